Source: an optimization exercise on an open RTL-to-GDS flow (aim: small area). Production flows keep margins and buffers that such runs may drop.
Where RTL was checked, it was by simulation tests only, not by an equivalence proof against the original.
Runs are listed by start time; runs that overlapped did not see each other's results, and the first one shown may already differ from the original design.
Some runs may be left out. An edit can pass the tests and still lose a function that they never use.
For runs 1 to 5, 10, 17, 18 and 24, only the layout was checked, not whether the RTL still works.
Power figures rest on the tool's default switching activity, not on a simulated workload. No driver is modelled on the clock port, so clocking that relies on it looks cheaper here than on a real chip.

--- design/flow/run.sh ---
#!/bin/bash
# synth_recipe.tcl (not shown) runs the flow's synth.tcl, then flattens the netlist and writes it again
# the make line also repeats each setting of config.mk as NAME=value (left out here)
make -C /OpenROAD-flow-scripts/flow DESIGN_CONFIG=/design/flow/config.mk WORK_HOME=/design/flow/orfs CLKGATE_MAP_FILE= SYNTH_SCRIPT=/design/flow/synth_recipe.tcl finish
--- design/flow/config.mk ---
export PLATFORM = sky130hd
export DESIGN_NAME = sv_remapper_12k_top
export DESIGN_NICKNAME = sv_remapper_12k_top
export VERILOG_FILES = /design/flow/design.v
export SDC_FILE = /design/flow/constraint.sdc
export NUM_CORES = 4
export LEC_CHECK = 0
export CAP_MARGIN = 20
export CORE_MARGIN = 2
export CORE_UTILIZATION = 40
export SLEW_MARGIN = 20
--- design/flow/constraint.sdc ---
create_clock -name core_clock -period 4.0 [get_ports {i_clk}]
set_input_delay 0.8000 -clock core_clock [delete_from_list [all_inputs] [get_ports {i_clk}]]
set_output_delay 0.8000 -clock core_clock [all_outputs]
set_load 0.01 [all_outputs]
--- design/flow/design.v ---
`timescale 1ns / 1ps
module s_axis_remapper #(
  parameter DATA_WIDTH       = 8,
  parameter IMAGE_KERNEL_12K = 64
)(
  input  logic                                         i_clk,
  input  logic                                         i_aresetn,
  input  logic [DATA_WIDTH-1:0]                        i_axis_tdata,
  input  logic                                         i_axis_tvalid,
  output logic [0:IMAGE_KERNEL_12K-1] [DATA_WIDTH-1:0] o_image_kernel,
  output logic                                         o_kernel_is_ready,
  output logic                                         o_kernel_is_odd
);
always_ff @( posedge i_clk, negedge i_aresetn )
  begin
    if ( ~i_aresetn ) begin 
      o_image_kernel <= '0;
    end else begin
      if ( i_axis_tvalid ) begin
        o_image_kernel <= {o_image_kernel[1:IMAGE_KERNEL_12K-1], i_axis_tdata};
      end	
    end	
  end
logic [5:0] pixels_in_kernel;
always_ff @( posedge i_clk, negedge i_aresetn )
  begin
    if ( ~i_aresetn ) begin
      pixels_in_kernel  <= 0;
      o_kernel_is_ready <= 1'b0;
    end else begin
      o_kernel_is_ready <= 1'b0;	
      if ( i_axis_tvalid ) begin
        pixels_in_kernel <= pixels_in_kernel + 1;
        if ( pixels_in_kernel == (IMAGE_KERNEL_12K-1) ) begin
          pixels_in_kernel  <= 0;
          o_kernel_is_ready <= 1'b1;
        end 
      end	
    end	
  end 
always_ff @( posedge i_clk, negedge i_aresetn ) 
  begin
    if ( ~i_aresetn ) begin
      o_kernel_is_odd <= 1'b0;
    end else begin
      if ( o_kernel_is_ready ) begin
        o_kernel_is_odd <= ~o_kernel_is_odd;  
      end
    end	
  end 	
endmodule
`timescale 1ns / 1ps
module remapper_module #(
  parameter DATA_WIDTH       = 8,
  parameter IMAGE_KERNEL_12K = 64
)(
  input  logic                                         i_clk,
  input  logic                                         i_aresetn,
  input  logic [0:IMAGE_KERNEL_12K-1] [DATA_WIDTH-1:0] i_image_kernel,
  input  logic                                         i_kernel_is_ready,
  input  logic                                         i_kernel_is_odd,
  output logic [0:IMAGE_KERNEL_12K-1] [DATA_WIDTH-1:0] o_image_kernel_remapped,
  output logic                                         o_kernel_is_remapped	
);
logic [0:IMAGE_KERNEL_12K-1] [DATA_WIDTH-1:0]  image_kernel_remapped;
always_ff @( posedge i_clk, negedge i_aresetn )
  begin
    if ( ~i_aresetn ) begin
      o_image_kernel_remapped <= '0;
      o_kernel_is_remapped    <= 1'b0;
    end else begin
      o_image_kernel_remapped <= image_kernel_remapped;
      o_kernel_is_remapped    <= i_kernel_is_ready; 	
    end	
  end
always_comb
  begin
    image_kernel_remapped = o_image_kernel_remapped;
    if ( i_kernel_is_ready ) begin
      for ( int i = 0; i <= 3; i++ ) begin
        for ( int j = 0; j <= 7; j++ ) begin
          for ( int k = 0; k <= 1; k++ ) begin
          	if ( i_kernel_is_odd ) begin
              image_kernel_remapped[(3-i)*16 + (7-j)*2 + (1-k)] = i_image_kernel[k*32 + j*4 + i*1];
            end else begin
              image_kernel_remapped[i*16 + j*2 + k] = i_image_kernel[k*32 + j*4 + i*1];
            end  
          end	
        end	
      end
    end	
  end 
endmodule
`timescale 1ns / 1ps
module m_axis_remapper #(
  parameter DATA_WIDTH       = 8,
  parameter IMAGE_KERNEL_12K = 64,
  parameter IMG_WIDTH        = 4096,
  parameter IMG_HEIGHT       = 3072
)(
  input  logic                                         i_clk,
  input  logic                                         i_aresetn,
  input  logic [0:IMAGE_KERNEL_12K-1] [DATA_WIDTH-1:0] i_image_kernel_remapped,
  input  logic                                         i_kernel_is_remapped,
  output logic [DATA_WIDTH-1:0]                        m_axis_tdata,
  output logic                                         m_axis_tvalid,
  output logic                                         m_axis_tuser,
  output logic                                         m_axis_tlast
);
typedef enum logic [2:0] {IDLE, TUSER, KERNEL_TRANSMITTING, WAIT_FOR_NEW_KERNEL, TLAST} statetype;
statetype state, nextstate;
logic [DATA_WIDTH-1:0] axis_tdata;
logic                  axis_tvalid;
logic                  axis_tuser;
logic                  axis_tlast;
logic                  en_counter, en_counter_reg;
logic [5:0]            kernel_addr_next_to_rd;
logic [11:0]           img_pixel_counter;
logic [11:0]           img_line_counter;
logic                  end_of_frame;
logic                  next_is_tlast;
always_ff @( posedge i_clk, negedge i_aresetn )
  begin
    if   ( ~i_aresetn ) state <= IDLE;
    else                state <= nextstate;	
  end
always_ff @( posedge i_clk, negedge i_aresetn )
  begin
    if ( ~i_aresetn ) begin
      m_axis_tdata   <= '0;
      m_axis_tvalid  <= 1'b0;
      m_axis_tuser   <= 1'b0;
      m_axis_tlast   <= 1'b0;
      en_counter_reg <= 1'b0;
    end else begin
      m_axis_tdata   <= axis_tdata;
      m_axis_tvalid  <= axis_tvalid;	
      m_axis_tuser   <= axis_tuser;
      m_axis_tlast   <= axis_tlast;
      en_counter_reg <= en_counter;
    end   
  end
always_comb
  begin
    nextstate   = state;
    axis_tdata  = m_axis_tdata;
    axis_tvalid = 1'b0;
    axis_tuser  = 1'b0;
    axis_tlast  = 1'b0;
    en_counter  = en_counter_reg;
    case ( state )
      IDLE : begin
        en_counter = 1'b0;
        if ( i_kernel_is_remapped ) begin
          axis_tdata  = i_image_kernel_remapped [kernel_addr_next_to_rd];
          axis_tvalid = 1'b1;
          axis_tuser  = 1'b1;
          en_counter  = 1'b1;
          nextstate   = TUSER;
        end	
      end  
      TUSER : begin
      	axis_tdata  = i_image_kernel_remapped [kernel_addr_next_to_rd];
        axis_tvalid = 1'b1;
        nextstate   = KERNEL_TRANSMITTING;
      end  
      KERNEL_TRANSMITTING : begin
      	if ( ( ~i_kernel_is_remapped ) && ( kernel_addr_next_to_rd == 0 ) ) begin
          axis_tdata = 0;
          axis_tvalid = 1'b0;
          en_counter = 1'b0;	
          nextstate = WAIT_FOR_NEW_KERNEL;
        end	else begin
          axis_tdata  = i_image_kernel_remapped [kernel_addr_next_to_rd];
          axis_tvalid = 1'b1;
          nextstate = KERNEL_TRANSMITTING;
          if ( img_pixel_counter == (IMG_WIDTH-2) ) begin	
            axis_tlast = 1'b1;
            nextstate  = TLAST;
          end 
        end	
      end  
      WAIT_FOR_NEW_KERNEL : begin
        if ( i_kernel_is_remapped ) begin
          axis_tdata  = i_image_kernel_remapped [kernel_addr_next_to_rd];
          axis_tvalid = 1'b1;
          en_counter  = 1'b1;
          nextstate   = KERNEL_TRANSMITTING;
        end 
      end  
      TLAST : begin
        if ( i_kernel_is_remapped ) begin
          axis_tdata  = i_image_kernel_remapped [kernel_addr_next_to_rd];
          axis_tvalid = 1'b1;
          en_counter  = 1'b1;
          nextstate   = KERNEL_TRANSMITTING;
        end else begin
      	  en_counter = 1'b0;
          nextstate  = WAIT_FOR_NEW_KERNEL;
        end  
        if ( ( img_line_counter == (IMG_HEIGHT-1) ) && ( img_pixel_counter == (IMG_WIDTH-1) ) ) begin
          nextstate = IDLE;
          if ( i_kernel_is_remapped ) begin
            axis_tuser = 1'b1;
            nextstate  = TUSER;
          end
        end	
      end  
      default : nextstate = IDLE;	
    endcase	
  end	
always @( posedge i_clk, negedge i_aresetn )
  begin
    if ( ~i_aresetn ) begin
      img_pixel_counter <= 0;
      img_line_counter  <= 0;
    end else begin
      if ( en_counter_reg ) begin
        img_pixel_counter <= img_pixel_counter + 1;
      end
      if ( img_pixel_counter == IMG_WIDTH - 1 ) begin
      	img_pixel_counter  <= 0;
        img_line_counter   <= img_line_counter + 1;
        if ( img_line_counter == IMG_HEIGHT - 1 ) begin
          img_line_counter <= 0;	
        end 	
      end    
    end
  end 
always @( posedge i_clk, negedge i_aresetn )
  begin
    if ( ~i_aresetn ) begin
      kernel_addr_next_to_rd <= 0;
    end else begin
      if ( en_counter ) begin
        kernel_addr_next_to_rd <= kernel_addr_next_to_rd + 1;
      end
      if ( kernel_addr_next_to_rd == IMAGE_KERNEL_12K - 1 ) begin
      	kernel_addr_next_to_rd  <= 0;
      end    
    end
  end 
endmodule
`timescale 1ns / 1ps
module sv_remapper_12k_top #(
  parameter DATA_WIDTH       = 8,
  parameter IMAGE_KERNEL_12K = 64,
  parameter IMG_WIDTH        = 256,
  parameter IMG_HEIGHT       = 128	
)(
  input  logic                  i_clk,
  input  logic                  i_aresetn,
  input  logic [DATA_WIDTH-1:0] s_axis_tdata,
  input  logic                  s_axis_tvalid,
  input  logic                  s_axis_tuser,
  input  logic                  s_axis_tlast,
  output logic                  s_axis_tready,
  output logic [DATA_WIDTH-1:0] m_axis_tdata,
  output logic                  m_axis_tvalid,
  output logic                  m_axis_tuser,
  output logic                  m_axis_tlast	
);
always_ff @( posedge i_clk, negedge i_aresetn )
  begin 
    if ( ~i_aresetn ) begin
      s_axis_tready <= 1'b0;
    end else begin
      s_axis_tready <= 1'b1;
    end
end
logic [0:IMAGE_KERNEL_12K-1] [DATA_WIDTH-1:0] image_kernel_from_rec;
logic                                         kernel_is_ready_from_rec;
logic                                         kernel_is_odd_from_rec;
s_axis_remapper #(
  .DATA_WIDTH       ( DATA_WIDTH       ),
  .IMAGE_KERNEL_12K ( IMAGE_KERNEL_12K )
) remapper_receiver (
  .i_clk             ( i_clk                    ),
  .i_aresetn         ( i_aresetn                ),
  .i_axis_tdata      ( s_axis_tdata             ),
  .i_axis_tvalid     ( s_axis_tvalid            ),
  .o_image_kernel    ( image_kernel_from_rec    ),
  .o_kernel_is_ready ( kernel_is_ready_from_rec ),
  .o_kernel_is_odd   ( kernel_is_odd_from_rec   )
);
logic [0:IMAGE_KERNEL_12K-1] [DATA_WIDTH-1:0] image_kernel_remapped_from_rem;
logic                                         kernel_is_remapped_from_rem;
remapper_module #(
  .DATA_WIDTH       ( DATA_WIDTH       ),
  .IMAGE_KERNEL_12K ( IMAGE_KERNEL_12K )
) remapper_proc (
  .i_clk                   ( i_clk                          ),
  .i_aresetn               ( i_aresetn                      ),
  .i_image_kernel          ( image_kernel_from_rec          ),
  .i_kernel_is_ready       ( kernel_is_ready_from_rec       ),
  .i_kernel_is_odd         ( kernel_is_odd_from_rec         ),
  .o_image_kernel_remapped ( image_kernel_remapped_from_rem ),
  .o_kernel_is_remapped    ( kernel_is_remapped_from_rem    )	
);
m_axis_remapper #(
  .DATA_WIDTH       ( DATA_WIDTH       ),
  .IMAGE_KERNEL_12K ( IMAGE_KERNEL_12K ),
  .IMG_WIDTH        ( IMG_WIDTH        ),
  .IMG_HEIGHT       ( IMG_HEIGHT       )
) remapper_transmitter (
  .i_clk                   ( i_clk ),
  .i_aresetn               ( i_aresetn ),
  .i_image_kernel_remapped ( image_kernel_remapped_from_rem ),
  .i_kernel_is_remapped    ( kernel_is_remapped_from_rem ),
  .m_axis_tdata            ( m_axis_tdata ),
  .m_axis_tvalid           ( m_axis_tvalid ),
  .m_axis_tuser            ( m_axis_tuser ),
  .m_axis_tlast            ( m_axis_tlast )
);
endmodule
==> flow_summary.json, run 1 <==
{
  "root_buffer": "clkbuf_16",
  "p_int_mw": 21.3,
  "setup.worst_path.class": "reg -> reg",
  "critical-path-top-delay-family": "compound AO/OA/AOI/OAI gates",
  "cellLeakagePower_nw": 23.3,
  "skew_ns": 0.0311,
  "crit_chain": "clkinv_1 -> ha_1 -> or4b_4 -> o21ai_1 -> a211o_2 -> a2bb2oi_1 -> o211ai_1",
  "antenna_cells": 0,
  "worstPathRequired_ns": 4.56,
  "fill_cells": 10900,
  "syn-instance-count": 3866,
  "yosysWarnings": 4,
  "fin_util": 0.453,
  "worst_path_largest_cell_delay_ns": 0.61,
  "clock_sinks": 1079,
  "route.detailed.drc": 0,
  "die_height_um": 352,
  "crit_arrival_ns": 3.24,
  "cts_max_level": 3,
  "synth-seq-cells": 1079,
  "routedWlPerCell_um": 19.3,
  "pwr-share-clk": 0.360,
  "hold_path.class": "reg -> reg",
  "pin_count": 25,
  "antenna_found_initial": 4,
  "yosys-top-cells-area": "dfrtp_1, mux2_2, mux2i_1",
  "grt_usage": 0.171,
  "port_buffers": 22,
  "cts_tree": "yes",
  "via_per_inst": 5.30,
  "setup.worst_path.end_class": "flop",
  "crit_buf_inv": 1,
  "ir_drop_mv": 0.372,
  "first_global_vias": 28800,
  "die_area_sq_um": 124000,
  "hpwl_mm": 66.3,
  "num-nets-final": 3828,
  "firstDrtPassIters": 5,
  "comb_power_share": 0.157,
  "netSwitchingPower_mw": 8.14,
  "fin_crit_sh": 0.671,
  "ys_seq_area_frac": 0.556,
  "status": "complete, no violations",
  "min_period_ns": 2.68,
  "grt-ovfl-total": 0,
  "max_freq_mhz": 373,
  "start_util": 0.404,
  "ff_latch_area_sq_um": 27000,
  "postCtsSetupBuffers": 0,
  "fin_tns_setup_ns": 0,
  "worst_skew_pair.late_latency_ns": 0.71,
  "cts_made_buffers": 116,
  "start_kind": "flop",
  "fp.dieW_um": 352,
  "gp_congestion": 0.769,
  "power_frac_seq": 0.484,
  "cts.clk_slew.worst_paths_ns": 0.06,
  "synth_area_sq_um": 48600,
  "cts_max_path_buffers": 3,
  "grt_setup_unrepaired": "false",
  "rows": 127,
  "synth_largest_area_cell": "dfrtp_1",
  "hold_viol": 0,
  "area_growth_pct": 12.2,
  "synth-main-ff-cell": "dfrtp_1",
  "wirelength_mm": 106,
  "power_density_nw_per_um2": 540,
  "synth_top_area_frac": 0.556,
  "grt_start_max_net_pins": 185,
  "syn_area_per_cell_sq_um": 12.6,
  "finalSetupViolations": 0,
  "worst_slew_margin_rel": 0.297,
  "worst-slew-pin-transition_ns": 1.05,
  "cp_max_fo": 17,
  "multi_input_area_sq_um": 20400,
  "final_max_slew_viol_count": 0,
  "drtAntennaViolNets": 0,
  "reg.largest.list": "remapper_proc.o_image_kernel_remapped (512), remapper_receiver.o_image_kernel (512)",
  "first_iter_violations": 2200,
  "synth_edf_count": 0,
  "grt_pass1_wl_mm": 170,
  "num_vias": 29200,
  "final_layout_size_suffix_gt1_frac": 0.235,
  "power.share.switching": 0.277,
  "cp_slowest_cell": "dfrtp_4",
  "async_flop_share": 1.00,
  "coreArea_sq_um": 120000,
  "synth_cell_types": 60,
  "maxCapViolCount": 0
}
## Yosys cell counts (all sizes together), types with 2 or more instances
| master | number |
|---|---|
| dfrtp | 1079 |
| nor2 | 549 |
| mux2i | 537 |
| a21oi | 520 |
| mux2 | 517 |
| clkbuf | 177 |
| mux4 | 123 |
| buf | 102 |
| nand2 | 41 |
| a22oi | 20 |
| nor2b | 18 |
| o21ai | 17 |
| xor2 | 16 |
| a211oi | 15 |
| nand3 | 14 |
| nand4 | 13 |
| inv | 10 |
| o22ai | 10 |
| xnor2 | 10 |
| a2bb2oi | 9 |
| a21o | 7 |
| ha | 7 |
| nor4 | 7 |
| nand2b | 5 |
| nor3 | 5 |
| a22o | 3 |
| or3 | 3 |
| a211o | 2 |
| and2 | 2 |
| nor3b | 2 |
| nor4b | 2 |
| o211ai | 2 |
| o21bai | 2 |
| o31ai | 2 |
| or2 | 2 |
## per-stage QoR
stage	area, sq um	power [mW]	instances	worst slack, ns	hold WS (ns)
3_5_place_dp	50600	19.1	5300	1.32	0.459
6_report	54500	29.4	5509	1.32	0.469
4_1_cts	54400	29.8	5508	1.25	0.470
3_3_place_gp	50600	19.0	5300	1.29	0.461
5_1_grt	54500	31.0	5509	1.16	0.478
2_1_floorplan	48600	17.5	3866	1.56	0.352
## power by group through the flow
stage / Combinational (mW) / Sequential [mW] / Clock, mW
floorplan: 3.74 / 13.8 / 0
finish: 4.61 / 14.2 / 10.6
global placement: 4.60 / 14.4 / 0
global route: 5.15 / 14.5 / 11.3
CTS: 4.70 / 14.2 / 10.9
detailed placement: 4.67 / 14.4 / 0
## cell type report
class / count / area share
Timing Repair Buffer: 103 / 0.0229
Multi-Input combinational cell: 2497 / 0.374
Tap cell: 1612 / 0.0370
Clock inverter: 28 / 0.00519
Sequential cell: 1079 / 0.496
Inverter: 11 / 0.000758
Clock buffer: 179 / 0.0643
## per-layer routing
metal	up-vias	track usage	part of all wire
li1	13700	-	-
met1	14900	0.256	0.49
met2	420	0.259	0.45
met3	131	0.0249	0.038
met4	0	0.0456	0.020
met5	-	0	0
## logic make-up after synthesis
| kind of cell | Yosys count | share of synthesized area |
|---|---|---|
| multiplexers | 1177 | 0.288 |
| flip-flops | 1079 | 0.556 |
| AND/OR/NAND/NOR | 668 | 0.0561 |
| AO/OA/AOI/OAI | 618 | 0.0686 |
| buffers and inverters | 290 | 0.0251 |
| XOR/XNOR | 26 | 0.00469 |
| adder cells (fa/ha/maj) | 7 | 0.00180 |
| other | 1 | 0.0000772 |
## placed cells by master, fill, tap and decap left out, types with 15 or more instances in the layout
cell,n
a21oi_1,519
mux2i_1,537
buf_12,31
clkbuf_8,32
clkdlybuf4s50_1,20
nand2_1,41
nor2_1,548
nor2b_1,16
a22oi_1,20
mux2_2,517
clkbuf_16,118
xor2_1,16
a211oi_1,15
clkbuf_1,29
buf_4,48
clkinv_2,15
dfrtp_1,1074
mux4_2,123
## timing repair
action / 4_1_cts / 5_1_grt
resized for setup: 0 / 0
hold endpoints to repair: 18 / 0
hold buffers: 1 / 0
## final timing paths
path / end / slack, ns / cells after the start / startpoint
max: remapper_transmitter.m_axis_tdata[7] / 1.32 / 7 / remapper_transmitter.kernel_addr_next_to_rd[1]
min: remapper_transmitter.img_pixel_counter[11] / 0.47 / 1 / remapper_transmitter.img_pixel_counter[11]
max reg2reg: remapper_transmitter.m_axis_tdata[7] / 1.32 / 7 / remapper_transmitter.kernel_addr_next_to_rd[1]
min reg2reg: remapper_transmitter.img_pixel_counter[11] / 0.47 / 1 / remapper_transmitter.img_pixel_counter[11]
max in group asynchronous: remapper_receiver.o_image_kernel[315] / 2.06 / 3 / i_aresetn
min in group asynchronous: remapper_receiver.o_image_kernel[287] / 0.65 / 2 / i_aresetn
==> run 2: changes to the inputs <==
==> design/flow/design.v (replaced) <==
`timescale 1ns / 1ps
module s_axis_remapper #(
  parameter DATA_WIDTH       = 8,
  parameter IMAGE_KERNEL_12K = 64
)(
  input  logic                  i_clk,
  input  logic                  i_aresetn,
  input  logic [DATA_WIDTH-1:0] i_axis_tdata,
  input  logic                  i_axis_tvalid,
  output logic [DATA_WIDTH-1:0] o_wr_data,      
  output logic                  o_wr_en,        
  output logic [5:0]            o_wr_idx,       
  output logic                  o_kernel_done   
);
always_ff @( posedge i_clk )
  o_wr_data <= i_axis_tdata;
always_ff @( posedge i_clk, negedge i_aresetn )
  begin
    if ( ~i_aresetn ) begin
      o_wr_en  <= 1'b0;
      o_wr_idx <= '0;
    end else begin
      o_wr_en <= i_axis_tvalid;
      if ( o_wr_en ) o_wr_idx <= o_wr_idx + 1'b1;
    end
  end
assign o_kernel_done = o_wr_en & ( &o_wr_idx );
endmodule
`timescale 1ns / 1ps
module remapper_module #(
  parameter DATA_WIDTH       = 8,
  parameter IMAGE_KERNEL_12K = 64
)(
  input  logic                  i_clk,
  input  logic                  i_aresetn,
  input  logic [DATA_WIDTH-1:0] i_wr_data,
  input  logic                  i_wr_en,
  input  logic [5:0]            i_wr_idx,
  input  logic                  i_kernel_done,
  input  logic [5:0]            i_rd_idx,
  output logic [DATA_WIDTH-1:0] o_rd_data,
  output logic                  o_rd_frame_start,  
  output logic                  o_rd_line_end      
);
logic [8:0] kernel_cnt;
logic [1:0] kernel_mod3;
always_ff @( posedge i_clk, negedge i_aresetn )
  begin
    if ( ~i_aresetn ) begin
      kernel_cnt  <= '0;
      kernel_mod3 <= '0;
    end else if ( i_kernel_done ) begin
      kernel_cnt  <= kernel_cnt + 1'b1;
      kernel_mod3 <= ( kernel_mod3 == 2'd2 ) ? 2'd0 : kernel_mod3 + 1'b1;
    end
  end
assign o_rd_frame_start = ( kernel_cnt == 9'd1 );
assign o_rd_line_end    = ( kernel_cnt[1:0] == 2'd0 );
function automatic logic [5:0] slot_of ( input logic [5:0] x, input logic [1:0] m3,
                                         input logic m0, input logic m1 );
  logic [5:0] y;
  case ( { m3, m0 } )
    3'b000 : y = x;                                            
    3'b011 : y = { x[0], x[3], x[2], x[1], x[5], x[4] };       
    3'b100 : y = { x[4], x[2], x[1], x[5], x[0], x[3] };       
    3'b001 : y = { x[3], x[1], x[5], x[0], x[4], x[2] };       
    3'b010 : y = { x[2], x[5], x[0], x[4], x[3], x[1] };       
    default: y = { x[1], x[0], x[4], x[3], x[2], x[5] };       
  endcase
  slot_of = y ^ { 6 { m1 } };
endfunction
logic [5:0] wr_slot, rd_slot;
assign wr_slot = slot_of( i_wr_idx, kernel_mod3, kernel_cnt[0], kernel_cnt[1] );
assign rd_slot = slot_of( i_rd_idx, kernel_mod3, kernel_cnt[0], kernel_cnt[1] );
logic [DATA_WIDTH-1:0] mem [0:IMAGE_KERNEL_12K-1];
always_ff @( posedge i_clk )
  if ( i_wr_en ) mem[wr_slot] <= i_wr_data;
assign o_rd_data = mem[rd_slot];
endmodule
`timescale 1ns / 1ps
module m_axis_remapper #(
  parameter DATA_WIDTH       = 8,
  parameter IMAGE_KERNEL_12K = 64
)(
  input  logic                  i_clk,
  input  logic                  i_aresetn,
  input  logic                  i_kernel_done,
  output logic [5:0]            o_rd_idx,
  input  logic [DATA_WIDTH-1:0] i_rd_data,
  input  logic                  i_rd_frame_start,
  input  logic                  i_rd_line_end,
  output logic [DATA_WIDTH-1:0] m_axis_tdata,
  output logic                  m_axis_tvalid,
  output logic                  m_axis_tuser,
  output logic                  m_axis_tlast
);
logic rd_active;
always_ff @( posedge i_clk, negedge i_aresetn )
  begin
    if ( ~i_aresetn ) begin
      rd_active     <= 1'b0;
      o_rd_idx      <= '0;
      m_axis_tvalid <= 1'b0;
      m_axis_tuser  <= 1'b0;
      m_axis_tlast  <= 1'b0;
    end else begin
      rd_active     <= i_kernel_done | ( rd_active & ~( &o_rd_idx ) );
      if ( rd_active ) o_rd_idx <= o_rd_idx + 1'b1;
      m_axis_tvalid <= rd_active;
      m_axis_tuser  <= ( o_rd_idx == 6'd0 ) & i_rd_frame_start;
      m_axis_tlast  <= ( &o_rd_idx ) & i_rd_line_end;
    end
  end
always_ff @( posedge i_clk )
  m_axis_tdata <= i_rd_data;
endmodule
`timescale 1ns / 1ps
module sv_remapper_12k_top #(
  parameter DATA_WIDTH       = 8,
  parameter IMAGE_KERNEL_12K = 64,
  parameter IMG_WIDTH        = 256,
  parameter IMG_HEIGHT       = 128
)(
  input  logic                  i_clk,
  input  logic                  i_aresetn,
  input  logic [DATA_WIDTH-1:0] s_axis_tdata,
  input  logic                  s_axis_tvalid,
  input  logic                  s_axis_tuser,
  input  logic                  s_axis_tlast,
  output logic                  s_axis_tready,
  output logic [DATA_WIDTH-1:0] m_axis_tdata,
  output logic                  m_axis_tvalid,
  output logic                  m_axis_tuser,
  output logic                  m_axis_tlast
);
always_ff @( posedge i_clk, negedge i_aresetn )
  begin
    if ( ~i_aresetn ) s_axis_tready <= 1'b0;
    else              s_axis_tready <= 1'b1;
  end
logic [DATA_WIDTH-1:0] wr_data;
logic                  wr_en;
logic [5:0]            wr_idx;
logic                  kernel_done;
logic [5:0]            rd_idx;
logic [DATA_WIDTH-1:0] rd_data;
logic                  rd_frame_start;
logic                  rd_line_end;
s_axis_remapper #(
  .DATA_WIDTH       ( DATA_WIDTH       ),
  .IMAGE_KERNEL_12K ( IMAGE_KERNEL_12K )
) remapper_receiver (
  .i_clk         ( i_clk         ),
  .i_aresetn     ( i_aresetn     ),
  .i_axis_tdata  ( s_axis_tdata  ),
  .i_axis_tvalid ( s_axis_tvalid ),
  .o_wr_data     ( wr_data       ),
  .o_wr_en       ( wr_en         ),
  .o_wr_idx      ( wr_idx        ),
  .o_kernel_done ( kernel_done   )
);
remapper_module #(
  .DATA_WIDTH       ( DATA_WIDTH       ),
  .IMAGE_KERNEL_12K ( IMAGE_KERNEL_12K )
) remapper_proc (
  .i_clk            ( i_clk          ),
  .i_aresetn        ( i_aresetn      ),
  .i_wr_data        ( wr_data        ),
  .i_wr_en          ( wr_en          ),
  .i_wr_idx         ( wr_idx         ),
  .i_kernel_done    ( kernel_done    ),
  .i_rd_idx         ( rd_idx         ),
  .o_rd_data        ( rd_data        ),
  .o_rd_frame_start ( rd_frame_start ),
  .o_rd_line_end    ( rd_line_end    )
);
m_axis_remapper #(
  .DATA_WIDTH       ( DATA_WIDTH       ),
  .IMAGE_KERNEL_12K ( IMAGE_KERNEL_12K )
) remapper_transmitter (
  .i_clk            ( i_clk          ),
  .i_aresetn        ( i_aresetn      ),
  .i_kernel_done    ( kernel_done    ),
  .o_rd_idx         ( rd_idx         ),
  .i_rd_data        ( rd_data        ),
  .i_rd_frame_start ( rd_frame_start ),
  .i_rd_line_end    ( rd_line_end    ),
  .m_axis_tdata     ( m_axis_tdata   ),
  .m_axis_tvalid    ( m_axis_tvalid  ),
  .m_axis_tuser     ( m_axis_tuser   ),
  .m_axis_tlast     ( m_axis_tlast   )
);
endmodule
==> run 2 against run 1 <==
  * Flip-flop and latch count is 522 lower
  * Clock skew is 0.022 ns higher
  * Combinational power is 34% lower
  * Wire length is 31% lower
  * Sequential power is 52% lower
  * Total power is 49% lower
  * Core utilization is 1.6 points higher
  * Setup slack worse by 1.1 ns
  * Critical endpoint is now remapper_proc.mem[11][7]
  * Largest cell class unchanged
  * Highest routed layer is now met5
==> flow_summary.json, run 2 <==
{
  "status": "complete, no violations",
  "first_global_vias": 16600,
  "synth_cell_types": 84,
  "finalSetupViolations": 0,
  "final_common_cell": "edfxtp_1",
  "yosys.cell_count.top_type": "edfxtp_1",
  "crit_arrival_ns": 4.12,
  "coreArea_sq_um": 61500,
  "rows": 91,
  "cellLeakagePower_nw": 9.86,
  "worst_slew_margin_rel": 0.316,
  "mostFrequentLayoutCells": "edfxtp_1, nand2_1, buf_4",
  "cts_made_buffers": 57,
  "ir_drop_mv": 0.441,
  "synth_area_sq_um": 24800,
  "whs_path_depth": 0,
  "setup.worst_path.end_class": "flop",
  "first_iter_violations": 2001,
  "firstDrtPassIters": 5,
  "hold-path-endpoint": "remapper_proc.mem[59][5]",
  "regMostFlops": "remapper_proc.mem",
  "min_period_ns": 3.79,
  "yosys-top-cells-area": "edfxtp_1, nand2_1, mux2i_1",
  "fin_util": 0.469,
  "synth_top_area_frac": 0.621,
  "grt_setup_unrepaired": "false",
  "final_layout_size_suffix_gt1_frac": 0.174,
  "synth_edf_count": 512,
  "area_growth_pct": 16.6,
  "gp_congestion": 0.921,
  "cts_max_level": 2,
  "start_util": 0.403,
  "grt-ovfl-total": 0,
  "muxShareOfSynthArea": 0.0656,
  "worstPathRequired_ns": 4.33,
  "hpwl_mm": 48.0,
  "hp-start": "remapper_receiver.o_wr_data[5]",
  "syn_area_per_cell_sq_um": 13.3,
  "root_buffer": "clkbuf_16",
  "async_flop_share": 0.0521,
  "setup_slack_ns": 0.213,
  "r2r-end": "remapper_proc.mem[11][7]",
  "cp_max_fo": 10,
  "fp.dieW_um": 253,
  "hold_path.class": "reg -> reg",
  "rr_worst_depth": 10,
  "largest_register_ffs": 512,
  "routedWlPerCell_um": 25.6,
  "synth-xor-area-share": 0.0106,
  "synth-adder-area-share": 0.00303,
  "drtAntennaViolNets": 0,
  "antenna_found_initial": 1,
  "maxCapViolCount": 0,
  "fin_crit_sh": 0.947,
  "wirelength_mm": 72.8,
  "cts_max_path_buffers": 3,
  "via_per_inst": 6.11,
  "syn-instance-count": 1868,
  "setup.worst_path.class": "reg -> reg",
  "dp_worst_setup_slack_ns": 0.0783,
  "r2r_start": "remapper_proc.kernel_cnt[0]",
  "start_kind": "flop",
  "hold_viol": 0,
  "clock_sinks": 557,
  "fin_total_pwr_mw": 15.1,
  "num-nets-final": 2024,
  "cts_hold_buf": 0,
  "synth_top_family_by_area": "compound AO/OA/AOI/OAI gates",
  "skew_ns": 0.0528,
  "antenna_cells": 0,
  "synth-main-ff-cell": "edfxtp_1",
  "cts_tree": "yes",
  "synth_largest_area_cell": "edfxtp_1",
  "final_max_slew_viol_count": 0,
  "die_height_um": 253,
  "route.detailed.drc": 0,
  "grt_pass1_wl_mm": 107,
  "cts.clk_slew.worst_paths_ns": 0.06,
  "num_vias": 17400,
  "power_density_nw_per_um2": 523,
  "port_buffers": 22,
  "ys_seq_area_frac": 0.663,
  "worst_skew_pair.late_latency_ns": 0.65,
  "yosys.area_share.simple": 0.103,
  "rrSetupSlack_ns": 0.21,
  "fin_tns_setup_ns": 0,
  "grt_start_max_net_pins": 66,
  "reg.largest.list": "remapper_proc.mem (512), remapper_proc.kernel_cnt (9)",
  "synth_common_cells": "edfxtp_1, nand2_1, nor2_1, mux2i_1, clkbuf_1",
  "synth_compound_area_frac": 0.128,
  "synth-seq-cells": 557,
  "die_area_sq_um": 63900,
  "worst-slew-pin-transition_ns": 1.02,
  "yosysWarnings": 4,
  "grt_usage": 0.226,
  "pin_count": 25,
  "max_freq_mhz": 264
}
run 2: changes by cell type after synthesis, sizes merged, moves of 99 or more:
| cell | delta |
|---|---|
| dfrtp | -1050 |
| mux2 | -500 |
| mux2i | -448 |
| nor2 | -436 |
| clkbuf | -99 |
| edfxtp | +512 |
| nand2 | +223 |
| mux4 | -99 |
| a21oi | -478 |
run 2: cell families after synthesis:
group | count (synthesis)
simple gates | 566
flops | 557
compound gates | 428
buf+inv | 150
mux | 130
xor+xnor | 30
fa+ha+maj | 6
other cells | 1
run 2: power breakdown:
group	switching [mW]	internal (mW)	leakage (nW)
Sequential	0.194	6.64	5.13
Combinational	1.92	1.12	3.84
Clock	2.27	2.95	0.893
Total	4.38	10.7	9.86
run 2: metal layers:
metal  routed length [um]  share of wire  vias to the layer above  GRT usage
met5                   11        0.00015                        -          0
met1                29500           0.40                     8746      0.305
li1                     -              -                     7640          -
met3                 6390          0.088                      135     0.0388
met2                34300           0.47                      855      0.367
met4                 2620          0.036                        2     0.0854
run 2: final cells by class:
class,count,area (sq um)
fill,5382,32600
sequential,557,16400
inverter,10,37.5
tap,790,988
clock inverter,27,255
timing repair buffer,218,1800
clock buffer,80,1580
multi-input combinational,1161,7760
run 2: worst max-delay path by stage:
stage                     slack, ns  cells past startpoint                                    to                    startpoint
after floorplan                0.77                     13              remapper_proc.mem[56][0]  remapper_proc.kernel_mod3[0]
after global placement         0.07                     12  remapper_transmitter.m_axis_tdata[4]   remapper_proc.kernel_cnt[0]
after detailed placement       0.08                     12  remapper_transmitter.m_axis_tdata[4]   remapper_proc.kernel_cnt[0]
after CTS                      0.03                     12  remapper_transmitter.m_axis_tdata[4]   remapper_proc.kernel_cnt[0]
after global routing           0.06                     13  remapper_transmitter.m_axis_tdata[7]  remapper_proc.kernel_mod3[1]
final                          0.21                     10              remapper_proc.mem[11][7]   remapper_proc.kernel_cnt[0]
run 2: metrics by stage:
| stage | std cells | area (sq um) | hold slack, ns |
|---|---|---|---|
| final | 2843 | 28900 | 0.448 |
| after detailed placement | 2736 | 27000 | 0.443 |
| after global routing | 2843 | 28900 | 0.458 |
| after global placement | 2736 | 27000 | 0.446 |
| after CTS | 2843 | 28800 | 0.454 |
| after floorplan | 1868 | 24800 | 0.352 |
run 2: what timing repair did:
| action | 4_1_cts | 5_1_grt |
|---|---|---|
| setup endpoints to repair | 0 | 82 |
| resized for setup | 0 | 2 |
| buffers inserted | 0 | 0 |
run 2: critical path, stage by stage, from the launching register on:
cell      delay [ns]
dfrtp_1         0.46
buf_4           0.21
nor2b_1         0.23
buf_4           0.16
a32oi_1         0.09
o211ai_1        0.12
o21ai_0         0.38
xnor2_1         0.73
nand3_1         0.51
nor2_1          0.38
buf_4           0.23
==> run 3: changes to the inputs <==
--- a/design/flow/design.v
+++ b/design/flow/design.v
@@ -73,8 +73,26 @@
 assign wr_slot = slot_of( i_wr_idx, kernel_mod3, kernel_cnt[0], kernel_cnt[1] );
 assign rd_slot = slot_of( i_rd_idx, kernel_mod3, kernel_cnt[0], kernel_cnt[1] );
+logic [7:0] wr_hi, wr_lo, rd_hi, rd_lo;
+always_comb
+  begin
+    for ( int i = 0; i < 8; i++ ) begin
+      wr_hi[i] = i_wr_en & ( wr_slot[5:3] == i );
+      wr_lo[i] = ( wr_slot[2:0] == i );
+      rd_hi[i] = ( rd_slot[5:3] == i );
+      rd_lo[i] = ( rd_slot[2:0] == i );
+    end
+  end
 logic [DATA_WIDTH-1:0] mem [0:IMAGE_KERNEL_12K-1];
+logic [DATA_WIDTH-1:0] rd_or;
 always_ff @( posedge i_clk )
-  if ( i_wr_en ) mem[wr_slot] <= i_wr_data;
-assign o_rd_data = mem[rd_slot];
+  for ( int s = 0; s < IMAGE_KERNEL_12K; s++ )
+    if ( wr_hi[s/8] & wr_lo[s%8] ) mem[s] <= i_wr_data;
+always_comb
+  begin
+    rd_or = '0;
+    for ( int s = 0; s < IMAGE_KERNEL_12K; s++ )
+      rd_or = rd_or | ( mem[s] & { DATA_WIDTH { rd_hi[s/8] & rd_lo[s%8] } } );
+  end
+assign o_rd_data = rd_or;
 endmodule
 `timescale 1ns / 1ps
==> run 3 against run 2 <==
  * Fmax fell by 3.1%
  * Combinational power is 41% higher
  * Setup slack got worse by 0.12 ns
  * Clock-buffer cell count decreased by 16
  * Register-to-register slack lost 0.12 ns
  * Design area shrank 3.3%
  * Via count down 7.1%
  * Still clean on timing, DRC and antenna
  * First-iteration DRC count up 24%
  * Global-route usage increased by 3.7 points
  * Largest power group unchanged
  * Sequential power grew 2%
  * Total power increased by 12%
  * Synthesized area is 8.4% lower
==> flow_summary.json, run 3 <==
{
  "firstDrtPassIters": 6,
  "rrSetupSlack_ns": 0.09,
  "cp_max_fo": 25,
  "fill_cells": 4897,
  "setup.worst_path.end_class": "flop",
  "ys_seq_area_frac": 0.725,
  "status": "complete, no violations",
  "synth_edf_count": 512,
  "antenna_cells": 0,
  "use_met2": 0.393,
  "start_util": 0.403,
  "grt_setup_unrepaired": "false",
  "cts_hold_buf": 0,
  "min_period_ns": 3.91,
  "synth_cell_types": 83,
  "final_common_cell": "edfxtp_1",
  "fin_hold_ws_ns": 0.464,
  "maxCapViolCount": 0,
  "area_growth_pct": 23.1,
  "yosysWarnings": 5,
  "hpwl_mm": 55.0,
  "first_global_vias": 15500,
  "wirelength_mm": 77.8,
  "drtAntennaViolNets": 0,
  "final_max_slew_viol_count": 0,
  "yosys.cell_count.top_type": "edfxtp_1",
  "cellLeakagePower_nw": 9.53,
  "skew_ns": 0.0299,
  "setup.worst_path.class": "reg -> reg",
  "use_met3": 0.0606,
  "yosys-top-cells-area": "edfxtp_1, a22oi_1, dfrtp_1",
  "fp.dieW_um": 242,
  "crit_arrival_ns": 4.43,
  "synth_top_area_frac": 0.678,
  "route.detailed.drc": 0,
  "grt_busiest_layer": "met2",
  "gp_congestion": 0.995,
  "async_flop_share": 0.0521,
  "num-nets-final": 1859,
  "syn_area_per_cell_sq_um": 14.7,
  "grt-ovfl-total": 0,
  "multi_input_area_sq_um": 5930,
  "hold_viol": 0,
  "cts_made_buffers": 57,
  "reg.largest.list": "remapper_proc.mem (512), remapper_proc.kernel_cnt (9)",
  "ff_latch_area_sq_um": 16400,
  "use_met1": 0.368,
  "pin_count": 25,
  "synth_largest_area_cell": "edfxtp_1",
  "worst-slew-pin-transition_ns": 1.07,
  "clock_sinks": 557,
  "final_layout_size_suffix_gt1_frac": 0.231,
  "die_area_sq_um": 58600,
  "synth-main-ff-cell": "edfxtp_1",
  "grt_usage": 0.263,
  "cts.clk_slew.worst_paths_ns": 0.06,
  "largest_register_ffs": 512,
  "finalSetupViolations": 0,
  "hold_path.class": "reg -> reg",
  "power_density_nw_per_um2": 606,
  "root_buffer": "clkbuf_16",
  "worst_skew_pair.late_latency_ns": 0.64,
  "grt_start_max_net_pins": 65,
  "worstPathRequired_ns": 4.52,
  "coreArea_sq_um": 56200,
  "synth_common_cells": "edfxtp_1, nand2_1, nor2_1, a22oi_1, nor3_1",
  "fin_crit_sh": 0.977,
  "grt_pass1_wl_mm": 111,
  "fin_tns_setup_ns": 0,
  "ir_drop_mv": 0.395,
  "first_iter_violations": 2485,
  "regMostFlops": "remapper_proc.mem",
  "synth-seq-cells": 557,
  "mostFrequentLayoutCells": "edfxtp_1, buf_4, nand2_1",
  "max_freq_mhz": 256,
  "routedWlPerCell_um": 29.4,
  "num_vias": 16100,
  "cts_tree": "yes",
  "fin_util": 0.497,
  "synth_area_sq_um": 22700,
  "via_per_inst": 6.10,
  "rows": 87,
  "die_height_um": 242,
  "worst_slew_margin_rel": 0.286,
  "antenna_found_initial": 0,
  "syn-instance-count": 1538,
  "cts_max_path_buffers": 3,
  "port_buffers": 22,
  "cts_max_level": 2,
  "start_kind": "flop"
}
## run 3: cell types whose count changed after synthesis, sizes merged, moves of 26 or more
cell,before,now
a22oi,12,111
nand2,264,122
buf,62,29
clkbuf,78,40
mux2i,89,31
a211oi,38,12
## run 3: path summary, 6_finish.rpt
path	start	to	cells after the start
min reg2reg	remapper_proc.kernel_cnt[8]	remapper_proc.kernel_cnt[8]	1
max in group asynchronous	i_aresetn	remapper_proc.kernel_mod3[1]	2
min in group asynchronous	i_aresetn	s_axis_tready	1
max	remapper_proc.kernel_cnt[0]	remapper_transmitter.m_axis_tdata[3]	15
max reg2reg	remapper_proc.kernel_cnt[0]	remapper_transmitter.m_axis_tdata[3]	15
min	remapper_proc.kernel_cnt[8]	remapper_proc.kernel_cnt[8]	1
## run 3: metal layers
layer	routed length (um)	share of wire
met5	0	0
met2	34200	0.44
met3	8420	0.11
met4	3800	0.049
met1	31400	0.40
## run 3: power breakdown
| part | switching [mW] | internal (mW) |
|---|---|---|
| Clock | 2.30 | 3.33 |
| Combinational | 2.72 | 1.57 |
| Sequential | 0.242 | 6.77 |
## run 3: timing repair
| action | in CTS | in global routing |
|---|---|---|
| resized for setup | 0 | 18 |
| endpoints found under the setup margin | 0 | 7 |
| buffers inserted | 0 | 4 |
## run 3: critical path: stages, from the launching register on
cell      delay, ns
dfrtp_1        0.38
buf_12         0.18
buf_4          0.20
inv_2          0.10
and4_1         0.21
o32a_4         0.37
xnor2_4        0.17
buf_12         0.21
nor2_1         0.13
a32oi_1        0.42
buf_4          0.19
o211ai_1       0.09
nor4_1         0.30
buf_4          0.18
nand4_1        0.10
or4_1          0.54
## run 3: stage by stage
step / setup WS (ns) / area (sq um) / std cells / power [mW]
finish: 0.0909 / 27900 / 2645 / 16.9
global route: 0.00371 / 27900 / 2645 / 17.4
detailed placement: 0.0709 / 25800 / 2533 / 11.2
CTS: 0.0640 / 27800 / 2641 / 16.8
global placement: 0.0162 / 25800 / 2533 / 11.1
floorplan: 0.762 / 22700 / 1538 / 8.97
## run 3: cell type report
class                   instances  area share
flip-flops and latches        557       0.589
multi-input cells             895       0.213
repair buffers                312      0.0913
clock buffers                  64      0.0521
well taps                     756      0.0339
clock inverters                44      0.0189
inverters                      17     0.00233
## run 3: logic make-up (layout without fill, tap and decap cells)
| kind of cell | count (synthesis) | in the layout | synth area share |
|---|---|---|---|
| AND/OR/NAND/NOR | 437 | 437 | 0.0935 |
| XOR/XNOR | 31 | 31 | 0.0148 |
| buffers and inverters | 86 | 437 | 0.0178 |
| multiplexers | 42 | 42 | 0.0202 |
| flip-flops | 557 | 557 | 0.725 |
| adder cells (fa/ha/maj) | 6 | 6 | 0.00331 |
| AO/OA/AOI/OAI | 378 | 378 | 0.126 |
| other | 1 | 1 | 0.000165 |
==> run 4: changes to the inputs <==
--- a/design/flow/config.mk
+++ b/design/flow/config.mk
@@ -9,3 +9,4 @@
 export CORE_MARGIN = 2
 export CORE_UTILIZATION = 40
+export GPL_TIMING_DRIVEN = 0
 export SLEW_MARGIN = 20
==> run 4 against run 3 <==
  * The layout now fails its checks (negative setup slack)
  * Flip-flop and latch count is the same
  * Clock-buffer cell count grew 1
  * Final cell count shrank 7.0%
  * Total power shrank 1.3%
  * Setup slack lost 0.21 ns
  * Non-clock buffer count shrank 179
  * Critical path type unchanged
  * Critical endpoint is now remapper_transmitter.m_axis_tdata[6]
  * Largest power group unchanged
==> flow_summary.json, run 4 <==
{
  "regMostFlops": "remapper_proc.mem",
  "yosysWarnings": 5,
  "setup.worst_path.class": "reg -> reg",
  "grt_pass1_wl_mm": 111,
  "fin_total_pwr_mw": 16.7,
  "grt-ovfl-total": 0,
  "syn_area_per_cell_sq_um": 14.7,
  "drtAntennaViolNets": 0,
  "dp_worst_setup_slack_ns": -1.30,
  "root_buffer": "clkbuf_16",
  "num_vias": 15600,
  "status": "complete, but fails checks",
  "yosys-top-cells-area": "edfxtp_1, a22oi_1, dfrtp_1",
  "worstPathRequired_ns": 4.44,
  "cellLeakagePower_nw": 8.64,
  "power.share.switching": 0.337,
  "ff_latch_area_sq_um": 16500,
  "final_common_cell": "edfxtp_1",
  "antenna_found_initial": 1,
  "first_iter_violations": 2221,
  "synth_top_area_frac": 0.678,
  "synth_common_cells": "edfxtp_1, nand2_1, nor2_1, a22oi_1, nor3_1",
  "hpwl_mm": 54.5,
  "grt_start_max_net_pins": 65,
  "via_per_inst": 6.34,
  "grt_usage": 0.266,
  "synth_largest_area_cell": "edfxtp_1",
  "cts_max_path_buffers": 3,
  "synth-seq-cells": 557,
  "finalSetupViolations": 2,
  "fin_crit_sh": 1.03,
  "synth-main-ff-cell": "edfxtp_1",
  "wl_met2_mm": 34.9,
  "fp.dieW_um": 242,
  "pwr-share-clk": 0.319,
  "die_height_um": 242,
  "largest_register_ffs": 512,
  "violations": "negative setup slack",
  "finalNonFillerCells": 2460,
  "mostFrequentLayoutCells": "edfxtp_1, a22oi_1, nand2_1",
  "synth_edf_count": 512,
  "reg.largest.list": "remapper_proc.mem (512), remapper_proc.kernel_cnt (9)",
  "worst-slew-pin-transition_ns": 1.26,
  "worst_skew_pair.late_latency_ns": 0.63,
  "power_frac_seq": 0.416,
  "cp_max_fo": 10,
  "cts.clk_slew.worst_paths_ns": 0.06,
  "ys_seq_area_frac": 0.725,
  "netSwitchingPower_mw": 5.63,
  "die_area_sq_um": 58600,
  "place_inst": 2334,
  "crit_arrival_ns": 4.56,
  "port_buffers": 22,
  "final_max_slew_viol_count": 0,
  "final_layout_size_suffix_gt1_frac": 0.229,
  "m1WireLength_mm": 31.4,
  "hold_viol": 0,
  "power_density_nw_per_um2": 611,
  "start_util": 0.403,
  "rows": 87,
  "fill_cells": 4861,
  "async_flop_share": 0.0521,
  "fin_area_sq_um": 27300,
  "grt_setup_unrepaired": "true",
  "placed_area_sq_um": 24200,
  "top_layer": "met4",
  "route.detailed.drc": 0,
  "num-nets-final": 1679,
  "max_freq_mhz": 243,
  "min_period_ns": 4.12,
  "pin_count": 25,
  "met3_length_mm": 8.58,
  "maxCapViolCount": 0,
  "syn-instance-count": 1538,
  "hold_path.class": "in -> async",
  "skew_ns": 0.0295,
  "ir_drop_mv": 0.403,
  "comb_power_share": 0.265,
  "firstDrtPassIters": 5,
  "multi_input_area_sq_um": 6880,
  "coreArea_sq_um": 56200,
  "setup.worst_path.end_class": "flop",
  "synth_cell_types": 83,
  "cts_tree": "yes",
  "setup_slack_ns": -0.118,
  "start_kind": "flop",
  "wirelength_mm": 78.9,
  "first_global_vias": 14800,
  "cts_max_level": 2,
  "area_growth_pct": 20.6,
  "worst_slew_margin_rel": 0.150,
  "yosys.cell_count.top_type": "edfxtp_1",
  "gp_congestion": 1.02,
  "cts_made_buffers": 56,
  "cts_hold_buf": 0,
  "p_int_mw": 11.1,
  "synth_area_sq_um": 22700,
  "clock_sinks": 557,
  "routedWlPerCell_um": 32.1
}
==> run 4: cell counts after synthesis <==
Identical to the previous run, type by type.
==> run 4: critical path: stages (launching register included) <==
cell       delay, ns
dfrtp_1         0.39
buf_6           0.16
buf_8           0.14
mux2i_2         0.25
nand2_2         0.17
and3_1          0.23
buf_4           0.17
xnor2_2         0.40
clkbuf_8        0.33
mux2i_2         0.41
a2bb2oi_1       0.32
nand4_1         0.25
nor4_4          0.47
nand4_1         0.23
==> run 4: worst paths after layout <==
| check | startpoint | end | slack, ns | depth (start not counted) |
|---|---|---|---|---|
| setup / recovery | remapper_proc.kernel_cnt[0] | remapper_transmitter.m_axis_tdata[6] | -0.12 | 13 |
| hold / removal | i_aresetn | remapper_receiver.o_wr_idx[4] | 0.20 | 1 |
| setup reg to reg | remapper_proc.kernel_cnt[0] | remapper_transmitter.m_axis_tdata[6] | -0.12 | 13 |
| hold reg to reg | remapper_transmitter.rd_active | remapper_transmitter.m_axis_tvalid | 0.37 | 0 |
| max in group asynchronous | i_aresetn | remapper_transmitter.o_rd_idx[1] | 3.34 | 1 |
| min in group core_clock | remapper_transmitter.rd_active | remapper_transmitter.m_axis_tvalid | 0.37 | 0 |
==> run 4: what timing repair did <==
item,CTS,global route
resized for setup,166,126
hold endpoints to repair,0,0
pin swaps,12,16
buffers inserted,22,7
setup endpoints to repair,520,520
==> run 4: metrics by stage <==
step / TNS [ns] / util / hold WS [ns]
after CTS: -42.23 / 0.477 / 0.210
after detailed placement: -217.66 / 0.430 / 0.358
final: -0.122 / 0.486 / 0.196
after global placement: -205.80 / 0.424 / 0.360
after global routing: -0.254 / 0.486 / 0.249
after floorplan: 0 / - / 0.352
==> run 4: metal layers <==
metal | GRT usage | vias to the layer above
met5 | 0 | -
met4 | 0.120 | 0
met3 | 0.0576 | 195
met2 | 0.401 | 1013
met1 | 0.372 | 7914
li1 | - | 6463
==> run 4: power groups by stage <==
stage          registers, mW  clock network [mW]  logic (mW)
6_report                6.94                5.32        4.43
5_1_grt                 6.98                5.57        4.55
4_1_cts                 6.94                5.35        4.06
3_5_place_dp            7.06                   0        3.60
3_3_place_gp            7.11                   0        3.48
2_1_floorplan           7.04                   0        1.93
==> run 4: cells by family after synthesis <==
| family | after synthesis | synth area share |
|---|---|---|
| compound gates | 378 | 0.126 |
| xor+xnor | 31 | 0.0148 |
| fa+ha+maj | 6 | 0.00331 |
| buf+inv | 86 | 0.0178 |
| flops | 557 | 0.725 |
| mux | 42 | 0.0202 |
| other cells | 1 | 0.000165 |
| simple gates | 437 | 0.0935 |
==> run 4: layout make-up <==
cell class / count / area share
sequential: 557 / 0.602
clock buffer: 65 / 0.0533
multi-input combinational: 895 / 0.252
inverter: 17 / 0.00243
antenna: 1 / 0.0000916
timing repair buffer: 69 / 0.0266
clock inverter: 36 / 0.0136
tap: 756 / 0.0346
buffer: 64 / 0.0152
==> run 5: changes to the inputs <==
--- a/design/flow/config.mk
+++ b/design/flow/config.mk
@@ -8,5 +8,6 @@
 export CAP_MARGIN = 20
 export CORE_MARGIN = 2
-export CORE_UTILIZATION = 40
+export CORE_UTILIZATION = 55
+export CTS_BUF_LIST = sky130_fd_sc_hd__clkbuf_4 sky130_fd_sc_hd__clkbuf_8
 export GPL_TIMING_DRIVEN = 0
 export SLEW_MARGIN = 20
==> run 5 against run 4 <==
  * Still fails the layout checks on negative setup slack
  * Register-to-register slack improved by 0.05 ns
  * First-iteration DRC count increased by 6.2%
  * Critical path type unchanged
  * Total power decreased by 2.3%
  * Global-route usage increased by 10 points
  * Synthesized cell count unchanged
  * Clock skew increased by 0.012 ns
  * Critical endpoint is now remapper_transmitter.m_axis_tdata[3]
  * Largest power group unchanged
  * Largest cell class unchanged
  * Flip-flop and latch count unchanged
  * Die area decreased by 27%
  * Combinational power increased by 0.9%
==> flow_summary.json, run 5 <==
{
  "firstDrtPassIters": 5,
  "reg.largest.list": "remapper_proc.mem (512), remapper_proc.kernel_cnt (9)",
  "grt_pass1_wl_mm": 108,
  "finalNonFillerCells": 2307,
  "worst-slew-pin-transition_ns": 1.06,
  "hold_path.class": "in -> async",
  "syn-instance-count": 1538,
  "pin_count": 25,
  "max_freq_mhz": 246,
  "ys_seq_area_frac": 0.725,
  "worst_slew_margin_rel": 0.290,
  "hpwl_mm": 51.9,
  "final_max_slew_viol_count": 0,
  "grt-ovfl-total": 0,
  "die_area_sq_um": 42800,
  "first_global_vias": 14700,
  "m1WireLength_mm": 30.4,
  "start_kind": "flop",
  "largest_register_ffs": 512,
  "status": "complete, but fails checks",
  "synth_cell_types": 83,
  "mostFrequentLayoutCells": "edfxtp_1, a22oi_1, nand2_1, clkbuf_8, nor2_4",
  "async_flop_share": 0.0521,
  "skew_ns": 0.0410,
  "yosysWarnings": 5,
  "top_layer": "met5",
  "route.detailed.drc": 0,
  "cts_max_path_buffers": 3,
  "routedWlPerCell_um": 33.5,
  "cts_made_buffers": 88,
  "violations": "negative setup slack",
  "first_iter_violations": 2359,
  "power_density_nw_per_um2": 601,
  "min_period_ns": 4.07,
  "port_buffers": 22,
  "worstPathRequired_ns": 4.54,
  "grt_setup_unrepaired": "true",
  "antenna_found_initial": 2,
  "setup.worst_path.end_class": "flop",
  "final_layout_size_suffix_gt1_frac": 0.266,
  "hold_viol": 0,
  "worst_skew_pair.late_latency_ns": 0.69,
  "num-nets-final": 1720,
  "synth_top_area_frac": 0.678,
  "synth_area_sq_um": 22700,
  "die_height_um": 207,
  "num_vias": 15900,
  "fin_hold_ws_ns": 0.147,
  "root_buffer": "clkbuf_8",
  "cts_max_level": 3,
  "met3_length_mm": 9.90,
  "yosys-top-cells-area": "edfxtp_1, a22oi_1, dfrtp_1",
  "syn_area_per_cell_sq_um": 14.7,
  "gp_congestion": 1.01,
  "wl_met2_mm": 33.3,
  "yosys.cell_count.top_type": "edfxtp_1",
  "via_per_inst": 6.91,
  "place_inst": 2109,
  "wirelength_mm": 77.4,
  "finalSetupViolations": 4,
  "synth_largest_area_cell": "edfxtp_1",
  "clock_sinks": 557,
  "cp_max_fo": 10,
  "crit_arrival_ns": 4.61,
  "maxCapViolCount": 0,
  "rows": 74,
  "grt_start_max_net_pins": 65,
  "cellLeakagePower_nw": 8.76,
  "drtAntennaViolNets": 0,
  "cts_tree": "yes",
  "start_util": 0.556,
  "regMostFlops": "remapper_proc.mem",
  "final_common_cell": "edfxtp_1",
  "ir_drop_mv": 0.400,
  "setup_slack_ns": -0.0665,
  "synth_common_cells": "edfxtp_1, nand2_1, nor2_1, a22oi_1, nor3_1",
  "fp.dieW_um": 207,
  "synth-seq-cells": 557,
  "synth-main-ff-cell": "edfxtp_1",
  "area_growth_pct": 19.7,
  "synth_edf_count": 512,
  "setup.worst_path.class": "reg -> reg",
  "grt_usage": 0.366,
  "fin_crit_sh": 1.02,
  "coreArea_sq_um": 40700,
  "cts.clk_slew.worst_paths_ns": 0.06
}
run 5: changes by cell type in the layout (fill, tap and decap cells not counted), sizes merged:
cell    previous run  this run
clkbuf           102       169
buf               75        89
bufinv             7         1
clkinv            26        23
inv               19        18
run 5: final timing paths:
check | from | endpoint | slack (ns) | depth (start not counted)
max | remapper_proc.kernel_cnt[0] | remapper_transmitter.m_axis_tdata[3] | -0.07 | 14
min | i_aresetn | remapper_receiver.o_wr_idx[0] | 0.15 | 1
max reg2reg | remapper_proc.kernel_cnt[0] | remapper_transmitter.m_axis_tdata[3] | -0.07 | 14
min reg2reg | remapper_transmitter.rd_active | remapper_transmitter.m_axis_tvalid | 0.38 | 0
max in group asynchronous | i_aresetn | remapper_transmitter.o_rd_idx[1] | 3.40 | 1
min in group core_clock | remapper_transmitter.rd_active | remapper_transmitter.m_axis_tvalid | 0.38 | 0
run 5: cell type report:
class	instances	area (sq um)
timing repair buffer	78	758
multi-input combinational	895	6990
fill	2887	13600
tap	532	666
antenna	1	2.50
clock inverter	26	144
sequential	557	16500
buffer	64	418
clock buffer	137	1640
inverter	17	66.3
run 5: stage by stage:
step | setup TNS (ns) | instance area (sq um) | setup WS (ns) | power (mW) | util
floorplan | 0 | 22700 | 0.762 | 8.97 | -
global placement | -180.32 | 23500 | -1.26 | 10.5 | 0.578
detailed placement | -171.04 | 23900 | -1.33 | 10.6 | 0.587
CTS | -16.65 | 26500 | -0.232 | 15.8 | 0.649
global route | -0.180 | 27100 | -0.0601 | 16.7 | 0.666
finish | -0.116 | 27100 | -0.0665 | 16.3 | 0.666
run 5: repair_timing:
item,CTS,global route
hold buffers,0,0
cloned,0,1
pin swaps,10,28
resized for setup,173,141
setup endpoints to repair,520,499
buffers inserted,13,24
run 5: cells by family (layout without fill, tap and decap cells):
family / after synthesis / count (layout) / synth area share
adder cells (fa/ha/maj): 6 / 6 / 0.00331
flip-flops: 557 / 557 / 0.725
AO/OA/AOI/OAI: 378 / 378 / 0.126
AND/OR/NAND/NOR: 437 / 437 / 0.0935
buffers and inverters: 86 / 322 / 0.0178
multiplexers: 42 / 42 / 0.0202
XOR/XNOR: 31 / 31 / 0.0148
other: 1 / 2 / 0.000165
run 5: power by group:
group	switching (mW)	internal [mW]	leakage (nW)	total [mW]
clock	2.22	2.67	0.957	4.89
sequential	0.178	6.77	5.13	6.95
combinational	3.18	1.29	2.68	4.47
total	5.58	10.7	8.76	16.3
run 5: critical path: stages (launching register included):
cell	delay, ns
dfrtp_1	0.40
buf_6	0.15
buf_8	0.14
o22a_1	0.19
nor2_1	0.18
or3_1	0.24
and3_1	0.21
buf_6	0.15
nor2_1	0.12
buf_6	0.17
a22oi_2	0.38
o22ai_2	0.18
a211oi_4	0.40
nand4_1	0.38
or4_4	0.62
run 5: layer usage:
layer,vias to the layer above,GRT usage
li1,6570,-
met1,8010,0.508
met2,1155,0.524
met3,200,0.128
met4,2,0.162
met5,-,0
==> run 6: changes to the inputs <==
--- a/design/flow/design.v
+++ b/design/flow/design.v
@@ -10,20 +10,22 @@
   output logic [DATA_WIDTH-1:0] o_wr_data,      
   output logic                  o_wr_en,        
-  output logic [5:0]            o_wr_idx,       
+  output logic [5:0]            o_wr_idx_nx,    
   output logic                  o_kernel_done   
 );
 always_ff @( posedge i_clk )
   o_wr_data <= i_axis_tdata;
+logic [5:0] wr_idx;
+assign o_wr_idx_nx = wr_idx + o_wr_en;
 always_ff @( posedge i_clk, negedge i_aresetn )
   begin
     if ( ~i_aresetn ) begin
-      o_wr_en  <= 1'b0;
-      o_wr_idx <= '0;
+      o_wr_en <= 1'b0;
+      wr_idx  <= '0;
     end else begin
       o_wr_en <= i_axis_tvalid;
-      if ( o_wr_en ) o_wr_idx <= o_wr_idx + 1'b1;
-    end
-  end
-assign o_kernel_done = o_wr_en & ( &o_wr_idx );
+      wr_idx  <= o_wr_idx_nx;
+    end
+  end
+assign o_kernel_done = o_wr_en & ( &wr_idx );
 endmodule
 `timescale 1ns / 1ps
@@ -36,13 +38,22 @@
   input  logic [DATA_WIDTH-1:0] i_wr_data,
   input  logic                  i_wr_en,
-  input  logic [5:0]            i_wr_idx,
+  input  logic [5:0]            i_wr_idx_nx,    
   input  logic                  i_kernel_done,
-  input  logic [5:0]            i_rd_idx,
+  input  logic [5:0]            i_rd_idx_nx,    
   output logic [DATA_WIDTH-1:0] o_rd_data,
   output logic                  o_rd_frame_start,  
   output logic                  o_rd_line_end      
 );
-logic [8:0] kernel_cnt;
-logic [1:0] kernel_mod3;
+logic [8:0] kernel_cnt, kernel_cnt_nx;
+logic [1:0] kernel_mod3, kernel_mod3_nx;
+always_comb
+  begin
+    kernel_cnt_nx  = kernel_cnt;
+    kernel_mod3_nx = kernel_mod3;
+    if ( i_kernel_done ) begin
+      kernel_cnt_nx  = kernel_cnt + 1'b1;
+      kernel_mod3_nx = ( kernel_mod3 == 2'd2 ) ? 2'd0 : kernel_mod3 + 1'b1;
+    end
+  end
 always_ff @( posedge i_clk, negedge i_aresetn )
   begin
@@ -50,7 +61,7 @@
       kernel_cnt  <= '0;
       kernel_mod3 <= '0;
-    end else if ( i_kernel_done ) begin
-      kernel_cnt  <= kernel_cnt + 1'b1;
-      kernel_mod3 <= ( kernel_mod3 == 2'd2 ) ? 2'd0 : kernel_mod3 + 1'b1;
+    end else begin
+      kernel_cnt  <= kernel_cnt_nx;
+      kernel_mod3 <= kernel_mod3_nx;
     end
   end
@@ -71,6 +82,9 @@
 endfunction
 logic [5:0] wr_slot, rd_slot;
-assign wr_slot = slot_of( i_wr_idx, kernel_mod3, kernel_cnt[0], kernel_cnt[1] );
-assign rd_slot = slot_of( i_rd_idx, kernel_mod3, kernel_cnt[0], kernel_cnt[1] );
+always_ff @( posedge i_clk )
+  begin
+    wr_slot <= slot_of( i_wr_idx_nx, kernel_mod3_nx, kernel_cnt_nx[0], kernel_cnt_nx[1] );
+    rd_slot <= slot_of( i_rd_idx_nx, kernel_mod3_nx, kernel_cnt_nx[0], kernel_cnt_nx[1] );
+  end
 logic [7:0] wr_hi, wr_lo, rd_hi, rd_lo;
 always_comb
@@ -104,5 +118,5 @@
   input  logic                  i_aresetn,
   input  logic                  i_kernel_done,
-  output logic [5:0]            o_rd_idx,
+  output logic [5:0]            o_rd_idx_nx,    
   input  logic [DATA_WIDTH-1:0] i_rd_data,
   input  logic                  i_rd_frame_start,
@@ -113,19 +127,21 @@
   output logic                  m_axis_tlast
 );
-logic rd_active;
+logic       rd_active;
+logic [5:0] rd_idx;
+assign o_rd_idx_nx = rd_idx + rd_active;
 always_ff @( posedge i_clk, negedge i_aresetn )
   begin
     if ( ~i_aresetn ) begin
       rd_active     <= 1'b0;
-      o_rd_idx      <= '0;
+      rd_idx        <= '0;
       m_axis_tvalid <= 1'b0;
       m_axis_tuser  <= 1'b0;
       m_axis_tlast  <= 1'b0;
     end else begin
-      rd_active     <= i_kernel_done | ( rd_active & ~( &o_rd_idx ) );
-      if ( rd_active ) o_rd_idx <= o_rd_idx + 1'b1;
+      rd_active     <= i_kernel_done | ( rd_active & ~( &rd_idx ) );
+      rd_idx        <= o_rd_idx_nx;
       m_axis_tvalid <= rd_active;
-      m_axis_tuser  <= ( o_rd_idx == 6'd0 ) & i_rd_frame_start;
-      m_axis_tlast  <= ( &o_rd_idx ) & i_rd_line_end;
+      m_axis_tuser  <= ( rd_idx == 6'd0 ) & i_rd_frame_start;
+      m_axis_tlast  <= ( &rd_idx ) & i_rd_line_end;
     end
   end
@@ -159,7 +175,7 @@
 logic [DATA_WIDTH-1:0] wr_data;
 logic                  wr_en;
-logic [5:0]            wr_idx;
+logic [5:0]            wr_idx_nx;
 logic                  kernel_done;
-logic [5:0]            rd_idx;
+logic [5:0]            rd_idx_nx;
 logic [DATA_WIDTH-1:0] rd_data;
 logic                  rd_frame_start;
@@ -175,5 +191,5 @@
   .o_wr_data     ( wr_data       ),
   .o_wr_en       ( wr_en         ),
-  .o_wr_idx      ( wr_idx        ),
+  .o_wr_idx_nx   ( wr_idx_nx     ),
   .o_kernel_done ( kernel_done   )
 );
@@ -186,7 +202,7 @@
   .i_wr_data        ( wr_data        ),
   .i_wr_en          ( wr_en          ),
-  .i_wr_idx         ( wr_idx         ),
+  .i_wr_idx_nx      ( wr_idx_nx      ),
   .i_kernel_done    ( kernel_done    ),
-  .i_rd_idx         ( rd_idx         ),
+  .i_rd_idx_nx      ( rd_idx_nx      ),
   .o_rd_data        ( rd_data        ),
   .o_rd_frame_start ( rd_frame_start ),
@@ -200,5 +216,5 @@
   .i_aresetn        ( i_aresetn      ),
   .i_kernel_done    ( kernel_done    ),
-  .o_rd_idx         ( rd_idx         ),
+  .o_rd_idx_nx      ( rd_idx_nx      ),
   .i_rd_data        ( rd_data        ),
   .i_rd_frame_start ( rd_frame_start ),
--- a/design/flow/config.mk
+++ b/design/flow/config.mk
@@ -9,5 +9,5 @@
 export CORE_MARGIN = 2
 export CORE_UTILIZATION = 55
-export CTS_BUF_LIST = sky130_fd_sc_hd__clkbuf_4 sky130_fd_sc_hd__clkbuf_8
+export CTS_BUF_LIST = sky130_fd_sc_hd__clkbuf_8
 export GPL_TIMING_DRIVEN = 0
 export SLEW_MARGIN = 20
==> run 6 against run 5 <==
  * The layout still fails its checks (negative setup slack)
  * Fmax decreased by 1.8%
  * Setup slack got worse by 0.074 ns
  * Wire length down 0.33%
  * Register-to-register slack got worse by 0.07 ns
  * Final cell count fell by 8.1%
  * Global-route usage is 1.5 points higher
  * First-iteration DRC count increased by 5.1%
  * Sequential power grew 1%
  * Clock skew fell by 0.013 ns
  * Clock power fell by 9.0%
  * Synthesized area fell by 3.9%
  * Total power is 19% lower
  * Highest routed layer is now met4
==> flow_summary.json, run 6 <==
{
  "num-nets-final": 1550,
  "port_buffers": 22,
  "cts_made_buffers": 87,
  "power_density_nw_per_um2": 539,
  "grt-ovfl-total": 0,
  "fin_crit_sh": 1.04,
  "cts.clk_slew.worst_paths_ns": 0.06,
  "synth-seq-cells": 569,
  "worstPathRequired_ns": 4.50,
  "grt_usage": 0.381,
  "fin_total_pwr_mw": 13.3,
  "routedWlPerCell_um": 36.4,
  "mostFrequentLayoutCells": "edfxtp_1, a22oi_1, nand2_1",
  "setup.worst_path.class": "reg -> reg",
  "drtAntennaViolNets": 0,
  "synth_area_sq_um": 21800,
  "gp_congestion": 1.02,
  "max_freq_mhz": 242,
  "start_util": 0.561,
  "reg.largest.list": "remapper_proc.mem (512), remapper_proc.kernel_cnt (9)",
  "power_frac_seq": 0.530,
  "pwr-share-clk": 0.335,
  "cellLeakagePower_nw": 8.21,
  "critical-path-top-delay-family": "simple AND/OR/NAND/NOR gates",
  "cts_max_path_buffers": 3,
  "grt_pass1_wl_mm": 106,
  "root_buffer": "clkbuf_8",
  "fp.dieW_um": 203,
  "first_iter_violations": 2479,
  "postCtsSetupBuffers": 0,
  "dp_worst_setup_slack_ns": 0.125,
  "grt_setup_unrepaired": "false",
  "synth_top_area_frac": 0.706,
  "clock_sinks": 569,
  "synth_common_cells": "edfxtp_1, a22oi_1, nor2_1, nand2_1, nand4_1",
  "die_area_sq_um": 41200,
  "status": "complete, but fails checks",
  "pin_count": 25,
  "final_common_cell": "edfxtp_1",
  "violations": "negative setup slack",
  "synth_edf_count": 512,
  "power.share.switching": 0.281,
  "grt_start_max_net_pins": 65,
  "setup_slack_ns": -0.140,
  "cts_max_level": 3,
  "regMostFlops": "remapper_proc.mem",
  "fin_hold_ws_ns": 0.171,
  "syn-instance-count": 1401,
  "worst_skew_pair.late_latency_ns": 0.67,
  "cts_tree": "yes",
  "largest_register_ffs": 512,
  "final_max_slew_viol_count": 0,
  "cts_hold_buf": 0,
  "setup.worst_path.end_class": "flop",
  "synth_largest_area_cell": "edfxtp_1",
  "wirelength_mm": 77.1,
  "via_per_inst": 6.89,
  "worst_path_largest_cell_delay_ns": 1.03,
  "yosysWarnings": 5,
  "skew_ns": 0.0281,
  "coreArea_sq_um": 38800,
  "fin_util": 0.635,
  "ys_seq_area_frac": 0.765,
  "cpMostUsedCell": "nand3_1",
  "route.detailed.drc": 0,
  "cp_slowest_cell": "nor4_1",
  "cp_max_fo": 8,
  "yosys.cell_count.top_type": "edfxtp_1",
  "final_layout_size_suffix_gt1_frac": 0.153,
  "syn_area_per_cell_sq_um": 15.5,
  "worst_slew_margin_rel": 0.109,
  "min_period_ns": 4.14,
  "comb_power_share": 0.135,
  "p_int_mw": 9.55,
  "num_vias": 14600,
  "worst-slew-pin-transition_ns": 1.33,
  "yosys-top-cells-area": "edfxtp_1, a22oi_1, dfrtp_1",
  "die_height_um": 203,
  "maxCapViolCount": 0,
  "antenna_found_initial": 0,
  "rows": 72,
  "cts_resized": 0,
  "hpwl_mm": 51.4,
  "crit_buf_inv": 1,
  "hold_path.class": "in -> async",
  "fill_cells": 2891,
  "firstDrtPassIters": 7,
  "async_flop_share": 0.0510,
  "antenna_cells": 0,
  "crit_chain": "or3b_1 -> clkbuf_1 -> nor2_1 -> a2111oi_1 -> nand3_1 -> nor4_1 -> nand3_1",
  "crit_arrival_ns": 4.64,
  "hold_viol": 0,
  "synth_cell_types": 67,
  "synth-main-ff-cell": "edfxtp_1",
  "first_global_vias": 13700,
  "ir_drop_mv": 0.347,
  "start_kind": "flop",
  "area_growth_pct": 13.1,
  "finalSetupViolations": 1,
  "netSwitchingPower_mw": 3.73
}
==> run 6: changes by cell type in the layout (fill, tap and decap cells not counted), sizes merged, moves of 27 or more <==
cell / delta
a22oi: +136
nand2: -27
a21oi: -31
mux2i: -29
a221oi: -30
buf: -48
o22ai: -29
clkbuf: -62
nor2: +33
==> run 6: power by group through the flow <==
| stage | combinational [mW] | sequential (mW) | clock, mW |
|---|---|---|---|
| finish | 1.80 | 7.04 | 4.45 |
| CTS | 1.74 | 7.03 | 4.43 |
| global route | 1.87 | 7.07 | 4.71 |
| detailed placement | 1.73 | 7.15 | 0 |
| floorplan | 0.943 | 7.11 | 0 |
| global placement | 1.63 | 7.16 | 0 |
==> run 6: layout make-up <==
cell class	instances	area, sq um	share of cell area
multi-input combinational	783	5030	0.204
inverter	12	45.0	0.00183
timing repair buffer	40	447	0.0181
clock buffer	92	1270	0.0514
tap	518	648	0.0263
sequential	569	16700	0.677
clock inverter	69	312	0.0126
buffer	37	205	0.00833
==> run 6: per-layer routing <==
metal | track usage | vias to the layer above | part of all wire
met2 | 0.548 | 1172 | 0.43
met1 | 0.528 | 7287 | 0.37
li1 | - | 5907 | -
met5 | 0 | - | 0
met3 | 0.117 | 233 | 0.14
met4 | 0.197 | 0 | 0.059
==> run 6: stage by stage <==
| step | instances | TNS, ns | instance area, sq um |
|---|---|---|---|
| floorplan | 1401 | 0 | 21800 |
| global route | 2120 | 0 | 24600 |
| finish | 2120 | -0.140 | 24600 |
| detailed placement | 1957 | 0 | 23000 |
| CTS | 2118 | 0 | 24600 |
| global placement | 1941 | 0 | 22600 |
==> run 6: worst paths after layout <==
check | start | end | slack (ns) | depth (start not counted)
worst max-delay path | remapper_proc.rd_slot[2] | remapper_transmitter.m_axis_tdata[6] | -0.14 | 7
worst min-delay path | i_aresetn | remapper_receiver.o_wr_en | 0.17 | 1
worst max register to register | remapper_proc.rd_slot[2] | remapper_transmitter.m_axis_tdata[6] | -0.14 | 7
worst min register to register | remapper_transmitter.rd_active | remapper_transmitter.m_axis_tvalid | 0.41 | 0
max in group asynchronous | i_aresetn | remapper_proc.kernel_cnt[2] | 3.38 | 1
min in group core_clock | remapper_transmitter.rd_active | remapper_transmitter.m_axis_tvalid | 0.41 | 0
==> run 6: cell families (layout without fill, tap and decap cells) <==
| family | count (synthesis) | count (layout) | share of synthesized area |
|---|---|---|---|
| buffers and inverters | 49 | 250 | 0.0115 |
| multiplexers | 2 | 2 | 0.000919 |
| flip-flops | 569 | 569 | 0.765 |
| AO/OA/AOI/OAI | 321 | 321 | 0.113 |
| XOR/XNOR | 28 | 28 | 0.0113 |
| AND/OR/NAND/NOR | 424 | 424 | 0.0941 |
| adder cells (fa/ha/maj) | 7 | 7 | 0.00402 |
| other | 1 | 1 | 0.000172 |
==> run 7: changes to the inputs <==
--- a/design/flow/config.mk
+++ b/design/flow/config.mk
@@ -8,6 +8,5 @@
 export CAP_MARGIN = 20
 export CORE_MARGIN = 2
-export CORE_UTILIZATION = 55
-export CTS_BUF_LIST = sky130_fd_sc_hd__clkbuf_8
+export CORE_UTILIZATION = 40
 export GPL_TIMING_DRIVEN = 0
 export SLEW_MARGIN = 20
==> run 7 against run 6 <==
  * Synthesized cell count unchanged
  * Global-route usage decreased by 11 points
  * Core utilization decreased by 17 points
  * Combinational power about the same
  * Non-clock buffer count decreased by 4
  * The run now finishes clean
  * Register-to-register slack improved by 0.35 ns
  * Flip-flop and latch count unchanged
  * Worst hold slack improved by 0.034 ns
  * Setup slack better by 0.35 ns
  * Die area rose by 37%
  * Total power is 8.1% higher
==> flow_summary.json, run 7 <==
{
  "synth_top_area_frac": 0.706,
  "synth-seq-cells": 569,
  "cts_made_buffers": 56,
  "first_global_vias": 13600,
  "setup.worst_path.end_class": "flop",
  "maxCapViolCount": 0,
  "die_area_sq_um": 56300,
  "mostFrequentLayoutCells": "edfxtp_1, a22oi_1, nand2_1",
  "synth_cell_types": 67,
  "port_buffers": 22,
  "hold_path.class": "in -> async",
  "regMostFlops": "remapper_proc.mem",
  "synth-main-ff-cell": "edfxtp_1",
  "yosysWarnings": 5,
  "die_height_um": 237,
  "skew_ns": 0.0478,
  "ys_seq_area_frac": 0.765,
  "first_iter_violations": 2993,
  "synth_common_cells": "edfxtp_1, a22oi_1, nor2_1, nand2_1, nand4_1",
  "worst_skew_pair.late_latency_ns": 0.66,
  "largest_register_ffs": 512,
  "use_met3": 0.0836,
  "synth_area_sq_um": 21800,
  "antenna_found_initial": 1,
  "fin_crit_sh": 0.947,
  "grt_usage": 0.272,
  "syn_area_per_cell_sq_um": 15.5,
  "place_inst": 2133,
  "final_max_slew_viol_count": 0,
  "pin_count": 25,
  "firstDrtPassIters": 6,
  "root_buffer": "clkbuf_16",
  "num-nets-final": 1515,
  "drtAntennaViolNets": 0,
  "fp.dieW_um": 237,
  "final_layout_size_suffix_gt1_frac": 0.143,
  "grt_busiest_layer": "met2",
  "grt-ovfl-total": 0,
  "cts_max_path_buffers": 3,
  "cts_resized": 0,
  "synth_edf_count": 512,
  "coreArea_sq_um": 53800,
  "power_density_nw_per_um2": 570,
  "routedWlPerCell_um": 34.4,
  "status": "complete, no violations",
  "area_growth_pct": 15.6,
  "setup.worst_path.class": "reg -> reg",
  "hold_viol": 0,
  "cts_max_level": 2,
  "hpwl_mm": 50.5,
  "use_met1": 0.364,
  "use_met2": 0.407,
  "num_vias": 14500,
  "finalSetupViolations": 0,
  "grt_setup_unrepaired": "false",
  "reg.largest.list": "remapper_proc.mem (512), remapper_proc.kernel_cnt (9)",
  "gp_congestion": 1.00,
  "cts_hold_buf": 0,
  "start_util": 0.405,
  "final_common_cell": "edfxtp_1",
  "min_period_ns": 3.79,
  "fill_cells": 4638,
  "grt_start_max_net_pins": 65,
  "async_flop_share": 0.0510,
  "start_kind": "flop",
  "grt_pass1_wl_mm": 105,
  "cts_tree": "yes",
  "worst_slew_margin_rel": 0.172,
  "yosys.cell_count.top_type": "edfxtp_1",
  "cellLeakagePower_nw": 8.19,
  "cts.clk_slew.worst_paths_ns": 0.07,
  "max_freq_mhz": 264,
  "finalNonFillerCells": 2235,
  "clock_sinks": 569,
  "ir_drop_mv": 0.319,
  "crit_arrival_ns": 4.25,
  "antenna_cells": 0,
  "yosys-top-cells-area": "edfxtp_1, a22oi_1, dfrtp_1",
  "postCtsSetupBuffers": 0,
  "synth_largest_area_cell": "edfxtp_1",
  "route.detailed.drc": 0,
  "rows": 85,
  "syn-instance-count": 1401,
  "worst-slew-pin-transition_ns": 1.24,
  "wirelength_mm": 76.9,
  "cp_max_fo": 10,
  "via_per_inst": 6.48,
  "worstPathRequired_ns": 4.46,
  "fin_tns_setup_ns": 0
}
==> run 7: final timing paths <==
| kind | from | to | slack [ns] | cells after the start |
|---|---|---|---|---|
| worst min-delay path | i_aresetn | remapper_transmitter.m_axis_tuser | 0.21 | 1 |
| worst min register to register | remapper_transmitter.rd_active | remapper_transmitter.m_axis_tvalid | 0.41 | 0 |
| min in group core_clock | remapper_transmitter.rd_active | remapper_transmitter.m_axis_tvalid | 0.41 | 0 |
| worst max register to register | remapper_proc.rd_slot[4] | remapper_transmitter.m_axis_tdata[6] | 0.21 | 7 |
| max in group asynchronous | i_aresetn | remapper_proc.kernel_cnt[1] | 3.36 | 1 |
| worst max-delay path | remapper_proc.rd_slot[4] | remapper_transmitter.m_axis_tdata[6] | 0.21 | 7 |
==> run 7: metrics by stage <==
| stage | worst slack [ns] | hold WS [ns] | util | power, mW | area [sq um] |
|---|---|---|---|---|---|
| 2_1_floorplan | 1.98 | 0.377 | - | 8.05 | 21800 |
| 3_3_place_gp | 0.518 | 0.402 | 0.425 | 8.79 | 22900 |
| 3_5_place_dp | 0.554 | 0.404 | 0.432 | 8.89 | 23200 |
| 4_1_cts | 0.562 | 0.213 | 0.468 | 14.3 | 25200 |
| 5_1_grt | 0.376 | 0.254 | 0.468 | 14.7 | 25200 |
| 6_report | 0.212 | 0.205 | 0.468 | 14.4 | 25200 |
==> run 7: logic make-up after synthesis <==
| family | after synthesis | share of synthesized area |
|---|---|---|
| fa+ha+maj | 7 | 0.00402 |
| flops | 569 | 0.765 |
| other cells | 1 | 0.000172 |
| mux | 2 | 0.000919 |
| simple gates | 424 | 0.0941 |
| buf+inv | 49 | 0.0115 |
| xor+xnor | 28 | 0.0113 |
| compound gates | 321 | 0.113 |
==> run 7: layer usage <==
metal / vias up / part of all wire
met5: - / 0.00010
met1: 7278 / 0.38
met2: 1152 / 0.44
li1: 5832 / -
met4: 2 / 0.053
met3: 229 / 0.13
==> run 7: power breakdown <==
group          switching, mW  internal, mW  total (mW)
sequential             0.232          6.81        7.04
clock                   2.33          3.19        5.53
combinational           1.26         0.526        1.78
total                   3.82          10.5        14.4
==> run 7: worst max-delay path, cell delays in order, from the launching register on <==
cell and delay (ns):
dfxtp_1 0.35, buf_2 0.23, nand3b_2 0.30, nor2_1 0.33
a2111oi_0 0.92, nand3_1 0.23, nor4_1 0.97, nand3_1 0.28
==> run 7: cell type report <==
class | count | area [sq um] | share of cell area
Clock buffer | 70 | 1500 | 0.0597
Clock inverter | 32 | 422 | 0.0167
Timing Repair Buffer | 36 | 413 | 0.0164
Tap cell | 696 | 871 | 0.0346
Buffer | 37 | 205 | 0.00815
Sequential cell | 569 | 16700 | 0.663
Multi-Input combinational cell | 783 | 5040 | 0.200
Inverter | 12 | 45.0 | 0.00179
==> run 8: changes to the inputs <==
--- a/design/flow/config.mk
+++ b/design/flow/config.mk
@@ -8,5 +8,7 @@
 export CAP_MARGIN = 20
 export CORE_MARGIN = 2
-export CORE_UTILIZATION = 40
+export CORE_UTILIZATION = 55
+export CTS_BUF_LIST = sky130_fd_sc_hd__clkbuf_8
 export GPL_TIMING_DRIVEN = 0
+export SETUP_SLACK_MARGIN = 0.3
 export SLEW_MARGIN = 20
==> run 8 against run 7 <==
  * Combinational power barely moved
  * Register-to-register slack improved by 0.11 ns
  * Clock power fell by about 20%
  * Total power is 7.5% lower
==> flow_summary.json, run 8 <==
{
  "largest_register_ffs": 512,
  "synth_largest_area_cell": "edfxtp_1",
  "grt_start_max_net_pins": 65,
  "startpoint": "remapper_proc.rd_slot[2]",
  "syn-instance-count": 1401,
  "cts_tree": "yes",
  "area_growth_pct": 13.2,
  "firstDrtPassIters": 6,
  "fp.dieW_um": 203,
  "antenna_cells": 0,
  "power_density_nw_per_um2": 539,
  "setup.worst_path.class": "reg -> reg",
  "reg.largest.list": "remapper_proc.mem (512), remapper_proc.kernel_cnt (9)",
  "final_max_slew_viol_count": 0,
  "clock_sinks": 569,
  "routedWlPerCell_um": 36.4,
  "port_buffers": 22,
  "ys_seq_area_frac": 0.765,
  "min_period_ns": 3.68,
  "synth-adder-area-share": 0.00402,
  "fin_util": 0.635,
  "synth-main-ff-cell": "edfxtp_1",
  "fin_crit_sh": 0.920,
  "via_per_inst": 6.92,
  "hold_path.class": "in -> async",
  "fin_tns_setup_ns": 0,
  "grt_pass1_wl_mm": 106,
  "async_flop_share": 0.0510,
  "grt_setup_unrepaired": "false",
  "synth_top_family_by_area": "compound AO/OA/AOI/OAI gates",
  "rows": 72,
  "fin_hold_ws_ns": 0.176,
  "hpwl_mm": 51.4,
  "finalSetupViolations": 0,
  "num-nets-final": 1550,
  "crit_chain": "or3b_1 -> clkbuf_1 -> nor2_1 -> a2111oi_1 -> nand3_1 -> nor4_2 -> nand3_1",
  "synth_edf_count": 512,
  "gp_congestion": 1.02,
  "final_common_cell": "edfxtp_1",
  "root_buffer": "clkbuf_8",
  "regMostFlops": "remapper_proc.mem",
  "first_global_vias": 13700,
  "wirelength_mm": 77.2,
  "first_iter_violations": 2408,
  "worst-slew-pin-transition_ns": 1.34,
  "hold_viol": 0,
  "r2r_start": "remapper_proc.rd_slot[2]",
  "muxShareOfSynthArea": 0.000919,
  "cts.clk_slew.worst_paths_ns": 0.06,
  "worst_path_largest_cell_delay_ns": 0.88,
  "max_freq_mhz": 272,
  "worstPathRequired_ns": 4.51,
  "cp_max_fo": 8,
  "yosys.cell_count.top_type": "edfxtp_1",
  "worst_slew_margin_rel": 0.106,
  "cpMostUsedCell": "nand3_1",
  "final_layout_size_suffix_gt1_frac": 0.154,
  "mostFrequentLayoutCells": "edfxtp_1, a22oi_1, nand2_1",
  "cellLeakagePower_nw": 8.22,
  "maxCapViolCount": 0,
  "coreArea_sq_um": 38800,
  "yosys.area_share.simple": 0.0941,
  "route.detailed.drc": 0,
  "ir_drop_mv": 0.347,
  "worst_skew_pair.late_latency_ns": 0.67,
  "cts_made_buffers": 87,
  "yosysWarnings": 5,
  "antenna_found_initial": 0,
  "die_height_um": 203,
  "rr_worst_depth": 7,
  "synth-seq-cells": 569,
  "die_area_sq_um": 41200,
  "synth-xor-area-share": 0.0113,
  "cts_max_path_buffers": 3,
  "yosys-top-cells-area": "edfxtp_1, a22oi_1, dfrtp_1",
  "synth_area_sq_um": 21800,
  "postCtsSetupBuffers": 0,
  "synth_top_area_frac": 0.706,
  "synth_compound_area_frac": 0.113,
  "start_util": 0.561,
  "setup.worst_path.end_class": "flop",
  "skew_ns": 0.0279,
  "start_kind": "flop",
  "crit_arrival_ns": 4.19,
  "pin_count": 25,
  "cp_slowest_cell": "a2111oi_1",
  "num_vias": 14700,
  "synth_cell_types": 67,
  "status": "complete, no violations",
  "grt_usage": 0.381,
  "cts_hold_buf": 0,
  "fill_cells": 2890,
  "synth_common_cells": "edfxtp_1, a22oi_1, nor2_1, nand2_1, nand4_1",
  "cts_max_level": 3,
  "grt-ovfl-total": 0,
  "syn_area_per_cell_sq_um": 15.5,
  "drtAntennaViolNets": 0
}
-- run 8: layout make-up --
class	count	area [sq um]	area share
inverter	12	45.0	0.00183
clock buffer	92	1270	0.0514
clock inverter	69	312	0.0126
buffer	37	205	0.00832
multi-input combinational	783	5040	0.204
tap	518	648	0.0263
sequential	569	16700	0.677
timing repair buffer	40	447	0.0181
-- run 8: per-stage QoR --
| step | std cells | worst slack, ns | area [sq um] | power [mW] |
|---|---|---|---|---|
| 2_1_floorplan | 1401 | 1.98 | 21800 | 8.05 |
| 3_3_place_gp | 1941 | 0.136 | 22600 | 8.79 |
| 3_5_place_dp | 1957 | 0.125 | 23000 | 8.88 |
| 4_1_cts | 2118 | 0.302 | 24600 | 13.2 |
| 5_1_grt | 2120 | 0.384 | 24700 | 13.6 |
| 6_report | 2120 | 0.321 | 24700 | 13.3 |
-- run 8: routing by layer --
layer  global-route usage  vias up  share of wire
met5                    0        -              0
met4                0.197        0          0.059
met3                0.117      245           0.14
met2                0.548     1181           0.43
met1                0.528     7334           0.37
li1                     -     5915              -
-- run 8: timing repair --
item	CTS	global route
endpoints found under the setup margin	1	2
resized for setup	1	2
cloned	0	0
-- run 8: logic make-up after synthesis --
group | after synthesis
AOI/OAI and AO/OA | 321
muxes | 2
xor gates and xnor gates | 28
and+or+nand+nor | 424
buffers and inverters | 49
other | 1
adders and majority gates | 7
DFF | 569
-- run 8: path summary, 6_finish.rpt --
check	end	slack (ns)
max reg2reg	remapper_transmitter.m_axis_tdata[6]	0.32
min	remapper_receiver.o_wr_en	0.18
max	remapper_transmitter.m_axis_tdata[6]	0.32
min in group core_clock	remapper_transmitter.m_axis_tvalid	0.41
max in group asynchronous	remapper_proc.kernel_cnt[2]	3.36
min reg2reg	remapper_transmitter.m_axis_tvalid	0.41
-- run 8: where the power goes --
part	switching (mW)	leakage (nW)	total [mW]	internal (mW)
clock	2.25	0.934	4.45	2.19
combinational	1.26	2.05	1.80	0.539
sequential	0.221	5.23	7.04	6.81
-- run 8: worst max-delay path, delay by kind of cell, from the launching register on --
kind,cells,cell delay (ns)
compound gates,1,0.88
buf+inv,1,0.48
flops,1,0.32
simple gates,5,1.86
==> run 9: changes to the inputs <==
--- a/design/flow/config.mk
+++ b/design/flow/config.mk
@@ -9,5 +9,7 @@
 export CORE_MARGIN = 2
 export CORE_UTILIZATION = 55
-export CTS_BUF_LIST = sky130_fd_sc_hd__clkbuf_8
+export CTS_BUF_LIST = sky130_fd_sc_hd__clkbuf_16
+export CTS_CLUSTER_DIAMETER = 80
+export CTS_CLUSTER_SIZE = 30
 export GPL_TIMING_DRIVEN = 0
 export SETUP_SLACK_MARGIN = 0.3
==> run 9 against run 8 <==
  * Sequential power hardly changed
  * Sequential share of layout area increased by 1.9 points
  * Core utilization fell by 1.7 points
  * Design area shrank 2.7%
  * Worst hold slack better by 0.060 ns
  * Wire length fell by 1.4%
  * Synthesized area did not move
  * Highest routed layer is now met5
  * Clock power shrank 26%
  * Critical path depth stayed put
  * Non-clock buffer count fell by 1
  * Via count shrank 2.5%
  * Still clean on timing, DRC and antenna
  * Final cell count is 5.3% lower
==> flow_summary.json, run 9 <==
{
  "status": "complete, no violations",
  "worst-slew-pin-transition_ns": 1.33,
  "start_kind": "flop",
  "die_area_sq_um": 41200,
  "power_density_nw_per_um2": 506,
  "ff_latch_area_sq_um": 16700,
  "cts_made_buffers": 27,
  "pin_count": 25,
  "final_layout_size_suffix_gt1_frac": 0.121,
  "routedWlPerCell_um": 37.9,
  "syn_area_per_cell_sq_um": 15.5,
  "maxCapViolCount": 0,
  "grt_usage": 0.374,
  "regMostFlops": "remapper_proc.mem",
  "synth-seq-cells": 569,
  "finalSetupViolations": 0,
  "syn-instance-count": 1401,
  "route.detailed.drc": 0,
  "final_max_slew_viol_count": 0,
  "synth_edf_count": 512,
  "start_util": 0.561,
  "crit_buf_inv": 1,
  "yosys-top-cells-area": "edfxtp_1, a22oi_1, dfrtp_1",
  "num_vias": 14300,
  "largest_register_ffs": 512,
  "placed_area_sq_um": 23000,
  "grt-ovfl-total": 0,
  "cp_max_fo": 8,
  "yosysWarnings": 5,
  "hold_viol": 0,
  "min_period_ns": 3.64,
  "synth_cell_types": 67,
  "antenna_found_initial": 2,
  "power.share.switching": 0.285,
  "cts_max_level": 1,
  "drtAntennaViolNets": 0,
  "comb_power_share": 0.148,
  "mostFrequentLayoutCells": "edfxtp_1, a22oi_1, nand2_1",
  "ys_seq_area_frac": 0.765,
  "setup.worst_path.end_class": "flop",
  "fin_crit_sh": 0.911,
  "hold_path.class": "in -> async",
  "worst_skew_pair.late_latency_ns": 0.61,
  "power_frac_seq": 0.579,
  "grt_start_max_net_pins": 65,
  "pwr-share-clk": 0.273,
  "dp_worst_setup_slack_ns": 0.125,
  "firstDrtPassIters": 7,
  "cpMostUsedCell": "nand3_1",
  "fin_area_sq_um": 24000,
  "antenna_cells": 0,
  "p_int_mw": 8.67,
  "cp_slowest_cell": "a2111oi_1",
  "max_freq_mhz": 274,
  "synth_area_sq_um": 21800,
  "netSwitchingPower_mw": 3.45,
  "multi_input_area_sq_um": 5050,
  "cts_tree": "yes",
  "hpwl_mm": 51.4,
  "synth-main-ff-cell": "edfxtp_1",
  "grt_pass1_wl_mm": 104,
  "critical-path-top-delay-family": "simple AND/OR/NAND/NOR gates",
  "synth_largest_area_cell": "edfxtp_1",
  "worstPathRequired_ns": 4.45,
  "ir_drop_mv": 0.390,
  "root_buffer": "clkbuf_16",
  "first_iter_violations": 2574,
  "fill_cells": 2915,
  "async_flop_share": 0.0510,
  "cts_max_path_buffers": 3,
  "setup.worst_path.class": "reg -> reg",
  "fp.dieW_um": 203,
  "first_global_vias": 13100,
  "final_common_cell": "edfxtp_1",
  "coreArea_sq_um": 38800,
  "place_inst": 1957,
  "area_growth_pct": 10.1,
  "cts.clk_slew.worst_paths_ns": 0.10,
  "fin_util": 0.618,
  "grt_setup_unrepaired": "false",
  "port_buffers": 22,
  "fin_tns_setup_ns": 0,
  "gp_congestion": 1.02,
  "worst_slew_margin_rel": 0.111,
  "crit_arrival_ns": 4.10,
  "synth_top_area_frac": 0.706,
  "die_height_um": 203,
  "worst_path_largest_cell_delay_ns": 0.83,
  "clock_sinks": 569,
  "setup_slack_ns": 0.356,
  "via_per_inst": 7.13,
  "rows": 72,
  "cellLeakagePower_nw": 7.73,
  "wirelength_mm": 76.1,
  "yosys.cell_count.top_type": "edfxtp_1",
  "crit_chain": "or3b_1 -> clkbuf_1 -> nor2_1 -> a2111oi_1 -> nand3_1 -> nor4_2 -> nand3_1",
  "num-nets-final": 1489,
  "synth_common_cells": "edfxtp_1, a22oi_1, nor2_1, nand2_1, nand4_1",
  "skew_ns": 0.0324,
  "finalNonFillerCells": 2007,
  "reg.largest.list": "remapper_proc.mem (512), remapper_proc.kernel_cnt (9)"
}
-- run 9: cell counts after synthesis --
Identical to the previous run, type by type.
-- run 9: timing repair --
action	4_1_cts	5_1_grt
endpoints found under the hold margin	0	0
resized for setup	2	1
endpoints found under the setup margin	1	1
hold buffers	0	0
buffers inserted	0	0
-- run 9: metrics by stage --
stage               hold WS (ns)  total power, mW
global placement           0.389             8.79
CTS                        0.247             12.1
floorplan                  0.377             8.05
global route               0.277             12.4
detailed placement         0.400             8.88
finish                     0.236             12.1
-- run 9: area by class of cell --
type,instances,area share
timing repair buffer,39,0.0183
buffer,37,0.00856
tap,518,0.0270
clock buffer,27,0.0282
multi-input combinational,783,0.210
clock inverter,22,0.00955
sequential,569,0.696
inverter,12,0.00188
-- run 9: logic make-up (layout without fill, tap and decap cells) --
family                     Yosys count  in the layout  synth area share
muxes                                2              2          0.000919
AOI/OAI and AO/OA                  321            321             0.113
xor gates and xnor gates            28             28            0.0113
DFF                                569            569             0.765
other                                1              1          0.000172
adders and majority gates            7              7           0.00402
buffers and inverters               49            137            0.0115
and+or+nand+nor                    424            424            0.0941
-- run 9: metal layers --
| metal | GRT usage | wire length, um | part of all wire | vias to the layer above |
|---|---|---|---|---|
| met5 | 0 | 31 | 0.00041 | - |
| met4 | 0.169 | 4430 | 0.058 | 4 |
| met3 | 0.0981 | 10300 | 0.13 | 211 |
| met2 | 0.555 | 33400 | 0.44 | 1109 |
| met1 | 0.523 | 28000 | 0.37 | 7240 |
| li1 | - | - | - | 5751 |
-- run 9: final timing paths --
path / startpoint / end / slack, ns / depth (start not counted)
max reg2reg: remapper_proc.rd_slot[2] / remapper_transmitter.m_axis_tdata[6] / 0.36 / 7
min in group core_clock: remapper_transmitter.rd_active / remapper_transmitter.m_axis_tvalid / 0.42 / 0
min: i_aresetn / remapper_proc.kernel_cnt[4] / 0.24 / 1
max: remapper_proc.rd_slot[2] / remapper_transmitter.m_axis_tdata[6] / 0.36 / 7
max in group asynchronous: i_aresetn / remapper_transmitter.m_axis_tvalid / 3.33 / 1
min reg2reg: remapper_transmitter.rd_active / remapper_transmitter.m_axis_tvalid / 0.42 / 0
-- run 9: power groups by stage --
stage	sequential [mW]	clock, mW	combinational, mW
after floorplan	7.11	0	0.943
after global placement	7.16	0	1.63
after global routing	7.06	3.52	1.87
after detailed placement	7.15	0	1.73
after CTS	7.02	3.31	1.74
final	7.02	3.31	1.80
==> run 10: changes to the inputs <==
--- a/design/flow/design.v
+++ b/design/flow/design.v
@@ -45,15 +45,6 @@
   output logic                  o_rd_line_end      
 );
-logic [8:0] kernel_cnt, kernel_cnt_nx;
-logic [1:0] kernel_mod3, kernel_mod3_nx;
-always_comb
-  begin
-    kernel_cnt_nx  = kernel_cnt;
-    kernel_mod3_nx = kernel_mod3;
-    if ( i_kernel_done ) begin
-      kernel_cnt_nx  = kernel_cnt + 1'b1;
-      kernel_mod3_nx = ( kernel_mod3 == 2'd2 ) ? 2'd0 : kernel_mod3 + 1'b1;
-    end
-  end
+logic [8:0] kernel_cnt;
+logic [1:0] kernel_mod3;
 always_ff @( posedge i_clk, negedge i_aresetn )
   begin
@@ -61,29 +52,30 @@
       kernel_cnt  <= '0;
       kernel_mod3 <= '0;
-    end else begin
-      kernel_cnt  <= kernel_cnt_nx;
-      kernel_mod3 <= kernel_mod3_nx;
+    end else if ( i_kernel_done ) begin
+      kernel_cnt  <= kernel_cnt + 1'b1;
+      kernel_mod3 <= ( kernel_mod3 == 2'd2 ) ? 2'd0 : kernel_mod3 + 1'b1;
     end
   end
 assign o_rd_frame_start = ( kernel_cnt == 9'd1 );
 assign o_rd_line_end    = ( kernel_cnt[1:0] == 2'd0 );
-function automatic logic [5:0] slot_of ( input logic [5:0] x, input logic [1:0] m3,
-                                         input logic m0, input logic m1 );
-  logic [5:0] y;
-  case ( { m3, m0 } )
-    3'b000 : y = x;                                            
-    3'b011 : y = { x[0], x[3], x[2], x[1], x[5], x[4] };       
-    3'b100 : y = { x[4], x[2], x[1], x[5], x[0], x[3] };       
-    3'b001 : y = { x[3], x[1], x[5], x[0], x[4], x[2] };       
-    3'b010 : y = { x[2], x[5], x[0], x[4], x[3], x[1] };       
-    default: y = { x[1], x[0], x[4], x[3], x[2], x[5] };       
-  endcase
-  slot_of = y ^ { 6 { m1 } };
-endfunction
-logic [5:0] wr_slot, rd_slot;
-always_ff @( posedge i_clk )
-  begin
-    wr_slot <= slot_of( i_wr_idx_nx, kernel_mod3_nx, kernel_cnt_nx[0], kernel_cnt_nx[1] );
-    rd_slot <= slot_of( i_rd_idx_nx, kernel_mod3_nx, kernel_cnt_nx[0], kernel_cnt_nx[1] );
+logic [5:0] wr_slot, rd_slot, wr_slot_nx, rd_slot_nx;
+remapper_slot wr_slot_map (
+  .i_idx_nx ( i_wr_idx_nx    ),
+  .i_m3     ( kernel_mod3    ),
+  .i_m      ( kernel_cnt[1:0] ),
+  .i_done   ( i_kernel_done  ),
+  .o_slot   ( wr_slot_nx     )
+);
+remapper_slot rd_slot_map (
+  .i_idx_nx ( i_rd_idx_nx    ),
+  .i_m3     ( kernel_mod3    ),
+  .i_m      ( kernel_cnt[1:0] ),
+  .i_done   ( i_kernel_done  ),
+  .o_slot   ( rd_slot_nx     )
+);
+always_ff @( posedge i_clk )
+  begin
+    wr_slot <= wr_slot_nx;
+    rd_slot <= rd_slot_nx;
   end
 logic [7:0] wr_hi, wr_lo, rd_hi, rd_lo;
@@ -98,15 +90,82 @@
   end
 logic [DATA_WIDTH-1:0] mem [0:IMAGE_KERNEL_12K-1];
-logic [DATA_WIDTH-1:0] rd_or;
 always_ff @( posedge i_clk )
   for ( int s = 0; s < IMAGE_KERNEL_12K; s++ )
     if ( wr_hi[s/8] & wr_lo[s%8] ) mem[s] <= i_wr_data;
+logic [IMAGE_KERNEL_12K-1:0] rd_sel;
 always_comb
-  begin
-    rd_or = '0;
-    for ( int s = 0; s < IMAGE_KERNEL_12K; s++ )
-      rd_or = rd_or | ( mem[s] & { DATA_WIDTH { rd_hi[s/8] & rd_lo[s%8] } } );
-  end
-assign o_rd_data = rd_or;
+  for ( int s = 0; s < IMAGE_KERNEL_12K; s++ )
+    rd_sel[s] = rd_hi[s/8] & rd_lo[s%8];
+for ( genvar b = 0; b < DATA_WIDTH; b++ ) begin : g_rd_bit
+  logic [IMAGE_KERNEL_12K-1:0] col;
+  for ( genvar s = 0; s < IMAGE_KERNEL_12K; s++ ) begin : g_col
+    assign col[s] = mem[s][b];
+  end
+  remapper_rd_bit rd_bit ( .i_data ( col ), .i_sel ( rd_sel ), .o_bit ( o_rd_data[b] ) );
+end
+endmodule
+module remapper_rd_bit (
+  input  logic [63:0] i_data,
+  input  logic [63:0] i_sel,
+  output logic        o_bit
+);
+logic [21:0] nterm;    
+for ( genvar t = 0; t < 21; t++ ) begin : g_aoi
+  remapper_aoi222 aoi (
+    .i_a ( i_data[3*t+2:3*t] ),
+    .i_b ( i_sel[3*t+2:3*t]  ),
+    .o_y ( nterm[t]          )
+  );
+end
+assign nterm[21] = ~( i_data[63] & i_sel[63] );
+assign o_bit = ~&nterm;
+endmodule
+module remapper_aoi222 (
+  input  logic [2:0] i_a,
+  input  logic [2:0] i_b,
+  output logic       o_y
+);
+assign o_y = ~|( i_a & i_b );
+endmodule
+module remapper_slot (
+  input  logic [5:0] i_idx_nx,
+  input  logic [1:0] i_m3,       
+  input  logic [1:0] i_m,        
+  input  logic       i_done,
+  output logic [5:0] o_slot
+);
+logic [5:0] b, t, u;
+logic       fill;
+assign b    = { i_idx_nx[4], i_idx_nx[3], i_idx_nx[2], i_idx_nx[1], i_idx_nx[5], i_idx_nx[0] };
+assign fill = i_m[1] ^ i_m[0];
+for ( genvar j = 0; j < 6; j++ ) begin : g_bit
+  remapper_mux4 rot_m3 (
+    .i_d ( { b[j], b[(j+4)%6], b[(j+2)%6], b[j] } ),
+    .i_s ( i_m3 ),
+    .o_y ( t[j] )
+  );
+  remapper_mux2 rot_m0 (
+    .i_d0 ( t[j]       ),
+    .i_d1 ( t[(j+3)%6] ),
+    .i_s  ( i_m[0]     ),
+    .o_y  ( u[j]       )
+  );
+  assign o_slot[j] = i_done ? fill : u[j] ^ i_m[1];
+end
+endmodule
+module remapper_mux4 (
+  input  logic [3:0] i_d,
+  input  logic [1:0] i_s,
+  output logic       o_y
+);
+assign o_y = i_d[i_s];
+endmodule
+module remapper_mux2 (
+  input  logic i_d0,
+  input  logic i_d1,
+  input  logic i_s,
+  output logic o_y
+);
+assign o_y = i_s ? i_d1 : i_d0;
 endmodule
 `timescale 1ns / 1ps
--- a/design/flow/config.mk
+++ b/design/flow/config.mk
@@ -15,2 +15,3 @@
 export SETUP_SLACK_MARGIN = 0.3
 export SLEW_MARGIN = 20
+export SYNTH_HIERARCHICAL = 1
==> run 10 against run 9 <==
  * Synthesized area fell by 4.2%
  * Worst hold slack worse by 0.0074 ns
  * Clock power decreased by 2%
  * Total power fell by 3.5%
  * Critical path depth stayed put
  * Die area shrank 4.1%
  * Synthesized cell count is 21% lower
  * Critical endpoint is now remapper_transmitter.m_axis_tdata[5]
  * Via count is 24% lower
  * Core utilization is 1.3 points lower
==> flow_summary.json, run 10 <==
{
  "yosysWarnings": 11,
  "die_height_um": 199,
  "crit_arrival_ns": 3.82,
  "first_global_vias": 10500,
  "synth-main-ff-cell": "edfxtp_1",
  "area_growth_pct": 8.60,
  "fill_cells": 2873,
  "num-nets-final": 1181,
  "routedWlPerCell_um": 27.5,
  "die_area_sq_um": 39500,
  "hpwl_mm": 29.0,
  "clock_sinks": 569,
  "fin_hold_ws_ns": 0.228,
  "worstPathRequired_ns": 4.42,
  "finalSetupViolations": 0,
  "drtAntennaViolNets": 0,
  "cellLeakagePower_nw": 7.09,
  "fin_area_sq_um": 22700,
  "ys_seq_area_frac": 0.799,
  "place_inst": 1644,
  "skew_ns": 0.0332,
  "fin_crit_sh": 0.851,
  "cts_max_level": 1,
  "yosys-top-cells-area": "edfxtp_1, a222oi_1, dfrtp_1",
  "fin_tns_setup_ns": 0,
  "crit_chain": "buf_6 -> nand3b_1 -> nor2_1 -> a222oi_1 -> nand4_1 -> nor4_1 -> nand2_1",
  "hold_path.class": "in -> async",
  "via_per_inst": 6.43,
  "start_util": 0.557,
  "ir_drop_mv": 0.496,
  "syn-instance-count": 1110,
  "power_density_nw_per_um2": 516,
  "reg.largest.list": "remapper_proc.mem (512), remapper_proc.kernel_cnt (9)",
  "num_vias": 10900,
  "maxCapViolCount": 0,
  "multi_input_area_sq_um": 3980,
  "postCtsSetupBuffers": 0,
  "placed_area_sq_um": 21800,
  "cts.clk_slew.worst_paths_ns": 0.10,
  "setup.worst_path.class": "reg -> reg",
  "min_period_ns": 3.40,
  "final_max_slew_viol_count": 0,
  "grt_start_max_net_pins": 65,
  "worst_skew_pair.late_latency_ns": 0.60,
  "coreArea_sq_um": 37500,
  "port_buffers": 22,
  "root_buffer": "clkbuf_16",
  "critical-path-top-delay-family": "simple AND/OR/NAND/NOR gates",
  "cp_max_fo": 8,
  "wirelength_mm": 46.5,
  "grt_setup_unrepaired": "false",
  "status": "complete, no violations",
  "final_layout_size_suffix_gt1_frac": 0.101,
  "hold_viol": 0,
  "rows": 71,
  "first_iter_violations": 1723,
  "ff_latch_area_sq_um": 16700,
  "synth_top_area_frac": 0.737,
  "cts_hold_buf": 0,
  "cts_tree": "yes",
  "setup_slack_ns": 0.597,
  "finalNonFillerCells": 1692,
  "setup.worst_path.end_class": "flop",
  "antenna_found_initial": 0,
  "synth-seq-cells": 569,
  "final_common_cell": "edfxtp_1",
  "cts_max_path_buffers": 3,
  "crit_buf_inv": 1,
  "synth_largest_area_cell": "edfxtp_1",
  "worst_slew_margin_rel": 0.402,
  "grt_pass1_wl_mm": 67.4,
  "synth_common_cells": "edfxtp_1, a222oi_1, nor2_1, nand4_1, dfrtp_1",
  "firstDrtPassIters": 9,
  "synth_area_sq_um": 20900,
  "cts_made_buffers": 26,
  "cp_slowest_cell": "nor4_1",
  "rr_worst_depth": 7,
  "regMostFlops": "remapper_proc.mem",
  "pin_count": 25,
  "fp.dieW_um": 199,
  "dp_worst_setup_slack_ns": 0.692,
  "max_freq_mhz": 294,
  "async_flop_share": 0.0510,
  "worst_path_largest_cell_delay_ns": 0.81,
  "gp_congestion": 0.788,
  "yosys.cell_count.top_type": "edfxtp_1",
  "mostFrequentLayoutCells": "edfxtp_1, a222oi_1, nor2_1",
  "route.detailed.drc": 0,
  "start_kind": "flop",
  "grt_usage": 0.237,
  "cts_resized": 0,
  "synth_cell_types": 38,
  "worst-slew-pin-transition_ns": 0.894,
  "grt-ovfl-total": 0,
  "worst-path-stages": 7,
  "syn_area_per_cell_sq_um": 18.8,
  "antenna_cells": 0,
  "synth_edf_count": 512,
  "largest_register_ffs": 512
}
## run 10: worst paths after layout
kind                                                      from  slack [ns]                              endpoint
worst max-delay path                  remapper_proc.rd_slot[2]        0.60  remapper_transmitter.m_axis_tdata[5]
worst min-delay path                                 i_aresetn        0.23           remapper_proc.kernel_cnt[7]
worst min register to register  remapper_transmitter.rd_active        0.43    remapper_transmitter.m_axis_tvalid
max in group asynchronous                            i_aresetn        3.32           remapper_proc.kernel_cnt[0]
worst max register to register        remapper_proc.rd_slot[2]        0.60  remapper_transmitter.m_axis_tdata[5]
min in group core_clock         remapper_transmitter.rd_active        0.43    remapper_transmitter.m_axis_tvalid
## run 10: logic make-up (layout without fill, tap and decap cells)
logic type	Yosys count	count (layout)	synth area share
flops	569	569	0.799
simple gates	261	261	0.0620
compound gates	178	178	0.0841
mux	38	38	0.0284
xor+xnor	28	28	0.0118
buf+inv	28	99	0.0109
fa+ha+maj	7	7	0.00420
other cells	1	1	0.000180
## run 10: through the flow
stage	total power, mW	utilization
after floorplan	8.01	-
after global placement	8.61	0.579
after detailed placement	8.63	0.581
after CTS	11.8	0.604
after global routing	12.1	0.604
final	11.7	0.604
## run 10: power breakdown
part	leakage (nW)	internal (mW)	switching (mW)
Sequential	5.23	6.81	0.229
Combinational	1.40	0.576	0.860
Clock	0.461	1.37	1.86
Total	7.09	8.76	2.95
## run 10: layer usage
| metal | global-route usage | vias up | part of all wire |
|---|---|---|---|
| met5 | 0 | - | 0 |
| met4 | 0.0506 | 0 | 0.019 |
| met3 | 0.0287 | 46 | 0.066 |
| met2 | 0.394 | 408 | 0.50 |
| met1 | 0.343 | 5549 | 0.42 |
| li1 | - | 4872 | - |
## run 10: per-module statistics from Yosys (local to each module, per instance), excerpt
module / cells / times used
remapper_slot: 14 / 2
remapper_rd_bit: 9 / 8
sv_remapper_12k_top: 2 / 1
remapper_mux4: 1 / 12
remapper_mux2: 1 / 12
remapper_aoi222: 1 / 168
## run 10: area by class of cell
class / instances / share of cell area
Tap cell: 511 / 0.0282
Clock buffer: 27 / 0.0298
Buffer: 25 / 0.00950
Multi-Input combinational cell: 513 / 0.175
Inverter: 3 / 0.000497
Timing Repair Buffer: 23 / 0.0107
Sequential cell: 569 / 0.737
Clock inverter: 21 / 0.00906
==> run 11: changes to the inputs <==
--- a/design/flow/design.v
+++ b/design/flow/design.v
@@ -135,8 +135,8 @@
   output logic [5:0] o_slot
 );
-logic [5:0] b, t, u;
-logic       fill;
+logic [5:0] b, t, u_n;
+logic       inv;
 assign b    = { i_idx_nx[4], i_idx_nx[3], i_idx_nx[2], i_idx_nx[1], i_idx_nx[5], i_idx_nx[0] };
-assign fill = i_m[1] ^ i_m[0];
+assign inv  = i_m[1] ^ ( i_done & i_m[0] );
 for ( genvar j = 0; j < 6; j++ ) begin : g_bit
   remapper_mux4 rot_m3 (
@@ -145,11 +145,15 @@
     .o_y ( t[j] )
   );
-  remapper_mux2 rot_m0 (
+  remapper_mux2i rot_m0 (
     .i_d0 ( t[j]       ),
     .i_d1 ( t[(j+3)%6] ),
     .i_s  ( i_m[0]     ),
-    .o_y  ( u[j]       )
-  );
-  assign o_slot[j] = i_done ? fill : u[j] ^ i_m[1];
+    .o_y  ( u_n[j]     )
+  );
+  remapper_xnor2 apply_inv (
+    .i_a ( u_n[j]    ),
+    .i_b ( inv       ),
+    .o_y ( o_slot[j] )
+  );
 end
 endmodule
@@ -161,5 +165,5 @@
 assign o_y = i_d[i_s];
 endmodule
-module remapper_mux2 (
+module remapper_mux2i (
   input  logic i_d0,
   input  logic i_d1,
@@ -167,5 +171,12 @@
   output logic o_y
 );
-assign o_y = i_s ? i_d1 : i_d0;
+assign o_y = ~( i_s ? i_d1 : i_d0 );
+endmodule
+module remapper_xnor2 (
+  input  logic i_a,
+  input  logic i_b,
+  output logic o_y
+);
+assign o_y = ~( i_a ^ i_b );
 endmodule
 `timescale 1ns / 1ps
==> run 11 against run 10 <==
  * Core utilization is 0.35 points lower
  * Non-clock buffer count is 5 lower
  * Setup slack better by 0.078 ns
  * Register-to-register slack better by 0.08 ns
  * First-iteration DRC count is 10% lower
  * Combinational power is 8% lower
  * Largest cell class unchanged
==> flow_summary.json, run 11 <==
{
  "multi_input_area_sq_um": 3820,
  "dp_worst_setup_slack_ns": 0.657,
  "place_inst": 1594,
  "regMostFlops": "remapper_proc.mem",
  "maxCapViolCount": 0,
  "rr_worst_depth": 7,
  "route.detailed.drc": 0,
  "setup.worst_path.end_class": "flop",
  "min_period_ns": 3.32,
  "hold_viol": 0,
  "skew_ns": 0.0364,
  "num-nets-final": 1169,
  "die_area_sq_um": 39200,
  "power_density_nw_per_um2": 520,
  "hold_path.class": "in -> async",
  "worst_skew_pair.late_latency_ns": 0.59,
  "finalSetupViolations": 0,
  "worst_slew_margin_rel": 0.358,
  "cp_max_fo": 8,
  "fill_cells": 2765,
  "r2r-end": "remapper_transmitter.m_axis_tdata[3]",
  "setup.worst_path.class": "reg -> reg",
  "fin_tns_setup_ns": 0,
  "gp_congestion": 0.826,
  "cts_hold_buf": 0,
  "critical-path-top-delay-family": "simple AND/OR/NAND/NOR gates",
  "coreArea_sq_um": 37300,
  "root_buffer": "clkbuf_16",
  "crit_buf_inv": 1,
  "mostFrequentLayoutCells": "edfxtp_1, a222oi_1, nor2_1",
  "synth-main-ff-cell": "edfxtp_1",
  "antenna_found_initial": 0,
  "worst_path_largest_cell_delay_ns": 0.72,
  "cts_tree": "yes",
  "yosys.cell_count.top_type": "edfxtp_1",
  "max_freq_mhz": 301,
  "setup_slack_ns": 0.675,
  "ir_drop_mv": 0.436,
  "rrSetupSlack_ns": 0.68,
  "fin_util": 0.601,
  "yosysWarnings": 11,
  "drtAntennaViolNets": 0,
  "finalNonFillerCells": 1643,
  "reg.largest.list": "remapper_proc.mem (512), remapper_proc.kernel_cnt (9)",
  "fp.dieW_um": 198,
  "num_vias": 10900,
  "status": "complete, no violations",
  "fin_hold_ws_ns": 0.224,
  "antenna_cells": 0,
  "final_max_slew_viol_count": 0,
  "crit_arrival_ns": 3.77,
  "rows": 71,
  "crit_chain": "buf_2 -> nand3b_1 -> nor2_1 -> a222oi_1 -> nand4_1 -> nor4_1 -> nand2_1",
  "synth_largest_area_cell": "edfxtp_1",
  "syn-instance-count": 1098,
  "hpwl_mm": 29.5,
  "clock_sinks": 569,
  "synth_common_cells": "edfxtp_1, a222oi_1, nor2_1, nand4_1",
  "synth_edf_count": 512,
  "first_global_vias": 10900,
  "grt-ovfl-total": 0,
  "first_iter_violations": 1549,
  "async_flop_share": 0.0510,
  "r2r_start": "remapper_proc.rd_slot[1]",
  "yosys-top-cells-area": "edfxtp_1, a222oi_1, dfrtp_1",
  "cts_max_level": 1,
  "cp_slowest_cell": "nand3b_1",
  "cts.clk_slew.worst_paths_ns": 0.11,
  "die_height_um": 198,
  "routedWlPerCell_um": 28.8,
  "grt_usage": 0.248,
  "synth_area_sq_um": 20700,
  "postCtsSetupBuffers": 0,
  "grt_start_max_net_pins": 65,
  "final_common_cell": "edfxtp_1",
  "area_growth_pct": 8.44,
  "cts_resized": 0,
  "start_kind": "flop",
  "cts_made_buffers": 27,
  "largest_register_ffs": 512,
  "wirelength_mm": 47.3,
  "syn_area_per_cell_sq_um": 18.8,
  "fin_crit_sh": 0.831,
  "final_layout_size_suffix_gt1_frac": 0.0890,
  "synth-seq-cells": 569,
  "start_util": 0.554,
  "cts_max_path_buffers": 3,
  "synth_cell_types": 36,
  "grt_pass1_wl_mm": 70.3,
  "worst-slew-pin-transition_ns": 0.959,
  "firstDrtPassIters": 10,
  "pin_count": 25,
  "ff_latch_area_sq_um": 16700,
  "ys_seq_area_frac": 0.806,
  "via_per_inst": 6.61,
  "synth_top_area_frac": 0.744,
  "port_buffers": 22,
  "cellLeakagePower_nw": 6.98,
  "grt_setup_unrepaired": "false",
  "worstPathRequired_ns": 4.44
}
==> run 11: cell types whose count changed after synthesis <==
cell | before | now
xnor2_1 | 20 | 22
clkbuf_2 | 2 | 0
buf_6 | 14 | 12
nand2_1 | 27 | 29
mux2_4 | 12 | 0
==> run 11: worst reg2reg max path: stages (launching register included) <==
cell and delay, ns:
dfxtp_1 0.31, buf_2 0.14, nand3b_1 0.72, nor2_1 0.37
a222oi_1 0.49, nand4_1 0.32, nor4_1 0.70, nand2_1 0.13
==> run 11: worst max path at each step <==
| stage | from | to | slack (ns) | cells past startpoint |
|---|---|---|---|---|
| after floorplan | remapper_receiver.o_wr_en | remapper_proc.wr_slot[0] | 2.09 | 6 |
| after global placement | remapper_proc.rd_slot[1] | remapper_transmitter.m_axis_tdata[6] | 0.59 | 7 |
| after detailed placement | remapper_proc.rd_slot[0] | remapper_transmitter.m_axis_tdata[6] | 0.66 | 7 |
| after CTS | remapper_proc.rd_slot[2] | remapper_transmitter.m_axis_tdata[6] | 0.63 | 7 |
| after global routing | remapper_proc.rd_slot[1] | remapper_transmitter.m_axis_tdata[7] | 0.54 | 7 |
| final | remapper_proc.rd_slot[1] | remapper_transmitter.m_axis_tdata[3] | 0.68 | 7 |
==> run 11: Yosys stat by module, one instance, submodules excluded, excerpt <==
module	times used	cells	flip-flops and latches	cell area (sq um)
remapper_xnor2	12	1	0	8.76
remapper_slot	2	2	0	12.5
remapper_aoi222	168	1	0	10.0
remapper_mux2i	12	1	0	10.0
remapper_mux4	12	1	0	22.5
remapper_rd_bit	8	9	0	51.3
sv_remapper_12k_top	1	2	1	28.8
==> run 11: metal layers <==
layer,share of wire,GRT usage
met4,0.028,0.0646
met1,0.41,0.357
met3,0.083,0.0434
met5,0,0
met2,0.47,0.397
==> run 11: kinds of logic after synthesis <==
logic type	Yosys count	synth area share
AOI/OAI and AO/OA	178	0.0848
other	1	0.000181
adders and majority gates	7	0.00424
DFF	569	0.806
xor gates and xnor gates	30	0.0127
and+or+nand+nor	263	0.0629
buffers and inverters	24	0.00938
muxes	26	0.0199
==> run 11: cell type report <==
type / count / area share
timing repair buffer: 22 / 0.00960
tap: 474 / 0.0265
clock buffer: 27 / 0.0301
multi-input combinational: 505 / 0.170
buffer: 21 / 0.00815
inverter: 3 / 0.000502
sequential: 569 / 0.744
clock inverter: 22 / 0.0103
==> run 11: metrics by stage <==
| stage | instance area [sq um] | power [mW] |
|---|---|---|
| after global placement | 21500 | 8.50 |
| after global routing | 22400 | 12.1 |
| after floorplan | 20700 | 7.91 |
| after detailed placement | 21500 | 8.52 |
| final | 22400 | 11.7 |
| after CTS | 22400 | 11.8 |
==> run 11: where the power goes <==
| group | internal, mW | switching [mW] |
|---|---|---|
| Sequential | 6.81 | 0.233 |
| Combinational | 0.496 | 0.835 |
| Clock | 1.39 | 1.91 |
| Total | 8.69 | 2.97 |
==> run 12: changes to the inputs <==
--- a/design/flow/config.mk
+++ b/design/flow/config.mk
@@ -8,5 +8,5 @@
 export CAP_MARGIN = 20
 export CORE_MARGIN = 2
-export CORE_UTILIZATION = 55
+export CORE_UTILIZATION = 70
 export CTS_BUF_LIST = sky130_fd_sc_hd__clkbuf_16
 export CTS_CLUSTER_DIAMETER = 80
==> run 12 against run 11 <==
  * Clock power shrank 19%
  * Critical endpoint is now remapper_transmitter.m_axis_tdata[0]
  * Core utilization grew 17 points
  * Die area shrank 21%
  * Flip-flop and latch count is the same
  * Wire length shrank 6.8%
  * Clock skew shrank 0.021 ns
  * Non-clock buffer count grew 7
  * Largest power group unchanged
  * Fmax shrank 7.8%
  * Largest cell class unchanged
  * First-iteration DRC count grew 38%
==> flow_summary.json, run 12 <==
{
  "status": "complete, no violations",
  "cts_max_level": 1,
  "fin_hold_ws_ns": 0.258,
  "synth-main-ff-cell": "edfxtp_1",
  "final_common_cell": "edfxtp_1",
  "rows": 62,
  "synth_largest_area_cell": "edfxtp_1",
  "pin_count": 25,
  "worstPathRequired_ns": 4.39,
  "final_max_slew_viol_count": 0,
  "ys_seq_area_frac": 0.806,
  "grt-ovfl-total": 0,
  "rr_worst_depth": 7,
  "yosys-top-cells-area": "edfxtp_1, a222oi_1, dfrtp_1",
  "yosysWarnings": 11,
  "worst-slew-pin-transition_ns": 1.16,
  "grt_setup_unrepaired": "false",
  "first_iter_violations": 2141,
  "worst_slew_margin_rel": 0.217,
  "clock_sinks": 569,
  "hpwl_mm": 29.1,
  "synth_common_cells": "edfxtp_1, a222oi_1, nor2_1, nand4_1",
  "num-nets-final": 1171,
  "antenna_found_initial": 0,
  "rrSetupSlack_ns": 0.39,
  "critical-path-top-delay-family": "simple AND/OR/NAND/NOR gates",
  "grt_pass1_wl_mm": 65.2,
  "syn-instance-count": 1098,
  "crit_chain": "buf_2 -> nand3b_1 -> nor2_1 -> a222oi_1 -> nand4_1 -> nor4_1 -> nand2_1",
  "setup.worst_path.end_class": "flop",
  "crit_arrival_ns": 4.00,
  "mostFrequentLayoutCells": "edfxtp_1, a222oi_1, nor2_1",
  "gp_congestion": 0.871,
  "min_period_ns": 3.61,
  "first_global_vias": 10800,
  "ir_drop_mv": 0.470,
  "route.detailed.drc": 0,
  "cp_slowest_cell": "nor4_1",
  "cts_made_buffers": 22,
  "power_density_nw_per_um2": 498,
  "hold_viol": 0,
  "syn_area_per_cell_sq_um": 18.8,
  "firstDrtPassIters": 8,
  "cts_resized": 0,
  "port_buffers": 22,
  "wirelength_mm": 44.1,
  "cts_hold_buf": 0,
  "cts_tree": "yes",
  "grt_usage": 0.290,
  "die_area_sq_um": 30900,
  "r2r-end": "remapper_transmitter.m_axis_tdata[0]",
  "antenna_cells": 0,
  "coreArea_sq_um": 28900,
  "cts.clk_slew.worst_paths_ns": 0.11,
  "setup.worst_path.class": "reg -> reg",
  "postCtsSetupBuffers": 0,
  "root_buffer": "clkbuf_16",
  "fp.dieW_um": 176,
  "cp_max_fo": 8,
  "synth_edf_count": 512,
  "final_layout_size_suffix_gt1_frac": 0.0797,
  "drtAntennaViolNets": 0,
  "skew_ns": 0.0157,
  "place_inst": 1511,
  "synth_area_sq_um": 20700,
  "synth_top_area_frac": 0.744,
  "synth_cell_types": 36,
  "max_freq_mhz": 277,
  "async_flop_share": 0.0510,
  "largest_register_ffs": 512,
  "reg.largest.list": "remapper_proc.mem (512), remapper_proc.kernel_cnt (9)",
  "worst_skew_pair.late_latency_ns": 0.56,
  "r2r_start": "remapper_proc.rd_slot[1]",
  "area_growth_pct": 7.30,
  "routedWlPerCell_um": 28.4,
  "num_vias": 11100,
  "die_height_um": 176,
  "finalNonFillerCells": 1551,
  "worst_path_largest_cell_delay_ns": 1.03,
  "fin_util": 0.769,
  "fin_tns_setup_ns": 0,
  "cts_max_path_buffers": 3,
  "cellLeakagePower_nw": 6.97,
  "maxCapViolCount": 0,
  "finalSetupViolations": 0,
  "synth-seq-cells": 569,
  "grt_start_max_net_pins": 65,
  "start_util": 0.716,
  "regMostFlops": "remapper_proc.mem",
  "crit_buf_inv": 1,
  "start_kind": "flop",
  "yosys.cell_count.top_type": "edfxtp_1",
  "via_per_inst": 7.16,
  "hold_path.class": "in -> async",
  "fin_crit_sh": 0.902
}
-- run 12: per-stage QoR --
stage	power (mW)	cell area (sq um)	worst slack, ns
3_3_place_gp	8.44	21400	0.694
2_1_floorplan	7.91	20700	2.09
6_report	11.0	22200	0.393
4_1_cts	11.1	22200	0.560
5_1_grt	11.4	22200	0.401
3_5_place_dp	8.49	21500	0.683
-- run 12: final cells by class --
class                           count  area (sq um)
Sequential cell                   569         16700
Fill cell                        1656          6670
Multi-Input combinational cell    505          3820
Clock buffer                       23           576
Tap cell                          384           480
Timing Repair Buffer               29           378
Buffer                             21           183
Clock inverter                     17          63.8
Inverter                            3          11.3
-- run 12: how the worst max path moves through the flow --
| stage | from | to | slack (ns) | depth (start not counted) |
|---|---|---|---|---|
| 2_1_floorplan | remapper_receiver.o_wr_en | remapper_proc.wr_slot[0] | 2.09 | 6 |
| 3_3_place_gp | remapper_proc.rd_slot[1] | remapper_transmitter.m_axis_tdata[0] | 0.69 | 7 |
| 3_5_place_dp | remapper_proc.rd_slot[1] | remapper_transmitter.m_axis_tdata[0] | 0.68 | 7 |
| 4_1_cts | remapper_proc.rd_slot[1] | remapper_transmitter.m_axis_tdata[0] | 0.56 | 7 |
| 5_1_grt | remapper_proc.rd_slot[1] | remapper_transmitter.m_axis_tdata[0] | 0.40 | 7 |
| 6_report | remapper_proc.rd_slot[1] | remapper_transmitter.m_axis_tdata[0] | 0.39 | 7 |
-- run 12: modules after synthesis (local to each module, per instance), excerpt --
module / cells / flops+latches / cell area, sq um / copies in the design
remapper_aoi222: 1 / 0 / 10.0 / 168
remapper_slot: 2 / 0 / 12.5 / 2
remapper_xnor2: 1 / 0 / 8.76 / 12
remapper_rd_bit: 9 / 0 / 51.3 / 8
remapper_mux4: 1 / 0 / 22.5 / 12
remapper_mux2i: 1 / 0 / 10.0 / 12
sv_remapper_12k_top: 2 / 1 / 28.8 / 1
-- run 12: logic make-up (layout without fill, tap and decap cells) --
| family | after synthesis | count (layout) | share of synthesized area |
|---|---|---|---|
| other | 1 | 1 | 0.000181 |
| AO/OA/AOI/OAI | 178 | 178 | 0.0848 |
| adder cells (fa/ha/maj) | 7 | 7 | 0.00424 |
| multiplexers | 26 | 26 | 0.0199 |
| flip-flops | 569 | 569 | 0.806 |
| AND/OR/NAND/NOR | 263 | 263 | 0.0629 |
| buffers and inverters | 24 | 93 | 0.00938 |
| XOR/XNOR | 30 | 30 | 0.0127 |
-- run 12: layer usage --
metal | wire length (um) | global-route usage | share of wire | vias to the layer above
met4 | 1430 | 0.0892 | 0.032 | 0
met3 | 4350 | 0.0481 | 0.099 | 73
met2 | 21400 | 0.472 | 0.49 | 663
li1 | - | - | - | 4825
met1 | 16900 | 0.413 | 0.38 | 5539
met5 | 0 | 0 | 0 | -
-- run 12: worst reg2reg max path, delay by kind of cell (launching register included) --
kind,cells,cell delay [ns]
AND/OR/NAND/NOR,5,2.48
AO/OA/AOI/OAI,1,0.48
flip-flops,1,0.33
buffers and inverters,1,0.16
-- run 12: power breakdown --
| group | internal (mW) | leakage (nW) | switching [mW] |
|---|---|---|---|
| combinational | 0.512 | 1.37 | 0.863 |
| sequential | 6.81 | 5.23 | 0.196 |
| clock | 1.06 | 0.374 | 1.61 |
==> run 13: changes to the inputs <==
--- a/design/flow/config.mk
+++ b/design/flow/config.mk
@@ -8,5 +8,5 @@
 export CAP_MARGIN = 20
 export CORE_MARGIN = 2
-export CORE_UTILIZATION = 70
+export CORE_UTILIZATION = 80
 export CTS_BUF_LIST = sky130_fd_sc_hd__clkbuf_16
 export CTS_CLUSTER_DIAMETER = 80
==> run 13 against run 12 <==
  * Setup slack got worse by 0.064 ns
  * Wire length rose by 23%
  * Via count up 13%
  * Global-route usage increased by 13 points
  * Largest cell class unchanged
  * First-iteration DRC count increased by 59%
  * Sequential share of layout area increased by 0.45 points
  * Final cell count is 3.6% lower
  * Core utilization rose by 10 points
  * Clock skew about the same
==> flow_summary.json, run 13 <==
{
  "wirelength_mm": 54.2,
  "cts_made_buffers": 22,
  "cts_max_path_buffers": 3,
  "synth_top_area_frac": 0.744,
  "cellLeakagePower_nw": 6.94,
  "via_per_inst": 8.36,
  "min_period_ns": 3.67,
  "cts_hold_buf": 0,
  "r2r-end": "remapper_transmitter.m_axis_tdata[4]",
  "cp_slowest_cell": "a222oi_1",
  "worst-slew-pin-transition_ns": 1.08,
  "area_growth_pct": 6.70,
  "skew_ns": 0.0155,
  "cts.clk_slew.worst_paths_ns": 0.11,
  "rrSetupSlack_ns": 0.33,
  "synth-seq-cells": 569,
  "synth_common_cells": "edfxtp_1, a222oi_1, nor2_1, nand4_1",
  "largest_register_ffs": 512,
  "first_iter_violations": 3406,
  "drtAntennaViolNets": 0,
  "hold_path.class": "in -> async",
  "yosys-top-cells-area": "edfxtp_1, a222oi_1, dfrtp_1",
  "grt_pass1_wl_mm": 79.0,
  "mostFrequentLayoutCells": "edfxtp_1, a222oi_1, nor2_1",
  "hold_viol": 0,
  "dp_worst_setup_slack_ns": 1.00,
  "setup.worst_path.end_class": "flop",
  "firstDrtPassIters": 14,
  "max_freq_mhz": 272,
  "status": "complete, no violations",
  "port_buffers": 22,
  "maxCapViolCount": 0,
  "antenna_cells": 0,
  "root_buffer": "clkbuf_16",
  "ir_drop_mv": 0.612,
  "use_met1": 0.555,
  "final_common_cell": "edfxtp_1",
  "gp_congestion": 0.925,
  "setup.worst_path.class": "reg -> reg",
  "hpwl_mm": 31.4,
  "setup_slack_ns": 0.330,
  "synth_area_sq_um": 20700,
  "pin_count": 25,
  "num_vias": 12500,
  "worstPathRequired_ns": 4.43,
  "cp_max_fo": 8,
  "postCtsSetupBuffers": 0,
  "finalSetupViolations": 0,
  "fin_crit_sh": 0.918,
  "start_util": 0.819,
  "grt_busiest_layer": "met2",
  "power_density_nw_per_um2": 509,
  "crit_chain": "buf_2 -> nand3b_1 -> nor2_1 -> a222oi_1 -> nand4_1 -> nor4_1 -> nand2_1",
  "use_met3": 0.114,
  "r2r_start": "remapper_proc.rd_slot[1]",
  "synth-main-ff-cell": "edfxtp_1",
  "fin_tns_setup_ns": 0,
  "synth_edf_count": 512,
  "antenna_found_initial": 0,
  "synth_largest_area_cell": "edfxtp_1",
  "ys_seq_area_frac": 0.806,
  "worst_skew_pair.late_latency_ns": 0.58,
  "grt_usage": 0.417,
  "async_flop_share": 0.0510,
  "cts_tree": "yes",
  "yosysWarnings": 11,
  "num-nets-final": 1169,
  "grt-ovfl-total": 0,
  "cts_resized": 0,
  "fin_area_sq_um": 22100,
  "routedWlPerCell_um": 36.3,
  "grt_setup_unrepaired": "false",
  "die_height_um": 165,
  "rr_worst_depth": 7,
  "clock_sinks": 569,
  "placed_area_sq_um": 21400,
  "route.detailed.drc": 0,
  "regMostFlops": "remapper_proc.mem",
  "syn_area_per_cell_sq_um": 18.8,
  "yosys.cell_count.top_type": "edfxtp_1",
  "worst_slew_margin_rel": 0.279,
  "worst_path_largest_cell_delay_ns": 0.95,
  "coreArea_sq_um": 25300,
  "final_max_slew_viol_count": 0,
  "reg.largest.list": "remapper_proc.mem (512), remapper_proc.kernel_cnt (9)",
  "die_area_sq_um": 27100,
  "syn-instance-count": 1098,
  "use_met2": 0.660,
  "first_global_vias": 12100,
  "rows": 58,
  "start_kind": "flop",
  "synth_cell_types": 36,
  "final_layout_size_suffix_gt1_frac": 0.0781,
  "grt_start_max_net_pins": 65,
  "cts_max_level": 1,
  "fp.dieW_um": 165,
  "crit_arrival_ns": 4.10
}
-- run 13: cell types whose count changed in the layout (fill, tap and decap cells not counted) --
cell,previous run,this run
dfxtp_2,7,5
buf_12,4,5
buf_16,3,0
dfxtp_4,1,3
-- run 13: layer usage --
| metal | up-vias | part of all wire |
|---|---|---|
| met2 | 1479 | 0.47 |
| met3 | 270 | 0.17 |
| met1 | 5930 | 0.30 |
| li1 | 4823 | - |
| met4 | 0 | 0.065 |
| met5 | - | 0 |
-- run 13: kinds of logic after synthesis --
logic type      Yosys count  synth area share
other cells               1          0.000181
compound gates          178            0.0848
fa+ha+maj                 7           0.00424
xor+xnor                 30            0.0127
buf+inv                  24           0.00938
flops                   569             0.806
simple gates            263            0.0629
mux                      26            0.0199
-- run 13: per-module statistics from Yosys (local to each module, per instance), a selection --
module | copies in the design | flip-flops and latches | cells inside
remapper_xnor2 | 12 | 0 | 1
sv_remapper_12k_top | 1 | 1 | 2
remapper_slot | 2 | 0 | 2
remapper_mux4 | 12 | 0 | 1
remapper_rd_bit | 8 | 0 | 9
remapper_mux2i | 12 | 0 | 1
remapper_aoi222 | 168 | 0 | 1
-- run 13: per-stage QoR --
step                hold slack, ns  utilization  power (mW)  instances
floorplan                    0.381            -        7.91       1098
global placement             0.414        0.844        8.43       1450
detailed placement           0.414        0.848        8.51       1455
CTS                          0.246        0.874        11.1       1495
global route                 0.286        0.874        11.4       1495
finish                       0.227        0.874        11.2       1495
-- run 13: area by class of cell --
class,instances,area (sq um)
buffer,21,183
clock buffer,23,576
clock inverter,17,63.8
fill,926,3190
inverter,3,11.3
multi-input combinational,505,3820
sequential,569,16700
tap,330,413
timing repair buffer,27,315
-- run 13: critical path, delay by kind of cell, from the launching register on --
family	cells	cell delay [ns]
simple gates	5	2.11
compound gates	1	0.95
flops	1	0.32
buf+inv	1	0.16
-- run 13: where the power goes --
part	switching, mW	leakage (nW)	internal (mW)	total, mW
clock	1.70	0.374	1.06	2.76
combinational	0.916	1.34	0.506	1.42
sequential	0.234	5.23	6.81	7.05
-- run 13: how the worst max path moves through the flow --
stage	from	endpoint	slack, ns	cells after the start
floorplan	remapper_receiver.o_wr_en	remapper_proc.wr_slot[0]	2.09	6
global placement	remapper_proc.rd_slot[2]	remapper_transmitter.m_axis_tdata[2]	1.07	7
detailed placement	remapper_proc.rd_slot[2]	remapper_transmitter.m_axis_tdata[4]	1.00	7
CTS	remapper_proc.rd_slot[1]	remapper_transmitter.m_axis_tdata[3]	0.84	7
global route	remapper_proc.rd_slot[0]	remapper_transmitter.m_axis_tdata[4]	0.49	7
finish	remapper_proc.rd_slot[1]	remapper_transmitter.m_axis_tdata[4]	0.33	7
==> run 14: changes to the inputs <==
==> design/flow/flow/run.sh (new file) <==
#!/bin/bash
# Layout flow: the standard layout (standard.sh), unchanged except that
# the clock tree is built without dummy loads and the ports are buffered with
# buf_2 cells. The whole make output goes to standard.log here; each ORFS
# step also keeps its own log under orfs/logs/.
set -euo pipefail
CTS_ARGS="-sink_clustering_enable -repair_clock_nets -dont_use_dummy_load"
CTS_ARGS+=" -sink_clustering_size 30 -sink_clustering_max_diameter 80"
CTS_ARGS+=" -buf_list sky130_fd_sc_hd__clkbuf_16"
bash standard.sh "CTS_ARGS=$CTS_ARGS" \
  "BUFFER_PORTS_ARGS=-buffer_cell sky130_fd_sc_hd__buf_2" \
  finish > standard.log 2>&1
==> design/flow/standard.sh (new file) <==
#!/bin/bash
# synth_recipe.tcl (not shown) runs the flow's synth.tcl, then flattens the netlist and writes it again
# the make line also repeats each setting of config.mk as NAME=value (left out here)
make -C /OpenROAD-flow-scripts/flow DESIGN_CONFIG=/design/flow/config.mk WORK_HOME=/design/flow/orfs CLKGATE_MAP_FILE= SYNTH_SCRIPT=/design/flow/synth_recipe.tcl "${@:-finish}"
--- a/design/flow/config.mk
+++ b/design/flow/config.mk
@@ -8,5 +8,5 @@
 export CAP_MARGIN = 20
 export CORE_MARGIN = 2
-export CORE_UTILIZATION = 80
+export CORE_UTILIZATION = 70
 export CTS_BUF_LIST = sky130_fd_sc_hd__clkbuf_16
 export CTS_CLUSTER_DIAMETER = 80
removed: design/flow/run.sh
==> run 14 against run 13 <==
  * Still clean
  * Clock power shrank 7%
  * Worst hold slack improved by 0.046 ns
  * Final cell count grew 2.7%
  * Fmax is 5.4% higher
  * Synthesized area stayed put
==> flow_summary.json, run 14 <==
{
  "status": "complete, no violations",
  "setup.worst_path.end_class": "flop",
  "max_freq_mhz": 287,
  "pin_count": 25,
  "hold_viol": 0,
  "area_growth_pct": 6.55,
  "cts_resized": 0,
  "fin_total_pwr_mw": 10.9,
  "yosysWarnings": 11,
  "cellLeakagePower_nw": 6.89,
  "hpwl_mm": 29.1,
  "drtAntennaViolNets": 0,
  "fin_util": 0.763,
  "cts_made_buffers": 22,
  "synth-main-ff-cell": "edfxtp_1",
  "grt_pass1_wl_mm": 65.6,
  "reg.largest.list": "remapper_proc.mem (512), remapper_proc.kernel_cnt (9)",
  "ir_drop_mv": 0.389,
  "antenna_found_initial": 0,
  "largest_register_ffs": 512,
  "synth_cell_types": 36,
  "fp.dieW_um": 176,
  "syn-instance-count": 1098,
  "worst_path_largest_cell_delay_ns": 0.87,
  "postCtsSetupBuffers": 0,
  "cp_max_fo": 8,
  "grt_setup_unrepaired": "false",
  "port_buffers": 22,
  "synth-seq-cells": 569,
  "setup_slack_ns": 0.517,
  "yosys.cell_count.top_type": "edfxtp_1",
  "coreArea_sq_um": 28900,
  "syn_area_per_cell_sq_um": 18.8,
  "fill_cells": 1656,
  "firstDrtPassIters": 10,
  "gp_congestion": 0.902,
  "crit_arrival_ns": 3.84,
  "start_util": 0.716,
  "antenna_cells": 0,
  "maxCapViolCount": 0,
  "regMostFlops": "remapper_proc.mem",
  "min_period_ns": 3.48,
  "cts_max_level": 1,
  "async_flop_share": 0.0510,
  "start_kind": "flop",
  "fin_crit_sh": 0.871,
  "final_max_slew_viol_count": 0,
  "mostFrequentLayoutCells": "edfxtp_1, a222oi_1, nor2_1",
  "first_global_vias": 10900,
  "crit_chain": "buf_2 -> nand3b_1 -> nor2_1 -> a222oi_1 -> nand4_1 -> nor4_1 -> nand2_1",
  "setup.worst_path.class": "reg -> reg",
  "grt-ovfl-total": 0,
  "cts_hold_buf": 0,
  "root_buffer": "clkbuf_16",
  "worst-slew-pin-transition_ns": 0.945,
  "skew_ns": 0.0530,
  "worstPathRequired_ns": 4.36,
  "rows": 62,
  "ff_latch_area_sq_um": 16700,
  "multi_input_area_sq_um": 3820,
  "yosys-top-cells-area": "edfxtp_1, a222oi_1, dfrtp_1",
  "wirelength_mm": 43.9,
  "grt_start_max_net_pins": 44,
  "worst_skew_pair.late_latency_ns": 0.57,
  "grt_usage": 0.290,
  "cts_tree": "yes",
  "fin_tns_setup_ns": 0,
  "cp_slowest_cell": "nor4_1",
  "clock_sinks": 569,
  "synth_area_sq_um": 20700,
  "num_vias": 11100,
  "final_layout_size_suffix_gt1_frac": 0.0999,
  "via_per_inst": 7.23,
  "synth_largest_area_cell": "edfxtp_1",
  "final_common_cell": "edfxtp_1",
  "ys_seq_area_frac": 0.806,
  "synth_edf_count": 512,
  "synth_common_cells": "edfxtp_1, a222oi_1, nor2_1, nand4_1",
  "hold_path.class": "in -> async",
  "cts_max_path_buffers": 3,
  "synth_top_area_frac": 0.744,
  "first_iter_violations": 1962,
  "routedWlPerCell_um": 28.6,
  "dp_worst_setup_slack_ns": 0.734,
  "route.detailed.drc": 0,
  "finalSetupViolations": 0,
  "die_area_sq_um": 30900,
  "power_density_nw_per_um2": 494,
  "die_height_um": 176,
  "num-nets-final": 1173,
  "cts.clk_slew.worst_paths_ns": 0.11,
  "worst_slew_margin_rel": 0.364
}
run 14: cell counts after synthesis:
No cell type changed its count.
run 14: cell type report:
| cell class | instances | share of cell area |
|---|---|---|
| Buffer | 21 | 0.00829 |
| Clock buffer | 22 | 0.0250 |
| Inverter | 3 | 0.000511 |
| Multi-Input combinational cell | 505 | 0.173 |
| Sequential cell | 569 | 0.757 |
| Tap cell | 384 | 0.0218 |
| Timing Repair Buffer | 31 | 0.0142 |
run 14: cells by family after synthesis:
group / count (synthesis) / share of synthesized area
fa+ha+maj: 7 / 0.00424
compound gates: 178 / 0.0848
xor+xnor: 30 / 0.0127
mux: 26 / 0.0199
flops: 569 / 0.806
simple gates: 263 / 0.0629
buf+inv: 24 / 0.00938
other cells: 1 / 0.000181
run 14: per-stage QoR:
| stage | instance area (sq um) | cells | hold WS, ns |
|---|---|---|---|
| after floorplan | 20700 | 1098 | 0.381 |
| after global placement | 21300 | 1504 | 0.398 |
| after detailed placement | 21500 | 1513 | 0.411 |
| after CTS | 22000 | 1535 | 0.282 |
| after global routing | 22000 | 1535 | 0.309 |
| final | 22000 | 1535 | 0.273 |
run 14: worst paths after layout:
path / cells past startpoint / start / slack [ns] / end
setup / recovery: 7 / remapper_proc.rd_slot[1] / 0.52 / remapper_transmitter.m_axis_tdata[4]
hold / removal: 1 / i_aresetn / 0.27 / remapper_receiver.wr_idx[5]
setup reg to reg: 7 / remapper_proc.rd_slot[1] / 0.52 / remapper_transmitter.m_axis_tdata[4]
max in group asynchronous: 1 / i_aresetn / 3.31 / remapper_transmitter.rd_idx[4]
hold reg to reg: 0 / remapper_transmitter.rd_active / 0.43 / remapper_transmitter.m_axis_tvalid
min in group core_clock: 1 / s_axis_tdata[3] / 0.32 / remapper_receiver.o_wr_data[3]
run 14: worst max-delay path, delay by kind of cell, from the launching register on:
family / cells / cell delay (ns)
flops: 1 / 0.32
buf+inv: 1 / 0.16
compound gates: 1 / 0.51
simple gates: 5 / 2.31
run 14: power breakdown:
part           switching (mW)  internal, mW
logic                   0.867         0.466
registers               0.183          6.81
clock network            1.57         0.995
total                    2.62          8.27
run 14: routing by layer:
layer / vias up / part of all wire / GRT usage
li1: 4809 / - / -
met1: 5574 / 0.39 / 0.424
met2: 628 / 0.48 / 0.462
met3: 89 / 0.098 / 0.0431
met4: 0 / 0.037 / 0.0988
met5: - / 0 / 0
run 14: Yosys stat by module (local to each module, per instance), a selection:
module	flip-flops and latches	area (sq um)
remapper_xnor2	0	8.76
sv_remapper_12k_top	1	28.8
remapper_aoi222	0	10.0
remapper_slot	0	12.5
remapper_rd_bit	0	51.3
remapper_mux4	0	22.5
remapper_mux2i	0	10.0
==> run 15: changes to the inputs <==
--- a/design/flow/config.mk
+++ b/design/flow/config.mk
@@ -6,5 +6,5 @@
 export NUM_CORES = 4
 export LEC_CHECK = 0
-export CAP_MARGIN = 20
+export CAP_MARGIN = 0
 export CORE_MARGIN = 2
 export CORE_UTILIZATION = 70
@@ -14,4 +14,4 @@
 export GPL_TIMING_DRIVEN = 0
 export SETUP_SLACK_MARGIN = 0.3
-export SLEW_MARGIN = 20
+export SLEW_MARGIN = 0
 export SYNTH_HIERARCHICAL = 1
==> run 15 against run 14 <==
  * Clock-buffer cell count unchanged
  * Clock power about the same
  * Setup slack gained 0.054 ns
  * Critical endpoint unchanged
  * Final cell count about the same
  * Clock skew decreased by 0.027 ns
  * Synthesized area unchanged
  * Worst hold slack lost 0.0062 ns
  * First-iteration DRC count up 12%
  * Sequential power about the same
  * Non-clock buffer count fell by 1
  * Still clean
==> flow_summary.json, run 15 <==
{
  "yosys.cell_count.top_type": "edfxtp_1",
  "synth_cell_types": 36,
  "crit_buf_inv": 1,
  "route.detailed.drc": 0,
  "fin_crit_sh": 0.857,
  "cts_max_path_buffers": 3,
  "power_density_nw_per_um2": 495,
  "power.share.switching": 0.240,
  "rrSetupSlack_ns": 0.57,
  "skew_ns": 0.0261,
  "fp.dieW_um": 176,
  "final_max_slew_viol_count": 0,
  "muxShareOfSynthArea": 0.0199,
  "synth_largest_area_cell": "edfxtp_1",
  "cp_slowest_cell": "nor4_1",
  "grt_usage": 0.289,
  "cts_tree": "yes",
  "largest_register_ffs": 512,
  "startpoint": "remapper_proc.rd_slot[1]",
  "port_buffers": 22,
  "ys_seq_area_frac": 0.806,
  "status": "complete, no violations",
  "synth_top_family_by_area": "compound AO/OA/AOI/OAI gates",
  "die_height_um": 176,
  "firstDrtPassIters": 12,
  "gp_congestion": 0.902,
  "routedWlPerCell_um": 28.6,
  "num_vias": 11100,
  "area_growth_pct": 6.38,
  "cts.clk_slew.worst_paths_ns": 0.10,
  "comb_power_share": 0.122,
  "place_inst": 1512,
  "maxCapViolCount": 0,
  "power_frac_seq": 0.643,
  "cts_made_buffers": 22,
  "min_period_ns": 3.43,
  "setup.worst_path.class": "reg -> reg",
  "setup_slack_ns": 0.571,
  "synth-main-ff-cell": "edfxtp_1",
  "yosysWarnings": 11,
  "first_global_vias": 10800,
  "yosys.area_share.simple": 0.0629,
  "netSwitchingPower_mw": 2.61,
  "fill_cells": 1669,
  "worst_skew_pair.late_latency_ns": 0.56,
  "crit_path_end": "remapper_transmitter.m_axis_tdata[4]",
  "pin_count": 25,
  "fin_tns_setup_ns": 0,
  "finalSetupViolations": 0,
  "worst-slew-pin-transition_ns": 0.972,
  "drtAntennaViolNets": 0,
  "synth-seq-cells": 569,
  "r2r-end": "remapper_transmitter.m_axis_tdata[4]",
  "regMostFlops": "remapper_proc.mem",
  "postCtsSetupBuffers": 0,
  "cts_max_level": 1,
  "synth_common_cells": "edfxtp_1, a222oi_1, nor2_1, nand4_1",
  "fin_total_pwr_mw": 10.9,
  "max_freq_mhz": 292,
  "cts_hold_buf": 0,
  "start_util": 0.716,
  "crit_arrival_ns": 3.80,
  "synth_top_area_frac": 0.744,
  "worstPathRequired_ns": 4.37,
  "mostFrequentLayoutCells": "edfxtp_1, a222oi_1, nor2_1",
  "rr_worst_depth": 7,
  "crit_chain": "buf_2 -> nand3b_1 -> nor2_1 -> a222oi_1 -> nand4_1 -> nor4_1 -> nand2_1",
  "dp_worst_setup_slack_ns": 0.733,
  "cellLeakagePower_nw": 6.88,
  "start_kind": "flop",
  "grt_start_max_net_pins": 52,
  "via_per_inst": 7.26,
  "ir_drop_mv": 0.401,
  "coreArea_sq_um": 28900,
  "synth-xor-area-share": 0.0127,
  "placed_area_sq_um": 21400,
  "grt_pass1_wl_mm": 65.1,
  "cp_max_fo": 8,
  "grt-ovfl-total": 0,
  "synth_compound_area_frac": 0.0848,
  "async_flop_share": 0.0510,
  "worst-path-stages": 7,
  "worst_path_largest_cell_delay_ns": 0.79,
  "synth-adder-area-share": 0.00424,
  "rows": 62,
  "yosys-top-cells-area": "edfxtp_1, a222oi_1, dfrtp_1",
  "antenna_found_initial": 0,
  "cts_resized": 0,
  "wirelength_mm": 43.8,
  "p_int_mw": 8.27,
  "synth_area_sq_um": 20700,
  "num-nets-final": 1172,
  "fin_area_sq_um": 22000,
  "synth_edf_count": 512,
  "die_area_sq_um": 30900,
  "final_layout_size_suffix_gt1_frac": 0.0991,
  "grt_setup_unrepaired": "false",
  "final_common_cell": "edfxtp_1",
  "hold_viol": 0,
  "worst_slew_margin_rel": 0.349,
  "hpwl_mm": 28.9,
  "pwr-share-clk": 0.235,
  "setup.worst_path.end_class": "flop",
  "root_buffer": "clkbuf_16",
  "critical-path-top-delay-family": "simple AND/OR/NAND/NOR gates",
  "syn_area_per_cell_sq_um": 18.8,
  "finalNonFillerCells": 1534,
  "antenna_cells": 0,
  "first_iter_violations": 2191,
  "clock_sinks": 569,
  "syn-instance-count": 1098,
  "r2r_start": "remapper_proc.rd_slot[1]",
  "reg.largest.list": "remapper_proc.mem (512), remapper_proc.kernel_cnt (9)",
  "hold_path.class": "in -> async"
}
run 15: worst min path at each step:
stage / from / to / slack, ns / depth (start not counted)
global placement: remapper_transmitter.rd_active / remapper_transmitter.m_axis_tvalid / 0.40 / 0
CTS: i_aresetn / remapper_receiver.wr_idx[5] / 0.26 / 1
floorplan: remapper_transmitter.rd_active / remapper_transmitter.m_axis_tvalid / 0.38 / 0
detailed placement: remapper_transmitter.rd_active / remapper_transmitter.m_axis_tvalid / 0.41 / 0
global route: i_aresetn / remapper_receiver.wr_idx[3] / 0.31 / 1
finish: i_aresetn / remapper_receiver.wr_idx[5] / 0.27 / 1
run 15: cells by family (layout without fill, tap and decap cells):
kind of cell / Yosys count / after routing
fa+ha+maj: 7 / 7
compound gates: 178 / 178
buf+inv: 24 / 76
mux: 26 / 26
xor+xnor: 30 / 30
flops: 569 / 569
simple gates: 263 / 263
other cells: 1 / 1
run 15: worst reg2reg max path: cells and delay by family, from the launching register on:
kind,cells,cell delay [ns]
AOI/OAI and AO/OA,1,0.57
DFF,1,0.32
and+or+nand+nor,5,2.23
buffers and inverters,1,0.15
run 15: final cells by class:
type	count	area, sq um	area share
Timing Repair Buffer	30	278	0.0126
Multi-Input combinational cell	505	3820	0.174
Sequential cell	569	16700	0.758
Buffer	21	183	0.00831
Clock buffer	22	551	0.0250
Inverter	3	11.3	0.000512
Tap cell	384	480	0.0218
run 15: metal layers:
metal	vias to the layer above	share of wire	track usage
met3	80	0.11	0.0411
met5	-	0	0
met1	5565	0.37	0.420
met2	673	0.48	0.465
met4	0	0.036	0.0937
li1	4816	-	-
run 15: Yosys stat by module, one instance, submodules excluded, excerpt:
module / cells inside / area (sq um) / flops+latches
sv_remapper_12k_top: 2 / 28.8 / 1
remapper_rd_bit: 9 / 51.3 / 0
remapper_aoi222: 1 / 10.0 / 0
remapper_slot: 2 / 12.5 / 0
remapper_mux2i: 1 / 10.0 / 0
remapper_mux4: 1 / 22.5 / 0
remapper_xnor2: 1 / 8.76 / 0
run 15: power groups by stage:
stage	Clock (mW)	Combinational [mW]	Sequential, mW
after floorplan	0	0.785	7.13
after global placement	0	1.22	7.16
after detailed placement	0	1.32	7.12
after CTS	2.59	1.32	6.99
after global routing	2.76	1.42	7.03
final	2.56	1.33	6.99
run 15: through the flow:
stage / hold WS, ns / util
4_1_cts: 0.263 / 0.762
5_1_grt: 0.312 / 0.762
3_3_place_gp: 0.398 / 0.737
6_report: 0.266 / 0.762
3_5_place_dp: 0.411 / 0.743
2_1_floorplan: 0.381 / -
==> run 16: changes to the inputs <==
--- a/design/flow/flow/run.sh
+++ b/design/flow/flow/run.sh
@@ -2,5 +2,6 @@
 # Layout flow: the standard layout (standard.sh), unchanged except that
 # the clock tree is built without dummy loads and the ports are buffered with
-# buf_2 cells. The whole make output goes to standard.log here; each ORFS
+# buf_2 cells, and the buffers of synthesis are removed before placement
+# (repair then adds the ones the layout needs). The whole make output goes to standard.log here; each ORFS
 # step also keeps its own log under orfs/logs/.
 set -euo pipefail
@@ -10,3 +11,4 @@
 bash standard.sh "CTS_ARGS=$CTS_ARGS" \
   "BUFFER_PORTS_ARGS=-buffer_cell sky130_fd_sc_hd__buf_2" \
+  REMOVE_ABC_BUFFERS=1 \
   finish > standard.log 2>&1
==> run 16 against run 15 <==
  * Design area shrank 0.84%
  * Via count shrank 0.48%
  * Synthesized area is the same
  * Setup slack lost 0.20 ns
  * Global-route usage grew 0.18 points
  * Non-clock buffer count shrank 21
  * Critical path depth shrank 1
  * Clock-buffer cell count is the same
  * Sequential share of layout area grew 0.64 points
  * Largest cell class unchanged
==> flow_summary.json, run 16 <==
{
  "start_util": 0.716,
  "final_max_slew_viol_count": 0,
  "yosys-top-cells-area": "edfxtp_1, a222oi_1, dfrtp_1",
  "first_global_vias": 10600,
  "mostFrequentLayoutCells": "edfxtp_1, a222oi_1, nor2_1",
  "synth_area_sq_um": 20700,
  "route.detailed.drc": 0,
  "hold_viol": 0,
  "worstPathRequired_ns": 4.39,
  "cts_max_path_buffers": 3,
  "skew_ns": 0.0156,
  "cellLeakagePower_nw": 6.76,
  "pin_count": 25,
  "fp.dieW_um": 176,
  "cts.clk_slew.worst_paths_ns": 0.11,
  "comb_power_share": 0.113,
  "grt-ovfl-total": 0,
  "hpwl_mm": 28.6,
  "synth_top_area_frac": 0.744,
  "syn_area_per_cell_sq_um": 18.8,
  "async_flop_share": 0.0510,
  "pwr-share-clk": 0.237,
  "largest_register_ffs": 512,
  "reg.largest.list": "remapper_proc.mem (512), remapper_proc.kernel_cnt (9)",
  "grt_setup_unrepaired": "false",
  "firstDrtPassIters": 9,
  "wirelength_mm": 43.9,
  "maxCapViolCount": 0,
  "yosysWarnings": 11,
  "gp_congestion": 0.812,
  "port_buffers": 22,
  "area_growth_pct": 5.48,
  "fin_crit_sh": 0.907,
  "max_freq_mhz": 276,
  "via_per_inst": 7.32,
  "start_kind": "flop",
  "worst_path_largest_cell_delay_ns": 0.86,
  "cp_max_fo": 8,
  "syn-instance-count": 1098,
  "crit_arrival_ns": 4.02,
  "cts_made_buffers": 22,
  "worst_slew_margin_rel": 0.343,
  "cts_max_level": 1,
  "power.share.switching": 0.242,
  "routedWlPerCell_um": 29.0,
  "clock_sinks": 569,
  "die_area_sq_um": 30900,
  "synth-main-ff-cell": "edfxtp_1",
  "regMostFlops": "remapper_proc.mem",
  "worst-slew-pin-transition_ns": 0.976,
  "final_layout_size_suffix_gt1_frac": 0.0833,
  "finalSetupViolations": 0,
  "antenna_cells": 0,
  "cp_slowest_cell": "nor4_1",
  "cts_resized": 0,
  "status": "complete, no violations",
  "fin_hold_ws_ns": 0.239,
  "die_height_um": 176,
  "postCtsSetupBuffers": 0,
  "num-nets-final": 1151,
  "synth_common_cells": "edfxtp_1, a222oi_1, nor2_1, nand4_1",
  "synth-seq-cells": 569,
  "setup.worst_path.end_class": "flop",
  "rows": 62,
  "fin_util": 0.756,
  "synth_largest_area_cell": "edfxtp_1",
  "root_buffer": "clkbuf_16",
  "netSwitchingPower_mw": 2.61,
  "synth_cell_types": 36,
  "grt_usage": 0.291,
  "worst_skew_pair.late_latency_ns": 0.56,
  "antenna_found_initial": 0,
  "cts_tree": "yes",
  "setup.worst_path.class": "reg -> reg",
  "final_common_cell": "edfxtp_1",
  "multi_input_area_sq_um": 3830,
  "min_period_ns": 3.63,
  "power_frac_seq": 0.650,
  "grt_start_max_net_pins": 47,
  "fill_cells": 1646,
  "crit_chain": "nand3b_1 -> nor2_1 -> a222oi_1 -> nand4_1 -> nor4_1 -> nand2_1",
  "ff_latch_area_sq_um": 16700,
  "power_density_nw_per_um2": 496,
  "yosys.cell_count.top_type": "edfxtp_1",
  "drtAntennaViolNets": 0,
  "grt_pass1_wl_mm": 65.5,
  "hold_path.class": "in -> async",
  "coreArea_sq_um": 28900,
  "ys_seq_area_frac": 0.806,
  "num_vias": 11100,
  "cts_hold_buf": 0,
  "ir_drop_mv": 0.419,
  "synth_edf_count": 512,
  "p_int_mw": 8.20,
  "first_iter_violations": 1992,
  "fin_tns_setup_ns": 0
}
==> run 16: final timing paths <==
| kind | slack [ns] | startpoint | endpoint | cells after the start |
|---|---|---|---|---|
| worst min register to register | 0.43 | remapper_transmitter.rd_active | remapper_transmitter.m_axis_tvalid | 0 |
| min in group core_clock | 0.33 | s_axis_tdata[3] | remapper_receiver.o_wr_data[3] | 1 |
| worst max-delay path | 0.37 | remapper_proc.rd_slot[2] | remapper_transmitter.m_axis_tdata[2] | 6 |
| worst min-delay path | 0.24 | i_aresetn | remapper_receiver.wr_idx[0] | 1 |
| max in group asynchronous | 3.36 | i_aresetn | remapper_transmitter.rd_idx[4] | 1 |
| worst max register to register | 0.37 | remapper_proc.rd_slot[2] | remapper_transmitter.m_axis_tdata[2] | 6 |
==> run 16: cell families (layout without fill, tap and decap cells) <==
| group | Yosys count | after routing | synth area share |
|---|---|---|---|
| AND/OR/NAND/NOR | 263 | 263 | 0.0629 |
| other | 1 | 1 | 0.000181 |
| AO/OA/AOI/OAI | 178 | 178 | 0.0848 |
| XOR/XNOR | 30 | 30 | 0.0127 |
| multiplexers | 26 | 26 | 0.0199 |
| adder cells (fa/ha/maj) | 7 | 7 | 0.00424 |
| flip-flops | 569 | 569 | 0.806 |
| buffers and inverters | 24 | 55 | 0.00938 |
==> run 16: modules after synthesis, one instance, submodules excluded, a selection <==
module               flops+latches  times used  cells  area, sq um
remapper_rd_bit                  0           8      9         51.3
remapper_mux4                    0          12      1         22.5
remapper_xnor2                   0          12      1         8.76
remapper_slot                    0           2      2         12.5
remapper_mux2i                   0          12      1         10.0
sv_remapper_12k_top              1           1      2         28.8
remapper_aoi222                  0         168      1         10.0
==> run 16: cell type report <==
cell class / count / share of cell area
Tap cell: 384 / 0.0220
Timing Repair Buffer: 30 / 0.0124
Multi-Input combinational cell: 505 / 0.175
Clock buffer: 22 / 0.0252
Inverter: 3 / 0.000516
Sequential cell: 569 / 0.764
==> run 16: through the flow <==
| step | total power, mW | area [sq um] | worst slack (ns) | instances |
|---|---|---|---|---|
| 2_1_floorplan | 7.83 | 20500 | 1.81 | 1077 |
| 3_3_place_gp | 8.32 | 21100 | 0.601 | 1483 |
| 3_5_place_dp | 8.36 | 21300 | 0.500 | 1491 |
| 4_1_cts | 10.8 | 21800 | 0.454 | 1513 |
| 5_1_grt | 11.1 | 21800 | 0.314 | 1513 |
| 6_report | 10.8 | 21800 | 0.372 | 1513 |
==> run 16: critical path: cells and delay by family (launching register included) <==
family          cells  cell delay (ns)
compound gates      1             0.63
flops               1             0.43
simple gates        5             2.38
==> run 16: power groups by stage <==
stage                     combinational [mW]  clock (mW)  sequential [mW]
final                                   1.22        2.57             7.02
after global routing                    1.29        2.78             7.06
after CTS                               1.21        2.58             7.02
after detailed placement                1.20           0             7.16
after global placement                  1.12           0             7.20
after floorplan                        0.682           0             7.15
==> run 16: metal layers <==
layer  GRT usage  vias up  share of wire
li1            -     4766              -
met4      0.0992        0          0.034
met3      0.0392       91           0.10
met5           0        -              0
met1       0.425     5584           0.38
met2       0.466      640           0.49
==> run 17: changes to the inputs <==
--- a/design/flow/design.v
+++ b/design/flow/design.v
@@ -10,22 +10,20 @@
   output logic [DATA_WIDTH-1:0] o_wr_data,      
   output logic                  o_wr_en,        
-  output logic [5:0]            o_wr_idx_nx,    
+  output logic [5:0]            o_wr_idx,       
   output logic                  o_kernel_done   
 );
 always_ff @( posedge i_clk )
   o_wr_data <= i_axis_tdata;
-logic [5:0] wr_idx;
-assign o_wr_idx_nx = wr_idx + o_wr_en;
 always_ff @( posedge i_clk, negedge i_aresetn )
   begin
     if ( ~i_aresetn ) begin
       o_wr_en <= 1'b0;
-      wr_idx  <= '0;
+      o_wr_idx <= '0;
     end else begin
       o_wr_en <= i_axis_tvalid;
-      wr_idx  <= o_wr_idx_nx;
-    end
-  end
-assign o_kernel_done = o_wr_en & ( &wr_idx );
+      o_wr_idx <= o_wr_idx + o_wr_en;
+    end
+  end
+assign o_kernel_done = o_wr_en & ( &o_wr_idx );
 endmodule
 `timescale 1ns / 1ps
@@ -38,7 +36,7 @@
   input  logic [DATA_WIDTH-1:0] i_wr_data,
   input  logic                  i_wr_en,
-  input  logic [5:0]            i_wr_idx_nx,    
+  input  logic [5:0]            i_wr_idx,       
   input  logic                  i_kernel_done,
-  input  logic [5:0]            i_rd_idx_nx,    
+  input  logic [5:0]            i_rd_idx,       
   output logic [DATA_WIDTH-1:0] o_rd_data,
   output logic                  o_rd_frame_start,  
@@ -59,24 +57,17 @@
 assign o_rd_frame_start = ( kernel_cnt == 9'd1 );
 assign o_rd_line_end    = ( kernel_cnt[1:0] == 2'd0 );
-logic [5:0] wr_slot, rd_slot, wr_slot_nx, rd_slot_nx;
+logic [5:0] wr_slot, rd_slot;
 remapper_slot wr_slot_map (
-  .i_idx_nx ( i_wr_idx_nx    ),
-  .i_m3     ( kernel_mod3    ),
+  .i_idx    ( i_wr_idx        ),
+  .i_m3     ( kernel_mod3     ),
   .i_m      ( kernel_cnt[1:0] ),
-  .i_done   ( i_kernel_done  ),
-  .o_slot   ( wr_slot_nx     )
+  .o_slot   ( wr_slot         )
 );
 remapper_slot rd_slot_map (
-  .i_idx_nx ( i_rd_idx_nx    ),
-  .i_m3     ( kernel_mod3    ),
+  .i_idx    ( i_rd_idx        ),
+  .i_m3     ( kernel_mod3     ),
   .i_m      ( kernel_cnt[1:0] ),
-  .i_done   ( i_kernel_done  ),
-  .o_slot   ( rd_slot_nx     )
-);
-always_ff @( posedge i_clk )
-  begin
-    wr_slot <= wr_slot_nx;
-    rd_slot <= rd_slot_nx;
-  end
+  .o_slot   ( rd_slot         )
+);
 logic [7:0] wr_hi, wr_lo, rd_hi, rd_lo;
 always_comb
@@ -129,14 +120,11 @@
 endmodule
 module remapper_slot (
-  input  logic [5:0] i_idx_nx,
+  input  logic [5:0] i_idx,
   input  logic [1:0] i_m3,       
   input  logic [1:0] i_m,        
-  input  logic       i_done,
   output logic [5:0] o_slot
 );
 logic [5:0] b, t, u_n;
-logic       inv;
-assign b    = { i_idx_nx[4], i_idx_nx[3], i_idx_nx[2], i_idx_nx[1], i_idx_nx[5], i_idx_nx[0] };
-assign inv  = i_m[1] ^ ( i_done & i_m[0] );
+assign b = { i_idx[4], i_idx[3], i_idx[2], i_idx[1], i_idx[5], i_idx[0] };
 for ( genvar j = 0; j < 6; j++ ) begin : g_bit
   remapper_mux4 rot_m3 (
@@ -153,5 +141,5 @@
   remapper_xnor2 apply_inv (
     .i_a ( u_n[j]    ),
-    .i_b ( inv       ),
+    .i_b ( i_m[1]    ),
     .o_y ( o_slot[j] )
   );
@@ -188,5 +176,5 @@
   input  logic                  i_aresetn,
   input  logic                  i_kernel_done,
-  output logic [5:0]            o_rd_idx_nx,    
+  output logic [5:0]            o_rd_idx,       
   input  logic [DATA_WIDTH-1:0] i_rd_data,
   input  logic                  i_rd_frame_start,
@@ -199,5 +187,5 @@
 logic       rd_active;
 logic [5:0] rd_idx;
-assign o_rd_idx_nx = rd_idx + rd_active;
+assign o_rd_idx = rd_idx;
 always_ff @( posedge i_clk, negedge i_aresetn )
   begin
@@ -210,5 +198,5 @@
     end else begin
       rd_active     <= i_kernel_done | ( rd_active & ~( &rd_idx ) );
-      rd_idx        <= o_rd_idx_nx;
+      rd_idx        <= rd_idx + rd_active;
       m_axis_tvalid <= rd_active;
       m_axis_tuser  <= ( rd_idx == 6'd0 ) & i_rd_frame_start;
@@ -245,7 +233,7 @@
 logic [DATA_WIDTH-1:0] wr_data;
 logic                  wr_en;
-logic [5:0]            wr_idx_nx;
+logic [5:0]            wr_idx;
 logic                  kernel_done;
-logic [5:0]            rd_idx_nx;
+logic [5:0]            rd_idx;
 logic [DATA_WIDTH-1:0] rd_data;
 logic                  rd_frame_start;
@@ -261,5 +249,5 @@
   .o_wr_data     ( wr_data       ),
   .o_wr_en       ( wr_en         ),
-  .o_wr_idx_nx   ( wr_idx_nx     ),
+  .o_wr_idx      ( wr_idx     ),
   .o_kernel_done ( kernel_done   )
 );
@@ -272,7 +260,7 @@
   .i_wr_data        ( wr_data        ),
   .i_wr_en          ( wr_en          ),
-  .i_wr_idx_nx      ( wr_idx_nx      ),
+  .i_wr_idx         ( wr_idx      ),
   .i_kernel_done    ( kernel_done    ),
-  .i_rd_idx_nx      ( rd_idx_nx      ),
+  .i_rd_idx         ( rd_idx      ),
   .o_rd_data        ( rd_data        ),
   .o_rd_frame_start ( rd_frame_start ),
@@ -286,5 +274,5 @@
   .i_aresetn        ( i_aresetn      ),
   .i_kernel_done    ( kernel_done    ),
-  .o_rd_idx_nx      ( rd_idx_nx      ),
+  .o_rd_idx         ( rd_idx      ),
   .i_rd_data        ( rd_data        ),
   .i_rd_frame_start ( rd_frame_start ),
==> design/flow/flow/run.sh (replaced) <==
#!/bin/bash
# Layout flow: the standard layout (standard.sh), unchanged except that
# the clock tree is built without dummy loads and the ports are buffered with
# buf_2 cells. The whole make output goes to standard.log here; each ORFS
# step also keeps its own log under orfs/logs/.
set -euo pipefail
CTS_ARGS="-sink_clustering_enable -repair_clock_nets -dont_use_dummy_load"
CTS_ARGS+=" -sink_clustering_size 30 -sink_clustering_max_diameter 80"
CTS_ARGS+=" -buf_list sky130_fd_sc_hd__clkbuf_16"
bash standard.sh "CTS_ARGS=$CTS_ARGS" \
  "BUFFER_PORTS_ARGS=-buffer_cell sky130_fd_sc_hd__buf_2" \
  finish > standard.log 2>&1
==> run 17 against run 16 <==
  * Flip-flop and latch count fell by 12
  * Total power rose by 2.8%
  * Clock-buffer cell count did not move
  * Non-clock buffer count rose by 49
  * Final cell count rose by 2.1%
  * Critical path depth rose by 7
  * Setup slack got worse by 0.0093 ns
  * Combinational power rose by 36%
  * Global-route usage rose by 0.24 points
  * Largest power group unchanged
==> flow_summary.json, run 17 <==
{
  "routedWlPerCell_um": 29.0,
  "worstPathRequired_ns": 4.43,
  "min_period_ns": 3.64,
  "finalSetupViolations": 0,
  "comb_power_share": 0.149,
  "hold_path.class": "in -> async",
  "yosysWarnings": 11,
  "root_buffer": "clkbuf_16",
  "first_global_vias": 10700,
  "crit_chain": "buf_4 -> mux4_2 -> mux2i_2 -> xnor2_1 -> buf_6 -> nand3b_1 -> buf_12 -> buf_4 -> nor2_2 -> a222oi_1 -> nand4_1 -> nor4_4 -> nand2_1",
  "setup.worst_path.end_class": "flop",
  "pwr-share-clk": 0.228,
  "start_util": 0.711,
  "cp_max_fo": 8,
  "syn_area_per_cell_sq_um": 18.9,
  "cpMostUsedCell": "buf_4",
  "grt_start_max_net_pins": 53,
  "route.detailed.drc": 0,
  "maxCapViolCount": 0,
  "p_int_mw": 8.26,
  "largest_register_ffs": 512,
  "power.share.switching": 0.256,
  "synth-main-ff-cell": "edfxtp_1",
  "mostFrequentLayoutCells": "edfxtp_1, a222oi_1, nor2_1",
  "synth_common_cells": "edfxtp_1, a222oi_1, nor2_1, nand4_1, dfrtp_1",
  "skew_ns": 0.0396,
  "worst_path_largest_cell_delay_ns": 0.53,
  "reg.largest.list": "remapper_proc.mem (512), remapper_proc.kernel_cnt (9)",
  "cellLeakagePower_nw": 6.94,
  "crit_buf_inv": 4,
  "worst_skew_pair.late_latency_ns": 0.56,
  "cts_hold_buf": 0,
  "grt_usage": 0.293,
  "cp_slowest_cell": "dfrtp_4",
  "ir_drop_mv": 0.501,
  "antenna_found_initial": 0,
  "die_area_sq_um": 30500,
  "clock_sinks": 557,
  "via_per_inst": 7.21,
  "gp_congestion": 0.856,
  "fin_area_sq_um": 22200,
  "yosys.cell_count.top_type": "edfxtp_1",
  "synth_area_sq_um": 20400,
  "worst-slew-pin-transition_ns": 0.798,
  "antenna_cells": 0,
  "syn-instance-count": 1081,
  "placed_area_sq_um": 21200,
  "grt_setup_unrepaired": "true",
  "num_vias": 11100,
  "final_common_cell": "edfxtp_1",
  "startpoint": "remapper_proc.kernel_mod3[0]",
  "port_buffers": 22,
  "hold_viol": 0,
  "synth_cell_types": 36,
  "async_flop_share": 0.0521,
  "cts_tree": "yes",
  "synth-seq-cells": 557,
  "start_kind": "flop",
  "worst_slew_margin_rel": 0.466,
  "area_growth_pct": 8.58,
  "num-nets-final": 1183,
  "hpwl_mm": 28.5,
  "power_density_nw_per_um2": 501,
  "cts_made_buffers": 22,
  "synth_top_area_frac": 0.753,
  "die_height_um": 175,
  "final_layout_size_suffix_gt1_frac": 0.144,
  "synth_edf_count": 512,
  "r2r_start": "remapper_proc.kernel_mod3[0]",
  "critical-path-top-delay-family": "simple AND/OR/NAND/NOR gates",
  "first_iter_violations": 2158,
  "yosys-top-cells-area": "edfxtp_1, a222oi_1, dfrtp_1",
  "max_freq_mhz": 275,
  "synth_largest_area_cell": "edfxtp_1",
  "pin_count": 25,
  "coreArea_sq_um": 28700,
  "netSwitchingPower_mw": 2.85,
  "regMostFlops": "remapper_proc.mem",
  "cts_max_level": 1,
  "setup.worst_path.class": "reg -> reg",
  "cts.clk_slew.worst_paths_ns": 0.10,
  "firstDrtPassIters": 12,
  "ys_seq_area_frac": 0.805,
  "power_frac_seq": 0.623,
  "fp.dieW_um": 175,
  "final_max_slew_viol_count": 0,
  "crit_arrival_ns": 4.06,
  "rows": 62,
  "wirelength_mm": 44.8,
  "cts_max_path_buffers": 3,
  "status": "complete, no violations",
  "grt-ovfl-total": 0,
  "grt_pass1_wl_mm": 65.4,
  "drtAntennaViolNets": 0,
  "fill_cells": 1591,
  "fin_crit_sh": 0.909,
  "fin_tns_setup_ns": 0
}
[run 17: changes by cell type in the layout (fill, tap and decap cells not counted), sizes merged]
cell	before	now
xor2	8	4
nand3	21	23
nor3	2	0
buf	30	79
and2	0	1
nor2	137	135
and4	1	3
xnor2	22	24
nand4	38	36
nand2	29	27
dfxtp	28	16
[run 17: logic make-up after synthesis]
kind of cell	count (synthesis)	share of synthesized area
flip-flops	557	0.805
adder cells (fa/ha/maj)	7	0.00429
other	1	0.000184
buffers and inverters	24	0.00938
AO/OA/AOI/OAI	178	0.0859
AND/OR/NAND/NOR	260	0.0635
XOR/XNOR	28	0.0120
multiplexers	26	0.0202
[run 17: per-layer routing]
| layer | routed length [um] | up-vias | part of all wire | track usage |
|---|---|---|---|---|
| met3 | 4060 | 86 | 0.091 | 0.0363 |
| met2 | 22600 | 649 | 0.50 | 0.492 |
| li1 | - | 4815 | - | - |
| met4 | 1380 | 0 | 0.031 | 0.0924 |
| met5 | 0 | - | 0 | 0 |
| met1 | 16800 | 5593 | 0.38 | 0.413 |
[run 17: power groups by stage]
stage | logic (mW) | clock network, mW | registers (mW)
floorplan | 0.903 | 0 | 7.05
global placement | 1.46 | 0 | 7.11
global route | 1.74 | 2.73 | 6.95
detailed placement | 1.56 | 0 | 7.06
CTS | 1.59 | 2.54 | 6.92
finish | 1.66 | 2.53 | 6.92
[run 17: Yosys stat by module (local to each module, per instance), excerpt]
module	area [sq um]	copies in the design	cells inside
remapper_rd_bit	51.3	8	9
sv_remapper_12k_top	28.8	1	2
remapper_mux4	22.5	12	1
remapper_aoi222	10.0	168	1
remapper_mux2i	10.0	12	1
remapper_xnor2	8.76	12	1
[run 17: repair_timing]
action | CTS | global route
pin swaps | 11 | 35
setup buffers | 14 | 14
endpoints found under the setup margin | 22 | 32
resized for setup | 14 | 24
[run 17: per-stage QoR]
| stage | setup slack [ns] | utilization | total power, mW | hold slack (ns) | instances |
|---|---|---|---|---|---|
| 2_1_floorplan | 0.930 | - | 7.96 | 0.378 | 1081 |
| 3_3_place_gp | -0.583 | 0.732 | 8.56 | 0.398 | 1487 |
| 3_5_place_dp | -0.710 | 0.738 | 8.61 | 0.399 | 1495 |
| 4_1_cts | 0.296 | 0.765 | 11.1 | 0.271 | 1531 |
| 5_1_grt | 0.244 | 0.772 | 11.4 | 0.317 | 1545 |
| 6_report | 0.363 | 0.772 | 11.1 | 0.254 | 1545 |
[run 17: layout make-up]
| type | count | area, sq um | share of cell area |
|---|---|---|---|
| Clock buffer | 22 | 551 | 0.0248 |
| Multi-Input combinational cell | 500 | 3940 | 0.178 |
| Sequential cell | 557 | 16400 | 0.742 |
| Buffer | 21 | 188 | 0.00847 |
| Tap cell | 384 | 480 | 0.0217 |
| Inverter | 3 | 11.3 | 0.000508 |
| Timing Repair Buffer | 58 | 556 | 0.0251 |
[run 17: path summary, 6_finish.rpt]
kind / to / slack, ns / cells past startpoint
max: remapper_transmitter.m_axis_tdata[1] / 0.36 / 13
min: remapper_receiver.o_wr_idx[0] / 0.25 / 1
max reg2reg: remapper_transmitter.m_axis_tdata[1] / 0.36 / 13
min reg2reg: remapper_transmitter.m_axis_tvalid / 0.41 / 0
max in group asynchronous: remapper_proc.kernel_mod3[0] / 3.29 / 1
min in group core_clock: remapper_receiver.o_wr_data[0] / 0.34 / 1
==> run 18: changes to the inputs <==
--- a/design/flow/flow/run.sh
+++ b/design/flow/flow/run.sh
@@ -2,5 +2,6 @@
 # Layout flow: the standard layout (standard.sh), unchanged except that
 # the clock tree is built without dummy loads and the ports are buffered with
-# buf_2 cells. The whole make output goes to standard.log here; each ORFS
+# buf_2 cells, and the buffers of synthesis are removed before placement
+# (repair then adds the ones the layout needs). The whole make output goes to standard.log here; each ORFS
 # step also keeps its own log under orfs/logs/.
 set -euo pipefail
@@ -10,3 +11,4 @@
 bash standard.sh "CTS_ARGS=$CTS_ARGS" \
   "BUFFER_PORTS_ARGS=-buffer_cell sky130_fd_sc_hd__buf_2" \
+  REMOVE_ABC_BUFFERS=1 \
   finish > standard.log 2>&1
==> run 18 against run 17 <==
  * Die area did not move
  * Global-route usage up 0.18 points
  * Still clean on timing, DRC and antenna
  * Sequential power about the same
  * Setup slack worse by 0.067 ns
  * Sequential share of layout area is 0.54 points higher
  * Clock-buffer cell count unchanged
  * Fmax shrank 1.8%
  * Via count about the same
  * Largest cell class unchanged
  * Total power fell by 0.34%
  * First-iteration DRC count is 5.1% lower
==> flow_summary.json, run 18 <==
{
  "status": "complete, no violations",
  "fin_hold_ws_ns": 0.264,
  "yosys.cell_count.top_type": "edfxtp_1",
  "multi_input_area_sq_um": 3980,
  "via_per_inst": 7.32,
  "ff_latch_area_sq_um": 16400,
  "first_iter_violations": 2048,
  "min_period_ns": 3.70,
  "root_buffer": "clkbuf_16",
  "grt_setup_unrepaired": "true",
  "hold_path.class": "in -> async",
  "grt_pass1_wl_mm": 66.0,
  "first_global_vias": 10800,
  "cts_max_path_buffers": 3,
  "hold_viol": 0,
  "cp_max_fo": 8,
  "rrSetupSlack_ns": 0.30,
  "cts_hold_buf": 0,
  "synth_area_sq_um": 20400,
  "synth-seq-cells": 557,
  "pwr-share-clk": 0.230,
  "async_flop_share": 0.0521,
  "max_freq_mhz": 270,
  "final_common_cell": "edfxtp_1",
  "synth_cell_types": 36,
  "fin_crit_sh": 0.926,
  "drtAntennaViolNets": 0,
  "r2r-end": "remapper_proc.mem[61][6]",
  "crit_chain": "buf_4 -> mux4_2 -> mux2i_1 -> xnor2_1 -> nand3b_1 -> nor2_1",
  "antenna_cells": 0,
  "p_int_mw": 8.21,
  "power.share.switching": 0.258,
  "route.detailed.drc": 0,
  "synth-main-ff-cell": "edfxtp_1",
  "pin_count": 25,
  "cts.clk_slew.worst_paths_ns": 0.10,
  "synth_edf_count": 512,
  "fin_total_pwr_mw": 11.1,
  "rr_worst_depth": 6,
  "die_area_sq_um": 30500,
  "ys_seq_area_frac": 0.805,
  "hpwl_mm": 28.4,
  "worstPathRequired_ns": 4.18,
  "cts_made_buffers": 22,
  "syn_area_per_cell_sq_um": 18.9,
  "worst_skew_pair.late_latency_ns": 0.56,
  "coreArea_sq_um": 28700,
  "worst_slew_margin_rel": 0.386,
  "worst_path_largest_cell_delay_ns": 0.89,
  "gp_congestion": 0.841,
  "die_height_um": 175,
  "firstDrtPassIters": 14,
  "ir_drop_mv": 0.419,
  "synth_common_cells": "edfxtp_1, a222oi_1, nor2_1, nand4_1, dfrtp_1",
  "largest_register_ffs": 512,
  "power_frac_seq": 0.626,
  "comb_power_share": 0.145,
  "routedWlPerCell_um": 29.1,
  "antenna_found_initial": 0,
  "grt_usage": 0.295,
  "grt-ovfl-total": 0,
  "skew_ns": 0.0511,
  "fill_cells": 1633,
  "mostFrequentLayoutCells": "edfxtp_1, a222oi_1, nor2_1",
  "setup.worst_path.end_class": "flop",
  "cts_tree": "yes",
  "start_kind": "flop",
  "cts_max_level": 1,
  "syn-instance-count": 1081,
  "r2r_start": "remapper_proc.kernel_mod3[0]",
  "maxCapViolCount": 0,
  "synth_top_area_frac": 0.753,
  "finalSetupViolations": 0,
  "rows": 62,
  "worst-slew-pin-transition_ns": 0.919,
  "cellLeakagePower_nw": 6.89,
  "reg.largest.list": "remapper_proc.mem (512), remapper_proc.kernel_cnt (9)",
  "crit_buf_inv": 1,
  "synth_largest_area_cell": "edfxtp_1",
  "netSwitchingPower_mw": 2.86,
  "clock_sinks": 557,
  "power_density_nw_per_um2": 503,
  "area_growth_pct": 7.81,
  "cp_slowest_cell": "nor2_1",
  "fp.dieW_um": 175,
  "yosys-top-cells-area": "edfxtp_1, a222oi_1, dfrtp_1",
  "regMostFlops": "remapper_proc.mem",
  "grt_start_max_net_pins": 51,
  "num_vias": 11100,
  "num-nets-final": 1159,
  "final_max_slew_viol_count": 0,
  "port_buffers": 22,
  "critical-path-top-delay-family": "simple AND/OR/NAND/NOR gates",
  "crit_arrival_ns": 3.89,
  "final_layout_size_suffix_gt1_frac": 0.128,
  "start_util": 0.711,
  "setup.worst_path.class": "reg -> reg",
  "yosysWarnings": 11,
  "wirelength_mm": 44.2
}
## run 18: changes by cell type in the layout (fill, tap and decap cells not counted), moves of 4 or more
cell,change
xnor2_2,+6
or3b_1,-4
xnor2_1,-6
nor2_1,+12
or3b_4,+4
buf_6,-12
buf_4,-7
nor2_2,-11
buf_2,-6
## run 18: kinds of logic (layout without fill, tap and decap cells)
group,Yosys count,in the layout,share of synthesized area
other,1,1,0.000184
flip-flops,557,557,0.805
XOR/XNOR,28,28,0.0120
AO/OA/AOI/OAI,178,178,0.0859
buffers and inverters,24,80,0.00938
AND/OR/NAND/NOR,260,260,0.0635
adder cells (fa/ha/maj),7,7,0.00429
multiplexers,26,26,0.0202
## run 18: through the flow
| step | cell area, sq um | std cells | setup slack (ns) | TNS, ns | util |
|---|---|---|---|---|---|
| after floorplan | 20200 | 1060 | 0.909 | 0 | - |
| after global placement | 20800 | 1466 | -0.699 | -4.51 | 0.725 |
| after detailed placement | 21000 | 1474 | -0.742 | -5.11 | 0.731 |
| after CTS | 21900 | 1518 | 0.299 | 0 | 0.764 |
| after global routing | 22000 | 1521 | 0.229 | 0 | 0.767 |
| final | 22000 | 1521 | 0.296 | 0 | 0.767 |
## run 18: power by group through the flow
stage | Clock, mW | Sequential [mW] | Combinational [mW]
floorplan | 0 | 7.05 | 0.792
global placement | 0 | 7.11 | 1.33
detailed placement | 0 | 7.06 | 1.44
CTS | 2.56 | 6.93 | 1.53
global route | 2.73 | 6.96 | 1.68
finish | 2.54 | 6.92 | 1.60
## run 18: worst max-delay path by stage
stage | from | to | cells past startpoint
finish | remapper_proc.kernel_mod3[0] | remapper_proc.mem[61][6] | 6
global route | remapper_proc.kernel_mod3[0] | remapper_proc.mem[61][4] | 6
CTS | remapper_proc.kernel_mod3[0] | remapper_transmitter.m_axis_tdata[3] | 10
detailed placement | remapper_proc.kernel_mod3[0] | remapper_transmitter.m_axis_tdata[3] | 9
global placement | remapper_proc.kernel_mod3[0] | remapper_transmitter.m_axis_tdata[3] | 9
floorplan | remapper_proc.kernel_mod3[0] | remapper_transmitter.m_axis_tdata[0] | 9
## run 18: timing repair
item	CTS	global route
buffers inserted	22	3
pin swaps	9	22
gates resized for setup	27	10
hold endpoints to repair	0	0
setup endpoints to repair	120	8
## run 18: cell type report
type / count / area share
inverter: 3 / 0.000512
timing repair buffer: 55 / 0.0248
clock buffer: 22 / 0.0250
tap: 384 / 0.0218
sequential: 557 / 0.747
multi-input combinational: 500 / 0.181
## run 18: per-module statistics from Yosys (local to each module, per instance), a selection
module | area (sq um) | cells | flip-flops and latches | copies in the design
remapper_xnor2 | 8.76 | 1 | 0 | 12
remapper_aoi222 | 10.0 | 1 | 0 | 168
remapper_rd_bit | 51.3 | 9 | 0 | 8
remapper_mux4 | 22.5 | 1 | 0 | 12
remapper_mux2i | 10.0 | 1 | 0 | 12
sv_remapper_12k_top | 28.8 | 2 | 1 | 1
## run 18: layer usage
metal | wire length [um] | track usage | part of all wire | up-vias
met2 | 21400 | 0.468 | 0.48 | 690
met5 | 0 | 0 | 0 | -
met4 | 1460 | 0.100 | 0.033 | 0
li1 | - | - | - | 4767
met3 | 4600 | 0.0448 | 0.10 | 87
met1 | 16700 | 0.432 | 0.38 | 5593
==> run 19: changes to the inputs <==
==> design/flow/design.v: back to that of run 11 <==
--- a/design/flow/flow/run.sh
+++ b/design/flow/flow/run.sh
@@ -7,6 +7,6 @@
 set -euo pipefail
 CTS_ARGS="-sink_clustering_enable -repair_clock_nets -dont_use_dummy_load"
-CTS_ARGS+=" -sink_clustering_size 30 -sink_clustering_max_diameter 80"
-CTS_ARGS+=" -buf_list sky130_fd_sc_hd__clkbuf_16"
+CTS_ARGS+=" -sink_clustering_size 18 -sink_clustering_max_diameter 50"
+CTS_ARGS+=" -buf_list sky130_fd_sc_hd__clkbuf_8"
 bash standard.sh "CTS_ARGS=$CTS_ARGS" \
   "BUFFER_PORTS_ARGS=-buffer_cell sky130_fd_sc_hd__buf_2" \
==> run 19 against run 18 <==
  * Global-route usage decreased by 0.42 points
  * Register-to-register slack about the same
  * Sequential power rose by 1%
  * Via count rose by 0.31%
  * Total power fell by 3.1%
  * Flip-flop and latch count increased by 12
  * Critical path depth did not move
  * Core utilization decreased by 1.1 points
  * First-iteration DRC count decreased by 4.1%
  * Synthesized area increased by 1.3%
  * Sequential share of layout area grew 1.7 points
  * Critical endpoint is now remapper_transmitter.m_axis_tdata[2]
==> flow_summary.json, run 19 <==
{
  "status": "complete, no violations",
  "crit_arrival_ns": 4.12,
  "final_layout_size_suffix_gt1_frac": 0.0976,
  "cts_max_path_buffers": 3,
  "synth_area_sq_um": 20700,
  "cts_tree": "yes",
  "yosys.cell_count.top_type": "edfxtp_1",
  "num-nets-final": 1169,
  "yosys-top-cells-area": "edfxtp_1, a222oi_1, dfrtp_1",
  "first_global_vias": 10800,
  "finalSetupViolations": 0,
  "setup.worst_path.class": "reg -> reg",
  "reg.largest.list": "remapper_proc.mem (512), remapper_proc.kernel_cnt (9)",
  "synth_largest_area_cell": "edfxtp_1",
  "worstPathRequired_ns": 4.42,
  "ys_seq_area_frac": 0.806,
  "fin_area_sq_um": 21800,
  "coreArea_sq_um": 28900,
  "crit_chain": "nand3b_1 -> nor2_1 -> a222oi_1 -> nand4_1 -> nor4_1 -> nand2_1",
  "fin_total_pwr_mw": 10.7,
  "root_buffer": "clkbuf_8",
  "mostFrequentLayoutCells": "edfxtp_1, a222oi_1, nor2_1",
  "largest_register_ffs": 512,
  "hold_viol": 0,
  "final_common_cell": "edfxtp_1",
  "first_iter_violations": 1965,
  "finalNonFillerCells": 1531,
  "hpwl_mm": 28.6,
  "cellLeakagePower_nw": 6.78,
  "cts.clk_slew.worst_paths_ns": 0.11,
  "synth_top_area_frac": 0.744,
  "fin_crit_sh": 0.926,
  "synth-main-ff-cell": "edfxtp_1",
  "start_util": 0.716,
  "grt_usage": 0.291,
  "placed_area_sq_um": 21300,
  "max_freq_mhz": 270,
  "gp_congestion": 0.812,
  "wirelength_mm": 43.7,
  "syn_area_per_cell_sq_um": 18.8,
  "antenna_found_initial": 0,
  "cp_slowest_cell": "nor4_1",
  "area_growth_pct": 5.48,
  "dp_worst_setup_slack_ns": 0.500,
  "die_area_sq_um": 30900,
  "cts_made_buffers": 40,
  "worst_slew_margin_rel": 0.264,
  "setup.worst_path.end_class": "flop",
  "maxCapViolCount": 0,
  "async_flop_share": 0.0510,
  "fin_tns_setup_ns": 0,
  "start_kind": "flop",
  "place_inst": 1491,
  "setup_slack_ns": 0.298,
  "route.detailed.drc": 0,
  "final_max_slew_viol_count": 0,
  "cts_hold_buf": 0,
  "firstDrtPassIters": 9,
  "synth-seq-cells": 569,
  "worst-slew-pin-transition_ns": 1.09,
  "hold_path.class": "in -> async",
  "worst_skew_pair.late_latency_ns": 0.59,
  "port_buffers": 22,
  "cp_max_fo": 8,
  "grt_setup_unrepaired": "false",
  "cts_resized": 0,
  "synth_common_cells": "edfxtp_1, a222oi_1, nor2_1, nand4_1",
  "grt-ovfl-total": 0,
  "fin_hold_ws_ns": 0.263,
  "drtAntennaViolNets": 0,
  "cts_max_level": 2,
  "power_density_nw_per_um2": 492,
  "min_period_ns": 3.70,
  "routedWlPerCell_um": 28.6,
  "yosysWarnings": 11,
  "skew_ns": 0.0874,
  "grt_pass1_wl_mm": 65.3,
  "fin_util": 0.756,
  "synth_cell_types": 36,
  "postCtsSetupBuffers": 0,
  "synth_edf_count": 512,
  "grt_start_max_net_pins": 47,
  "antenna_cells": 0,
  "rows": 62,
  "clock_sinks": 569,
  "syn-instance-count": 1098,
  "pin_count": 25,
  "fp.dieW_um": 176,
  "ir_drop_mv": 0.474,
  "fill_cells": 1648,
  "num_vias": 11200,
  "worst_path_largest_cell_delay_ns": 0.91,
  "die_height_um": 176,
  "via_per_inst": 7.30,
  "regMostFlops": "remapper_proc.mem"
}
run 19: changes by cell type after synthesis, sizes merged:
| cell | before | now |
|---|---|---|
| and4 | 3 | 1 |
| nand4 | 36 | 38 |
| nor3 | 0 | 2 |
| dfxtp | 16 | 28 |
| nor2 | 135 | 137 |
| xnor2 | 24 | 22 |
| nand3 | 23 | 21 |
| nand2 | 27 | 29 |
| xor2 | 4 | 8 |
| and2 | 1 | 0 |
run 19: cell families (layout without fill, tap and decap cells):
| logic type | Yosys count | count (layout) | synth area share |
|---|---|---|---|
| DFF | 569 | 569 | 0.806 |
| other | 1 | 1 | 0.000181 |
| buffers and inverters | 24 | 73 | 0.00938 |
| xor gates and xnor gates | 30 | 30 | 0.0127 |
| AOI/OAI and AO/OA | 178 | 178 | 0.0848 |
| and+or+nand+nor | 263 | 263 | 0.0629 |
| muxes | 26 | 26 | 0.0199 |
| adders and majority gates | 7 | 7 | 0.00424 |
run 19: critical path: cells and delay by family, from the launching register on:
family,cells,cell delay (ns)
simple gates,5,2.47
compound gates,1,0.65
flops,1,0.44
run 19: area by class of cell:
cell class                 instances  area, sq um  share of cell area
sequential                       569        16700               0.764
multi-input combinational        505         3830               0.175
clock buffer                      40          551              0.0252
tap                              384          480              0.0220
timing repair buffer              30          270              0.0124
inverter                           3         11.3            0.000516
run 19: metal layers:
| layer | up-vias | GRT usage | part of all wire |
|---|---|---|---|
| met3 | 108 | 0.0431 | 0.090 |
| li1 | 4798 | - | - |
| met1 | 5661 | 0.425 | 0.39 |
| met2 | 604 | 0.458 | 0.48 |
| met4 | 0 | 0.112 | 0.040 |
| met5 | - | 0 | 0 |
run 19: path summary, 6_finish.rpt:
kind                                                start                                    to  slack (ns)  cells after the start
min reg2reg                remapper_transmitter.rd_active    remapper_transmitter.m_axis_tvalid        0.43                      0
max reg2reg                      remapper_proc.rd_slot[2]  remapper_transmitter.m_axis_tdata[2]        0.30                      6
max                              remapper_proc.rd_slot[2]  remapper_transmitter.m_axis_tdata[2]        0.30                      6
min in group core_clock                   s_axis_tdata[2]        remapper_receiver.o_wr_data[2]        0.30                      1
max in group asynchronous                       i_aresetn           remapper_proc.kernel_cnt[4]        3.30                      1
min                                             i_aresetn           remapper_receiver.wr_idx[1]        0.26                      1
run 19: power by group:
group          internal, mW  total [mW]  switching, mW
sequential             6.81        7.02          0.212
clock                 0.902        2.49           1.59
combinational         0.391        1.22          0.825
total                  8.10        10.7           2.62
run 19: modules after synthesis (local to each module, per instance), a selection:
module | flip-flops and latches | cell area, sq um
sv_remapper_12k_top | 1 | 28.8
remapper_slot | 0 | 12.5
remapper_aoi222 | 0 | 10.0
remapper_xnor2 | 0 | 8.76
remapper_mux4 | 0 | 22.5
remapper_rd_bit | 0 | 51.3
remapper_mux2i | 0 | 10.0
==> run 20: changes to the inputs <==
--- a/design/flow/design.v
+++ b/design/flow/design.v
@@ -42,6 +42,6 @@
   input  logic [5:0]            i_rd_idx_nx,    
   output logic [DATA_WIDTH-1:0] o_rd_data,
-  output logic                  o_rd_frame_start,  
-  output logic                  o_rd_line_end      
+  output logic                  o_frame_start,     
+  output logic [1:0]            o_kernel_cnt       
 );
 logic [8:0] kernel_cnt;
@@ -57,6 +57,6 @@
     end
   end
-assign o_rd_frame_start = ( kernel_cnt == 9'd1 );
-assign o_rd_line_end    = ( kernel_cnt[1:0] == 2'd0 );
+assign o_frame_start = ( kernel_cnt == 9'd1 );
+assign o_kernel_cnt  = kernel_cnt[1:0];
 logic [5:0] wr_slot, rd_slot, wr_slot_nx, rd_slot_nx;
 remapper_slot wr_slot_map (
@@ -190,6 +190,6 @@
   output logic [5:0]            o_rd_idx_nx,    
   input  logic [DATA_WIDTH-1:0] i_rd_data,
-  input  logic                  i_rd_frame_start,
-  input  logic                  i_rd_line_end,
+  input  logic                  i_frame_start,    
+  input  logic [1:0]            i_kernel_cnt,     
   output logic [DATA_WIDTH-1:0] m_axis_tdata,
   output logic                  m_axis_tvalid,
@@ -206,14 +206,13 @@
       rd_idx        <= '0;
       m_axis_tvalid <= 1'b0;
-      m_axis_tuser  <= 1'b0;
-      m_axis_tlast  <= 1'b0;
     end else begin
       rd_active     <= i_kernel_done | ( rd_active & ~( &rd_idx ) );
       rd_idx        <= o_rd_idx_nx;
       m_axis_tvalid <= rd_active;
-      m_axis_tuser  <= ( rd_idx == 6'd0 ) & i_rd_frame_start;
-      m_axis_tlast  <= ( &rd_idx ) & i_rd_line_end;
-    end
-  end
+    end
+  end
+assign m_axis_tuser = m_axis_tvalid & ( rd_idx == 6'd1 ) & i_frame_start;
+assign m_axis_tlast = m_axis_tvalid & ( rd_idx == 6'd0 ) & ~i_kernel_cnt[1]
+                    & ( i_kernel_cnt[0] == rd_active );
 always_ff @( posedge i_clk )
   m_axis_tdata <= i_rd_data;
@@ -249,6 +248,6 @@
 logic [5:0]            rd_idx_nx;
 logic [DATA_WIDTH-1:0] rd_data;
-logic                  rd_frame_start;
-logic                  rd_line_end;
+logic                  frame_start;
+logic [1:0]            kernel_cnt;
 s_axis_remapper #(
   .DATA_WIDTH       ( DATA_WIDTH       ),
@@ -276,6 +275,6 @@
   .i_rd_idx_nx      ( rd_idx_nx      ),
   .o_rd_data        ( rd_data        ),
-  .o_rd_frame_start ( rd_frame_start ),
-  .o_rd_line_end    ( rd_line_end    )
+  .o_frame_start    ( frame_start    ),
+  .o_kernel_cnt     ( kernel_cnt     )
 );
 m_axis_remapper #(
@@ -288,6 +287,6 @@
   .o_rd_idx_nx      ( rd_idx_nx      ),
   .i_rd_data        ( rd_data        ),
-  .i_rd_frame_start ( rd_frame_start ),
-  .i_rd_line_end    ( rd_line_end    ),
+  .i_frame_start    ( frame_start    ),
+  .i_kernel_cnt     ( kernel_cnt     ),
   .m_axis_tdata     ( m_axis_tdata   ),
   .m_axis_tvalid    ( m_axis_tvalid  ),
--- a/design/flow/flow/run.sh
+++ b/design/flow/flow/run.sh
@@ -7,6 +7,6 @@
 set -euo pipefail
 CTS_ARGS="-sink_clustering_enable -repair_clock_nets -dont_use_dummy_load"
-CTS_ARGS+=" -sink_clustering_size 18 -sink_clustering_max_diameter 50"
-CTS_ARGS+=" -buf_list sky130_fd_sc_hd__clkbuf_8"
+CTS_ARGS+=" -sink_clustering_size 30 -sink_clustering_max_diameter 80"
+CTS_ARGS+=" -buf_list sky130_fd_sc_hd__clkbuf_16"
 bash standard.sh "CTS_ARGS=$CTS_ARGS" \
   "BUFFER_PORTS_ARGS=-buffer_cell sky130_fd_sc_hd__buf_2" \
==> run 20 against run 19 <==
  * Still clean on timing, DRC and antenna
  * Synthesized cell count stayed put
  * Clock power is 5% higher
  * Die area is 0.17% lower
  * Total power is 6.8% higher
  * Global-route usage is 0.16 points higher
==> flow_summary.json, run 20 <==
{
  "status": "complete, no violations",
  "synth_largest_area_cell": "edfxtp_1",
  "first_global_vias": 10700,
  "postCtsSetupBuffers": 0,
  "cts.clk_slew.worst_paths_ns": 0.11,
  "hold_viol": 0,
  "clock_sinks": 567,
  "final_common_cell": "edfxtp_1",
  "num-nets-final": 1149,
  "start_kind": "flop",
  "rows": 62,
  "syn_area_per_cell_sq_um": 18.8,
  "num_vias": 11100,
  "fin_tns_setup_ns": 0,
  "worst-slew-pin-transition_ns": 1.00,
  "ir_drop_mv": 0.383,
  "fin_crit_sh": 0.925,
  "crit_arrival_ns": 4.09,
  "synth-main-ff-cell": "edfxtp_1",
  "synth_cell_types": 35,
  "maxCapViolCount": 0,
  "hold_path.class": "in -> async",
  "final_layout_size_suffix_gt1_frac": 0.0833,
  "power_density_nw_per_um2": 526,
  "die_height_um": 176,
  "root_buffer": "clkbuf_16",
  "port_buffers": 22,
  "final_max_slew_viol_count": 0,
  "synth_edf_count": 512,
  "placed_area_sq_um": 21200,
  "fin_hold_ws_ns": 0.233,
  "coreArea_sq_um": 28900,
  "cts_max_path_buffers": 3,
  "worstPathRequired_ns": 4.39,
  "route.detailed.drc": 0,
  "fill_cells": 1650,
  "wirelength_mm": 44.7,
  "setup.worst_path.class": "reg -> reg",
  "fin_util": 0.755,
  "pin_count": 25,
  "yosys-top-cells-area": "edfxtp_1, a222oi_1, dfrtp_1",
  "firstDrtPassIters": 10,
  "yosys.cell_count.top_type": "edfxtp_1",
  "syn-instance-count": 1098,
  "area_growth_pct": 5.59,
  "fin_area_sq_um": 21800,
  "synth_top_area_frac": 0.745,
  "first_iter_violations": 2021,
  "max_freq_mhz": 270,
  "drtAntennaViolNets": 0,
  "synth_area_sq_um": 20600,
  "cts_max_level": 1,
  "grt_pass1_wl_mm": 65.7,
  "min_period_ns": 3.70,
  "cts_made_buffers": 23,
  "hpwl_mm": 28.5,
  "skew_ns": 0.0433,
  "async_flop_share": 0.0476,
  "reg.largest.list": "remapper_proc.mem (512), remapper_proc.kernel_cnt (9)",
  "cts_resized": 0,
  "grt_setup_unrepaired": "false",
  "die_area_sq_um": 30900,
  "routedWlPerCell_um": 29.5,
  "start_util": 0.715,
  "worst_slew_margin_rel": 0.327,
  "gp_congestion": 0.821,
  "setup.worst_path.end_class": "flop",
  "ys_seq_area_frac": 0.805,
  "cellLeakagePower_nw": 6.73,
  "antenna_found_initial": 0,
  "synth_common_cells": "edfxtp_1, a222oi_1, nor2_1, nand4_1",
  "cts_hold_buf": 0,
  "grt_start_max_net_pins": 53,
  "worst_skew_pair.late_latency_ns": 0.56,
  "cp_max_fo": 8,
  "synth-seq-cells": 567,
  "finalSetupViolations": 0,
  "rrSetupSlack_ns": 0.30,
  "via_per_inst": 7.36,
  "fin_total_pwr_mw": 11.5,
  "largest_register_ffs": 512,
  "grt_usage": 0.292,
  "cts_tree": "yes",
  "yosysWarnings": 11,
  "antenna_cells": 0,
  "regMostFlops": "remapper_proc.mem",
  "grt-ovfl-total": 0,
  "mostFrequentLayoutCells": "edfxtp_1, a222oi_1, nor2_1",
  "fp.dieW_um": 176
}
==> run 20: final timing paths <==
check | from | end | cells past startpoint
max | remapper_proc.rd_slot[2] | remapper_transmitter.m_axis_tdata[2] | 6
min | i_aresetn | remapper_receiver.wr_idx[3] | 1
max reg2reg | remapper_proc.rd_slot[2] | remapper_transmitter.m_axis_tdata[2] | 6
min reg2reg | remapper_proc.kernel_cnt[8] | remapper_proc.kernel_cnt[8] | 1
max in group asynchronous | i_aresetn | s_axis_tready | 1
min in group core_clock | s_axis_tdata[6] | remapper_receiver.o_wr_data[6] | 1
==> run 20: cells by family after synthesis <==
group	Yosys count	share of synthesized area
and+or+nand+nor	265	0.0637
muxes	26	0.0199
adders and majority gates	6	0.00364
other	1	0.000182
xor gates and xnor gates	31	0.0132
buffers and inverters	24	0.00964
DFF	567	0.805
AOI/OAI and AO/OA	178	0.0850
==> run 20: layer usage <==
metal	vias to the layer above	GRT usage	share of wire
li1	4773	-	-
met1	5576	0.438	0.39
met2	685	0.460	0.47
met3	88	0.0400	0.11
met4	0	0.0933	0.033
met5	-	0	0
==> run 20: final cells by class <==
class                      count  area (sq um)  area share
clock buffer                  23           576      0.0264
inverter                       1          3.75    0.000172
timing repair buffer          30           278      0.0127
tap                          384           480      0.0220
multi-input combinational    507          3830       0.176
sequential                   567         16600       0.763
==> run 20: where the power goes <==
group	internal, mW	switching, mW	leakage, nW	total [mW]
Combinational	0.556	1.20	1.25	1.76
Sequential	6.82	0.257	5.20	7.08
Clock	1.04	1.59	0.283	2.62
==> run 20: through the flow <==
stage	setup slack, ns	instances
2_1_floorplan	1.76	1075
3_3_place_gp	0.694	1481
3_5_place_dp	0.621	1489
4_1_cts	0.584	1512
5_1_grt	0.384	1512
6_report	0.300	1512
==> run 20: modules after synthesis (local to each module, per instance), excerpt <==
| module | cell area [sq um] | cells inside | times used |
|---|---|---|---|
| remapper_rd_bit | 51.3 | 9 | 8 |
| sv_remapper_12k_top | 28.8 | 2 | 1 |
| remapper_mux4 | 22.5 | 1 | 12 |
| remapper_slot | 12.5 | 2 | 2 |
| remapper_aoi222 | 10.0 | 1 | 168 |
| remapper_mux2i | 10.0 | 1 | 12 |
| remapper_xnor2 | 8.76 | 1 | 12 |
==> run 20: critical path: stages, from the launching register on <==
cell and delay, ns:
dfxtp_1 0.44, nand3b_1 0.69, nor2_1 0.38, a222oi_1 0.65, nand4_1 0.30, nor4_1 0.89
nand2_1 0.18
==> run 21: changes to the inputs <==
--- a/design/flow/config.mk
+++ b/design/flow/config.mk
@@ -8,5 +8,5 @@
 export CAP_MARGIN = 0
 export CORE_MARGIN = 2
-export CORE_UTILIZATION = 70
+export CORE_UTILIZATION = 80
 export CTS_BUF_LIST = sky130_fd_sc_hd__clkbuf_16
 export CTS_CLUSTER_DIAMETER = 80
==> run 21 against run 20 <==
  * Worst hold slack better by 0.022 ns
  * Non-clock buffer count stayed put
  * Flip-flop and latch count stayed put
  * Register-to-register slack worse by 0.03 ns
  * Synthesized area stayed put
  * Critical path type unchanged
  * Global-route usage is 10 points higher
==> flow_summary.json, run 21 <==
{
  "status": "complete, no violations",
  "max_freq_mhz": 268,
  "synth-xor-area-share": 0.0132,
  "reg.largest.list": "remapper_proc.mem (512), remapper_proc.kernel_cnt (9)",
  "antenna_cells": 0,
  "setup.worst_path.class": "reg -> reg",
  "netSwitchingPower_mw": 3.18,
  "fin_tns_setup_ns": 0,
  "die_area_sq_um": 27100,
  "dp_worst_setup_slack_ns": 0.658,
  "synth_edf_count": 512,
  "routedWlPerCell_um": 35.6,
  "pin_count": 25,
  "grt_setup_unrepaired": "false",
  "pwr-share-clk": 0.227,
  "muxShareOfSynthArea": 0.0199,
  "cts.clk_slew.worst_paths_ns": 0.11,
  "synth_cell_types": 35,
  "start_util": 0.817,
  "cts_max_level": 1,
  "worstPathRequired_ns": 4.38,
  "yosys.cell_count.top_type": "edfxtp_1",
  "cts_made_buffers": 22,
  "rr_worst_depth": 6,
  "grt_pass1_wl_mm": 76.1,
  "largest_register_ffs": 512,
  "skew_ns": 0.0633,
  "fill_cells": 1016,
  "crit_arrival_ns": 4.11,
  "worst-slew-pin-transition_ns": 0.920,
  "antenna_found_initial": 0,
  "final_common_cell": "edfxtp_1",
  "cts_tree": "yes",
  "r2r_start": "remapper_proc.rd_slot[2]",
  "drtAntennaViolNets": 0,
  "syn_area_per_cell_sq_um": 18.8,
  "gp_congestion": 0.811,
  "grt_start_max_net_pins": 53,
  "async_flop_share": 0.0476,
  "yosys-top-cells-area": "edfxtp_1, a222oi_1, dfrtp_1",
  "hold_viol": 0,
  "final_layout_size_suffix_gt1_frac": 0.0825,
  "cp_slowest_cell": "nor4_1",
  "ir_drop_mv": 0.505,
  "synth-main-ff-cell": "edfxtp_1",
  "coreArea_sq_um": 25300,
  "finalSetupViolations": 0,
  "cellLeakagePower_nw": 6.72,
  "setup.worst_path.end_class": "flop",
  "root_buffer": "clkbuf_16",
  "rows": 58,
  "crit_chain": "nand3b_1 -> nor2_1 -> a222oi_1 -> nand4_1 -> nor4_1 -> nand2_1",
  "cp_max_fo": 8,
  "worst_slew_margin_rel": 0.387,
  "num-nets-final": 1148,
  "postCtsSetupBuffers": 0,
  "firstDrtPassIters": 14,
  "crit_buf_inv": 0,
  "critical-path-top-delay-family": "simple AND/OR/NAND/NOR gates",
  "synth_common_cells": "edfxtp_1, a222oi_1, nor2_1, nand4_1",
  "cts_max_path_buffers": 3,
  "syn-instance-count": 1098,
  "p_int_mw": 8.37,
  "yosys.area_share.simple": 0.0637,
  "hpwl_mm": 30.3,
  "clock_sinks": 567,
  "ys_seq_area_frac": 0.805,
  "rrSetupSlack_ns": 0.27,
  "worst_path_largest_cell_delay_ns": 0.78,
  "hold_path.class": "in -> async",
  "crit_path_end": "remapper_transmitter.m_axis_tdata[7]",
  "synth_top_area_frac": 0.745,
  "setup_slack_ns": 0.274,
  "via_per_inst": 8.38,
  "startpoint": "remapper_proc.rd_slot[2]",
  "start_kind": "flop",
  "grt_usage": 0.396,
  "synth_area_sq_um": 20600,
  "synth-adder-area-share": 0.00364,
  "maxCapViolCount": 0,
  "num_vias": 12200,
  "grt-ovfl-total": 0,
  "regMostFlops": "remapper_proc.mem",
  "r2r-end": "remapper_transmitter.m_axis_tdata[7]",
  "final_max_slew_viol_count": 0,
  "route.detailed.drc": 0,
  "power_density_nw_per_um2": 532,
  "wirelength_mm": 51.9,
  "mostFrequentLayoutCells": "edfxtp_1, a222oi_1, nor2_1",
  "comb_power_share": 0.158,
  "power_frac_seq": 0.615,
  "power.share.switching": 0.275,
  "cts_hold_buf": 0,
  "first_global_vias": 11600,
  "port_buffers": 22,
  "synth-seq-cells": 567,
  "synth_compound_area_frac": 0.0850,
  "area_growth_pct": 5.10,
  "synth_largest_area_cell": "edfxtp_1",
  "synth_top_family_by_area": "compound AO/OA/AOI/OAI gates",
  "min_period_ns": 3.73,
  "fp.dieW_um": 165,
  "die_height_um": 165,
  "worst-path-stages": 6,
  "yosysWarnings": 11,
  "cts_resized": 0,
  "fin_crit_sh": 0.932,
  "first_iter_violations": 3124,
  "worst_skew_pair.late_latency_ns": 0.58
}
-- run 21: cell counts after synthesis --
Identical to the previous run, type by type.
-- run 21: cell families (layout without fill, tap and decap cells) --
logic type / Yosys count / count (layout)
AND/OR/NAND/NOR: 265 / 265
other: 1 / 1
buffers and inverters: 24 / 53
multiplexers: 26 / 26
XOR/XNOR: 31 / 31
adder cells (fa/ha/maj): 6 / 6
flip-flops: 567 / 567
AO/OA/AOI/OAI: 178 / 178
-- run 21: area by class of cell --
type | count | area (sq um) | area share
Sequential cell | 567 | 16600 | 0.766
Clock buffer | 22 | 551 | 0.0254
Multi-Input combinational cell | 507 | 3830 | 0.177
Inverter | 1 | 3.75 | 0.000173
Tap cell | 330 | 413 | 0.0190
Timing Repair Buffer | 30 | 270 | 0.0125
-- run 21: modules after synthesis, one instance, submodules excluded, a selection --
module               copies in the design  cell area (sq um)  cells inside  flops+latches
remapper_rd_bit                         8               51.3             9              0
remapper_xnor2                         12               8.76             1              0
sv_remapper_12k_top                     1               28.8             2              1
remapper_slot                           2               12.5             2              0
remapper_mux4                          12               22.5             1              0
remapper_aoi222                       168               10.0             1              0
remapper_mux2i                         12               10.0             1              0
-- run 21: metal layers --
layer	routed length, um	part of all wire	vias up	global-route usage
met5	0	0	-	0
met4	3050	0.059	0	0.172
met3	7550	0.15	240	0.0959
met2	24800	0.48	1311	0.629
met1	16500	0.32	5896	0.538
li1	-	-	4762	-
-- run 21: metrics by stage --
step / hold WS (ns) / util / total power, mW / instance area (sq um) / instances
floorplan: 0.417 / - / 8.18 / 20400 / 1075
global placement: 0.445 / 0.830 / 8.81 / 21000 / 1427
detailed placement: 0.446 / 0.837 / 8.92 / 21100 / 1435
CTS: 0.271 / 0.859 / 11.4 / 21700 / 1457
global route: 0.311 / 0.859 / 11.8 / 21700 / 1457
finish: 0.255 / 0.859 / 11.5 / 21700 / 1457
-- run 21: worst min path at each step --
stage	start	endpoint	depth (start not counted)
CTS	i_aresetn	remapper_proc.kernel_cnt[1]	1
finish	i_aresetn	remapper_proc.kernel_cnt[1]	1
global route	i_aresetn	remapper_proc.kernel_cnt[8]	1
global placement	remapper_transmitter.rd_active	remapper_transmitter.m_axis_tvalid	0
floorplan	remapper_transmitter.rd_active	remapper_transmitter.m_axis_tvalid	0
detailed placement	remapper_transmitter.rd_active	remapper_transmitter.m_axis_tvalid	0
-- run 21: power groups by stage --
stage	Clock [mW]	Combinational [mW]	Sequential, mW
after floorplan	0	1.00	7.18
after global placement	0	1.58	7.23
after detailed placement	0	1.71	7.21
after CTS	2.58	1.74	7.09
after global routing	2.75	1.89	7.13
final	2.63	1.82	7.10
==> run 22: changes to the inputs <==
--- a/design/flow/flow/run.sh
+++ b/design/flow/flow/run.sh
@@ -7,5 +7,5 @@
 set -euo pipefail
 CTS_ARGS="-sink_clustering_enable -repair_clock_nets -dont_use_dummy_load"
-CTS_ARGS+=" -sink_clustering_size 30 -sink_clustering_max_diameter 80"
+CTS_ARGS+=" -sink_clustering_size 34 -sink_clustering_max_diameter 80"
 CTS_ARGS+=" -buf_list sky130_fd_sc_hd__clkbuf_16"
 bash standard.sh "CTS_ARGS=$CTS_ARGS" \
--- a/design/flow/config.mk
+++ b/design/flow/config.mk
@@ -8,5 +8,5 @@
 export CAP_MARGIN = 0
 export CORE_MARGIN = 2
-export CORE_UTILIZATION = 80
+export CORE_UTILIZATION = 70
 export CTS_BUF_LIST = sky130_fd_sc_hd__clkbuf_16
 export CTS_CLUSTER_DIAMETER = 80
==> run 22 against run 21 <==
  * Register-to-register slack gained 0.16 ns
  * Synthesized area is the same
  * Clock-buffer cell count shrank 2
  * Setup slack gained 0.16 ns
  * Sequential power is essentially flat
  * Design area grew 0.12%
  * Synthesized cell count is the same
  * Worst hold slack lost 0.010 ns
  * Via count shrank 8.5%
  * Global-route usage shrank 10 points
  * Critical path type unchanged
  * Largest cell class unchanged
  * Largest power group unchanged
==> flow_summary.json, run 22 <==
{
  "status": "complete, no violations",
  "finalNonFillerCells": 1509,
  "ff_latch_area_sq_um": 16600,
  "power_frac_seq": 0.626,
  "cellLeakagePower_nw": 6.70,
  "start_kind": "flop",
  "ir_drop_mv": 0.416,
  "mostFrequentLayoutCells": "edfxtp_1, a222oi_1, nor2_1",
  "use_met1": 0.435,
  "die_area_sq_um": 30900,
  "synth_cell_types": 35,
  "yosysWarnings": 11,
  "synth_top_area_frac": 0.745,
  "power_density_nw_per_um2": 520,
  "cp_max_fo": 8,
  "clock_sinks": 567,
  "yosys.cell_count.top_type": "edfxtp_1",
  "synth_edf_count": 512,
  "fin_util": 0.753,
  "root_buffer": "clkbuf_16",
  "cp_slowest_cell": "nor4_1",
  "multi_input_area_sq_um": 3830,
  "grt_start_max_net_pins": 53,
  "yosys-top-cells-area": "edfxtp_1, a222oi_1, dfrtp_1",
  "rows": 62,
  "power.share.switching": 0.266,
  "syn-instance-count": 1098,
  "cts_made_buffers": 20,
  "grt_busiest_layer": "met2",
  "fill_cells": 1665,
  "hold_viol": 0,
  "fin_crit_sh": 0.891,
  "ys_seq_area_frac": 0.805,
  "first_global_vias": 10600,
  "r2r-end": "remapper_transmitter.m_axis_tdata[2]",
  "grt_pass1_wl_mm": 65.6,
  "comb_power_share": 0.155,
  "grt_usage": 0.292,
  "port_buffers": 22,
  "cts_resized": 0,
  "hold_path.class": "in -> async",
  "gp_congestion": 0.821,
  "use_met3": 0.0461,
  "hpwl_mm": 28.5,
  "coreArea_sq_um": 28900,
  "die_height_um": 176,
  "async_flop_share": 0.0476,
  "skew_ns": 0.0241,
  "area_growth_pct": 5.23,
  "synth-main-ff-cell": "edfxtp_1",
  "cts.clk_slew.worst_paths_ns": 0.12,
  "via_per_inst": 7.40,
  "largest_register_ffs": 512,
  "cts_max_level": 1,
  "final_common_cell": "edfxtp_1",
  "final_max_slew_viol_count": 0,
  "netSwitchingPower_mw": 3.01,
  "r2r_start": "remapper_proc.rd_slot[2]",
  "setup.worst_path.class": "reg -> reg",
  "grt-ovfl-total": 0,
  "drtAntennaViolNets": 0,
  "num-nets-final": 1146,
  "synth_common_cells": "edfxtp_1, a222oi_1, nor2_1, nand4_1",
  "reg.largest.list": "remapper_proc.mem (512), remapper_proc.kernel_cnt (9)",
  "worst_slew_margin_rel": 0.389,
  "first_iter_violations": 2234,
  "fp.dieW_um": 176,
  "cts_tree": "yes",
  "setup.worst_path.end_class": "flop",
  "finalSetupViolations": 0,
  "regMostFlops": "remapper_proc.mem",
  "grt_setup_unrepaired": "false",
  "cts_hold_buf": 0,
  "synth_area_sq_um": 20600,
  "maxCapViolCount": 0,
  "num_vias": 11200,
  "antenna_found_initial": 0,
  "fin_area_sq_um": 21700,
  "synth_largest_area_cell": "edfxtp_1",
  "route.detailed.drc": 0,
  "worstPathRequired_ns": 4.38,
  "max_freq_mhz": 281,
  "crit_chain": "nand3b_1 -> nor2_1 -> a222oi_1 -> nand4_1 -> nor4_1 -> nand2_1",
  "final_layout_size_suffix_gt1_frac": 0.0809,
  "p_int_mw": 8.29,
  "pwr-share-clk": 0.219,
  "use_met2": 0.461,
  "rr_worst_depth": 6,
  "synth-seq-cells": 567,
  "pin_count": 25,
  "worst_path_largest_cell_delay_ns": 0.81,
  "fin_tns_setup_ns": 0,
  "worst_skew_pair.late_latency_ns": 0.56,
  "postCtsSetupBuffers": 0,
  "crit_arrival_ns": 3.95,
  "antenna_cells": 0,
  "worst-slew-pin-transition_ns": 0.917,
  "place_inst": 1489,
  "start_util": 0.715,
  "rrSetupSlack_ns": 0.44,
  "wirelength_mm": 44.5,
  "syn_area_per_cell_sq_um": 18.8,
  "min_period_ns": 3.56,
  "routedWlPerCell_um": 29.5,
  "cts_max_path_buffers": 3,
  "firstDrtPassIters": 11,
  "placed_area_sq_um": 21200
}
-- run 22: cell count changes in the layout (fill, tap and decap cells not counted) --
cell and delta:
buf_16 +1, clkbuf_16 -2, buf_12 -1
-- run 22: worst max-delay path by stage --
| stage | from | to |
|---|---|---|
| floorplan | remapper_receiver.o_wr_en | remapper_proc.rd_slot[0] |
| detailed placement | remapper_proc.rd_slot[2] | remapper_transmitter.m_axis_tdata[2] |
| global route | remapper_proc.rd_slot[2] | remapper_transmitter.m_axis_tdata[2] |
| CTS | remapper_proc.rd_slot[2] | remapper_transmitter.m_axis_tdata[2] |
| global placement | remapper_proc.rd_slot[2] | remapper_transmitter.m_axis_tdata[0] |
| finish | remapper_proc.rd_slot[2] | remapper_transmitter.m_axis_tdata[2] |
-- run 22: worst max-delay path: cells and delay by family, from the launching register on --
family             cells  cell delay, ns
AOI/OAI and AO/OA      1            0.62
and+or+nand+nor        5            2.34
DFF                    1            0.43
-- run 22: final cells by class --
type	instances	area share
Tap cell	384	0.0221
Timing Repair Buffer	30	0.0128
Inverter	1	0.000173
Sequential cell	567	0.765
Clock buffer	20	0.0230
Multi-Input combinational cell	507	0.177
-- run 22: per-layer routing --
metal / wire [um] / up-vias
met5: 0 / -
met4: 1400 / 0
met3: 4940 / 80
met2: 21100 / 769
met1: 17100 / 5562
li1: - / 4763
-- run 22: power groups by stage --
| stage | Sequential, mW | Clock [mW] | Combinational [mW] |
|---|---|---|---|
| floorplan | 7.18 | 0 | 1.00 |
| global placement | 7.24 | 0 | 1.63 |
| detailed placement | 7.20 | 0 | 1.72 |
| CTS | 7.07 | 2.48 | 1.73 |
| global route | 7.12 | 2.67 | 1.86 |
| finish | 7.07 | 2.48 | 1.75 |
-- run 22: through the flow --
stage          total power [mW]  hold WS, ns  setup slack, ns
4_1_cts                    11.3        0.254            0.590
5_1_grt                    11.7        0.284            0.323
2_1_floorplan              8.18        0.417             1.76
3_3_place_gp               8.87        0.448            0.694
6_report                   11.3        0.245            0.437
3_5_place_dp               8.92        0.454            0.621
-- run 22: kinds of logic after synthesis --
group | Yosys count | synth area share
fa+ha+maj | 6 | 0.00364
xor+xnor | 31 | 0.0132
mux | 26 | 0.0199
compound gates | 178 | 0.0850
flops | 567 | 0.805
buf+inv | 24 | 0.00964
other cells | 1 | 0.000182
simple gates | 265 | 0.0637
-- run 22: per-module statistics from Yosys (local to each module, per instance), a selection --
| module | cells inside | flops+latches |
|---|---|---|
| remapper_mux2i | 1 | 0 |
| sv_remapper_12k_top | 2 | 1 |
| remapper_xnor2 | 1 | 0 |
| remapper_rd_bit | 9 | 0 |
| remapper_mux4 | 1 | 0 |
| remapper_slot | 2 | 0 |
| remapper_aoi222 | 1 | 0 |
==> run 23: changes to the inputs <==
--- a/design/flow/config.mk
+++ b/design/flow/config.mk
@@ -8,5 +8,5 @@
 export CAP_MARGIN = 0
 export CORE_MARGIN = 2
-export CORE_UTILIZATION = 70
+export CORE_UTILIZATION = 80
 export CTS_BUF_LIST = sky130_fd_sc_hd__clkbuf_16
 export CTS_CLUSTER_DIAMETER = 80
==> run 23 against run 22 <==
  * Total power grew 1.1%
  * Synthesized cell count is the same
  * Critical endpoint is now remapper_transmitter.m_axis_tdata[6]
  * Sequential power is essentially flat
  * Final cell count shrank 3.5%
  * Clock-buffer cell count is the same
  * Still clean on timing, DRC and antenna
  * Wire length grew 14%
  * Clock skew grew 0.0078 ns
  * Register-to-register slack lost 0.08 ns
  * First-iteration DRC count grew 36%
  * Highest routed layer unchanged
  * Flip-flop and latch count is the same
  * Fmax shrank 2.3%
  * Via count grew 8.5%
  * Largest cell class unchanged
==> flow_summary.json, run 23 <==
{
  "status": "complete, no violations",
  "largest_register_ffs": 512,
  "route.detailed.drc": 0,
  "drtAntennaViolNets": 0,
  "async_flop_share": 0.0476,
  "synth-adder-area-share": 0.00364,
  "synth-main-ff-cell": "edfxtp_1",
  "port_buffers": 22,
  "synth-seq-cells": 567,
  "antenna_found_initial": 1,
  "synth_cell_types": 35,
  "syn_area_per_cell_sq_um": 18.8,
  "skew_ns": 0.0319,
  "final_common_cell": "edfxtp_1",
  "fp.dieW_um": 165,
  "synth-xor-area-share": 0.0132,
  "fin_total_pwr_mw": 11.4,
  "synth_compound_area_frac": 0.0850,
  "final_max_slew_viol_count": 0,
  "placed_area_sq_um": 21100,
  "comb_power_share": 0.159,
  "cts_hold_buf": 0,
  "ir_drop_mv": 0.588,
  "max_freq_mhz": 274,
  "netSwitchingPower_mw": 3.13,
  "pwr-share-clk": 0.220,
  "yosys.area_share.simple": 0.0637,
  "worst_slew_margin_rel": 0.320,
  "via_per_inst": 8.32,
  "cts_tree": "yes",
  "num_vias": 12100,
  "cp_slowest_cell": "nor4_1",
  "finalSetupViolations": 0,
  "cts.clk_slew.worst_paths_ns": 0.11,
  "syn-instance-count": 1098,
  "rows": 58,
  "setup.worst_path.class": "reg -> reg",
  "grt_setup_unrepaired": "false",
  "yosysWarnings": 11,
  "power_frac_seq": 0.622,
  "root_buffer": "clkbuf_16",
  "worst_path_largest_cell_delay_ns": 0.90,
  "first_iter_violations": 3029,
  "area_growth_pct": 4.87,
  "wirelength_mm": 50.6,
  "worst_skew_pair.late_latency_ns": 0.55,
  "cts_made_buffers": 20,
  "fin_crit_sh": 0.912,
  "gp_congestion": 0.811,
  "grt-ovfl-total": 0,
  "num-nets-final": 1146,
  "synth_top_family_by_area": "compound AO/OA/AOI/OAI gates",
  "die_area_sq_um": 27100,
  "cp_max_fo": 8,
  "clock_sinks": 567,
  "fin_tns_setup_ns": 0,
  "fin_area_sq_um": 21600,
  "crit_chain": "nand3b_1 -> nor2_1 -> a222oi_1 -> nand4_1 -> nor4_1 -> nand2_1",
  "hold_path.class": "in -> async",
  "routedWlPerCell_um": 34.8,
  "hold_viol": 0,
  "ys_seq_area_frac": 0.805,
  "grt_usage": 0.390,
  "start_kind": "flop",
  "yosys.cell_count.top_type": "edfxtp_1",
  "power_density_nw_per_um2": 528,
  "cellLeakagePower_nw": 6.69,
  "power.share.switching": 0.274,
  "synth_largest_area_cell": "edfxtp_1",
  "crit_arrival_ns": 4.05,
  "postCtsSetupBuffers": 0,
  "grt_pass1_wl_mm": 75.0,
  "regMostFlops": "remapper_proc.mem",
  "mostFrequentLayoutCells": "edfxtp_1, a222oi_1, nor2_1",
  "synth_top_area_frac": 0.745,
  "fin_hold_ws_ns": 0.232,
  "cts_resized": 0,
  "yosys-top-cells-area": "edfxtp_1, a222oi_1, dfrtp_1",
  "reg.largest.list": "remapper_proc.mem (512), remapper_proc.kernel_cnt (9)",
  "synth_common_cells": "edfxtp_1, a222oi_1, nor2_1, nand4_1",
  "maxCapViolCount": 0,
  "pin_count": 25,
  "coreArea_sq_um": 25300,
  "die_height_um": 165,
  "synth_area_sq_um": 20600,
  "worstPathRequired_ns": 4.40,
  "first_global_vias": 11700,
  "p_int_mw": 8.29,
  "firstDrtPassIters": 19,
  "hpwl_mm": 30.3,
  "worst-slew-pin-transition_ns": 1.01,
  "cts_max_path_buffers": 3,
  "setup.worst_path.end_class": "flop",
  "cts_max_level": 1,
  "min_period_ns": 3.65,
  "muxShareOfSynthArea": 0.0199,
  "start_util": 0.817,
  "synth_edf_count": 512,
  "grt_start_max_net_pins": 53,
  "final_layout_size_suffix_gt1_frac": 0.0809
}
[run 23: cell types whose count changed in the layout (fill, tap and decap cells not counted)]
cell,change
buf_12,+1
buf_16,-1
diode_2,+1
[run 23: path summary, 6_finish.rpt]
check                                                from                                   end  slack (ns)  cells past startpoint
setup reg to reg                 remapper_proc.rd_slot[2]  remapper_transmitter.m_axis_tdata[6]        0.35                      6
hold reg to reg            remapper_transmitter.rd_active    remapper_transmitter.m_axis_tvalid        0.48                      0
max in group asynchronous                       i_aresetn          remapper_proc.kernel_mod3[0]        3.37                      1
hold / removal                                  i_aresetn        remapper_transmitter.rd_idx[4]        0.23                      1
setup / recovery                 remapper_proc.rd_slot[2]  remapper_transmitter.m_axis_tdata[6]        0.35                      6
min in group core_clock                   s_axis_tdata[0]        remapper_receiver.o_wr_data[0]        0.33                      1
[run 23: cell type report]
class	instances	area, sq um
well taps	330	413
diodes	1	2.50
clock buffers	20	500
fillers	1026	3610
repair buffers	30	270
inverters	1	3.75
flip-flops and latches	567	16600
multi-input cells	507	3830
[run 23: kinds of logic (layout without fill, tap and decap cells)]
family	count (synthesis)	after routing
flip-flops	567	567
adder cells (fa/ha/maj)	6	6
AND/OR/NAND/NOR	265	265
buffers and inverters	24	51
AO/OA/AOI/OAI	178	178
other	1	2
multiplexers	26	26
XOR/XNOR	31	31
[run 23: per-module statistics from Yosys, one instance, submodules excluded, excerpt]
| module | cells | flip-flops and latches | cell area, sq um | times used |
|---|---|---|---|---|
| remapper_aoi222 | 1 | 0 | 10.0 | 168 |
| remapper_mux2i | 1 | 0 | 10.0 | 12 |
| remapper_mux4 | 1 | 0 | 22.5 | 12 |
| remapper_rd_bit | 9 | 0 | 51.3 | 8 |
| remapper_slot | 2 | 0 | 12.5 | 2 |
| remapper_xnor2 | 1 | 0 | 8.76 | 12 |
| sv_remapper_12k_top | 2 | 1 | 28.8 | 1 |
[run 23: power groups by stage]
stage	sequential (mW)	combinational [mW]	clock [mW]
after floorplan	7.18	1.00	0
after global placement	7.23	1.58	0
after detailed placement	7.21	1.71	0
after CTS	7.09	1.74	2.47
after global routing	7.13	1.88	2.63
final	7.10	1.81	2.51
[run 23: metrics by stage]
| stage | instances | setup slack, ns | utilization |
|---|---|---|---|
| after global routing | 1455 | 0.361 | 0.857 |
| final | 1456 | 0.353 | 0.857 |
| after floorplan | 1075 | 1.76 | - |
| after CTS | 1455 | 0.604 | 0.857 |
| after detailed placement | 1435 | 0.658 | 0.837 |
| after global placement | 1427 | 0.736 | 0.830 |
[run 23: layer usage]
metal	track usage	vias to the layer above	routed length, um
met5	0	-	0
met1	0.525	5781	16000
met4	0.185	0	3140
met2	0.609	1326	23800
li1	-	4764	-
met3	0.106	250	7770
[run 23: worst max-delay path, delay by kind of cell (launching register included)]
| family | cells | cell delay (ns) |
|---|---|---|
| compound gates | 1 | 0.63 |
| flops | 1 | 0.46 |
| simple gates | 5 | 2.39 |
==> run 24: changes to the inputs <==
--- a/design/flow/design.v
+++ b/design/flow/design.v
@@ -10,22 +10,20 @@
   output logic [DATA_WIDTH-1:0] o_wr_data,      
   output logic                  o_wr_en,        
-  output logic [5:0]            o_wr_idx_nx,    
+  output logic [5:0]            o_wr_idx,       
   output logic                  o_kernel_done   
 );
 always_ff @( posedge i_clk )
   o_wr_data <= i_axis_tdata;
-logic [5:0] wr_idx;
-assign o_wr_idx_nx = wr_idx + o_wr_en;
 always_ff @( posedge i_clk, negedge i_aresetn )
   begin
     if ( ~i_aresetn ) begin
       o_wr_en <= 1'b0;
-      wr_idx  <= '0;
+      o_wr_idx <= '0;
     end else begin
       o_wr_en <= i_axis_tvalid;
-      wr_idx  <= o_wr_idx_nx;
-    end
-  end
-assign o_kernel_done = o_wr_en & ( &wr_idx );
+      o_wr_idx <= o_wr_idx + o_wr_en;
+    end
+  end
+assign o_kernel_done = o_wr_en & ( &o_wr_idx );
 endmodule
 `timescale 1ns / 1ps
@@ -38,7 +36,7 @@
   input  logic [DATA_WIDTH-1:0] i_wr_data,
   input  logic                  i_wr_en,
-  input  logic [5:0]            i_wr_idx_nx,    
+  input  logic [5:0]            i_wr_idx,       
   input  logic                  i_kernel_done,
-  input  logic [5:0]            i_rd_idx_nx,    
+  input  logic [5:0]            i_rd_idx,       
   output logic [DATA_WIDTH-1:0] o_rd_data,
   output logic                  o_frame_start,     
@@ -59,24 +57,17 @@
 assign o_frame_start = ( kernel_cnt == 9'd1 );
 assign o_kernel_cnt  = kernel_cnt[1:0];
-logic [5:0] wr_slot, rd_slot, wr_slot_nx, rd_slot_nx;
+logic [5:0] wr_slot, rd_slot;
 remapper_slot wr_slot_map (
-  .i_idx_nx ( i_wr_idx_nx    ),
-  .i_m3     ( kernel_mod3    ),
+  .i_idx    ( i_wr_idx        ),
+  .i_m3     ( kernel_mod3     ),
   .i_m      ( kernel_cnt[1:0] ),
-  .i_done   ( i_kernel_done  ),
-  .o_slot   ( wr_slot_nx     )
+  .o_slot   ( wr_slot         )
 );
 remapper_slot rd_slot_map (
-  .i_idx_nx ( i_rd_idx_nx    ),
-  .i_m3     ( kernel_mod3    ),
+  .i_idx    ( i_rd_idx        ),
+  .i_m3     ( kernel_mod3     ),
   .i_m      ( kernel_cnt[1:0] ),
-  .i_done   ( i_kernel_done  ),
-  .o_slot   ( rd_slot_nx     )
-);
-always_ff @( posedge i_clk )
-  begin
-    wr_slot <= wr_slot_nx;
-    rd_slot <= rd_slot_nx;
-  end
+  .o_slot   ( rd_slot         )
+);
 logic [7:0] wr_hi, wr_lo, rd_hi, rd_lo;
 always_comb
@@ -129,14 +120,11 @@
 endmodule
 module remapper_slot (
-  input  logic [5:0] i_idx_nx,
+  input  logic [5:0] i_idx,
   input  logic [1:0] i_m3,       
   input  logic [1:0] i_m,        
-  input  logic       i_done,
   output logic [5:0] o_slot
 );
 logic [5:0] b, t, u_n;
-logic       inv;
-assign b    = { i_idx_nx[4], i_idx_nx[3], i_idx_nx[2], i_idx_nx[1], i_idx_nx[5], i_idx_nx[0] };
-assign inv  = i_m[1] ^ ( i_done & i_m[0] );
+assign b = { i_idx[4], i_idx[3], i_idx[2], i_idx[1], i_idx[5], i_idx[0] };
 for ( genvar j = 0; j < 6; j++ ) begin : g_bit
   remapper_mux4 rot_m3 (
@@ -153,5 +141,5 @@
   remapper_xnor2 apply_inv (
     .i_a ( u_n[j]    ),
-    .i_b ( inv       ),
+    .i_b ( i_m[1]    ),
     .o_y ( o_slot[j] )
   );
@@ -188,5 +176,5 @@
   input  logic                  i_aresetn,
   input  logic                  i_kernel_done,
-  output logic [5:0]            o_rd_idx_nx,    
+  output logic [5:0]            o_rd_idx,       
   input  logic [DATA_WIDTH-1:0] i_rd_data,
   input  logic                  i_frame_start,    
@@ -199,5 +187,5 @@
 logic       rd_active;
 logic [5:0] rd_idx;
-assign o_rd_idx_nx = rd_idx + rd_active;
+assign o_rd_idx = rd_idx;
 always_ff @( posedge i_clk, negedge i_aresetn )
   begin
@@ -208,5 +196,5 @@
     end else begin
       rd_active     <= i_kernel_done | ( rd_active & ~( &rd_idx ) );
-      rd_idx        <= o_rd_idx_nx;
+      rd_idx        <= rd_idx + rd_active;
       m_axis_tvalid <= rd_active;
     end
@@ -244,7 +232,7 @@
 logic [DATA_WIDTH-1:0] wr_data;
 logic                  wr_en;
-logic [5:0]            wr_idx_nx;
+logic [5:0]            wr_idx;
 logic                  kernel_done;
-logic [5:0]            rd_idx_nx;
+logic [5:0]            rd_idx;
 logic [DATA_WIDTH-1:0] rd_data;
 logic                  frame_start;
@@ -260,5 +248,5 @@
   .o_wr_data     ( wr_data       ),
   .o_wr_en       ( wr_en         ),
-  .o_wr_idx_nx   ( wr_idx_nx     ),
+  .o_wr_idx   ( wr_idx     ),
   .o_kernel_done ( kernel_done   )
 );
@@ -271,7 +259,7 @@
   .i_wr_data        ( wr_data        ),
   .i_wr_en          ( wr_en          ),
-  .i_wr_idx_nx      ( wr_idx_nx      ),
+  .i_wr_idx      ( wr_idx      ),
   .i_kernel_done    ( kernel_done    ),
-  .i_rd_idx_nx      ( rd_idx_nx      ),
+  .i_rd_idx      ( rd_idx      ),
   .o_rd_data        ( rd_data        ),
   .o_frame_start    ( frame_start    ),
@@ -285,5 +273,5 @@
   .i_aresetn        ( i_aresetn      ),
   .i_kernel_done    ( kernel_done    ),
-  .o_rd_idx_nx      ( rd_idx_nx      ),
+  .o_rd_idx      ( rd_idx      ),
   .i_rd_data        ( rd_data        ),
   .i_frame_start    ( frame_start    ),
--- a/design/flow/config.mk
+++ b/design/flow/config.mk
@@ -8,10 +8,10 @@
 export CAP_MARGIN = 0
 export CORE_MARGIN = 2
-export CORE_UTILIZATION = 80
+export CORE_UTILIZATION = 70
 export CTS_BUF_LIST = sky130_fd_sc_hd__clkbuf_16
 export CTS_CLUSTER_DIAMETER = 80
 export CTS_CLUSTER_SIZE = 30
 export GPL_TIMING_DRIVEN = 0
-export SETUP_SLACK_MARGIN = 0.3
+export SETUP_SLACK_MARGIN = 0.05
 export SLEW_MARGIN = 0
 export SYNTH_HIERARCHICAL = 1
==> run 24 against run 23 <==
  * Critical path depth grew 4
  * Design area increased by 0.38%
  * Clock skew fell by 0.0018 ns
  * Sequential share of layout area fell by 1.4 points
  * Sequential power fell by 0.8%
  * Largest power group unchanged
  * Register-to-register slack lost 0.17 ns
  * Still clean on timing, DRC and antenna
  * Flip-flop and latch count decreased by 12
  * Total power increased by 5.5%
==> flow_summary.json, run 24 <==
{
  "syn-instance-count": 1081,
  "antenna_cells": 0,
  "route.detailed.drc": 0,
  "crit_arrival_ns": 4.22,
  "firstDrtPassIters": 12,
  "power.share.switching": 0.299,
  "yosys.cell_count.top_type": "edfxtp_1",
  "grt_usage": 0.304,
  "finalNonFillerCells": 1505,
  "p_int_mw": 8.44,
  "final_max_slew_viol_count": 0,
  "antenna_found_initial": 1,
  "wirelength_mm": 45.6,
  "synth-seq-cells": 555,
  "hpwl_mm": 29.1,
  "pin_count": 25,
  "clock_sinks": 555,
  "skew_ns": 0.0301,
  "gp_congestion": 0.873,
  "power_density_nw_per_um2": 554,
  "first_global_vias": 10700,
  "startpoint": "remapper_proc.kernel_mod3[0]",
  "mostFrequentLayoutCells": "edfxtp_1, a222oi_1, nor2_1",
  "yosys-top-cells-area": "edfxtp_1, a222oi_1, dfrtp_1",
  "grt_setup_unrepaired": "false",
  "status": "complete, no violations",
  "die_height_um": 175,
  "cts_max_path_buffers": 3,
  "worstPathRequired_ns": 4.40,
  "synth_area_sq_um": 20400,
  "start_util": 0.710,
  "root_buffer": "clkbuf_16",
  "synth-main-ff-cell": "edfxtp_1",
  "syn_area_per_cell_sq_um": 18.8,
  "cp_max_fo": 10,
  "power_frac_seq": 0.585,
  "cts_max_level": 1,
  "via_per_inst": 7.38,
  "synth_cell_types": 35,
  "cellLeakagePower_nw": 6.73,
  "maxCapViolCount": 0,
  "drtAntennaViolNets": 0,
  "comb_power_share": 0.213,
  "worst_slew_margin_rel": 0.360,
  "grt_start_max_net_pins": 52,
  "hold_viol": 0,
  "area_growth_pct": 6.66,
  "num_vias": 11100,
  "grt-ovfl-total": 0,
  "worst-slew-pin-transition_ns": 0.957,
  "reg.largest.list": "remapper_proc.mem (512), remapper_proc.kernel_cnt (9)",
  "cts_tree": "yes",
  "async_flop_share": 0.0486,
  "rows": 62,
  "synth_common_cells": "edfxtp_1, a222oi_1, nor2_1, nand4_1",
  "final_common_cell": "edfxtp_1",
  "fp.dieW_um": 175,
  "synth_edf_count": 512,
  "max_freq_mhz": 262,
  "cts_hold_buf": 0,
  "num-nets-final": 1142,
  "worst_skew_pair.late_latency_ns": 0.55,
  "start_kind": "flop",
  "die_area_sq_um": 30500,
  "final_layout_size_suffix_gt1_frac": 0.111,
  "netSwitchingPower_mw": 3.60,
  "port_buffers": 22,
  "hold_path.class": "in -> async",
  "setup.worst_path.class": "reg -> reg",
  "min_period_ns": 3.82,
  "fin_hold_ws_ns": 0.230,
  "routedWlPerCell_um": 30.3,
  "coreArea_sq_um": 28700,
  "synth_largest_area_cell": "edfxtp_1",
  "ir_drop_mv": 0.467,
  "largest_register_ffs": 512,
  "setup.worst_path.end_class": "flop",
  "r2r_start": "remapper_proc.kernel_mod3[0]",
  "ys_seq_area_frac": 0.804,
  "first_iter_violations": 2340,
  "pwr-share-clk": 0.202,
  "place_inst": 1472,
  "cts.clk_slew.worst_paths_ns": 0.11,
  "finalSetupViolations": 0,
  "regMostFlops": "remapper_proc.mem",
  "fin_crit_sh": 0.955,
  "grt_pass1_wl_mm": 67.2,
  "synth_top_area_frac": 0.755,
  "cts_made_buffers": 20,
  "yosysWarnings": 11,
  "fin_util": 0.757
}
-- run 24: cell type report --
class	count	area [sq um]
inverters	1	3.75
multi-input cells	502	3950
repair buffers	43	405
clock buffers	20	500
flip-flops and latches	555	16400
well taps	384	480
fillers	1646	6970
-- run 24: timing repair --
item,4_1_cts,5_1_grt
gates resized for setup,19,11
cloned,0,0
endpoints found under the setup margin,8,8
pin swaps,3,7
buffers inserted,9,4
-- run 24: worst max-delay path: stages, from the launching register on --
cell      delay [ns]
dfrtp_4         0.52
mux4_2          0.53
mux2i_1         0.20
xnor2_1         0.32
nand3b_1        0.21
buf_4           0.17
nor2_1          0.15
a222oi_1        0.55
nand4_1         0.29
nor4_2          0.53
nand2_1         0.21
-- run 24: power by group through the flow --
stage | Sequential (mW) | Clock [mW] | Combinational (mW)
5_1_grt | 7.09 | 2.64 | 2.68
3_3_place_gp | 7.21 | 0 | 2.25
2_1_floorplan | 7.15 | 0 | 1.30
3_5_place_dp | 7.17 | 0 | 2.36
4_1_cts | 7.05 | 2.46 | 2.46
6_report | 7.04 | 2.43 | 2.57
-- run 24: cell families (layout without fill, tap and decap cells) --
group | after synthesis | count (layout) | synth area share
DFF | 555 | 555 | 0.804
and+or+nand+nor | 262 | 262 | 0.0639
AOI/OAI and AO/OA | 178 | 178 | 0.0861
xor gates and xnor gates | 29 | 29 | 0.0125
muxes | 26 | 26 | 0.0202
buffers and inverters | 24 | 64 | 0.00989
adders and majority gates | 6 | 6 | 0.00368
other | 1 | 1 | 0.000184
-- run 24: per-stage QoR --
| stage | power, mW | area [sq um] | setup TNS, ns | worst slack [ns] |
|---|---|---|---|---|
| 4_1_cts | 12.0 | 21600 | 0 | 0.0413 |
| 3_3_place_gp | 9.46 | 20800 | -6.83 | -1.01 |
| 2_1_floorplan | 8.45 | 20200 | 0 | 0.909 |
| 5_1_grt | 12.4 | 21700 | 0 | 0.0561 |
| 6_report | 12.0 | 21700 | 0 | 0.181 |
| 3_5_place_dp | 9.53 | 20900 | -7.07 | -1.03 |
-- run 24: per-module statistics from Yosys (local to each module, per instance), a selection --
module               times used  flops+latches
remapper_xnor2               12              0
sv_remapper_12k_top           1              1
remapper_mux2i               12              0
remapper_rd_bit               8              0
remapper_mux4                12              0
remapper_aoi222             168              0
-- run 24: routing by layer --
layer  vias to the layer above  global-route usage  routed length (um)
met2                       678               0.482               22000
met3                        87              0.0544                5230
met4                         0              0.0903                1550
met5                         -                   0                   0
met1                      5604               0.446               16800
li1                       4737                   -                   -
-- run 24: path summary, 6_finish.rpt --
check / to / slack, ns / cells past startpoint
min reg2reg: remapper_transmitter.m_axis_tvalid / 0.45 / 0
min in group core_clock: remapper_receiver.o_wr_data[4] / 0.34 / 1
max reg2reg: remapper_transmitter.m_axis_tdata[4] / 0.18 / 10
min: remapper_receiver.o_wr_idx[0] / 0.23 / 1
max in group asynchronous: remapper_proc.kernel_mod3[0] / 3.32 / 1
max: remapper_transmitter.m_axis_tdata[4] / 0.18 / 10

-- what the ideal ports hide --
No port has a modelled driver above. Below, the same layouts with a new extraction and two added sets of constraints. Step 1 sets driving cells, clkbuf_16 on the clock port and buf_2 on the other inputs (assumed; they add their load-dependent delay and slew). Step 2 times the ports against the registers' clock, not the clock port: input delays grow and output delays shrink by t, the midpoint of the rising clock arrivals with the driver on. Slacks: ideal / step 1 / step 2; pairs: ideal / step 1.
| run | t, ns | slack for setup (ns) | hold WS [ns] | worst slew at a driven data input, ns |
|---|---|---|---|---|
| run 1 | 0.758 | 1.316 / 1.260 / 1.316 | 0.469 / 0.469 / 0.469 | 0.11 |
| run 2 | 0.690 | 0.213 / 0.213 / 0.213 | 0.448 / 0.448 / 0.448 | 0.03 |
| run 3 | 0.686 | 0.091 / 0.091 / 0.091 | 0.464 / 0.447 / 0.464 | 0.03 |
| run 4 | 0.680 | -0.118 / -0.118 / -0.118 | 0.196 / 0.160 / 0.372 | 0.03 |
| run 5 | 0.725 | -0.067 / -0.067 / -0.067 | 0.147 / 0.115 / 0.376 | 0.03 |
| run 6 | 0.704 | -0.140 / -0.140 / -0.140 | 0.171 / 0.141 / 0.409 | 0.04 |
| run 7 | 0.700 | 0.212 / 0.212 / 0.212 | 0.205 / 0.162 / 0.413 | 0.03 |
| run 8 | 0.703 | 0.321 / 0.321 / 0.321 | 0.176 / 0.148 / 0.409 | 0.04 |
| run 9 | 0.652 | 0.356 / 0.356 / 0.356 | 0.236 / 0.197 / 0.417 | 0.03 |
| run 10 | 0.635 | 0.597 / 0.597 / 0.597 | 0.228 / 0.199 / 0.429 | 0.05 |
| run 11 | 0.631 | 0.675 / 0.675 / 0.675 | 0.224 / 0.191 / 0.464 | 0.04 |
| run 12 | 0.599 | 0.393 / 0.393 / 0.393 | 0.258 / 0.229 / 0.428 | 0.04 |
| run 13 | 0.619 | 0.330 / 0.330 / 0.330 | 0.227 / 0.193 / 0.438 | 0.04 |
| run 14 | 0.599 | 0.517 / 0.517 / 0.517 | 0.273 / 0.242 / 0.434 | 0.03 |
| run 15 | 0.595 | 0.571 / 0.571 / 0.571 | 0.266 / 0.238 / 0.434 | 0.04 |
| run 16 | 0.605 | 0.372 / 0.372 / 0.372 | 0.239 / 0.207 / 0.433 | 0.03 |
| run 17 | 0.589 | 0.363 / 0.363 / 0.363 | 0.254 / 0.222 / 0.413 | 0.03 |
| run 18 | 0.589 | 0.296 / 0.296 / 0.296 | 0.264 / 0.236 / 0.386 | 0.03 |
| run 19 | 0.595 | 0.298 / 0.298 / 0.298 | 0.263 / 0.237 / 0.433 | 0.03 |
| run 20 | 0.593 | 0.300 / 0.300 / 0.300 | 0.233 / 0.202 / 0.473 | 0.03 |
| run 21 | 0.603 | 0.274 / 0.274 / 0.274 | 0.255 / 0.224 / 0.476 | 0.04 |
| run 22 | 0.597 | 0.437 / 0.437 / 0.437 | 0.245 / 0.214 / 0.474 | 0.03 |
| run 23 | 0.597 | 0.353 / 0.353 / 0.353 | 0.232 / 0.201 / 0.476 | 0.05 |
| run 24 | 0.590 | 0.181 / 0.181 / 0.181 | 0.230 / 0.202 / 0.455 | 0.03 |
